What follows belongs to an exercise in optimizing a design on an open flow for small area and a short achievable clock period; a production flow would make more cautious choices.
Only simulation tests tie the RTL to the original design; equivalence was not proved.
Runs are listed by start time; runs that overlapped did not see each other's results, and the first one shown may already differ from the original design.
Not every run is shown, and edits may drop behaviour that the tests do not exercise.
No activity file was given, so power comes from the tool's default toggle rates.

## flow/design.v

```verilog
module fa(a, b, cin, sum, cout);
    input a, b, cin;
    output sum, cout;
    assign sum = a ^ b ^ cin;
    assign cout = (a&b)^(cin&(a^b));
endmodule  
module fa_nbit(A, B, cin, Sum, cout, of);
    parameter WIDTH=32;
    input [0:(WIDTH-1)] A, B;
    input cin;
    output [0:(WIDTH-1)] Sum;
    output cout;
    output of;
    wire [0:(WIDTH)] carry;
    genvar i;
    generate
        for (i=0; i<WIDTH; i=i+1) begin: FA_NBIT
            fa FA (
                .a(A[i]),
                .b(B[i]),
                .cin(carry[i+1]),
                .sum(Sum[i]),
                .cout(carry[i]));
        end
    endgenerate
    assign cout = carry[0];
    assign carry[WIDTH] = cin;
    assign of = carry[0] ^ carry[1];
endmodule
module and_1(x, y, z);
    input x, y;
    output z;
    assign z = x & y;
endmodule  
module and_32(X, Y, Z);
    parameter WIDTH = 32;
    input [0:(WIDTH-1)] X, Y;
    output [0:(WIDTH-1)] Z;
    genvar i;
    generate
        for (i=0;i<WIDTH;i=i+1) begin: AND_32BIT
            and_1 AND_1 (
                .x(X[i]),
                .y(Y[i]),
                .z(Z[i]));
        end
    endgenerate
endmodule
module or_1(x, y, z);
    input x, y;
    output z;
    assign z = x | y;
endmodule  
module or_32(X, Y, Z);
    parameter WIDTH = 32;
    input [0:(WIDTH-1)] X, Y;
    output [0:(WIDTH-1)] Z;
    genvar i;
    generate
        for (i=0;i<WIDTH;i=i+1) begin: OR_32BIT
            or_1 OR_1 (
                .x(X[i]),
                .y(Y[i]),
                .z(Z[i]));
        end
    endgenerate
endmodule
module not_1(x, z);
    input x;
    output z;
    assign z = ~x;
endmodule  
module not_32(X, Z);
    parameter WIDTH = 32;
    input [0:(WIDTH-1)] X;
    output [0:(WIDTH-1)] Z;
    genvar i;
    generate
        for (i=0;i<WIDTH;i=i+1) begin: NOT_32BIT
            not_1 NOT_1 (
                .x(X[i]),
                .z(Z[i]));
        end
    endgenerate
endmodule
module xor_1(x, y, z);
    input x, y;
    output z;
    assign z = x ^ y;
endmodule  
module xor_32(X, Y, Z);
    parameter WIDTH = 32;
    input [0:(WIDTH-1)] X, Y;
    output [0:(WIDTH-1)] Z;
    genvar i;
    generate
        for (i=0;i<WIDTH;i=i+1) begin: XOR_32BIT
            xor_1 XOR_1 (
                .x(X[i]),
                .y(Y[i]),
                .z(Z[i]));
        end
    endgenerate
endmodule
module xor_5(X, Y, Z);
    parameter WIDTH = 5;
    input [0:(WIDTH-1)] X, Y;
    output [0:(WIDTH-1)] Z;
    genvar i;
    generate
        for (i=0;i<WIDTH;i=i+1) begin: XOR_5BIT
            xor_1 XOR_1 (
                .x(X[i]),
                .y(Y[i]),
                .z(Z[i]));
        end
    endgenerate
endmodule
module zero(X,z);
    parameter WIDTH=32;
    input [0:(WIDTH-1)] X;
    output z;
    wire [0:WIDTH] cascade;
    assign z = (X==32'b0);
endmodule
module zero_5bit(X,z);
    parameter WIDTH=5;
    input [0:(WIDTH-1)] X;
    output z;
    wire [0:WIDTH] cascade;
    assign z = (X==5'b0);
endmodule
module mux_1(x,y,sel,z);
    input x,y,sel;
    output z;
    assign z = x&(~sel) | y&sel;
endmodule
module mux2to1_nbit #(parameter WIDTH=32) (X,Y,sel,Z);
    input [0:(WIDTH-1)] X, Y;
    input sel;
    output [0:(WIDTH-1)] Z;
    genvar i;
    generate
        for (i=0; i<WIDTH; i=i+1) begin: MUX2TO1_NBIT
            mux_1 MUX (
                .x(X[i]),
                .y(Y[i]),
                .sel(sel),
                .z(Z[i]));
        end
    endgenerate
endmodule
module mux2to1_277bit (X,Y,sel,Z);
    parameter WIDTH=277;
    input [0:(WIDTH-1)] X, Y;
    input sel;
    output [0:(WIDTH-1)] Z;
    genvar i;
    generate
        for (i=0; i<WIDTH; i=i+1) begin: MUX2TO1_NBIT
            mux_1 MUX (
                .x(X[i]),
                .y(Y[i]),
                .sel(sel),
                .z(Z[i]));
        end
    endgenerate
endmodule
module mux2to1_251bit  (X,Y,sel,Z);
    parameter WIDTH=251;
    input [0:(WIDTH-1)] X, Y;
    input sel;
    output [0:(WIDTH-1)] Z;
    genvar i;
    generate
        for (i=0; i<WIDTH; i=i+1) begin: MUX2TO1_NBIT
            mux_1 MUX (
                .x(X[i]),
                .y(Y[i]),
                .sel(sel),
                .z(Z[i]));
        end
    endgenerate
endmodule
module mux2to1_179bit (X,Y,sel,Z);
    parameter WIDTH=179;
    input [0:(WIDTH-1)] X, Y;
    input sel;
    output [0:(WIDTH-1)] Z;
    genvar i;
    generate
        for (i=0; i<WIDTH; i=i+1) begin: MUX2TO1_NBIT
            mux_1 MUX (
                .x(X[i]),
                .y(Y[i]),
                .sel(sel),
                .z(Z[i]));
        end
    endgenerate
endmodule
module mux2to1_64bit (X,Y,sel,Z);
    parameter WIDTH=64;
    input [0:(WIDTH-1)] X, Y;
    input sel;
    output [0:(WIDTH-1)] Z;
    genvar i;
    generate
        for (i=0; i<WIDTH; i=i+1) begin: MUX2TO1_NBIT
            mux_1 MUX (
                .x(X[i]),
                .y(Y[i]),
                .sel(sel),
                .z(Z[i]));
        end
    endgenerate
endmodule
module mux2to1_5bit(X,Y,sel,Z);
    parameter WIDTH=5;
    input [0:(WIDTH-1)] X, Y;
    input sel;
    output [0:(WIDTH-1)] Z;
    genvar i;
    generate
        for (i=0; i<WIDTH; i=i+1) begin: MUX2TO1_32BIT
            mux_1 MUX (
                .x(X[i]),
                .y(Y[i]),
                .sel(sel),
                .z(Z[i]));
        end
    endgenerate
endmodule
module mux2to1_32bit(X,Y,sel,Z);
    parameter WIDTH=32;
    input [0:(WIDTH-1)] X, Y;
    input sel;
    output [0:(WIDTH-1)] Z;
    genvar i;
    generate
        for (i=0; i<WIDTH; i=i+1) begin: MUX2TO1_32BIT
            mux_1 MUX (
                .x(X[i]),
                .y(Y[i]),
                .sel(sel),
                .z(Z[i]));
        end
    endgenerate
endmodule
module mux4to1_32bit(in0,in1,in2,in3,sel,Z);
    parameter WIDTH=32;
    parameter SEL=2;
    input [0:(WIDTH-1)] in0,in1,in2,in3;
    input [0:(SEL-1)] sel;
    output [0:(WIDTH-1)] Z;
    wire [0:(WIDTH-1)] bus1;
    wire [0:(WIDTH-1)] bus2;
    mux2to1_32bit MUX_BUS1 (
        .X(in0),
        .Y(in1),
        .sel(sel[1]),
        .Z(bus1)
    );
    mux2to1_32bit MUX_BUS2 (
        .X(in2),
        .Y(in3),
        .sel(sel[1]),
        .Z(bus2)
    );
    mux2to1_32bit MUX_OUT (
        .X(bus1),
        .Y(bus2),
        .sel(sel[0]),
        .Z(Z)
    );
endmodule
module mux8to1_32bit(in0,in1,in2,in3,in4,in5,in6,in7,sel,Z);
    parameter WIDTH=32;
    parameter SEL=3;
    input [0:(WIDTH-1)] in0,in1,in2,in3,in4,in5,in6,in7;
    input [0:(SEL-1)] sel;
    output [0:(WIDTH-1)] Z;
    wire [0:(WIDTH-1)] bus1;
    wire [0:(WIDTH-1)] bus2;
    mux4to1_32bit MUX_BUS1 (
        .in0(in0),
        .in1(in1),
        .in2(in2),
        .in3(in3),
        .sel(sel[1:2]),
        .Z(bus1)
    );
    mux4to1_32bit MUX_BUS2 (
        .in0(in4),
        .in1(in5),
        .in2(in6),
        .in3(in7),
        .sel(sel[1:2]),
        .Z(bus2)
    );
    mux2to1_32bit MUX_OUT (
        .X(bus1),
        .Y(bus2),
        .sel(sel[0]),
        .Z(Z)
    );
endmodule
module mux16to1_32bit(in0,in1,in2,in3,in4,in5,in6,in7,in8,in9,in10,in11,in12,in13,in14,in15,sel,Z);
    parameter WIDTH=32;
    parameter SEL=4;
    input [0:(WIDTH-1)] in0,in1,in2,in3,in4,in5,in6,in7,in8,in9,in10,in11,in12,in13,in14,in15;
    input [0:(SEL-1)] sel;
    output [0:(WIDTH-1)] Z;
    wire [0:(WIDTH-1)] bus1;
    wire [0:(WIDTH-1)] bus2;
    mux8to1_32bit MUX_BUS1 (
        .in0(in0),
        .in1(in1),
        .in2(in2),
        .in3(in3),
        .in4(in4),
        .in5(in5),
        .in6(in6),
        .in7(in7),
        .sel(sel[1:3]),
        .Z(bus1)
    );
    mux8to1_32bit MUX_BUS2 (
        .in0(in8),
        .in1(in9),
        .in2(in10),
        .in3(in11),
        .in4(in12),
        .in5(in13),
        .in6(in14),
        .in7(in15),
        .sel(sel[1:3]),
        .Z(bus2)
    );
    mux2to1_32bit MUX_OUT (
        .X(bus1),
        .Y(bus2),
        .sel(sel[0]),
        .Z(Z)
    );
endmodule
module mux32to1_32bit(in0,in1,in2,in3,in4,in5,in6,in7,in8,
                    in9,in10,in11,in12,in13,in14,in15,
                    in16,in17,in18,in19,in20,in21,in22,in23,in24,
                    in25,in26,in27,in28,in29,in30,in31,
                    sel,Z);
    parameter WIDTH=32;
    parameter SEL=5;
    input [0:(WIDTH-1)] in0,in1,in2,in3,in4,in5,in6,in7,in8,in9,in10,in11,in12,in13,in14,in15,in16,in17,in18,in19,in20,in21,in22,in23,in24,in25,in26,in27,in28,in29,in30,in31;
    input [0:(SEL-1)] sel;
    output [0:(WIDTH-1)] Z;
    wire [0:(WIDTH-1)] bus1;
    wire [0:(WIDTH-1)] bus2;
    mux16to1_32bit MUX_BUS1 (
        .in0(in0),
        .in1(in1),
        .in2(in2),
        .in3(in3),
        .in4(in4),
        .in5(in5),
        .in6(in6),
        .in7(in7),
        .in8(in8),
        .in9(in9),
        .in10(in10),
        .in11(in11),
        .in12(in12),
        .in13(in13),
        .in14(in14),
        .in15(in15),
        .sel(sel[1:4]),
        .Z(bus1)
    );
    mux16to1_32bit MUX_BUS2 (
        .in0(in16),
        .in1(in17),
        .in2(in18),
        .in3(in19),
        .in4(in20),
        .in5(in21),
        .in6(in22),
        .in7(in23),
        .in8(in24),
        .in9(in25),
        .in10(in26),
        .in11(in27),
        .in12(in28),
        .in13(in29),
        .in14(in30),
        .in15(in31),
        .sel(sel[1:4]),
        .Z(bus2)
    );
    mux2to1_32bit MUX_OUT (
        .X(bus1),
        .Y(bus2),
        .sel(sel[0]),
        .Z(Z)
    );
endmodule
module decoder_2to4(x, en, z);
    input [0:1] x;  
    input en;
    output [0:3] z;  
    assign z[0] = (en & ~x[1] & ~x[0]);
    assign z[1] = (en &  x[1] & ~x[0]);
    assign z[2] = (en & ~x[1] &  x[0]);
    assign z[3] = (en &  x[1] &  x[0]);
endmodule
module decoder_3to8(x, en, z);
    input [0:2] x;  
    input en;
    output [0:7] z;  
    wire not_x0;
    wire x0;
    assign not_x0 = ~ x[0] & en;
    assign x0 = x[0] & en;
    decoder_2to4 DECODER_1(x[1:2], not_x0, z[0:3]);
    decoder_2to4 DECODER_2(x[1:2], x0, z[4:7]);
endmodule
module decoder_5to32(x, en, z);
    input [0:4] x;  
    input en;
    output [0:31] z;  
    wire [0:3] enable;  
    decoder_2to4 GENERATE_ENABLE(x[0:1], en, enable[0:3]);
    decoder_3to8 DECODE_BYTE_0(x[2:4], enable[0], z[0:7]);
    decoder_3to8 DECODE_BYTE_1(x[2:4], enable[1], z[8:15]);
    decoder_3to8 DECODE_BYTE_2(x[2:4], enable[2], z[16:23]);
    decoder_3to8 DECODE_BYTE_3(x[2:4], enable[3], z[24:31]);
endmodule
module decoder_4to16(x, en, z);
    input [0:3] x;  
    input en;
    output [0:15] z;  
    wire enable_low;
    assign enable_low = en & (~x[0]);
    wire enable_high;
    assign enable_high = en & x[0];
    decoder_3to8 DECODE_BYTE_0(x[1:3], enable_low, z[0:7]);
    decoder_3to8 DECODE_BYTE_1(x[1:3], enable_high, z[8:15]);
endmodule
module dff(data, clk, reset, q);
    input data, clk, reset;
    output q;
    reg q;
    always @ (posedge clk)
    if (~reset) begin
        q <= 1'b0;
    end
    else begin
        q <= data;
    end
endmodule
module register1(inData, clk, writeEnable, reset, outData);
    input inData, clk, writeEnable,reset;
    output outData;
    wire ffOut;
    wire muxOut;
    mux_1 CHECK_WRITE(ffOut, inData, writeEnable, muxOut);
    dff STORE_DATA(muxOut, clk, reset, ffOut);
    assign outData = ffOut;
endmodule
module register32(inData,clk,writeEnable,reset,outData);
    input clk,writeEnable,reset;
    input [0:31] inData;
    output [0:31] outData;
    parameter WIDTH=32;
    genvar i;
    generate
        for (i=0; i<32; i=i+1) begin: REG_32BIT  
            register1 REGISTER1 (
                .inData(inData[i]),
                .clk(clk),
                .writeEnable(writeEnable),
                .reset(reset),
                .outData(outData[i]));
        end
    endgenerate
endmodule
module PipeCtlRegN #(parameter WIDTH=32) (out, in, ctl, clk, reset);  
   parameter init = 0;
   output [0:WIDTH-1] out;
   reg [0:WIDTH-1]    out;
   input [0:WIDTH-1]  in;
   input     	      ctl;
   input 	      clk, reset;
   always @ (posedge clk or negedge reset)
     if (~reset)
       out <= init;
     else begin
        if (ctl == 1'b0)
	        out <= in;
        else if (ctl == 1'b1)
	        out <= init;
     end
endmodule  
module PipeCtlRegN1 #(parameter WIDTH=32) (out, in, ctl, clk, reset,we);  
   parameter init = 0;
   output [0:WIDTH-1] out;
   reg [0:WIDTH-1]    out;
   input [0:WIDTH-1]  in;
   input            ctl;
   input        clk, reset;
   input we;
   always @ (posedge clk or negedge reset)
     if (~reset)
       out <= init;
     else begin
      if (we == 1'b0)
        out <= out;
      else begin
        if (ctl == 1'b0)
          out <= in;
        else if (ctl == 1'b1)
          out <= init;
      end
    end
endmodule  
module extend_1to32(x, sign, Z);
    input x, sign;
    output [0:31] Z;
    wire bit_to_extend;
    mux_1 SELECT_EXTEND(1'b0, x, sign, bit_to_extend);
    assign Z = {bit_to_extend,bit_to_extend,bit_to_extend,bit_to_extend,bit_to_extend,bit_to_extend,bit_to_extend,bit_to_extend,bit_to_extend,bit_to_extend,bit_to_extend,bit_to_extend,bit_to_extend,bit_to_extend,bit_to_extend,bit_to_extend,bit_to_extend,bit_to_extend,bit_to_extend,bit_to_extend,bit_to_extend,bit_to_extend,bit_to_extend,bit_to_extend,bit_to_extend,bit_to_extend,bit_to_extend,bit_to_extend,bit_to_extend,bit_to_extend,bit_to_extend,x};
endmodule
module extend_8to32(x, sign, Z);
    input [0:7] x;
    input sign;
    output [0:31] Z;
    wire bit_to_extend;
    mux_1 SELECT_EXTEND(1'b0, x[0], sign, bit_to_extend);
    assign Z = {
                bit_to_extend,bit_to_extend,bit_to_extend,bit_to_extend,
    			bit_to_extend,bit_to_extend,bit_to_extend,bit_to_extend,
    			bit_to_extend,bit_to_extend,bit_to_extend,bit_to_extend,
    			bit_to_extend,bit_to_extend,bit_to_extend,bit_to_extend,
    			bit_to_extend,bit_to_extend,bit_to_extend,bit_to_extend,
    			bit_to_extend,bit_to_extend,bit_to_extend,bit_to_extend,
    			bit_to_extend,bit_to_extend,bit_to_extend,bit_to_extend,
    			bit_to_extend,bit_to_extend,bit_to_extend,bit_to_extend,
    			x};
endmodule
module extend_16to32(x, sign, Z);
    input [0:15] x;
    input sign;
    output [0:31] Z;
    wire bit_to_extend;
    mux_1 SELECT_EXTEND(1'b0, x[0], sign, bit_to_extend);
    assign Z = {bit_to_extend,bit_to_extend,bit_to_extend,bit_to_extend,
    			bit_to_extend,bit_to_extend,bit_to_extend,bit_to_extend,
    			bit_to_extend,bit_to_extend,bit_to_extend,bit_to_extend,
    			bit_to_extend,bit_to_extend,bit_to_extend,bit_to_extend,
    			x};
endmodule
module extend_26to32(x, sign, Z);
    input [0:25] x; 
    input sign;
    output [0:31] Z;
    wire bit_to_extend;
    mux_1 SELECT_EXTEND(1'b0, x[0], sign, bit_to_extend);
    assign Z = {bit_to_extend,bit_to_extend,bit_to_extend,bit_to_extend,
    			bit_to_extend,bit_to_extend,x};
endmodule
module shift(X, shamt, arith, right, Z);
    input [0:31] X;
    input [0:4] shamt; 
    input arith, right;
    output [0:31] Z;
    wire [0:31] lmask0, lmask1, lmask2, lmask3, lmask4;
    wire [0:31] ltemp0, ltemp1, ltemp2, ltemp3, ltemp4;
    wire [0:31] rmask0, rmask1, rmask2, rmask3, rmask4;
    wire [0:31] rtemp0, rtemp1, rtemp2, rtemp3, rtemp4;
    wire extend;
    wire [0:15] extend16;
    assign lmask0 = {X[16:31], 16'h0000};
    mux2to1_32bit SHIFTLEFT16(X, lmask0, shamt[0], ltemp0);
    assign lmask1 = {ltemp0[8:31], 8'h00};
    mux2to1_32bit SHIFTLEFT8(ltemp0, lmask1, shamt[1], ltemp1);
    assign lmask2 = {ltemp1[4:31], 4'h0};
    mux2to1_32bit SHIFTLEFT4(ltemp1, lmask2, shamt[2], ltemp2);
    assign lmask3 = {ltemp2[2:31], 2'b00};
    mux2to1_32bit SHIFTLEFT2(ltemp2, lmask3, shamt[3], ltemp3);
    assign lmask4 = {ltemp3[1:31], 1'b0};
    mux2to1_32bit SHIFTLEFT1(ltemp3, lmask4, shamt[4], ltemp4);
    assign rmask0 = {extend16, X[0:15]};
    mux2to1_32bit SHIFTRIGHT16(X, rmask0, shamt[0], rtemp0);
    assign rmask1 = {extend16[0:7], rtemp0[0:23]};
    mux2to1_32bit SHIFTRIGHT8(rtemp0, rmask1, shamt[1], rtemp1);
    assign rmask2 = {extend16[0:3], rtemp1[0:27]};
    mux2to1_32bit SHIFTRIGHT4(rtemp1, rmask2, shamt[2], rtemp2);
    assign rmask3 = {extend16[0:1], rtemp2[0:29]};
    mux2to1_32bit SHIFTRIGHT2(rtemp2, rmask3, shamt[3], rtemp3);
    assign rmask4 = {extend, rtemp3[0:30]};
    mux2to1_32bit SHIFTRIGHT1(rtemp3, rmask4, shamt[4], rtemp4);
    assign extend = X[0] & arith;
    assign extend16 = {extend, extend, extend, extend, extend, extend, extend, extend, extend, extend, extend, extend, extend, extend, extend, extend};
    mux2to1_32bit LEFTORRIGHT(ltemp4, rtemp4, right, Z);
endmodule
module setter(A, B, seq, sne, sle, slt, sge, sgt);
    input [0:31] A, B;
    output seq, sne, sle, slt, sge, sgt;
    wire [0:31] b_not;
    wire [0:31] difference;
    wire sub_cout;
    wire seq_temp, slt_temp, sge_temp, sle_temp;
    wire sub_of;
    not_32 NEGATE_B(B, b_not);
    fa_nbit FULL_ADDER(A, b_not, 1'b1, difference, sub_cout, sub_of);
    zero CHECK_EQ(difference, seq_temp);
    assign slt_temp = difference[0] ^ sub_of;
    assign sge_temp = ~slt_temp;
    assign sle_temp = seq_temp | slt_temp;
    assign sgt = ~sle_temp;
    assign sne = ~seq_temp;
    assign seq = seq_temp;
    assign slt = slt_temp;
    assign sge = sge_temp;
    assign sle = sle_temp;
endmodule
module alu(A, B, ctrl, ALUout, zero,of);
    input [0:31] A, B;
    input [0:3] ctrl;
    output [0:31] ALUout;
    output zero;
    output of;
    wire [0:31] and_out, or_out, xor_out;
    wire [0:31] b_not, add_sub_in, add_sub_out;
    wire [0:31] shift_out;
    wire seq_1bit, sne_1bit, sle_1bit, sgt_1bit, sge_1bit, slt_1bit;
    wire [0:31] seq_out, sne_out, sle_out, sgt_out, sge_out, slt_out;
    wire [0:4] shift_amount;
    wire add_sub_cout;
    wire add_of;
    assign of = add_of;
    and_32 AND_32(A, B, and_out);
    or_32 OR_32(A, B, or_out);
    xor_32 XOR_32(A, B, xor_out);
    not_32 NEGATE_B(B, b_not);
    mux2to1_32bit ADD_OR_SUB(B, b_not, ctrl[3], add_sub_in);
    fa_nbit FULL_ADDER(A, add_sub_in, ctrl[3], add_sub_out, add_sub_cout,add_of);
    assign shift_amount = {B[27:31]};
    shift SHIFTER(A, shift_amount, ctrl[1], ctrl[2], shift_out);
    setter SET_FLAGS(A, B, seq_1bit, sne_1bit, sle_1bit, slt_1bit, sge_1bit, sgt_1bit);
    assign zero = seq_1bit;
    extend_1to32 EXTEND_SEQ(seq_1bit, 1'b0, seq_out);
    extend_1to32 EXTEND_SNE(sne_1bit, 1'b0, sne_out);
    extend_1to32 EXTEND_SLE(sle_1bit, 1'b0, sle_out);
    extend_1to32 EXTEND_SLT(slt_1bit, 1'b0, slt_out);
    extend_1to32 EXTEND_SGE(sge_1bit, 1'b0, sge_out);
    extend_1to32 EXTEND_SGT(sgt_1bit, 1'b0, sgt_out);
    mux16to1_32bit FINAL_MUX
                (
                add_sub_out,  
                add_sub_out,  
                slt_out,  
                sle_out,  
                sgt_out,  
                sge_out,  
                and_out, 
                shift_out,  
                and_out, 
                shift_out,  
                shift_out,  
                seq_out, 
                sne_out,  
                and_out,  
                or_out, 
                xor_out,  
                ctrl,
                ALUout
                );
endmodule
module check_branch(busA,aluZero,branchZero,branch,jump,leap);
    input [0:31] busA;
    input branchZero,branch,jump,aluZero;
    output leap;
    wire zeroBit;
    wire andZeroBEQZ,andNotZeroBNEQZ,andNotZeroNotBNEQZ;
    wire branchConditionTrue;
    wire branchTrue;
    zero ZERO_A (.X(busA),.z(zeroBit));
    assign andZeroBEQZ = zeroBit & branchZero;
    assign andNotZeroNotBNEQZ = (~zeroBit)&(~branchZero);
    assign branchConditionTrue = andZeroBEQZ | andNotZeroNotBNEQZ;
    assign branchTrue = branchConditionTrue & branch;
    assign leap = branchTrue | jump;
endmodule
module control(
    instruction,  
    PCtoReg, 
    regToPC, 
    jump, 
    branch,
    branchZero, 
    RType,  
    RegWrite,  
    DSize,
    MemToReg,  
    MemWrite,  
    loadSign,  
    ALUCtrl,
    mul_out,
    extOp,  
    LHIOp,  
    jumpNonReg,
    FPRType_out,  
    FPRegWrite_out,
    movfp2i_out,
    movi2fp_out  
);
    input [0:31] instruction;
    output PCtoReg, regToPC, jump, branch, branchZero, RType, RegWrite, MemToReg, MemWrite, mul_out, extOp, LHIOp,loadSign,jumpNonReg;
    output [0:1] DSize;
    output [0:3] ALUCtrl;
    output FPRType_out,FPRegWrite_out;
    output movi2fp_out,movfp2i_out;
    wire FPRType;
    assign FPRType_out = FPRType;
    wire movi2fp;
    wire movfp2i;
    wire [0:5] opcode, func;
    wire [0:4] fpfunc;
    wire [0:4] rs1, rs2, rd;
    wire [0:15] imm16;
    wire [0:25] imm26;
    wire jumpNotLink;
    wire mul;
    wire sub;  
    wire slt, sle, sgt, sge, seq, sne;
    wire sra, srl, sll;
    wire andwire, orwire, xorwire;
    wire iz;
    assign opcode = instruction[0:5];
    assign func = instruction[26:31];
    assign fpfunc = instruction[27:31];
    assign rs1 = instruction[6:10];
    assign rs2 = instruction[11:15];
    assign rd = instruction[16:20];
    assign imm16 = instruction[16:31];
    assign imm26 = instruction[6:31];
    assign mul_out = mul;
    zero INSTRUCTION_ZERO(
        .X(instruction),
        .z(iz)
    );
    assign jumpNonReg = ~(opcode[0] | opcode[1] | opcode[2] | opcode[3] ) & opcode[4]& ~iz;
    assign PCtoReg = (~opcode[0]) & (~opcode[2]) & (~opcode[3]) & opcode[4] & opcode[5]& ~iz;
    assign regToPC = (~opcode[0]) & opcode[1] & (~opcode[2]) & (~opcode[3]) & opcode[4]&~iz;
    assign jump = (~opcode[0]) & (~opcode[2]) & (~opcode[3]) & opcode[4]&~iz;
    assign branch = (~opcode[0]) & (~opcode[1]) & (~opcode[2]) & opcode[3] & (~opcode[4])&~iz;
    assign branchZero = branch & (~opcode[5])&~iz;
    assign jumpNotLink = jump & (~PCtoReg)&~iz;
    assign RType = ((~opcode[0]) & (~opcode[1]) & (~opcode[2]) & (~opcode[3]) & (~opcode[4]) & (~opcode[5]))&~iz;
    assign FPRType = (~opcode[0]) & (~opcode[1]) & (~opcode[2]) & (~opcode[3]) & (~opcode[4]) & opcode[5]&~iz;  
    assign RegWrite = (movfp2i | ((~MemWrite) & (~jumpNotLink) & (~branch)) ) & (~movi2fp) &(~iz);
    assign MemToReg = opcode[0] & (~opcode[1]) & (~opcode[2]) & ((~opcode[4]) | ((~opcode[3]) & opcode[4] & opcode[5]))&~iz;
    assign MemWrite = opcode[0] & (~opcode[1]) & opcode[2] & (~opcode[3]) & ((~opcode[4]) | (opcode[4] & opcode[5]))&~iz;
    assign loadSign = opcode[0] & (~opcode[1]) & (~opcode[2]) & (~opcode[3]) & (~opcode[4])&~iz;
    assign mul = FPRType & fpfunc[2] & fpfunc[3] & (~fpfunc[4]) & (fpfunc[0] ^ fpfunc[1])&~iz;  
    assign extOp = opcode[0] | opcode[1] | (~opcode[2]) | opcode[3] | (~opcode[5])&~iz;  
    assign LHIOp = (~opcode[0]) & (~opcode[1]) & opcode[2] & opcode[3] & opcode[4] & opcode[5]&~iz;
    assign DSize[0] = opcode[0] & (~opcode[1]) & (~opcode[3]) & opcode[4] & opcode[5]&~iz;
    assign DSize[1] = (opcode[0] & (~opcode[1]) & (~opcode[3]) & opcode[5]) | (opcode[0] & (~opcode[1]) & (~opcode[2]) & opcode[3] & (~opcode[4]) & opcode[5])&~iz;
    assign sub = ((~opcode[0]) & (~opcode[1]) & opcode[2] & (~opcode[3]) & opcode[4]) | (RType & func[0] & (~func[1]) & (~func[2]) & (~func[3]) & func[4])&~iz;
    assign slt = ((~opcode[0]) & opcode[1] & opcode[2] & (~opcode[3]) & opcode[4] & (~opcode[5])) | (RType & func[0] & (~func[1]) & func[2] & (~func[3]) & func[4] & (~func[5]))&~iz;
    assign sle = ((~opcode[0]) & opcode[1] & opcode[2] & opcode[3] & (~opcode[4]) & (~opcode[5])) | (RType & func[0] & (~func[1]) & func[2] & func[3] & (~func[4]) & (~func[5]))&~iz;
    assign sgt = ((~opcode[0]) & opcode[1] & opcode[2] & (~opcode[3]) & opcode[4] & opcode[5]) | (RType & func[0] & (~func[1]) & func[2] & (~func[3]) & func[4] & func[5])&~iz;
    assign sge = ((~opcode[0]) & opcode[1] & opcode[2] & opcode[3] & (~opcode[4]) & opcode[5]) | (RType & func[0] & (~func[1]) & func[2] & func[3] & (~func[4]) & func[5])&~iz;
    assign seq = ((~opcode[0]) & opcode[1] & opcode[2] & (~opcode[3]) & (~opcode[4]) & (~opcode[5])) | (RType & func[0] & (~func[1]) & func[2] & (~func[3]) & (~func[4]) & (~func[5]))&~iz;
    assign sne = ((~opcode[0]) & opcode[1] & opcode[2] & (~opcode[3]) & (~opcode[4]) & opcode[5]) | (RType & func[0] & (~func[1]) & func[2] & (~func[3]) & (~func[4]) & func[5])&~iz;
    assign sra = ((~opcode[0]) & opcode[1] & (~opcode[2]) & opcode[3] & opcode[4] & opcode[5]) | (RType & (~func[0]) & (~func[1]) & (~func[2]) & func[3] & func[4] & func[5])&~iz;
    assign srl = ((~opcode[0]) & opcode[1] & (~opcode[2]) & opcode[3] & opcode[4] & (~opcode[5])) | (RType & (~func[0]) & (~func[1]) & (~func[2]) & func[3] & func[4] & (~func[5]))&~iz;
    assign sll = ((~opcode[0]) & (~opcode[1]) & opcode[2] & opcode[3] & opcode[4] & opcode[5]) | ((~opcode[0]) & opcode[1] & (~opcode[2]) & opcode[3] & (~opcode[4]) & (~opcode[5])) | (RType & (~func[0]) & (~func[1]) & (~func[2]) & func[3] & (~func[4]) & (~func[5]))&~iz;
    assign andwire = ((~opcode[0]) & (~opcode[1]) & opcode[2] & opcode[3] & (~opcode[4]) & (~opcode[5])) | (RType & func[0] & (~func[1]) & (~func[2]) & func[3] & (~func[4]) & (~func[5]))&~iz;
    assign orwire = ((~opcode[0]) & (~opcode[1]) & opcode[2] & opcode[3] & (~opcode[4]) & opcode[5]) | (RType & func[0] & (~func[1]) & (~func[2]) & func[3] & (~func[4]) & func[5])&~iz;
    assign xorwire = ((~opcode[0]) & (~opcode[1]) & opcode[2] & opcode[3] & opcode[4] & (~opcode[5])) | (RType & func[0] & (~func[1]) & (~func[2]) & func[3] & func[4] & (~func[5]))&~iz;
    assign ALUCtrl[0] = (sll | srl | seq | sne | andwire | orwire | xorwire)&~iz;
    assign ALUCtrl[1] = (sgt | sge | sra | sne | andwire | orwire | xorwire)&~iz;
    assign ALUCtrl[2] = (slt | sle | sra | srl | seq | orwire | xorwire)&~iz;
    assign ALUCtrl[3] = (sub | sle | sge | sra | sll | seq | andwire | xorwire)&~iz;
    assign movfp2i = RType & (func[0] & func[1] & (~func[2]) & func[3] & (~func[4]) & (~func[5]));
    assign movi2fp = RType & (func[0] & func[1] & (~func[2]) & func[3] & (~func[4]) & func[5]);
    assign movfp2i_out = movfp2i;
    assign movi2fp_out = movi2fp;
    assign FPRegWrite_out =  mul | movi2fp;
endmodule
module outData(rawMemOut,DSize,loadSign,dataOut);
    input [0:31] rawMemOut;
    input [0:1] DSize;
    input loadSign; 
    output [0:31] dataOut;
    wire [0:7] lsByte;
    wire [0:15] lsHalf;
    wire [0:31] selByte,selHalf,selWord;
    assign selWord = rawMemOut[0:31];
    assign lsByte = rawMemOut[0:7];
    assign lsHalf = rawMemOut[0:15];
    extend_8to32 EXTEND_BYTE (
        .x(lsByte),
        .sign(loadSign),
        .Z(selByte)
    );
    extend_16to32 EXTEND_HALF (
        .x(lsHalf),
        .sign(loadSign),
        .Z(selHalf)
    );
    mux4to1_32bit SEL_SIGNAL (
        .in0(selByte),
        .in1(selHalf),
        .in2(32'h0),
        .in3(selWord),
        .sel(DSize),
        .Z(dataOut)
    );
endmodule
module multiplier(clk,reset,mul,a,b,done,working,result);
	input clk,reset,mul;
	input [0:31] a,b;
	output done,working;
	output [0:63] result;
	wire [0:15] a_h,a_l,b_h,b_l;
	assign a_h = a[0:15];
	assign a_l = a[16:31];
	assign b_h = b[0:15];
	assign b_l = b[16:31];
	localparam STATE_Initial = 3'd0,
				STATE_1 = 3'd1,
				STATE_2 = 3'd2,
				STATE_3 = 3'd3,
				STATE_4 = 3'd4,
				STATE_5 = 3'd5,
				STATE_6 = 3'd6,
				STATE_7 = 3'd7;
	reg [0:2] CurrentState,NextState;
	reg [0:31] H,L,Z,P,P1,P2,H_L; 
	reg working,done;
	always @ (posedge clk) begin
		if (~reset)  
			CurrentState <= STATE_Initial;
		else 
			CurrentState <= NextState;
	end
	always @ (*) begin
		NextState = CurrentState;
		case (CurrentState)
			STATE_Initial: begin 
				if (mul==1'b0) 
					NextState = STATE_Initial;
				else
					NextState = STATE_1;
			end
			STATE_1: begin
				NextState = STATE_2;
			end
			STATE_2: begin
				NextState = STATE_3;
			end
			STATE_3: begin 
				NextState = STATE_4;
			end
			STATE_4: begin
				NextState = STATE_Initial;
			end
			STATE_5: begin
				NextState = STATE_Initial;
			end
			STATE_6: begin
				NextState = STATE_Initial;
			end
			STATE_7: begin
				NextState = STATE_Initial;
			end
		endcase
	end
	always @ (posedge clk) begin 
		case (CurrentState)
			STATE_Initial: begin 
				H <= a_h * b_h;
				P1 <= a_h+a_l;
			end 
			STATE_1: begin 
				P2 <= b_h+b_l;
				L <= a_l * b_l;
			end 
			STATE_2 : begin 
				P <= (P1)*(P2);
				H_L <= H + L;
			end
			STATE_3 : begin 
				Z <= P - H_L;
			end 
			default: begin
			end
		endcase
	end
	always @ (*) begin
		working = (CurrentState == STATE_Initial) ? mul :
		          (CurrentState == STATE_4) ? 1'b0 : 1'b1;
		done = (CurrentState == STATE_4);
	end
	assign result = ({32'd0,H}<<32)+({32'd0,Z}<<16)+{32'd0,L};
endmodule
module register_file(
    rd,  
    ra,  
    rb,  
    busW,  
    clk,  
    writeEnable,  
    reset,  
    busA,  
    busB  
    );
    input [0:4] rd, ra, rb;
    input [0:31] busW;
    input clk, writeEnable, reset;
    output [0:31] busA, busB;
    wire [0:31] reg_out[0:31];
    wire [0:31] reg_we;
    decoder_5to32 DECODE_REG_WRITE (rd, writeEnable, reg_we);
    genvar i;
    generate
        for (i=0; i<32; i=i+1) begin: REGISTER_FILE_32
            register32 REGISTER32 (
                .inData(busW),
                .clk(clk),
                .writeEnable(reg_we[i]),
                .reset(reset),
                .outData(reg_out[i]));
        end
    endgenerate
    mux32to1_32bit MUX_A (
        reg_out[0], reg_out[1], reg_out[2], reg_out[3],
        reg_out[4], reg_out[5], reg_out[6], reg_out[7],
        reg_out[8], reg_out[9], reg_out[10], reg_out[11],
        reg_out[12], reg_out[13], reg_out[14], reg_out[15],
        reg_out[16], reg_out[17], reg_out[18], reg_out[19],
        reg_out[20], reg_out[21], reg_out[22], reg_out[23],
        reg_out[24], reg_out[25], reg_out[26], reg_out[27],
        reg_out[28], reg_out[29], reg_out[30], reg_out[31],
        ra,
        busA
    );
    mux32to1_32bit MUX_B (
        reg_out[0], reg_out[1], reg_out[2], reg_out[3],
        reg_out[4], reg_out[5], reg_out[6], reg_out[7],
        reg_out[8], reg_out[9], reg_out[10], reg_out[11],
        reg_out[12], reg_out[13], reg_out[14], reg_out[15],
        reg_out[16], reg_out[17], reg_out[18], reg_out[19],
        reg_out[20], reg_out[21], reg_out[22], reg_out[23],
        reg_out[24], reg_out[25], reg_out[26], reg_out[27],
        reg_out[28], reg_out[29], reg_out[30], reg_out[31],
        rb,
        busB
    );
endmodule
module register_file_fp(
    rd,  
    ra,  
    rb,  
    busW,  
    bit_64,  
    clk,  
    writeEnable,  
    reset,  
    busA,  
    busB  
    );
    input [0:4] rd, ra, rb;
    input [0:63] busW;
    input bit_64;
    input clk, writeEnable, reset;
    output [0:31] busA, busB;
    wire [0:31] reg_out[0:31];
    wire [0:31] reg32_we, reg_we;
    wire [0:15] reg64_we;
    wire [0:31] busW_even, busW_odd;
    assign busW_odd = busW[32:63];
    mux2to1_32bit CHOOSE_EVEN_BUSW(
    	.X(busW[32:63]),
    	.Y(busW[0:31]),
    	.sel(bit_64),
    	.Z(busW_even)
    );
    decoder_5to32 DECODE_32BIT (rd, writeEnable, reg32_we);
    decoder_4to16 DECODE_64BIT (rd[0:3], writeEnable, reg64_we);
    genvar i;
    genvar j;
    genvar k;
    generate
    	for (i=0;i<32; i=i+1) begin: MUX_WE
    		mux_1 CHOOSE_WRITE_ENABLE (
    			.x(reg32_we[i]),
    			.y(reg64_we[i/2]),
    			.sel(bit_64),
    			.z(reg_we[i])
    		);
    	end
    endgenerate
    generate
        for (j=0; j<32; j=j+2) begin: REGISTER_FILE_EVEN
            register32 REGISTER32_EVEN (
                .inData(busW_even),
                .clk(clk),
                .writeEnable(reg_we[j]),
                .reset(reset),
                .outData(reg_out[j]));
        end
    endgenerate
    generate
        for (k=1; k<32; k=k+2) begin: REGISTER_FILE_ODD
            register32 REGISTER32_ODD (
                .inData(busW_odd),
                .clk(clk),
                .writeEnable(reg_we[k]),
                .reset(reset),
                .outData(reg_out[k]));
        end
    endgenerate
    mux32to1_32bit MUX_A (
        reg_out[0], reg_out[1], reg_out[2], reg_out[3],
        reg_out[4], reg_out[5], reg_out[6], reg_out[7],
        reg_out[8], reg_out[9], reg_out[10], reg_out[11],
        reg_out[12], reg_out[13], reg_out[14], reg_out[15],
        reg_out[16], reg_out[17], reg_out[18], reg_out[19],
        reg_out[20], reg_out[21], reg_out[22], reg_out[23],
        reg_out[24], reg_out[25], reg_out[26], reg_out[27],
        reg_out[28], reg_out[29], reg_out[30], reg_out[31],
        ra,
        busA
    );
    mux32to1_32bit MUX_B (
        reg_out[0], reg_out[1], reg_out[2], reg_out[3],
        reg_out[4], reg_out[5], reg_out[6], reg_out[7],
        reg_out[8], reg_out[9], reg_out[10], reg_out[11],
        reg_out[12], reg_out[13], reg_out[14], reg_out[15],
        reg_out[16], reg_out[17], reg_out[18], reg_out[19],
        reg_out[20], reg_out[21], reg_out[22], reg_out[23],
        reg_out[24], reg_out[25], reg_out[26], reg_out[27],
        reg_out[28], reg_out[29], reg_out[30], reg_out[31],
        rb,
        busB
    );
endmodule
module instruction_fetch(leap_addr, leap, pc_we, clk, reset, pcplus4, pc_out_);
    input [0:31] leap_addr;
    input leap, pc_we, clk, reset;
    output [0:31] pcplus4,pc_out_;
    wire [0:31] pc_out;
    wire [0:31] pc_new;
    register32 PC_REG(
        .inData(pc_new),
        .clk(clk),
        .writeEnable(pc_we),
        .reset(reset),
        .outData(pc_out)
    );
    assign pc_out_ = pc_out;
    fa_nbit ADD_FOUR(
        .A(pc_out),
        .B(32'd4),
        .cin(1'b0),
        .Sum(pcplus4)
    );
    mux2to1_32bit ADD_FOUR_OR_JUMP(
        .X(pcplus4),
        .Y(leap_addr),
        .sel(leap),
        .Z(pc_new)
    );
endmodule
module if_id_reg(in, flush, out, clk, reset,we);
    parameter width = 64;
    input [0:width-1] in;
    input flush;
    input clk,reset,we;
    output [0:width-1] out;
    wire [0:31] nextPC = in[0:31];
    wire [0:31] instruction = in[32:63];
    PipeCtlRegN1 #(width) IF_ID_REG (
        .in(in),
        .ctl(flush),
        .we(~we),
        .clk(clk),
        .reset(reset),
        .out(out)
    );
endmodule
module instruction_decode(
    nextPC_in, instruction_in,clk,reset,busA_in,busB_in,
    nextPC_out, PCtoReg_out,RegToPC_out,jump_out,branch_out,branchZero_out,
    RType_out,RegWrite_out,MemToReg_out,MemWrite_out,loadSign_out,mul_out,
    extOp_out,LHIOp_out,DSize_out,ALUCtrl_out,
    imm16_out,imm26_out,busA_out,busB_out,destReg,
    memVal_out,
    jumpNonReg_out,
    r1_out, r2_out,trap_out,
    FPRType_out,FPRegWrite_out,
    movi2fp_out,movfp2i_out
    );
    parameter SIZE = 32;
    input [0:SIZE-1] nextPC_in,instruction_in,busA_in,busB_in;
    input clk,reset;
    output [0:SIZE-1] nextPC_out;
    output PCtoReg_out,RegToPC_out,jump_out,branch_out,branchZero_out;
    output RType_out,RegWrite_out,MemToReg_out,MemWrite_out;
    output loadSign_out,mul_out,extOp_out,LHIOp_out;
    output [0:1] DSize_out;
    output [0:3] ALUCtrl_out;
    output [0:SIZE-1] busA_out,busB_out;
    output [0:15] imm16_out;
    output [0:25] imm26_out;
    output [0:4] destReg;
    output [0:31] memVal_out;
    output jumpNonReg_out;
    output [0:4] r1_out,r2_out;
    output trap_out;
    output FPRType_out;
    output FPRegWrite_out;
    output movi2fp_out;
    output movfp2i_out;
    wire [0:31] trap_xor;
    wire [0:4] rd,r1,r2;
    wire [0:4] r2OrRd,rw;
    wire extOp;
    wire LHIOp;
    wire RType;
    wire PCtoReg;
    wire [0:31] opA;
    wire [0:31] opB;
    wire [0:15] imm16;
    wire [0:25] imm26;
    wire [0:25] imm26_32;
    wire [0:SIZE-1] imm16Extended;
    wire [0:SIZE-1] busBImmediate;
    xor_32 XOR_TRAP(
        .X(instruction_in),
        .Y(32'h44000300),
        .Z(trap_xor)
    );
    zero CHECK_TRAP_INSTRUCTION(
        .X(trap_xor),
        .z(trap_out)
    );
    assign nextPC_out = nextPC_in;
    control CONTROL_ID_STAGE(
        .instruction(instruction_in),
        .PCtoReg(PCtoReg),
        .regToPC(RegToPC_out),
        .jump(jump_out),
        .branch(branch_out),
        .branchZero(branchZero_out),
        .RType(RType),
        .RegWrite(RegWrite_out),
        .DSize(DSize_out),
        .MemToReg(MemToReg_out),
        .MemWrite(MemWrite_out),
        .loadSign(loadSign_out),
        .ALUCtrl(ALUCtrl_out),
        .mul_out(mul_out),
        .extOp(extOp),
        .LHIOp(LHIOp),
        .jumpNonReg(jumpNonReg_out),
        .FPRType_out(FPRType_out),
        .FPRegWrite_out(FPRegWrite_out),
        .movfp2i_out(movfp2i_out),
        .movi2fp_out(movi2fp_out)
    );
    assign PCtoReg_out = PCtoReg;
    assign opA = busA_in;
    assign opB = busB_in;
    assign imm16 = instruction_in[16:31];
    assign imm16_out = imm16;
    assign imm26 = instruction_in[6:31];
    assign imm26_out = imm26;
    assign destReg = rw;
    assign memVal_out = busB_in;
    assign extOp_out = extOp;
    assign LHIOp_out = LHIOp;
    assign RType_out = RType;
    extend_16to32 EXTEND_IMM(
        .x(imm16),
        .sign(extOp),
        .Z(imm16Extended)
    );
    mux2to1_32bit EXTEND_16(
        .X(imm16Extended),
        .Y(32'h00000010),  
        .sel(LHIOp),
        .Z(busBImmediate)
    );
    mux2to1_32bit WIRE_ALU_B(
        .X(busBImmediate),
        .Y(busB_in),
        .sel(RType),
        .Z(busB_out)
    );
    wire [0:31] imm16_aluA;
    extend_16to32 EXTEND_IMM_A(
        .x(imm16),
        .sign(1'b0),
        .Z(imm16_aluA)
    );
    mux2to1_32bit WIRE_ALU_A(
        .X(opA),
        .Y(imm16_aluA),
        .sel(LHIOp),
        .Z(busA_out)
    );
    assign r1 = instruction_in[6:10];
    assign r2 = instruction_in[11:15];
    assign rd = instruction_in[16:20];     
    assign r1_out = r1;
    assign r2_out = r2;
    mux2to1_5bit R2_OR_RD(
        .X(r2),
        .Y(rd),
        .sel(RType),
        .Z(r2OrRd)
    );
    mux2to1_5bit SAVE_TO_PC(
        .X(r2OrRd),
        .Y(5'd31),
        .sel(PCtoReg),
        .Z(rw)
    );
endmodule
module id_ex_reg (in, flush, out, clk, reset,we);
    parameter width=277;
    input [0:width-1] in;
    input flush;
    input clk,reset,we;
    output [0:width-1] out;
    wire [0:31] nextPC = in[0:31];
    wire [0:31] opA = in[32:63];
    wire [0:31] opB = in[64:95];
    wire [0:25] offset_26 = in[96:121]; 
    wire [0:15] offset_16 = in[122:137];
    wire [0:4] destReg = in[138:142];
    wire PCtoReg = in[143];
    wire RegToPC = in[144];
    wire jump = in[145];
    wire branch = in[146];
    wire branchZero = in[147];
    wire RType = in[148];
    wire RegWrite = in[149];
    wire MemToReg = in[150];
    wire MemWrite = in[151];
    wire loadSign = in[152];
    wire mul = in[153];
    wire [0:1] DSize = in[154:155];
    wire [0:3] ALUCtrl = in[156:159];
    wire [0:31] memVal = in[160:191];
    wire jumpNonReg = in[192];
    wire [0:4] r1 = in[193:197];
    wire [0:4] r2 = in[198:202];
    wire trap = in[203];
    wire [0:31] f1 = in[204:235];
    wire [0:31] f2 = in[236:267];
    wire [0:4] fDestReg = in[268:272];
    wire fprtype = in[273];
    wire fpregwrite = in[274];
    wire movfp2i = in[275];
    wire movi2fp = in[276];
    PipeCtlRegN1 #(width) ID_EX_REG (
        .in(in),
        .ctl(flush),
        .we(~we),
        .clk(clk),
        .reset(reset),
        .out(out)
    );
endmodule
module execute (
    nextPC_in,opA_in,opB_in,offset26_in,offset16_in,destReg_in,PCtoReg_in,
    RegToPC_in,jump_in,branch_in,branchZero_in,RType_in,RegWrite_in,MemToReg_in,
    MemWrite_in,loadSign_in,mul_in,DSize_in,ALUCtrl_in, memVal_in, f1_in, f2_in, fDestReg_in,
    FPRType_in, FPRegWrite_in, movfp2i_in, movi2fp_in,
    clk,reset,
    nextPC_out, aluResult_out, leapAddr_out, destReg_out, leap_out,
    PCtoReg_out, RegToPC_out, 
    RegWrite_out, MemToReg_out, MemWrite_out, loadSign_out, DSize_out, memVal_out,
    stall_out, fDestReg_out, fbusW, FPRegWrite_out, mul_out
    );
    input [0:31] nextPC_in;
    input [0:31] opA_in;
    input [0:31] opB_in;
    input [0:25] offset26_in;
    input [0:15] offset16_in;
    input [0:4] destReg_in;
    input PCtoReg_in;
    input RegToPC_in;
    input jump_in;
    input branch_in;
    input branchZero_in;
    input RType_in;
    input RegWrite_in;
    input MemToReg_in;
    input MemWrite_in;
    input loadSign_in;
    input mul_in;
    input [0:1] DSize_in;
    input [0:3] ALUCtrl_in;
    input [0:31] memVal_in;
    input [0:31] f1_in, f2_in;
    input [0:4] fDestReg_in;
    input FPRType_in, FPRegWrite_in, movfp2i_in, movi2fp_in;
    input clk,reset;
    output [0:31] nextPC_out;
    output [0:31] aluResult_out;
    output [0:31] leapAddr_out;
    output [0:4] destReg_out;
    output leap_out;
    output PCtoReg_out;
    output RegToPC_out;
    output RegWrite_out;
    output MemToReg_out;
    output MemWrite_out;
    output loadSign_out;
    output [0:1] DSize_out;
    output [0:31] memVal_out;
    output stall_out;
    output [0:4] fDestReg_out;
    output [0:63] fbusW;
    output FPRegWrite_out, mul_out;
    wire [0:31] imm16_32, imm26_32, imm_final;
    wire sum_cout, sum_of;
    wire zero, of;
    wire [0:31] not_mul_result;
    wire [0:31] mul_result_short;
    wire [0:63] mul_result_long;
    wire [0:31] pc_nonreg;
    wire [0:63] opA_long;
    assign PCtoReg_out = PCtoReg_in;
    assign RegToPC_out = RegToPC_in;  
    assign RegWrite_out = RegWrite_in;
    assign MemToReg_out = MemToReg_in;
    assign MemWrite_out = MemWrite_in;
    assign loadSign_out = loadSign_in;
    assign DSize_out = DSize_in;
    assign nextPC_out = nextPC_in;
    assign destReg_out = destReg_in;
    assign memVal_out = memVal_in;
    assign fDestReg_out = fDestReg_in;
    assign mul_out = mul_in;
    assign FPRegWrite_out = FPRegWrite_in;
    alu alu_ex(
       .A(opA_in),
       .B(opB_in),
       .ctrl(ALUCtrl_in),
       .ALUout(not_mul_result),
       .zero(zero),
       .of(of)
    );
    mux2to1_32bit CHOOSE_FP_OR_NOTMUL(
        .X(not_mul_result),
        .Y(f1_in),
        .sel(movfp2i_in),
        .Z(aluResult_out)
    );
    multiplier mul_ex(
        .clk(clk),
        .reset(reset),
        .mul(mul_in),
        .a(f1_in),
        .b(f2_in),
        .done(mul_done),
        .result(mul_result_long)
    );
    assign opA_long = {32'd0,opA_in};
    mux2to1_64bit CHOOSE_MULT_OR_INT(
        .X(mul_result_long),
        .Y(opA_long),
        .sel(movi2fp_in),
        .Z(fbusW)
    );
    assign stall_out = mul_in & (~mul_done);
    check_branch decide_if_leap(
        .busA(opA_in),
        .aluZero(zero),
        .branchZero(branchZero_in),
        .branch(branch_in),
        .jump(jump_in),
        .leap(leap_out)
    );
    extend_16to32 EXTEND_IMM16(offset16_in, 1'b1, imm16_32);
    extend_26to32 EXTEND_IMM26(offset26_in, 1'b1, imm26_32);
    mux2to1_32bit CHOOSE_IMMEDIATE(imm26_32, imm16_32, branch_in, imm_final);
    assign leapAddr_out = imm_final;
endmodule
module ex_mem_reg (in, flush, out,clk, reset,we);
    parameter width=283;
    input [0:(width-1)] in;
    input flush;
    input clk,reset,we;
    output [0:(width-1)] out;
    wire [0:31] nextPC = in[0:31];
    wire [0:31] opB = in[32:63];
    wire [0:4] destReg = in[64:68];
    wire [0:31] aluResult = in[69:100];
    wire PCtoReg = in[101];
    wire RegToPC = in[102];  
    wire RegWrite = in[103];
    wire MemToReg = in[104];
    wire MemWrite = in[105];
    wire loadSign = in[106];
    wire [0:1] DSize = in[107:108];
    wire [0:31] leapAddr = in[109:140];
    wire leap = in[141];
    wire [0:31] memVal = in[142:173];
    wire [0:4] rs2 = in[174:178];
    wire trap = in[179];
    wire [0:4] fDestReg = in[180:184];
    wire [0:63] fbusW = in[185:248];
    wire FPRegWrite = in[249];
    wire mul = in[250];
    wire opA = in[251:282];
    PipeCtlRegN1 #(width) EX_MEM_REG(
        .in(in),
        .ctl(flush),
        .we(~we),
        .clk(clk),
        .reset(reset),
        .out(out)
    );
endmodule
module memory_stage(
    nextPC_in, opB_in, destReg_in, aluResult_in,
    PCtoReg_in,
    RegToPC_in,  
    RegWrite_in, MemToReg_in, MemWrite_in, loadSign_in,
    DSize_in, fDestReg_in, fbusW_in, FPRegWrite_in, mul_in,
    clk, reset,
    dMemValue_in,
    nextPC_out, destReg_out, aluResult_out, dataOut_out,
    PCtoReg_out, RegWrite_out, MemToReg_out, loadSign_out,
    DSize_out, fDestReg_out, fbusW_out, FPRegWrite_out, mul_out
    );
    input [0:31] nextPC_in;
    input [0:4] destReg_in;
    input [0:31] aluResult_in;
    input [0:31] opB_in;
    input PCtoReg_in;
    input RegToPC_in;
    input RegWrite_in;
    input MemToReg_in;
    input MemWrite_in;
    input loadSign_in;
    input [0:1] DSize_in;
    input [0:4] fDestReg_in;
    input [0:63] fbusW_in;
    input FPRegWrite_in, mul_in;
    input clk, reset;
    input [0:31] dMemValue_in;
    output [0:31] nextPC_out;
    output [0:4] destReg_out;
    output [0:31] aluResult_out;
    output [0:31] dataOut_out;
    output PCtoReg_out;
    output RegWrite_out;
    output MemToReg_out;
    output loadSign_out;
    output [0:1] DSize_out;
    output [0:4] fDestReg_out;
    output [0:63] fbusW_out;
    output FPRegWrite_out, mul_out;
    assign nextPC_out = nextPC_in;
    assign destReg_out = destReg_in;
    assign aluResult_out = aluResult_in;
    assign PCtoReg_out = PCtoReg_in;
    assign RegWrite_out = RegWrite_in;
    assign MemToReg_out = MemToReg_in;
    assign loadSign_out = loadSign_in;
    assign DSize_out = DSize_in;
    assign fDestReg_out = fDestReg_in;
    assign fbusW_out = fbusW_in;
    assign FPRegWrite_out = FPRegWrite_in;
    assign mul_out = mul_in;
    assign dataOut_out = dMemValue_in;
endmodule
module mem_wb_reg (in, flush, out,clk,reset,we);
    parameter width=179;
    input [0:width-1] in;
    input flush;
    input clk, reset,we;
    output [0:width-1] out;
    wire [0:31] nextPC = in[0:31];
    wire [0:4] destReg = in[32:36];
    wire [0:31] aluResult = in[37:68];
    wire [0:31] dataOut = in[69:100];
    wire PCtoReg = in[101];
    wire RegWrite = in[102];
    wire MemToReg = in[103];
    wire loadSign = in[104];
    wire [0:1] DSize = in[105:106];
    wire trap = in[107];
    wire [0:4] fDestReg = in[108:112];
    wire [0:63] fbusW = in[113:176];
    wire FPRegWrite = in[177];
    wire mul = in[178];
    PipeCtlRegN1 #(width) MEM_WB_REG(
        .in(in),
        .ctl(1'b0),
        .we(~we),
        .clk(clk),
        .reset(reset),
        .out(out)
    );
endmodule
module write_back(
    nextPC_in, destReg_in, aluResult_in, dataOut_in,
    PCtoReg_in, RegWrite_in, MemToReg_in, loadSign_in,
    DSize_in, fDestReg_in, fbusW_in, FPRegWrite_in, mul_in,
    destReg_out, RegWrite_out, RegWriteVal_out,
    fDestReg_out, fbusW_out, FPRegWrite_out, mul_out
    );
    input [0:31] nextPC_in;
    input [0:4] destReg_in;
    input [0:31] aluResult_in;
    input [0:31] dataOut_in;
    input PCtoReg_in;
    input RegWrite_in;
    input MemToReg_in;
    input loadSign_in;
    input [0:1] DSize_in;
    input [0:4] fDestReg_in;
    input [0:63] fbusW_in;
    input FPRegWrite_in, mul_in;
    output [0:4] destReg_out;
    output RegWrite_out;
    output [0:31] RegWriteVal_out;
    output [0:4] fDestReg_out;
    output [0:63] fbusW_out;
    output FPRegWrite_out, mul_out;
    wire [0:31] dataOutSized;
    wire [0:31] regWriteNonJump;
    assign RegWrite_out = RegWrite_in;
    assign fDestReg_out = fDestReg_in;
    assign fbusW_out = fbusW_in;
    assign FPRegWrite_out = FPRegWrite_in;
    assign mul_out = mul_in;
    assign destReg_out = destReg_in;
    outData SET_LOAD_SIZE(
        .rawMemOut(dataOut_in),
        .DSize(DSize_in),
        .loadSign(loadSign_in),
        .dataOut(dataOutSized)
    );
    mux2to1_32bit MEM_OR_ALU(
        .X(aluResult_in),
        .Y(dataOutSized),
        .sel(MemToReg_in),
        .Z(regWriteNonJump)
    );
    mux2to1_32bit JUMP_OR_NOT(
        .X(regWriteNonJump),
        .Y(nextPC_in),
        .sel(PCtoReg_in),
        .Z(RegWriteVal_out)
    );
endmodule
module load_stall(
	MemToReg_id, rd_id,
	instruction_if,
	stall
);
	input MemToReg_id;
	input [0:4] rd_id;
	input [0:31] instruction_if;
	output stall;
	wire [0:4] rs1, rs2, rs1_xor, rs2_xor;
	wire [0:5] opcode;
	wire rs1_equal, rs2_equal;
	wire jumpNonReg_if, RType_if, store_if;
	assign opcode = instruction_if[0:5];
	assign rs1 = instruction_if[6:10];
	assign rs2 = instruction_if[11:15];
	assign jumpNonReg_if =  ~(opcode[0] | opcode[1] | opcode[2] | opcode[3] ) & opcode[4];
	assign RType_if = (~opcode[0]) & (~opcode[1]) & (~opcode[2]) & (~opcode[3]) & (~opcode[4]) & (~opcode[5]);
	assign store_if = opcode[0] & (~opcode[1]) & opcode[2] & (~opcode[3]) & ((~opcode[4]) | (opcode[4] & opcode[5]));
	xor_5 XOR_RS1(
		.X(rd_id),
		.Y(rs1),
		.Z(rs1_xor)
	);
	xor_5 XOR_RS2(
		.X(rd_id),
		.Y(rs2),
		.Z(rs2_xor)
	);
	zero_5bit RS1_CHECK_RS1_EQUAL(
		.X(rs1_xor),
		.z(rs1_equal)
	);
	zero_5bit RS2_CHECK_RS2_EQUAL(
		.X(rs2_xor),
		.z(rs2_equal)
	);
	assign stall = (rs1_equal & MemToReg_id & (~jumpNonReg_if) & (~store_if)) | (rs2_equal & MemToReg_id & (~jumpNonReg_if) & (RType_if | store_if));
endmodule
module mem_ex_hazard(
	regWrite_mem, rd_mem, load_mem,
	jumpNonReg_ex, RType_ex, store_ex, rs1_ex, rs2_ex,
	rs1_hazard, rs2_hazard,store_hazard
);
	input regWrite_mem;
	input [0:4] rd_mem;
	input load_mem;
	input jumpNonReg_ex;
	input RType_ex;
	input store_ex;
	input [0:4] rs1_ex;
	input [0:4] rs2_ex;
	output rs1_hazard;
	output rs2_hazard;
	output store_hazard;
	wire [0:4] rs1_xor, rs2_xor;
	wire rs1_equal, rs2_equal;
	xor_5 XOR_RS1(
		.X(rd_mem),
		.Y(rs1_ex),
		.Z(rs1_xor)
	);
	xor_5 XOR_RS2(
		.X(rd_mem),
		.Y(rs2_ex),
		.Z(rs2_xor)
	);
	zero_5bit RS1_CHECK_EQUAL(
		.X(rs1_xor),
		.z(rs1_equal)
	);
	zero_5bit RS2_CHECK_EQUAL(
		.X(rs2_xor),
		.z(rs2_equal)
	);
	assign rs1_hazard = rs1_equal & regWrite_mem & (~load_mem) & (~jumpNonReg_ex) & (~store_ex);
	assign rs2_hazard = rs2_equal & regWrite_mem & (~load_mem) & (~jumpNonReg_ex) & (RType_ex);
	assign store_hazard = rs2_equal & regWrite_mem & store_ex;
endmodule
module wb_ex_hazard(
	regWrite_wb, rd_wb,
	jumpNonReg_ex, RType_ex, store_ex, rs1_ex, rs2_ex,
	rs1_hazard, rs2_hazard,store_hazard
);
	input regWrite_wb;
	input [0:4] rd_wb;
	input jumpNonReg_ex;
	input RType_ex;
	input store_ex;
	input [0:4] rs1_ex;
	input [0:4] rs2_ex;
	output rs1_hazard;
	output rs2_hazard;
	output store_hazard;
	wire [0:4] rs1_xor, rs2_xor;
	wire rs1_equal, rs2_equal;
	xor_5 XOR_RS1(
		.X(rd_wb),
		.Y(rs1_ex),
		.Z(rs1_xor)
	);
	xor_5 XOR_RS2(
		.X(rd_wb),
		.Y(rs2_ex),
		.Z(rs2_xor)
	);
	zero_5bit RS1_CHECK_EQUAL(
		.X(rs1_xor),
		.z(rs1_equal)
	);
	zero_5bit RS2_CHECK_EQUAL(
		.X(rs2_xor),
		.z(rs2_equal)
	);
	assign rs1_hazard = rs1_equal & regWrite_wb & (~jumpNonReg_ex); 
	assign rs2_hazard = rs2_equal & regWrite_wb & (~jumpNonReg_ex) & (RType_ex );
	assign store_hazard = rs2_equal & regWrite_wb & store_ex;
endmodule
module wb_id_hazard(
	rs1_id,rs2_id,rd_wb,we_wb,
	wb_id_hazard_rs1,wb_id_hazard_rs2
);
	input [0:4] rs1_id,rs2_id,rd_wb;
	input we_wb;
	output wb_id_hazard_rs1,wb_id_hazard_rs2;
	wire [0:4] rs1_xor, rs2_xor;
	wire rs1_equal, rs2_equal;
	xor_5 XOR_S1(
		.X(rd_wb),
		.Y(rs1_id),
		.Z(rs1_xor)
	);
	xor_5 XOR_S2(
		.X(rd_wb),
		.Y(rs2_id),
		.Z(rs2_xor)
	);
	zero_5bit CHECK_RS1_EQUAL(
		.X(rs1_xor),
		.z(rs1_equal)
	);
	zero_5bit CHECK_RS2_EQUAL(
		.X(rs2_xor),
		.z(rs2_equal)
	);
	assign wb_id_hazard_rs1 = rs1_equal & we_wb;
	assign wb_id_hazard_rs2 = rs2_equal & we_wb;
endmodule
module pipeline_processor(clk,reset,DMEM_BUS_OUT,DMEM_BUS_IN,IMEM_BUS_OUT,IMEM_BUS_IN);
    parameter DMEM_BUS_OUT_SIZE = 67;  
    parameter DMEM_BUS_IN_SIZE = 32;
    parameter IMEM_BUS_OUT_SIZE = 32;
    parameter IMEM_BUS_IN_SIZE = 32;
    parameter ID_EXEC_WIDTH = 277;
    parameter EXEC_MEM_WIDTH = 283;
    parameter MEM_WB_WIDTH = 179;
    input clk,reset;
    input [0:DMEM_BUS_IN_SIZE-1] DMEM_BUS_IN;  
    input [0:IMEM_BUS_IN_SIZE-1] IMEM_BUS_IN;  
    output [0:DMEM_BUS_OUT_SIZE-1] DMEM_BUS_OUT;  
    output [0:IMEM_BUS_OUT_SIZE-1] IMEM_BUS_OUT;  
    wire rs1_mem_ex_hazard,rs2_mem_ex_hazard;
    wire store_mem_ex_hazard,store_wb_ex_hazard;
    wire rs1_wb_ex_hazard,rs2_wb_ex_hazard;
    wire [0:31] aluResult_mem_in,aluResult_wb_in;  
    wire [0:31] RegWriteVal_wb_out;
    wire load_stall_id_if;
    wire wb_mem_hazard;
    wire [0:31] leapAddr_ex_out;
    wire [0:31] leapAddr_mem_in;
    wire leap_ex_out;
    wire leap_mem_in;
    wire trap_id;
    wire trap_ex;
    wire trap_mem;
    wire trap_wb;
    wire stall_ex_out;
    wire [0:31] pcplus4_if_out, instruction_if_out;
    wire [0:31] pc_out;
    wire pc_we;
    assign pc_we = ~load_stall_id_if & ~stall_ex_out;
    assign IMEM_BUS_OUT = pc_out;
    instruction_fetch IF_STAGE(
        .leap_addr(leapAddr_mem_in),
        .leap(leap_mem_in),
        .pc_we(pc_we),
        .clk(clk),
        .reset(reset),
        .pcplus4(pcplus4_if_out),
        .pc_out_(pc_out)
    );
    assign instruction_if_out = IMEM_BUS_IN;
    wire [0:63] IF_ID_IN,IF_ID_OUT;
    assign IF_ID_IN = {pcplus4_if_out,instruction_if_out};
    wire if_id_flush;
    assign if_id_flush = leap_mem_in | load_stall_id_if;
    if_id_reg IF_ID_REG(
        .in(IF_ID_IN),
        .flush(if_id_flush),
        .out(IF_ID_OUT),
        .clk(clk),
        .we(stall_ex_out),
        .reset(reset)
    );
    wire [0:31] nextPC_id_in, instruction_id_in;
    wire [0:4] r1_id,r2_id; 
    wire [0:31] reg1_id,reg2_id; 
    wire [0:31] nextPC_id_out;
    wire [0:31] opA_id;
    wire [0:31] opB_id;
    wire [0:25] offset_26_id;
    wire [0:15] offset_16_id;
    wire [0:4] destReg_id;
    wire PCtoReg_id;
    wire RegToPC_id;
    wire jump_id;
    wire branch_id;
    wire branchZero_id;
    wire RType_id;
    wire RegWrite_id;
    wire MemToReg_id;
    wire MemWrite_id;
    wire loadSign_id;
    wire mul_id;
    wire extOp_id;
    wire LHIOp_id;
    wire [0:1] DSize_id;
    wire [0:3] ALUCtrl_id;
    wire [0:25] imm26_id;
    wire [0:15] imm16_id;
    wire [0:31] memVal_id;
    wire jumpNonReg_id;
    wire FPRType_id;
    wire FPRegWrite_id;
    wire movfp2i_id,movi2fp_id;
    assign nextPC_id_in = IF_ID_OUT[0:31];
    assign instruction_id_in = IF_ID_OUT[32:63];
    assign r1_id = instruction_id_in[6:10];
    assign r2_id = instruction_id_in[11:15];
    wire [0:4] fDestReg_id;
    assign fDestReg_id = instruction_id_in[16:20];
    instruction_decode ID_STAGE(
        .nextPC_in(nextPC_id_in),
        .instruction_in(instruction_id_in),
        .clk(clk),
        .reset(reset),
        .busA_in(reg1_id),
        .busB_in(reg2_id),
        .nextPC_out(nextPC_id_out),
        .PCtoReg_out(PCtoReg_id),
        .RegToPC_out(RegToPC_id),
        .jump_out(jump_id),
        .branch_out(branch_id),
        .branchZero_out(branchZero_id),
        .RType_out(RType_id),
        .RegWrite_out(RegWrite_id),
        .MemToReg_out(MemToReg_id),
        .MemWrite_out(MemWrite_id),
        .loadSign_out(loadSign_id),
        .mul_out(mul_id),
        .extOp_out(extOp_id),
        .LHIOp_out(LHIOp_id),
        .DSize_out(DSize_id),
        .ALUCtrl_out(ALUCtrl_id),
        .busA_out(opA_id),
        .busB_out(opB_id),
        .imm16_out(offset_16_id),
        .imm26_out(offset_26_id),
        .destReg(destReg_id),
        .memVal_out(memVal_id),
        .jumpNonReg_out(jumpNonReg_id),
        .trap_out(trap_id),
        .FPRType_out(FPRType_id),
        .FPRegWrite_out(FPRegWrite_id),
        .movfp2i_out(movfp2i_id),
        .movi2fp_out(movi2fp_id)
    );
    wire [0:31] f1_id, f2_id;
    wire [0:ID_EXEC_WIDTH-1] ID_EXEC_IN,ID_EXEC_OUT;
    assign ID_EXEC_IN = 
    {
            nextPC_id_in,
            opA_id,opB_id, offset_26_id, offset_16_id,
            destReg_id,
            PCtoReg_id, RegToPC_id,
            jump_id, branch_id,
            branchZero_id, RType_id, 
            RegWrite_id, MemToReg_id, 
            MemWrite_id, loadSign_id, 
            mul_id, DSize_id, ALUCtrl_id,
            memVal_id,
            jumpNonReg_id,
            r1_id,r2_id,
            trap_id,
            f1_id,f2_id,fDestReg_id,
            FPRType_id,FPRegWrite_id,
            movfp2i_id,movi2fp_id
    };
    wire id_ex_flush;
    assign id_ex_flush = leap_mem_in;
    id_ex_reg ID_EX_REG(
        .in(ID_EXEC_IN),
        .clk(clk),
        .reset(reset),
        .we(stall_ex_out),
        .out(ID_EXEC_OUT),
        .flush(id_ex_flush)
    );
    wire [0:31] nextPC_ex_in,nextPC_ex_out;
    wire [0:31] opA_ex_in;
    wire [0:31] opB_ex_in;
    wire [0:25] offset_26_ex_in;
    wire [0:15] offset_16_ex_in;
    wire [0:4] destReg_ex_in;
    wire PCtoReg_ex_in;
    wire RegToPC_ex_in;
    wire jump_ex_in;
    wire branch_ex_in;
    wire branchZero_ex_in;
    wire RType_ex_in;
    wire RegWrite_ex_in;
    wire MemToReg_ex_in;
    wire MemWrite_ex_in;
    wire loadSign_ex_in;
    wire mul_ex_in;
    wire [0:1] DSize_ex_in;
    wire [0:3] ALUCtrl_ex_in;
    wire [0:31] memVal_ex_in;
    wire jumpNonReg_ex_in;
    wire [0:4] r1_ex_in,r2_ex_in;
    wire [0:31] f1_ex_in,f2_ex_in;
    wire [0:4] fDestReg_ex_in;
    wire FPRType_ex_in,FPRegWrite_ex_in,movfp2i_ex_in,movi2fp_ex_in;
    wire [0:31] aluResult_ex_out;
    wire [0:4] destReg_ex_out;
    wire PCtoReg_ex_out;
    wire RegToPC_ex_out;
    wire RegWrite_ex_out;
    wire MemToReg_ex_out;
    wire MemWrite_ex_out;
    wire loadSign_ex_out;
    wire [0:1] DSize_ex_out;
    wire [0:31] memVal_ex_out;
    wire [0:4] fDestReg_ex_out;
    wire [0:63] fbusW_ex_out;
    wire FPRegWrite_ex_out; 
    wire mul_ex_out;  
    wire [0:31] opA_id_ex_out,opB_id_ex_out;
    assign nextPC_ex_in = ID_EXEC_OUT[0:31];
    assign opA_id_ex_out = ID_EXEC_OUT[32:63];
    assign opB_id_ex_out = ID_EXEC_OUT[64:95];
    assign offset_26_ex_in = ID_EXEC_OUT[96:121];
    assign offset_16_ex_in = ID_EXEC_OUT[122:137];
    assign destReg_ex_in = ID_EXEC_OUT[138:142];
    assign PCtoReg_ex_in = ID_EXEC_OUT[143];
    assign RegToPC_ex_in = ID_EXEC_OUT[144];
    assign jump_ex_in = ID_EXEC_OUT[145];
    assign branch_ex_in = ID_EXEC_OUT[146];
    assign branchZero_ex_in = ID_EXEC_OUT[147];
    assign RType_ex_in = ID_EXEC_OUT[148];
    assign RegWrite_ex_in = ID_EXEC_OUT[149];
    assign MemToReg_ex_in = ID_EXEC_OUT[150];
    assign MemWrite_ex_in = ID_EXEC_OUT[151];
    assign loadSign_ex_in = ID_EXEC_OUT[152];
    assign mul_ex_in = ID_EXEC_OUT[153];
    assign DSize_ex_in = ID_EXEC_OUT[154:155];
    assign ALUCtrl_ex_in = ID_EXEC_OUT[156:159];
    assign memVal_ex_in = ID_EXEC_OUT[160:191];
    assign jumpNonReg_ex_in = ID_EXEC_OUT[192];
    assign r1_ex_in = ID_EXEC_OUT[193:197];
    assign r2_ex_in = ID_EXEC_OUT[198:202];
    assign trap_ex = ID_EXEC_OUT[203];
    assign f1_ex_in = ID_EXEC_OUT[204:235];
    assign f2_ex_in = ID_EXEC_OUT[236:267];
    assign fDestReg_ex_in = ID_EXEC_OUT[268:272];
    assign FPRType_ex_in = ID_EXEC_OUT[273];
    assign FPRegWrite_ex_in = ID_EXEC_OUT[274];
    assign movfp2i_ex_in = ID_EXEC_OUT[275];
    assign movi2fp_ex_in = ID_EXEC_OUT[276];
    wire [0:31] opA_ex_mem_hzd,opB_ex_mem_hzd;
    wire [0:31] opA_wb_ex_hzd, opB_wb_ex_hzd;
    mux2to1_32bit OPA_WB_EX_HAZARD(
        .X(opA_id_ex_out),
        .Y(RegWriteVal_wb_out),
        .sel(rs1_wb_ex_hazard),
        .Z(opA_wb_ex_hzd)
    );
    mux2to1_32bit OPB_WB_EX_HAZARD(
        .X(opB_id_ex_out),
        .Y(RegWriteVal_wb_out),
        .sel(rs2_wb_ex_hazard),
        .Z(opB_wb_ex_hzd)
    );
    mux2to1_32bit OPA_MEM_EX_HAZARD(
        .X(opA_wb_ex_hzd),
        .Y(aluResult_mem_in),
        .sel(rs1_mem_ex_hazard),
        .Z(opA_ex_in)
    );
    mux2to1_32bit OPB_MEM_EX_HAZARD(
        .X(opB_wb_ex_hzd),
        .Y(aluResult_mem_in),
        .sel(rs2_mem_ex_hazard),
        .Z(opB_ex_in)
    );
    wire [0:31] memVal_partial_ex_in;
    wire [0:31] memVal_correct_ex_in;
    mux2to1_32bit WB_EX_STORE_HAZARD(
        .X(memVal_ex_in),
        .Y(aluResult_wb_in),
        .sel(store_wb_ex_hazard),
        .Z(memVal_partial_ex_in)
    );
    mux2to1_32bit MEM_EX_STORE_HAZARD(
        .X(memVal_partial_ex_in),
        .Y(aluResult_mem_in),
        .sel(store_mem_ex_hazard),
        .Z(memVal_correct_ex_in)
    );
    execute EXEC_STAGE(
        .clk(clk),
        .reset(reset),
        .nextPC_in(nextPC_ex_in),
        .opA_in(opA_ex_in),
        .opB_in(opB_ex_in),
        .offset26_in(offset_26_ex_in),
        .offset16_in(offset_16_ex_in),
        .destReg_in(destReg_ex_in),
        .PCtoReg_in(PCtoReg_ex_in),
        .RegToPC_in(RegToPC_ex_in),
        .jump_in(jump_ex_in),
        .branch_in(branch_ex_in),
        .branchZero_in(branchZero_ex_in),
        .RType_in(RType_ex_in),
        .RegWrite_in(RegWrite_ex_in),
        .MemToReg_in(MemToReg_ex_in),
        .MemWrite_in(MemWrite_ex_in),
        .loadSign_in(loadSign_ex_in),
        .mul_in(mul_ex_in),
        .DSize_in(DSize_ex_in),
        .ALUCtrl_in(ALUCtrl_ex_in),
        .memVal_in(memVal_correct_ex_in),
        .f1_in(f1_ex_in),  
        .f2_in(f2_ex_in),  
        .fDestReg_in(fDestReg_ex_in),  
        .FPRType_in(FPRType_ex_in),  
        .FPRegWrite_in(FPRegWrite_ex_in),  
        .movfp2i_in(movfp2i_ex_in),  
        .movi2fp_in(movi2fp_ex_in),  
        .nextPC_out(nextPC_ex_out),
        .aluResult_out(aluResult_ex_out),
        .leapAddr_out(leapAddr_ex_out),
        .destReg_out(destReg_ex_out),
        .PCtoReg_out(PCtoReg_ex_out),
        .RegToPC_out(RegToPC_ex_out),
        .RegWrite_out(RegWrite_ex_out),
        .MemToReg_out(MemToReg_ex_out),
        .MemWrite_out(MemWrite_ex_out),
        .loadSign_out(loadSign_ex_out),
        .DSize_out(DSize_ex_out),
        .leap_out(leap_ex_out),
        .memVal_out(memVal_ex_out),
        .stall_out(stall_ex_out),
        .fDestReg_out(fDestReg_ex_out),
        .fbusW(fbusW_ex_out),
        .FPRegWrite_out(FPRegWrite_ex_out),
        .mul_out(mul_ex_out)        
    );
    wire [0:31] opB_ex_out,opA_ex_out;
    assign opB_ex_out = opB_ex_in;
    assign opA_ex_out = opA_ex_in;
    wire [0:4] rs2_ex_out;
    assign rs2_ex_out = r2_ex_in;
    wire [0:EXEC_MEM_WIDTH-1] EXEC_MEM_IN,EXEC_MEM_OUT;
    assign EXEC_MEM_IN = 
    {
           nextPC_ex_out,opB_ex_out,
           destReg_ex_out,aluResult_ex_out,
           PCtoReg_ex_out,RegToPC_ex_out,
           RegWrite_ex_out,MemToReg_ex_out,
           MemWrite_ex_out,loadSign_ex_out,
           DSize_ex_out,
           leapAddr_ex_out, leap_ex_out,
           memVal_ex_out,
           rs2_ex_out,
           trap_ex,
           fDestReg_ex_out,fbusW_ex_out,
           FPRegWrite_ex_out,mul_ex_out,
           opA_ex_out
    };
    wire ex_mem_flush;
    assign ex_mem_flush = leap_mem_in;
    ex_mem_reg EX_MEM_REGISTER(
        .in(EXEC_MEM_IN),
        .clk(clk),
        .reset(reset),
        .we(stall_ex_out),
        .out(EXEC_MEM_OUT),
        .flush(ex_mem_flush)
    );
    wire [0:31] nextPC_mem_in;
    wire [0:31] opB_mem_in;
    wire [0:4] destReg_mem_in;
    wire PCtoReg_mem_in;
    wire RegToPC_mem_in;
    wire RegWrite_mem_in;
    wire MemToReg_mem_in;
    wire MemWrite_mem_in;
    wire loadSign_mem_in;
    wire [0:1] DSize_mem_in;
    wire [0:31] memVal_mem_in;
    wire [0:4] fDestReg_mem_in,fDestReg_mem_out;
    wire [0:63] fbusW_mem_in,fbusW_mem_out;
    wire FPRegWrite_mem_in, FPRegWrite_mem_out;
    wire mul_mem_in,mul_mem_out;
    wire [0:31] nextPC_mem_out;
    wire [0:4] destReg_mem_out;
    wire [0:31] aluResult_mem_out;
    wire [0:31] dataOut_mem_out;
    wire PCtoReg_mem_out, RegToPC_mem_out, RegWrite_mem_out, MemToReg_mem_out;
    wire loadSign_mem_out;
    wire [0:1] DSize_mem_out;
    wire [0:4] rs2_mem_in;
    assign nextPC_mem_in = EXEC_MEM_OUT[0:31];
    assign opB_mem_in = EXEC_MEM_OUT[32:63];
    assign destReg_mem_in = EXEC_MEM_OUT[64:68];
    assign aluResult_mem_in = EXEC_MEM_OUT[69:100];
    assign PCtoReg_mem_in = EXEC_MEM_OUT[101];
    assign RegToPC_mem_in = EXEC_MEM_OUT[102];
    assign RegWrite_mem_in = EXEC_MEM_OUT[103];
    assign MemToReg_mem_in = EXEC_MEM_OUT[104];
    assign MemWrite_mem_in = EXEC_MEM_OUT[105];
    assign loadSign_mem_in = EXEC_MEM_OUT[106];
    assign DSize_mem_in = EXEC_MEM_OUT[107:108];
    wire [0:31] leapAddr_mem_temp;
    assign leapAddr_mem_temp = EXEC_MEM_OUT[109:140];
    assign leap_mem_in = EXEC_MEM_OUT[141];
    assign memVal_mem_in = EXEC_MEM_OUT[142:173];
    assign rs2_mem_in = EXEC_MEM_OUT[174:178];
    assign trap_mem = EXEC_MEM_OUT[179];
    assign fDestReg_mem_in = EXEC_MEM_OUT[180:184];
    assign fbusW_mem_in = EXEC_MEM_OUT[185:248];
    assign FPRegWrite_mem_in = EXEC_MEM_OUT[249];
    assign mul_mem_in = EXEC_MEM_OUT[250];
    wire[0:31] OpA_mem_in;
    assign OpA_mem_in = EXEC_MEM_OUT[251:282];
    wire [0:31] pc_nonreg_mem;
    wire sum_cout,sum_of;
    fa_nbit ADD_IMM(leapAddr_mem_temp,nextPC_mem_in, 1'b0,pc_nonreg_mem,sum_cout,sum_of);
    mux2to1_32bit IMM_OR_REG(pc_nonreg_mem, OpA_mem_in, RegToPC_mem_in, leapAddr_mem_in);
    assign DMEM_BUS_OUT = {aluResult_mem_in,memVal_mem_in,MemWrite_mem_in,DSize_mem_in};
    wire [0:31] dataOut;
    assign dataOut = DMEM_BUS_IN;
    memory_stage MEM_STAGE(
        .clk(clk),
        .reset(reset),
        .nextPC_in(nextPC_mem_in),
        .opB_in(opB_mem_in),
        .destReg_in(destReg_mem_in),
        .aluResult_in(aluResult_mem_in),
        .PCtoReg_in(PCtoReg_mem_in),
        .RegWrite_in(RegWrite_mem_in),
        .MemToReg_in(MemToReg_mem_in),
        .loadSign_in(loadSign_mem_in),
        .DSize_in(DSize_mem_in),
        .dMemValue_in(dataOut),
        .fDestReg_in(fDestReg_mem_in),
        .fbusW_in(fbusW_mem_in),
        .FPRegWrite_in(FPRegWrite_mem_in),
        .mul_in(mul_mem_in),
        .nextPC_out(nextPC_mem_out),
        .destReg_out(destReg_mem_out),
        .aluResult_out(aluResult_mem_out),
        .dataOut_out(dataOut_mem_out),
        .PCtoReg_out(PCtoReg_mem_out),
        .RegWrite_out(RegWrite_mem_out),
        .MemToReg_out(MemToReg_mem_out),
        .loadSign_out(loadSign_mem_out),
        .DSize_out(DSize_mem_out),
        .fDestReg_out(fDestReg_mem_out),
        .fbusW_out(fbusW_mem_out),
        .FPRegWrite_out(FPRegWrite_mem_out),
        .mul_out(mul_mem_out)
    );
    wire[0:MEM_WB_WIDTH-1] MEM_WB_IN, MEM_WB_OUT;
    assign MEM_WB_IN = {
        nextPC_mem_out,destReg_mem_out,
        aluResult_mem_out,dataOut_mem_out,
        PCtoReg_mem_out, RegWrite_mem_out,
        MemToReg_mem_out, loadSign_mem_out,
        DSize_mem_out,
        trap_mem,
        fDestReg_mem_out,fbusW_mem_out,
        FPRegWrite_mem_out,mul_mem_out
    };
    mem_wb_reg MEM_WB_REG(
        .in(MEM_WB_IN),
        .clk(clk),
        .reset(reset),
        .we(stall_ex_out),
        .out(MEM_WB_OUT)
    );
    wire [0:31] nextPC_wb_in; 
    wire [0:4] destReg_wb_in; 
    wire [0:31] dataOut_wb_in; 
    wire PCtoReg_wb_in; 
    wire RegWrite_wb_in;
    wire MemToReg_wb_in;
    wire loadSign_wb_in;
    wire [0:1] DSize_wb_in;
    wire [0:4] destReg_wb_out;
    wire RegWrite_wb_out;
    wire [0:4] fDestReg_wb_in,fDestReg_wb_out;
    wire [0:63] fbusW_wb_in,fbusW_wb_out;
    wire FPRegWrite_wb_in,FPRegWrite_wb_out;
    wire mul_wb_in,mul_wb_out;
    assign nextPC_wb_in = MEM_WB_OUT[0:31];
    assign destReg_wb_in = MEM_WB_OUT[32:36];
    assign aluResult_wb_in = MEM_WB_OUT[37:68];
    assign dataOut_wb_in = MEM_WB_OUT[69:100];
    assign PCtoReg_wb_in = MEM_WB_OUT[101];
    assign RegWrite_wb_in = MEM_WB_OUT[102];
    assign MemToReg_wb_in = MEM_WB_OUT[103];
    assign loadSign_wb_in = MEM_WB_OUT[104];
    assign DSize_wb_in = MEM_WB_OUT[105:106];
    assign trap_wb = MEM_WB_OUT[107];
    assign fDestReg_wb_in = MEM_WB_OUT[108:112];
    assign fbusW_wb_in = MEM_WB_OUT[113:176];
    assign FPRegWrite_wb_in = MEM_WB_OUT[177];
    assign mul_wb_in = MEM_WB_OUT[178];
    assign fDestReg_wb_out = fDestReg_wb_in;
    assign fbusW_wb_out = fbusW_wb_in;
    assign FPRegWrite_wb_out = FPRegWrite_wb_in;
    assign mul_wb_out = mul_wb_in;
    write_back WRITE_BACK_STAGE(
        .nextPC_in(nextPC_wb_in),
        .destReg_in(destReg_wb_in),
        .aluResult_in(aluResult_wb_in),
        .dataOut_in(dataOut_wb_in),
        .PCtoReg_in(PCtoReg_wb_in),
        .RegWrite_in(RegWrite_wb_in),
        .MemToReg_in(MemToReg_wb_in),
        .loadSign_in(loadSign_wb_in),
        .DSize_in(DSize_wb_in),
        .destReg_out(destReg_wb_out),
        .RegWrite_out(RegWrite_wb_out),
        .RegWriteVal_out(RegWriteVal_wb_out)
    );
    wire [0:31] r1_reg_file,r2_reg_file;
    register_file REG_FILE(
            .rd(destReg_wb_out),  
            .ra(r1_id),  
            .rb(r2_id),  
            .busW(RegWriteVal_wb_out),  
            .clk(clk),  
            .writeEnable(RegWrite_wb_out),  
            .reset(reset),  
            .busA(r1_reg_file),  
            .busB(r2_reg_file)  
    );
    register_file_fp FP_REG_FILE(
        .rd(fDestReg_wb_out),
        .ra(r1_id),
        .rb(r2_id),
        .busW(fbusW_wb_out),
        .bit_64(mul_wb_out),
        .clk(clk),
        .reset(reset),
        .writeEnable(FPRegWrite_wb_out),
        .busA(f1_id),
        .busB(f2_id)
    );
    wire wb_id_hazard_rs1, wb_id_hazard_rs2;
    wire [0:31] busW;
    assign busW = RegWriteVal_wb_out;
    wb_id_hazard WB_ID_HAZARD(
        .rs1_id(r1_id),
        .rs2_id(r2_id),
        .rd_wb(destReg_wb_out),
        .we_wb(RegWrite_wb_out),
        .wb_id_hazard_rs1(wb_id_hazard_rs1),
        .wb_id_hazard_rs2(wb_id_hazard_rs2)
    );
    mux2to1_32bit HAZARD_BUS_A_ID(
        .X(r1_reg_file),
        .Y(busW),
        .sel(wb_id_hazard_rs1),
        .Z(reg1_id)
    );
    mux2to1_32bit HAZARD_BUS_B_ID(
        .X(r2_reg_file),
        .Y(busW),
        .sel(wb_id_hazard_rs2),
        .Z(reg2_id)
    );
    mem_ex_hazard MEM_EX_HAZARD(
        .regWrite_mem(RegWrite_mem_in),
        .rd_mem(destReg_mem_in),
        .load_mem(MemToReg_mem_in),
        .jumpNonReg_ex(jumpNonReg_ex_in),
        .RType_ex(RType_ex_in),
        .store_ex(MemWrite_ex_in),
        .rs1_ex(r1_ex_in),
        .rs2_ex(r2_ex_in),
        .rs1_hazard(rs1_mem_ex_hazard),
        .rs2_hazard(rs2_mem_ex_hazard),
        .store_hazard(store_mem_ex_hazard)
    );
    wb_ex_hazard WB_EX_HAZARD(
        .regWrite_wb(RegWrite_wb_in),
        .rd_wb(destReg_wb_in),
        .jumpNonReg_ex(jumpNonReg_ex_in),
        .RType_ex(RType_ex_in),
        .store_ex(MemWrite_ex_in),
        .rs1_ex(r1_ex_in),
        .rs2_ex(r2_ex_in),
        .rs1_hazard(rs1_wb_ex_hazard),
        .rs2_hazard(rs2_wb_ex_hazard),
        .store_hazard(store_wb_ex_hazard)
    );
    load_stall LOAD_STALL(
        .MemToReg_id(MemToReg_id),
        .rd_id(destReg_id),
        .instruction_if(instruction_if_out),
        .stall(load_stall_id_if)
    );
endmodule
```

## flow/run.sh

```bash
#!/bin/bash
# synth_recipe.tcl (not shown) runs the flow's synth.tcl, then flattens the netlist and writes it again
# the make line also repeats each setting of config.mk as NAME=value (left out here)
make -C /OpenROAD-flow-scripts/flow DESIGN_CONFIG=/design/flow/config.mk WORK_HOME=/design/flow/orfs CLKGATE_MAP_FILE= SYNTH_SCRIPT=/design/flow/synth_recipe.tcl finish
```

## flow/config.mk

```make
export PLATFORM = sky130hd
export DESIGN_NAME = pipeline_processor
export DESIGN_NICKNAME = pipeline_processor
export VERILOG_FILES = /design/flow/design.v
export SDC_FILE = /design/flow/constraint.sdc
export NUM_CORES = 4
export LEC_CHECK = 0
export CAP_MARGIN = 20
export CORE_MARGIN = 2
export CORE_UTILIZATION = 35
export SLEW_MARGIN = 20
```

## flow/constraint.sdc

```tcl
create_clock -name core_clock -period 18.0 [get_ports {clk}]
set_input_delay 3.6000 -clock core_clock [delete_from_list [all_inputs] [get_ports {clk}]]
set_output_delay 3.6000 -clock core_clock [all_outputs]
set_load 0.01 [all_outputs]
```

==> flow_metrics.env, run 1 <==
export IMPL_run_status="complete, no violations"
export IMPL_first_iter_violations=19170
export IMPL_synth_flop_cell="dfxtp_1"
export IMPL_fillers=52880
export IMPL_critPathSlowestCell="or4b_2"
export IMPL_hp_class="reg -> reg"
export IMPL_start_kind="register"
export IMPL_register_area_um2=65610
export IMPL_placed_cell_area_um2=198700
export IMPL_antenna_found_initial=86
export IMPL_async_flop_share_pct=24.02
export IMPL_die_w_um=740.0
export IMPL_drt_pass1_iter_count=10
export IMPL_cts_num_sinks=2997
export IMPL_clkTransAtPathRegs_ps=60
export IMPL_required_ps=18940
export IMPL_yosysMostFrequentCell="nand2_1"
export IMPL_cpMostUsedCell="fa_1"
export IMPL_ir_drop_v=0.0001518
export IMPL_hold_buffers=0
export IMPL_endpoint="EX_MEM_REGISTER.EX_MEM_REG.out[100]"
export IMPL_fin_crit_ps=17530
export IMPL_synth_area_leaders="dfxtp_1 (22%), mux4_2 (13%), nand2_1 (10%), dfrtp_1 (9.5%), fa_1 (7.4%)"
export IMPL_core_area_um2=540200
export IMPL_ys_types=107
export IMPL_critPathLaunch="MEM_WB_REG.MEM_WB_REG.out[36]"
export IMPL_rsz0062_at_grt="false"
export IMPL_grt_max_degree=191
export IMPL_die_y_um=740.0
export IMPL_r2r_end="EX_MEM_REGISTER.EX_MEM_REG.out[100]"
export IMPL_overflow=0
export IMPL_synthCells=19770
export IMPL_netlist_area_um2=189600
export IMPL_start_util_pct=35.10
export IMPL_arrival_ps=18470
export IMPL_dp_hpwl_um=561000
export IMPL_yosysSeqAreaShare_pct=34.57
export IMPL_multiInputGateArea_um2=114200
export IMPL_use_met1_pct=38.54
export IMPL_drive_above_1_share_pct=13.74
export IMPL_grt_pass1_wl_um=1173000
export IMPL_cellLeakagePower_uw=0.09123
export IMPL_area_delta_synth_final_pct=11.13
export IMPL_max_slew_worst_pin_slew_ps=1346
export IMPL_final_net_count=20420
export IMPL_root_buffer="clkbuf_16"
export IMPL_worstReg2RegStart="MEM_WB_REG.MEM_WB_REG.out[36]"
export IMPL_detail_route_antenna_nets=0
export IMPL_reg2reg_setup_slack_ps=470
export IMPL_met2_usage_pct=44.75
export IMPL_grt_util_all_layers_pct=29.80
export IMPL_via_per_inst=5.929
export IMPL_synth_edff_count=194
export IMPL_design_area_um2=210700
export IMPL_htreeDepth=5
export IMPL_hold_viol=0
export IMPL_yosys_warnings=9
export IMPL_wl_per_cell_um=31.62
export IMPL_worstSetupPathType="reg -> reg"
export IMPL_cap_violations=0
export IMPL_synth_top_area_share_pct=22.00
export IMPL_fin_skew_ps=97.29
export IMPL_vias=157900
export IMPL_setup_violations=0
export IMPL_cts_tree="built"
export IMPL_slew_headroom_pct=8.465
export IMPL_critPathMaxFanout=4
export IMPL_grt_busiest_layer="met2"
export IMPL_fin_tns_setup_ps=0
export IMPL_synth_area_leader_cell="dfxtp_1"
export IMPL_clock_path_buffers=4
export IMPL_grt_pass1_vias=150800
export IMPL_synth_area_per_cell_um2=9.589
export IMPL_synth_commonest_cells="nand2_1 (5242), dfxtp_1 (2083), clkbuf_1 (1445)"
export IMPL_syn_nets=21130
export IMPL_rr_worst_depth=58
export IMPL_max_freq_ghz=0.05705
export IMPL_slew_viol_final=0
export IMPL_clk_insertion_delay_late_ps=1030
export IMPL_routed_wl_um=842100
export IMPL_portBuffers=164
export IMPL_dieArea_um2=547600
export IMPL_ys_ff_latch=2997
export IMPL_post_route_period_util_pct=97.39
export IMPL_drc=0
export IMPL_num_io_pins=165
export IMPL_slowest_delay_ps=720
export IMPL_gp_congestion=1.028
export IMPL_power_density_nw_per_um2=155.1
export IMPL_rows=270
export IMPL_hold_ws_ps=414.0
export IMPL_use_met3_pct=6.812
export IMPL_cts_buffers=348
export IMPL_critical_path_endpoint_type="register"
## per-layer routing
layer | wire length, um | part of all wire (%)
met1 | 329200 | 39
met2 | 362200 | 43
met3 | 84110 | 10
met4 | 66310 | 7.9
met5 | 216 | 0.026
## cells by family after synthesis
group / after synthesis / share of synthesized area (%)
AO/OA/AOI/OAI: 4222 / 16.75
flip-flops: 2997 / 34.57
buffers and inverters: 2788 / 5.820
AND/OR/NAND/NOR: 6548 / 14.09
adder cells (fa/ha/maj): 1291 / 11.30
multiplexers: 1643 / 16.17
XOR/XNOR: 282 / 1.303
## what timing repair did
| action | in CTS | in global routing |
|---|---|---|
| gates resized for setup | 0 | 10 |
| setup endpoints to repair | 0 | 1 |
| setup buffers | 0 | 3 |
## final cells by class
cell class	count	share of cell area [%]
multi-input cells	13990	54.21
flip-flops and latches	2997	31.14
clock buffers	509	4.872
well taps	7208	4.281
repair buffers	765	3.045
inverters	968	1.726
clock inverters	121	0.6289
diodes	76	0.09027
## metrics by stage
step | worst slack (ps) | power, uW | util, % | std cells
floorplan | 1495 | 17900 | - | 19770
global placement | 103.2 | 24840 | 36.78 | 25920
detailed placement | 234.9 | 24840 | 36.79 | 25920
CTS | 201.5 | 32230 | 38.94 | 26550
global route | 32.81 | 33780 | 38.97 | 26560
finish | 470.3 | 32680 | 39.00 | 26630
## worst max-delay path, delay by kind of cell (launching register included)
| family | cells | cell delay [ps] |
|---|---|---|
| simple gates | 6 | 1670 |
| compound gates | 7 | 1190 |
| mux | 1 | 240 |
| buf+inv | 9 | 960 |
| flops | 1 | 430 |
| fa+ha+maj | 32 | 12320 |
| xor+xnor | 3 | 630 |
## cell usage in the layout (no fill, tap or decap), drive strengths merged, types with 602 or more instances in the layout
master and n:
a21boi 1279, buf 602, dfrtp 720, dfxtp 2083
fa 702, inv 980, mux4 1127, nand2 5243
o211a 808, o21ai 648
## report_power, final
group,switching (uW),total [uW],leakage [uW],internal [uW]
registers,1510,9250,0.0280,7740
logic,11000,16100,0.0575,5070
clock network,3150,7380,0.00571,4220
total,15600,32700,0.0912,17000
## worst min path at each step
| stage | endpoint | depth (start not counted) | slack (ps) | from |
|---|---|---|---|---|
| 6_report | MEM_WB_REG.MEM_WB_REG.out[163] | 2 | 410 | EX_MEM_REGISTER.EX_MEM_REG.out[235] |
| 3_5_place_dp | MEM_WB_REG.MEM_WB_REG.out[87] | 2 | 450 | MEM_WB_REG.MEM_WB_REG.out[87] |
| 2_1_floorplan | MEM_WB_REG.MEM_WB_REG.out[0] | 2 | 430 | MEM_WB_REG.MEM_WB_REG.out[0] |
| 3_3_place_gp | MEM_WB_REG.MEM_WB_REG.out[92] | 2 | 440 | MEM_WB_REG.MEM_WB_REG.out[92] |
| 4_1_cts | MEM_WB_REG.MEM_WB_REG.out[163] | 2 | 430 | EX_MEM_REGISTER.EX_MEM_REG.out[235] |
| 5_1_grt | MEM_WB_REG.MEM_WB_REG.out[171] | 2 | 460 | EX_MEM_REGISTER.EX_MEM_REG.out[243] |
==> run 2: changes to the inputs <==
==> flow/design.v (replaced) <==
module zero(X,z);
    parameter WIDTH=32;
    input [0:(WIDTH-1)] X;
    output z;
    wire [0:WIDTH] cascade;
    assign z = (X==32'b0);
endmodule
module zero_5bit(X,z);
    parameter WIDTH=5;
    input [0:(WIDTH-1)] X;
    output z;
    wire [0:WIDTH] cascade;
    assign z = (X==5'b0);
endmodule
module alu(A, B, ctrl, ALUout);
    input [0:31] A, B;
    input [0:3] ctrl;
    output reg [0:31] ALUout;
    wire sub = (ctrl != 4'd0);
    wire [0:31] sum = A + (B ^ {32{sub}}) + {31'd0, sub};
    wire eq = (A == B);
    wire lt = (A[0] ^ B[0]) ? A[0] : sum[0];
    wire [0:31] sl  = A << B[27:31];
    wire [0:63] srx = {{32{ctrl[1] & A[0]}}, A} >> B[27:31];
    wire [0:31] sr  = srx[32:63];
    always @(*) begin
        case (ctrl)
            4'd0, 4'd1: ALUout = sum;
            4'd2:  ALUout = {31'd0, lt};
            4'd3:  ALUout = {31'd0, lt | eq};
            4'd4:  ALUout = {31'd0, ~(lt | eq)};
            4'd5:  ALUout = {31'd0, ~lt};
            4'd7, 4'd10: ALUout = sr;
            4'd9:  ALUout = sl;
            4'd11: ALUout = {31'd0, eq};
            4'd12: ALUout = {31'd0, ~eq};
            4'd14: ALUout = A | B;
            4'd15: ALUout = A ^ B;
            default: ALUout = A & B;
        endcase
    end
endmodule
module control(
    instruction,  
    PCtoReg, 
    regToPC, 
    jump, 
    branch,
    branchZero, 
    RType,  
    RegWrite,  
    DSize,
    MemToReg,  
    MemWrite,  
    loadSign,  
    ALUCtrl,
    mul_out,
    extOp,  
    LHIOp,  
    jumpNonReg,
    FPRType_out,  
    FPRegWrite_out,
    movfp2i_out,
    movi2fp_out  
);
    input [0:31] instruction;
    output PCtoReg, regToPC, jump, branch, branchZero, RType, RegWrite, MemToReg, MemWrite, mul_out, extOp, LHIOp,loadSign,jumpNonReg;
    output [0:1] DSize;
    output [0:3] ALUCtrl;
    output FPRType_out,FPRegWrite_out;
    output movi2fp_out,movfp2i_out;
    wire FPRType;
    assign FPRType_out = FPRType;
    wire movi2fp;
    wire movfp2i;
    wire [0:5] opcode, func;
    wire [0:4] fpfunc;
    wire [0:4] rs1, rs2, rd;
    wire [0:15] imm16;
    wire [0:25] imm26;
    wire jumpNotLink;
    wire mul;
    wire sub;  
    wire slt, sle, sgt, sge, seq, sne;
    wire sra, srl, sll;
    wire andwire, orwire, xorwire;
    wire iz;
    assign opcode = instruction[0:5];
    assign func = instruction[26:31];
    assign fpfunc = instruction[27:31];
    assign rs1 = instruction[6:10];
    assign rs2 = instruction[11:15];
    assign rd = instruction[16:20];
    assign imm16 = instruction[16:31];
    assign imm26 = instruction[6:31];
    assign mul_out = mul;
    zero INSTRUCTION_ZERO(
        .X(instruction),
        .z(iz)
    );
    assign jumpNonReg = ~(opcode[0] | opcode[1] | opcode[2] | opcode[3] ) & opcode[4]& ~iz;
    assign PCtoReg = (~opcode[0]) & (~opcode[2]) & (~opcode[3]) & opcode[4] & opcode[5]& ~iz;
    assign regToPC = (~opcode[0]) & opcode[1] & (~opcode[2]) & (~opcode[3]) & opcode[4]&~iz;
    assign jump = (~opcode[0]) & (~opcode[2]) & (~opcode[3]) & opcode[4]&~iz;
    assign branch = (~opcode[0]) & (~opcode[1]) & (~opcode[2]) & opcode[3] & (~opcode[4])&~iz;
    assign branchZero = branch & (~opcode[5])&~iz;
    assign jumpNotLink = jump & (~PCtoReg)&~iz;
    assign RType = ((~opcode[0]) & (~opcode[1]) & (~opcode[2]) & (~opcode[3]) & (~opcode[4]) & (~opcode[5]))&~iz;
    assign FPRType = (~opcode[0]) & (~opcode[1]) & (~opcode[2]) & (~opcode[3]) & (~opcode[4]) & opcode[5]&~iz;  
    assign RegWrite = (movfp2i | ((~MemWrite) & (~jumpNotLink) & (~branch)) ) & (~movi2fp) &(~iz);
    assign MemToReg = opcode[0] & (~opcode[1]) & (~opcode[2]) & ((~opcode[4]) | ((~opcode[3]) & opcode[4] & opcode[5]))&~iz;
    assign MemWrite = opcode[0] & (~opcode[1]) & opcode[2] & (~opcode[3]) & ((~opcode[4]) | (opcode[4] & opcode[5]))&~iz;
    assign loadSign = opcode[0] & (~opcode[1]) & (~opcode[2]) & (~opcode[3]) & (~opcode[4])&~iz;
    assign mul = FPRType & fpfunc[2] & fpfunc[3] & (~fpfunc[4]) & (fpfunc[0] ^ fpfunc[1])&~iz;  
    assign extOp = opcode[0] | opcode[1] | (~opcode[2]) | opcode[3] | (~opcode[5])&~iz;  
    assign LHIOp = (~opcode[0]) & (~opcode[1]) & opcode[2] & opcode[3] & opcode[4] & opcode[5]&~iz;
    assign DSize[0] = opcode[0] & (~opcode[1]) & (~opcode[3]) & opcode[4] & opcode[5]&~iz;
    assign DSize[1] = (opcode[0] & (~opcode[1]) & (~opcode[3]) & opcode[5]) | (opcode[0] & (~opcode[1]) & (~opcode[2]) & opcode[3] & (~opcode[4]) & opcode[5])&~iz;
    assign sub = ((~opcode[0]) & (~opcode[1]) & opcode[2] & (~opcode[3]) & opcode[4]) | (RType & func[0] & (~func[1]) & (~func[2]) & (~func[3]) & func[4])&~iz;
    assign slt = ((~opcode[0]) & opcode[1] & opcode[2] & (~opcode[3]) & opcode[4] & (~opcode[5])) | (RType & func[0] & (~func[1]) & func[2] & (~func[3]) & func[4] & (~func[5]))&~iz;
    assign sle = ((~opcode[0]) & opcode[1] & opcode[2] & opcode[3] & (~opcode[4]) & (~opcode[5])) | (RType & func[0] & (~func[1]) & func[2] & func[3] & (~func[4]) & (~func[5]))&~iz;
    assign sgt = ((~opcode[0]) & opcode[1] & opcode[2] & (~opcode[3]) & opcode[4] & opcode[5]) | (RType & func[0] & (~func[1]) & func[2] & (~func[3]) & func[4] & func[5])&~iz;
    assign sge = ((~opcode[0]) & opcode[1] & opcode[2] & opcode[3] & (~opcode[4]) & opcode[5]) | (RType & func[0] & (~func[1]) & func[2] & func[3] & (~func[4]) & func[5])&~iz;
    assign seq = ((~opcode[0]) & opcode[1] & opcode[2] & (~opcode[3]) & (~opcode[4]) & (~opcode[5])) | (RType & func[0] & (~func[1]) & func[2] & (~func[3]) & (~func[4]) & (~func[5]))&~iz;
    assign sne = ((~opcode[0]) & opcode[1] & opcode[2] & (~opcode[3]) & (~opcode[4]) & opcode[5]) | (RType & func[0] & (~func[1]) & func[2] & (~func[3]) & (~func[4]) & func[5])&~iz;
    assign sra = ((~opcode[0]) & opcode[1] & (~opcode[2]) & opcode[3] & opcode[4] & opcode[5]) | (RType & (~func[0]) & (~func[1]) & (~func[2]) & func[3] & func[4] & func[5])&~iz;
    assign srl = ((~opcode[0]) & opcode[1] & (~opcode[2]) & opcode[3] & opcode[4] & (~opcode[5])) | (RType & (~func[0]) & (~func[1]) & (~func[2]) & func[3] & func[4] & (~func[5]))&~iz;
    assign sll = ((~opcode[0]) & (~opcode[1]) & opcode[2] & opcode[3] & opcode[4] & opcode[5]) | ((~opcode[0]) & opcode[1] & (~opcode[2]) & opcode[3] & (~opcode[4]) & (~opcode[5])) | (RType & (~func[0]) & (~func[1]) & (~func[2]) & func[3] & (~func[4]) & (~func[5]))&~iz;
    assign andwire = ((~opcode[0]) & (~opcode[1]) & opcode[2] & opcode[3] & (~opcode[4]) & (~opcode[5])) | (RType & func[0] & (~func[1]) & (~func[2]) & func[3] & (~func[4]) & (~func[5]))&~iz;
    assign orwire = ((~opcode[0]) & (~opcode[1]) & opcode[2] & opcode[3] & (~opcode[4]) & opcode[5]) | (RType & func[0] & (~func[1]) & (~func[2]) & func[3] & (~func[4]) & func[5])&~iz;
    assign xorwire = ((~opcode[0]) & (~opcode[1]) & opcode[2] & opcode[3] & opcode[4] & (~opcode[5])) | (RType & func[0] & (~func[1]) & (~func[2]) & func[3] & func[4] & (~func[5]))&~iz;
    assign ALUCtrl[0] = (sll | srl | seq | sne | andwire | orwire | xorwire)&~iz;
    assign ALUCtrl[1] = (sgt | sge | sra | sne | andwire | orwire | xorwire)&~iz;
    assign ALUCtrl[2] = (slt | sle | sra | srl | seq | orwire | xorwire)&~iz;
    assign ALUCtrl[3] = (sub | sle | sge | sra | sll | seq | andwire | xorwire)&~iz;
    assign movfp2i = RType & (func[0] & func[1] & (~func[2]) & func[3] & (~func[4]) & (~func[5]));
    assign movi2fp = RType & (func[0] & func[1] & (~func[2]) & func[3] & (~func[4]) & func[5]);
    assign movfp2i_out = movfp2i;
    assign movi2fp_out = movi2fp;
    assign FPRegWrite_out =  mul | movi2fp;
endmodule
module multiplier(clk, reset, mul, a, b, done, result);
    input clk, reset, mul;
    input [0:31] a, b;
    output done;
    output [0:63] result;
    reg [0:2] state;
    always @(posedge clk) begin
        if (~reset)
            state <= 3'd0;
        else case (state)
            3'd0: state <= mul ? 3'd1 : 3'd0;
            3'd1: state <= 3'd2;
            3'd2: state <= 3'd3;
            3'd3: state <= 3'd4;
            default: state <= 3'd0;
        endcase
    end
    assign done = (state == 3'd4);
    reg [0:31] H, L, X;
    wire a_lo = (state == 3'd0) | (state == 3'd3);
    wire b_lo = (state == 3'd0) | (state == 3'd2);
    wire [0:15] ma = a_lo ? a[16:31] : a[0:15];
    wire [0:15] mb = b_lo ? b[16:31] : b[0:15];
    wire [0:31] addend = (state == 3'd3) ? X : 32'd0;
    wire [0:31] p = ma * mb + addend;
    always @(posedge clk) begin
        case (state)
            3'd0: L <= p;
            3'd1: H <= p;
            3'd2, 3'd3: X <= p;
            default: ;
        endcase
    end
    assign result = {H, L} + {16'd0, X, 16'd0};
endmodule
module register_file(clk, reset, we, wa, wd, ra, rb, qa, qb);
    input clk, reset, we;
    input [0:4] wa, ra, rb;
    input [0:31] wd;
    output [0:31] qa, qb;
    reg [0:31] r [0:31];
    wire [0:31] wdr = wd & {32{reset}};
    genvar i;
    generate
        for (i = 0; i < 32; i = i + 1) begin: REGS
            wire wen = (we & (wa == i)) | ~reset;
            always @(posedge clk)
                if (wen) r[i] <= wdr;
        end
    endgenerate
    assign qa = r[ra];
    assign qb = r[rb];
endmodule
module register_file_fp(clk, reset, we, w64, wa, wd, ra, rb, qa, qb);
    input clk, reset, we, w64;
    input [0:4] wa, ra, rb;
    input [0:63] wd;
    output [0:31] qa, qb;
    reg [0:31] r [0:31];
    wire [0:31] wlo = wd[32:63] & {32{reset}};
    wire [0:31] whi = (w64 ? wd[0:31] : wd[32:63]) & {32{reset}};
    genvar i;
    generate
        for (i = 0; i < 32; i = i + 1) begin: REGS
            wire hit = w64 ? (wa[0:3] == (i >> 1)) : (wa == i);
            wire wen = (we & hit) | ~reset;
            always @(posedge clk)
                if (wen) r[i] <= (i % 2 == 0) ? whi : wlo;
        end
    endgenerate
    assign qa = r[ra];
    assign qb = r[rb];
endmodule
module pipeline_processor(clk,reset,DMEM_BUS_OUT,DMEM_BUS_IN,IMEM_BUS_OUT,IMEM_BUS_IN);
    input clk,reset;
    input [0:31] DMEM_BUS_IN;
    input [0:31] IMEM_BUS_IN;
    output [0:66] DMEM_BUS_OUT;
    output [0:31] IMEM_BUS_OUT;
    wire stall;              
    wire ls;                 
    reg  [0:31] pc;
    reg  [0:31] d_npc, d_ir;
    reg  [0:31] e_npc, e_ra, e_rb, e_f1, e_f2;
    reg  [0:25] e_imm;
    reg  [0:3]  e_aluc;
    reg  [0:1]  e_dsize;
    reg         e_regwrite, e_memtoreg, e_memwrite, e_jump, e_branch, e_mul, e_fpregwrite;
    reg         e_loadsign, e_rtype, e_jnr, e_pctoreg, e_regtopc, e_bz;
    reg         e_movfp2i, e_movi2fp, e_lhi, e_extop;
    reg  [0:31] m_alu, m_memval, m_la;
    reg  [0:63] m_fbus;
    reg  [0:4]  m_rd, m_fd;
    reg  [0:1]  m_dsize;
    reg         m_regwrite, m_memtoreg, m_memwrite, m_leap, m_fpregwrite;
    reg         m_loadsign, m_mul;
    reg  [0:31] w_val, w_alu;
    reg  [0:63] w_fbus;
    reg  [0:4]  w_rd, w_fd;
    reg         w_regwrite, w_fpregwrite, w_mul;
    wire [0:31] pc4 = pc + 32'd4;
    assign IMEM_BUS_OUT = pc;
    always @(posedge clk) begin
        if (~reset)
            pc <= 32'd0;
        else if (~ls & ~stall)
            pc <= m_leap ? m_la : pc4;
    end
    always @(posedge clk) begin
        if (~reset) begin
            d_ir  <= 32'd0;
        end else if (~stall) begin
            d_ir  <= (m_leap | ls) ? 32'd0 : IMEM_BUS_IN;
        end
    end
    always @(posedge clk) begin
        if (~stall)
            d_npc <= pc4;
    end
    wire [0:4] d_rs1 = d_ir[6:10];
    wire [0:4] d_rs2 = d_ir[11:15];
    wire [0:4] d_rdf = d_ir[16:20];
    wire c_pctoreg, c_regtopc, c_jump, c_branch, c_bz, c_rtype, c_regwrite;
    wire c_memtoreg, c_memwrite, c_loadsign, c_mul, c_extop, c_lhi, c_jnr;
    wire c_fprtype, c_fpregwrite, c_movfp2i, c_movi2fp;
    wire [0:1] c_dsize;
    wire [0:3] c_aluc;
    control CTRL(
        .instruction(d_ir),
        .PCtoReg(c_pctoreg), .regToPC(c_regtopc), .jump(c_jump), .branch(c_branch),
        .branchZero(c_bz), .RType(c_rtype), .RegWrite(c_regwrite), .DSize(c_dsize),
        .MemToReg(c_memtoreg), .MemWrite(c_memwrite), .loadSign(c_loadsign),
        .ALUCtrl(c_aluc), .mul_out(c_mul), .extOp(c_extop), .LHIOp(c_lhi),
        .jumpNonReg(c_jnr), .FPRType_out(c_fprtype), .FPRegWrite_out(c_fpregwrite),
        .movfp2i_out(c_movfp2i), .movi2fp_out(c_movi2fp)
    );
    wire [0:4] d_dest = c_pctoreg ? 5'd31 : (c_rtype ? d_rdf : d_rs2);
    wire [0:31] rf_a, rf_b, fp_a, fp_b;
    register_file RF(
        .clk(clk), .reset(reset),
        .we(w_regwrite), .wa(w_rd), .wd(w_val),
        .ra(d_rs1), .rb(d_rs2), .qa(rf_a), .qb(rf_b)
    );
    register_file_fp FPRF(
        .clk(clk), .reset(reset),
        .we(w_fpregwrite), .w64(w_mul), .wa(w_fd), .wd(w_fbus),
        .ra(d_rs1), .rb(d_rs2), .qa(fp_a), .qb(fp_b)
    );
    wire [0:31] d_ra = (w_regwrite && w_rd == d_rs1) ? w_val : rf_a;
    wire [0:31] d_rb = (w_regwrite && w_rd == d_rs2) ? w_val : rf_b;
    wire [0:5] f_op  = IMEM_BUS_IN[0:5];
    wire [0:4] f_rs1 = IMEM_BUS_IN[6:10];
    wire [0:4] f_rs2 = IMEM_BUS_IN[11:15];
    wire f_jnr   = ~(f_op[0] | f_op[1] | f_op[2] | f_op[3]) & f_op[4];
    wire f_rtype = (f_op == 6'd0);
    wire f_store = f_op[0] & ~f_op[1] & f_op[2] & ~f_op[3] & (~f_op[4] | (f_op[4] & f_op[5]));
    assign ls = c_memtoreg & ~f_jnr &
                (((f_rs1 == d_dest) & ~f_store) | ((f_rs2 == d_dest) & (f_rtype | f_store)));
    always @(posedge clk) begin
        if (~reset) begin
            e_regwrite <= 1'b0; e_memtoreg <= 1'b0; e_memwrite <= 1'b0;
            e_jump <= 1'b0; e_branch <= 1'b0; e_mul <= 1'b0; e_fpregwrite <= 1'b0;
        end else if (~stall) begin
            if (m_leap) begin
                e_regwrite <= 1'b0; e_memtoreg <= 1'b0; e_memwrite <= 1'b0;
                e_jump <= 1'b0; e_branch <= 1'b0; e_mul <= 1'b0; e_fpregwrite <= 1'b0;
            end else begin
                e_regwrite <= c_regwrite; e_memtoreg <= c_memtoreg; e_memwrite <= c_memwrite;
                e_jump <= c_jump; e_branch <= c_branch; e_mul <= c_mul; e_fpregwrite <= c_fpregwrite;
            end
        end
    end
    always @(posedge clk) begin
        if (~stall) begin
            e_npc <= d_npc;
            e_ra <= d_ra;
            e_rb <= d_rb;
            e_f1 <= fp_a;
            e_f2 <= fp_b;
            e_imm <= d_ir[6:31];
            e_aluc <= c_aluc;
            e_dsize <= c_dsize;
            e_loadsign <= c_loadsign;
            e_rtype <= c_rtype;
            e_jnr <= c_jnr;
            e_pctoreg <= c_pctoreg;
            e_regtopc <= c_regtopc;
            e_bz <= c_bz;
            e_movfp2i <= c_movfp2i;
            e_movi2fp <= c_movi2fp;
            e_lhi <= c_lhi;
            e_extop <= c_extop;
        end
    end
    wire [0:4]  e_rs1 = e_imm[0:4];
    wire [0:4]  e_rs2 = e_imm[5:9];
    wire [0:4]  e_rdf = e_imm[10:14];
    wire [0:15] e_i16 = e_imm[10:25];
    wire [0:4]  e_dest = e_pctoreg ? 5'd31 : (e_rtype ? e_rdf : e_rs2);
    wire m_eq1 = (m_rd == e_rs1) & m_regwrite;
    wire m_eq2 = (m_rd == e_rs2) & m_regwrite;
    wire w_eq1 = (w_rd == e_rs1) & w_regwrite;
    wire w_eq2 = (w_rd == e_rs2) & w_regwrite;
    wire hz1_m = m_eq1 & ~m_memtoreg & ~e_jnr & ~e_memwrite;
    wire hz2_m = m_eq2 & ~m_memtoreg & ~e_jnr & e_rtype;
    wire hzs_m = m_eq2 & e_memwrite;
    wire hz1_w = w_eq1 & ~e_jnr;
    wire hz2_w = w_eq2 & ~e_jnr & e_rtype;
    wire hzs_w = w_eq2 & e_memwrite;
    wire [0:31] e_a0 = e_lhi ? {16'd0, e_i16} : e_ra;
    wire [0:31] opA  = hz1_m ? m_alu : (hz1_w ? w_val : e_a0);
    wire [0:31] e_immb = e_lhi ? 32'd16 : {{16{e_extop & e_i16[0]}}, e_i16};
    wire [0:31] opB  = ~e_rtype ? e_immb : (hz2_m ? m_alu : (hz2_w ? w_val : e_rb));
    wire [0:31] e_memval = hzs_m ? m_alu : (hzs_w ? w_alu : e_rb);
    wire [0:31] alu_out;
    alu ALU(.A(opA), .B(opB), .ctrl(e_aluc), .ALUout(alu_out));
    wire [0:31] e_result = e_pctoreg ? e_npc : (e_movfp2i ? e_f1 : alu_out);
    wire a_zero = (opA == 32'd0);
    wire e_leap = e_jump | (e_branch & (e_bz ? a_zero : ~a_zero));
    wire [0:31] e_off = e_branch ? {{16{e_i16[0]}}, e_i16} : {{6{e_imm[0]}}, e_imm};
    wire [0:31] e_target = e_npc + e_off;
    wire [0:31] e_la = e_regtopc ? opA : e_target;
    wire        mul_done;
    wire [0:63] mul_result;
    multiplier MUL(
        .clk(clk), .reset(reset), .mul(e_mul),
        .a(e_f1), .b(e_f2), .done(mul_done), .result(mul_result)
    );
    assign stall = e_mul & ~mul_done;
    wire [0:63] e_fbus = {mul_result[0:31], e_movi2fp ? opA : mul_result[32:63]};
    always @(posedge clk) begin
        if (~reset) begin
            m_regwrite <= 1'b0; m_memwrite <= 1'b0; m_leap <= 1'b0; m_fpregwrite <= 1'b0;
        end else if (~stall) begin
            if (m_leap) begin
                m_regwrite <= 1'b0; m_memwrite <= 1'b0; m_leap <= 1'b0; m_fpregwrite <= 1'b0;
            end else begin
                m_regwrite <= e_regwrite; m_memwrite <= e_memwrite; m_leap <= e_leap;
                m_fpregwrite <= e_fpregwrite;
            end
        end
    end
    always @(posedge clk) begin
        if (~stall) begin
            m_alu <= e_result;
            m_memval <= e_memval;
            m_la <= e_la;
            m_fbus <= e_fbus;
            m_rd <= e_dest;
            m_fd <= e_rdf;
            m_dsize <= e_dsize;
            m_memtoreg <= e_memtoreg;
            m_loadsign <= e_loadsign;
            m_mul <= e_mul;
        end
    end
    assign DMEM_BUS_OUT = {m_alu, m_memval, m_memwrite, m_dsize};
    wire ext_b = m_loadsign & DMEM_BUS_IN[0];
    wire [0:31] m_load = (m_dsize == 2'b00) ? {{24{ext_b}}, DMEM_BUS_IN[0:7]} :
                         (m_dsize == 2'b01) ? {{16{ext_b}}, DMEM_BUS_IN[0:15]} :
                         (m_dsize == 2'b11) ? DMEM_BUS_IN : 32'd0;
    wire [0:31] m_val = m_memtoreg ? m_load : m_alu;
    always @(posedge clk) begin
        if (~reset) begin
            w_regwrite <= 1'b0; w_fpregwrite <= 1'b0;
        end else if (~stall) begin
            w_regwrite <= m_regwrite; w_fpregwrite <= m_fpregwrite;
        end
    end
    always @(posedge clk) begin
        if (~stall) begin
            w_val <= m_val;
            w_alu <= m_alu;
            w_fbus <= m_fbus;
            w_rd <= m_rd;
            w_fd <= m_fd;
            w_mul <= m_mul;
        end
    end
endmodule
==> flow_metrics.env, run 2 <==
export IMPL_detail_route_antenna_nets=0
export IMPL_critPathMaxFanout=33
export IMPL_top_regs="FPRF.r: 1024 flops, RF.r: 1024 flops"
export IMPL_critical_path_endpoint_type="register"
export IMPL_final_net_count=11040
export IMPL_start_kind="register"
export IMPL_critPathLaunch="MUL.state[2]"
export IMPL_required_ps=18650
export IMPL_first_iter_violations=25340
export IMPL_synth_flop_cell="edfxtp_1"
export IMPL_rows=227
export IMPL_hp_class="reg -> reg"
export IMPL_core_area_um2=382300
export IMPL_ctsResizeCount=0
export IMPL_p_total_uw=27250
export IMPL_portBuffers=164
export IMPL_clock_path_buffers=4
export IMPL_arrival_ps=9870
export IMPL_fillers=35160
export IMPL_ys_types=94
export IMPL_gp_congestion=1.000
export IMPL_setup_violations=0
export IMPL_syn_nets=10950
export IMPL_ys_ff_latch=2772
export IMPL_drc=0
export IMPL_dieArea_um2=389100
export IMPL_stdcell_count=15800
export IMPL_power_density_nw_per_um2=177.0
export IMPL_dp_cells=15220
export IMPL_yosys_warnings=7
export IMPL_synth_top_area_share_pct=60.12
export IMPL_critPathSlowestCell="mux2i_1"
export IMPL_synth_area_per_cell_um2=12.93
export IMPL_start_util_pct=35.17
export IMPL_post_route_period_util_pct=51.22
export IMPL_rr_worst_depth=26
export IMPL_slew_headroom_pct=8.598
export IMPL_grt_util_all_layers_pct=33.35
export IMPL_die_y_um=623.8
export IMPL_routed_wl_um=676000
export IMPL_clkTransAtPathRegs_ps=60
export IMPL_cellLeakagePower_uw=0.05506
export IMPL_die_w_um=623.8
export IMPL_slowest_delay_ps=910
export IMPL_cap_violations=0
export IMPL_synth_commonest_cells="edfxtp_1 (2692), a22oi_1 (668), clkbuf_1 (584)"
export IMPL_fin_skew_ps=102.3
export IMPL_cpMostUsedCell="fa_1"
export IMPL_most_common_layout_cells="edfxtp_1 (2692), a22oi_1 (668), a221oi_1 (572)"
export IMPL_hold_viol=0
export IMPL_synth_area_leaders="edfxtp_1 (60%), a22oi_1 (3.7%), a221oi_1 (3.7%), a22o_1 (3.6%), fa_1 (3.4%)"
export IMPL_netlist_area_um2=134500
export IMPL_grt_pass1_vias=105600
export IMPL_antenna_found_initial=57
export IMPL_grt_max_degree=116
export IMPL_worstReg2RegStart="MUL.state[2]"
export IMPL_fin_crit_ps=9220
export IMPL_hold_buffers=0
export IMPL_post_cts_buffers=0
export IMPL_clk_insertion_delay_late_ps=990
export IMPL_async_flop_share_pct=0
export IMPL_overflow=0
export IMPL_r2r_end="MUL.H[0]"
export IMPL_max_freq_ghz=0.1085
export IMPL_drt_pass1_iter_count=21
export IMPL_reg2reg_setup_slack_ps=8780
export IMPL_rsz0062_at_grt="false"
export IMPL_area_delta_synth_final_pct=14.46
export IMPL_drive_above_1_share_pct=9.863
export IMPL_cts_tree="built"
export IMPL_max_slew_worst_pin_slew_ps=1371
export IMPL_ir_drop_v=0.0006538
export IMPL_yosysSeqAreaShare_pct=61.32
export IMPL_vias=113600
export IMPL_worstSetupPathType="reg -> reg"
export IMPL_synth_area_leader_cell="edfxtp_1"
export IMPL_final_common_cell="edfxtp_1"
export IMPL_num_io_pins=165
export IMPL_slew_viol_final=0
export IMPL_cts_buffers=294
export IMPL_fin_tns_setup_ps=0
export IMPL_synth_edff_count=2692
export IMPL_run_status="complete, no violations"
export IMPL_synthCells=10400
export IMPL_endpoint="MUL.H[0]"
export IMPL_via_per_inst=7.189
export IMPL_yosysMostFrequentCell="edfxtp_1"
export IMPL_dp_hpwl_um=386300
export IMPL_htreeDepth=5
export IMPL_wl_per_cell_um=42.78
export IMPL_grt_pass1_wl_um=899900
export IMPL_root_buffer="clkbuf_16"
export IMPL_cts_num_sinks=2772
export IMPL_hold_ws_ps=399.3
[run 2: cell count changes after synthesis, moves of 425 or more]
cell,delta
dfxtp_1,-2003
a21boi_0,-1266
mux4_2,-1124
inv_1,-488
clkbuf_1,-861
nand2_1,-4671
fa_1,-474
a22oi_1,+626
a221oi_1,+516
o211a_1,-807
a22o_1,+425
edfxtp_1,+2498
dfrtp_1,-720
[run 2: kinds of logic after synthesis]
logic type / Yosys count / synth area share (%)
AND/OR/NAND/NOR: 2147 / 7.587
AO/OA/AOI/OAI: 3314 / 18.30
multiplexers: 281 / 2.175
adder cells (fa/ha/maj): 486 / 5.796
buffers and inverters: 1169 / 3.342
flip-flops: 2772 / 61.32
XOR/XNOR: 228 / 1.485
[run 2: worst min path at each step]
stage | end | from | depth (start not counted)
final | w_fbus[11] | m_fbus[11] | 0
after global routing | w_fbus[3] | m_fbus[3] | 0
after CTS | w_fbus[3] | m_fbus[3] | 0
after detailed placement | w_fbus[22] | m_fbus[22] | 0
after global placement | w_fd[0] | m_fd[0] | 0
after floorplan | e_npc[0] | d_npc[0] | 0
[run 2: power by group]
group	internal [uW]	switching, uW
Combinational	3130	6970
Sequential	9530	1150
Clock	3760	2710
Total	16400	10800
[run 2: cell type report]
type	count	area, um^2	share of cell area [%]
diodes	44	110.1	0.07155
clock buffers	347	7864	5.110
clock inverters	183	2167	1.408
inverters	470	1772	1.151
multi-input cells	6456	48900	31.78
flip-flops and latches	2772	82440	53.57
well taps	5038	6304	4.096
repair buffers	489	4339	2.820
[run 2: metrics by stage]
stage	util (%)	setup WS (ps)	area [um^2]
2_1_floorplan	-	5349	134500
3_3_place_gp	37.57	8910	143600
3_5_place_dp	37.57	8809	143600
4_1_cts	40.20	8807	153700
5_1_grt	40.23	8309	153800
6_report	40.26	8780	153900
[run 2: layer usage]
layer,track usage (%),vias up,share of wire [%]
li1,-,41640,-
met1,42.89,55270,34
met2,45.04,13080,39
met3,14.22,3571,18
met4,22.68,28,9.1
met5,0.4075,-,0.045
[run 2: worst max-delay path, delay by kind of cell, from the launching register on]
kind	cells	cell delay [ps]
compound gates	9	2240
xor+xnor	1	110
fa+ha+maj	7	3430
buf+inv	5	560
flops	1	760
mux	1	910
simple gates	3	940
==> run 3: changes to the inputs <==
--- a/flow/design.v
+++ b/flow/design.v
@@ -157,22 +157,66 @@
         endcase
     end
     assign done = (state == 3'd4);
-    reg [0:31] H, L, X;
-    wire a_lo = (state == 3'd0) | (state == 3'd3);
-    wire b_lo = (state == 3'd0) | (state == 3'd2);
-    wire [0:15] ma = a_lo ? a[16:31] : a[0:15];
-    wire [0:15] mb = b_lo ? b[16:31] : b[0:15];
-    wire [0:31] addend = (state == 3'd3) ? X : 32'd0;
-    wire [0:31] p = ma * mb + addend;
-    always @(posedge clk) begin
-        case (state)
-            3'd0: L <= p;
-            3'd1: H <= p;
-            3'd2, 3'd3: X <= p;
-            default: ;
-        endcase
+    wire st0 = (state == 3'd0);
+    wire st1 = (state == 3'd1);
+    wire st2 = (state == 3'd2);
+    wire st3 = (state == 3'd3);
+    wire [15:0] al = a[16:31];
+    wire [15:0] ah = a[0:15];
+    wire [15:0] bl = b[16:31];
+    wire [15:0] bh = b[0:15];
+    wire [15:0] ma = (st0 | st3) ? al : ah;
+    wire [15:0] mb = (st0 | st2) ? bl : bh;
+    reg [31:0] S, C, H, L;
+    wire [31:0] r [0:17];
+    genvar j;
+    generate
+        for (j = 0; j < 16; j = j + 1) begin: PP
+            assign r[j] = {16'd0, ma & {16{mb[j]}}} << j;
+        end
+    endgenerate
+    assign r[16] = S & {32{st3}};
+    assign r[17] = C & {32{st3}};
+    wire [31:0] s1 [0:5];
+    wire [31:0] c1 [0:5];
+    generate
+        for (j = 0; j < 6; j = j + 1) begin: L1
+            csa32 A(r[3*j], r[3*j+1], r[3*j+2], s1[j], c1[j]);
+        end
+    endgenerate
+    wire [31:0] s2 [0:3];
+    wire [31:0] c2 [0:3];
+    csa32 L2A(s1[0], c1[0], s1[1], s2[0], c2[0]);
+    csa32 L2B(c1[1], s1[2], c1[2], s2[1], c2[1]);
+    csa32 L2C(s1[3], c1[3], s1[4], s2[2], c2[2]);
+    csa32 L2D(c1[4], s1[5], c1[5], s2[3], c2[3]);
+    wire [31:0] s3 [0:1];
+    wire [31:0] c3 [0:1];
+    csa32 L3A(s2[0], c2[0], s2[1], s3[0], c3[0]);
+    csa32 L3B(c2[1], s2[2], c2[2], s3[1], c3[1]);
+    wire [31:0] s4 [0:1];
+    wire [31:0] c4 [0:1];
+    csa32 L4A(s3[0], c3[0], s3[1], s4[0], c4[0]);
+    csa32 L4B(c3[1], s2[3], c2[3], s4[1], c4[1]);
+    wire [31:0] s5, c5;
+    csa32 L5A(s4[0], c4[0], s4[1], s5, c5);
+    wire [31:0] s6, c6;
+    csa32 L6A(s5, c5, c4[1], s6, c6);
+    wire [31:0] sc = S + C;
+    always @(posedge clk) begin
+        S <= s6;
+        C <= c6;
+        if (st1) L <= sc;
+        if (st2) H <= sc;
     end
-    assign result = {H, L} + {16'd0, X, 16'd0};
+    assign result = {H, L} + {16'd0, sc, 16'd0};
+endmodule
+module csa32(x, y, z, s, c);
+    input [31:0] x, y, z;
+    output [31:0] s, c;
+    assign s = x ^ y ^ z;
+    wire [31:0] m = (x & y) | (x & z) | (y & z);
+    assign c = {m[30:0], 1'b0};
 endmodule
 module register_file(clk, reset, we, wa, wd, ra, rb, qa, qb);
     input clk, reset, we;
@@ -221,21 +265,26 @@
     wire stall;              
     wire ls;                 
     reg  [0:31] pc;
-    reg  [0:31] d_npc, d_ir;
-    reg  [0:31] e_npc, e_ra, e_rb, e_f1, e_f2;
+    reg  [0:31] d_ir;            
+    reg         d_kill;          
+    reg  [0:31] e_ra, e_rb, e_f1;
     reg  [0:25] e_imm;
-    reg  [0:3]  e_aluc;
+    reg  [0:4]  e_dest;
     reg  [0:1]  e_dsize;
     reg         e_regwrite, e_memtoreg, e_memwrite, e_jump, e_branch, e_mul, e_fpregwrite;
-    reg         e_loadsign, e_rtype, e_jnr, e_pctoreg, e_regtopc, e_bz;
-    reg         e_movfp2i, e_movi2fp, e_lhi, e_extop;
+    reg         e_loadsign, e_bz, e_movi2fp, e_lhi, e_extop;
+    reg         e_a_m, e_a_w, e_a_r, e_a_i;         
+    reg         e_b_m, e_b_w, e_b_r, e_b_i;         
+    reg         e_s_m, e_s_r;                       
+    reg         e_r_sum, e_r_and, e_r_or, e_r_xor, e_r_sl, e_r_sr, e_r_npc, e_r_f1;
+    reg         e_r_lt, e_r_le, e_r_gt, e_r_ge, e_r_eq, e_r_ne;
+    reg         e_sub, e_arith;
     reg  [0:31] m_alu, m_memval, m_la;
-    reg  [0:63] m_fbus;
     reg  [0:4]  m_rd, m_fd;
     reg  [0:1]  m_dsize;
-    reg         m_regwrite, m_memtoreg, m_memwrite, m_leap, m_fpregwrite;
-    reg         m_loadsign, m_mul;
-    reg  [0:31] w_val, w_alu;
+    reg         m_regwrite, m_memwrite, m_leap, m_fpregwrite, m_mul;
+    reg         m_v_alu, m_v_w, m_v_h, m_v_b, m_v_hx, m_v_bx;    
+    reg  [0:31] w_val;
     reg  [0:63] w_fbus;
     reg  [0:4]  w_rd, w_fd;
     reg         w_regwrite, w_fpregwrite, w_mul;
@@ -248,16 +297,17 @@
             pc <= m_leap ? m_la : pc4;
     end
     always @(posedge clk) begin
-        if (~reset) begin
-            d_ir  <= 32'd0;
-        end else if (~stall) begin
-            d_ir  <= (m_leap | ls) ? 32'd0 : IMEM_BUS_IN;
-        end
+        if (~reset)
+            d_kill <= 1'b1;
+        else if (~stall)
+            d_kill <= m_leap | ls;
     end
     always @(posedge clk) begin
-        if (~stall)
-            d_npc <= pc4;
+        if (~stall) begin
+            d_ir  <= IMEM_BUS_IN;
+        end
     end
+    wire [0:31] d_ins = d_ir & {32{~d_kill}};
     wire [0:4] d_rs1 = d_ir[6:10];
     wire [0:4] d_rs2 = d_ir[11:15];
     wire [0:4] d_rdf = d_ir[16:20];
@@ -267,7 +317,7 @@
     wire [0:1] c_dsize;
     wire [0:3] c_aluc;
     control CTRL(
-        .instruction(d_ir),
+        .instruction(d_ins),
         .PCtoReg(c_pctoreg), .regToPC(c_regtopc), .jump(c_jump), .branch(c_branch),
         .branchZero(c_bz), .RType(c_rtype), .RegWrite(c_regwrite), .DSize(c_dsize),
         .MemToReg(c_memtoreg), .MemWrite(c_memwrite), .loadSign(c_loadsign),
@@ -297,6 +347,19 @@
     wire f_store = f_op[0] & ~f_op[1] & f_op[2] & ~f_op[3] & (~f_op[4] | (f_op[4] & f_op[5]));
     assign ls = c_memtoreg & ~f_jnr &
                 (((f_rs1 == d_dest) & ~f_store) | ((f_rs2 == d_dest) & (f_rtype | f_store)));
+    wire x1m = (d_rs1 == e_dest) & e_regwrite;
+    wire x2m = (d_rs2 == e_dest) & e_regwrite;
+    wire x1w = (d_rs1 == m_rd) & m_regwrite;
+    wire x2w = (d_rs2 == m_rd) & m_regwrite;
+    wire h1m = x1m & ~e_memtoreg & ~c_jnr & ~c_memwrite;
+    wire h2m = x2m & ~e_memtoreg & ~c_jnr & c_rtype;
+    wire hsm = x2m & c_memwrite;
+    wire h1w = x1w & ~c_jnr;
+    wire h2w = x2w & ~c_jnr & c_rtype;
+    wire hsw = x2w & c_memwrite;
+    wire [0:31] d_off = c_branch ? {{16{d_ir[16]}}, d_ir[16:31]} : {{6{d_ir[6]}}, d_ir[6:31]};
+    wire [0:31] d_target = pc + d_off;
+    wire [0:31] d_rbx = c_branch ? d_target : (c_pctoreg ? pc : (c_mul ? fp_b : (hsw ? m_alu : d_rb)));
     always @(posedge clk) begin
         if (~reset) begin
             e_regwrite <= 1'b0; e_memtoreg <= 1'b0; e_memwrite <= 1'b0;
@@ -311,64 +374,80 @@
             end
         end
     end
+    wire d_alu = ~c_pctoreg & ~c_movfp2i;
     always @(posedge clk) begin
         if (~stall) begin
-            e_npc <= d_npc;
-            e_ra <= d_ra;
-            e_rb <= d_rb;
+            e_ra <= c_jnr ? d_target : d_ra;
+            e_rb <= d_rbx;
             e_f1 <= fp_a;
-            e_f2 <= fp_b;
             e_imm <= d_ir[6:31];
-            e_aluc <= c_aluc;
+            e_dest <= d_dest;
             e_dsize <= c_dsize;
             e_loadsign <= c_loadsign;
-            e_rtype <= c_rtype;
-            e_jnr <= c_jnr;
-            e_pctoreg <= c_pctoreg;
-            e_regtopc <= c_regtopc;
             e_bz <= c_bz;
-            e_movfp2i <= c_movfp2i;
             e_movi2fp <= c_movi2fp;
             e_lhi <= c_lhi;
             e_extop <= c_extop;
+            e_a_m <= h1m;
+            e_a_w <= ~h1m & h1w;
+            e_a_r <= ~h1m & ~h1w & ~c_lhi;
+            e_a_i <= ~h1m & ~h1w & c_lhi;
+            e_b_i <= ~c_rtype;
+            e_b_m <= h2m;
+            e_b_w <= ~h2m & h2w;
+            e_b_r <= c_rtype & ~h2m & ~h2w;
+            e_s_m <= hsm;
+            e_s_r <= ~hsm;
+            e_r_npc <= c_pctoreg;
+            e_r_f1  <= c_movfp2i;
+            e_r_sum <= d_alu & (c_aluc == 4'd0 || c_aluc == 4'd1);
+            e_r_lt  <= d_alu & (c_aluc == 4'd2);
+            e_r_le  <= d_alu & (c_aluc == 4'd3);
+            e_r_gt  <= d_alu & (c_aluc == 4'd4);
+            e_r_ge  <= d_alu & (c_aluc == 4'd5);
+            e_r_and <= d_alu & (c_aluc == 4'd6 || c_aluc == 4'd8 || c_aluc == 4'd13);
+            e_r_sr  <= d_alu & (c_aluc == 4'd7 || c_aluc == 4'd10);
+            e_r_sl  <= d_alu & (c_aluc == 4'd9);
+            e_r_eq  <= d_alu & (c_aluc == 4'd11);
+            e_r_ne  <= d_alu & (c_aluc == 4'd12);
+            e_r_or  <= d_alu & (c_aluc == 4'd14);
+            e_r_xor <= d_alu & (c_aluc == 4'd15);
+            e_sub   <= (c_aluc != 4'd0);
+            e_arith <= c_aluc[1];
         end
     end
-    wire [0:4]  e_rs1 = e_imm[0:4];
-    wire [0:4]  e_rs2 = e_imm[5:9];
-    wire [0:4]  e_rdf = e_imm[10:14];
     wire [0:15] e_i16 = e_imm[10:25];
-    wire [0:4]  e_dest = e_pctoreg ? 5'd31 : (e_rtype ? e_rdf : e_rs2);
-    wire m_eq1 = (m_rd == e_rs1) & m_regwrite;
-    wire m_eq2 = (m_rd == e_rs2) & m_regwrite;
-    wire w_eq1 = (w_rd == e_rs1) & w_regwrite;
-    wire w_eq2 = (w_rd == e_rs2) & w_regwrite;
-    wire hz1_m = m_eq1 & ~m_memtoreg & ~e_jnr & ~e_memwrite;
-    wire hz2_m = m_eq2 & ~m_memtoreg & ~e_jnr & e_rtype;
-    wire hzs_m = m_eq2 & e_memwrite;
-    wire hz1_w = w_eq1 & ~e_jnr;
-    wire hz2_w = w_eq2 & ~e_jnr & e_rtype;
-    wire hzs_w = w_eq2 & e_memwrite;
-    wire [0:31] e_a0 = e_lhi ? {16'd0, e_i16} : e_ra;
-    wire [0:31] opA  = hz1_m ? m_alu : (hz1_w ? w_val : e_a0);
+    wire [0:4]  e_rdf = e_imm[10:14];
     wire [0:31] e_immb = e_lhi ? 32'd16 : {{16{e_extop & e_i16[0]}}, e_i16};
-    wire [0:31] opB  = ~e_rtype ? e_immb : (hz2_m ? m_alu : (hz2_w ? w_val : e_rb));
-    wire [0:31] e_memval = hzs_m ? m_alu : (hzs_w ? w_alu : e_rb);
-    wire [0:31] alu_out;
-    alu ALU(.A(opA), .B(opB), .ctrl(e_aluc), .ALUout(alu_out));
-    wire [0:31] e_result = e_pctoreg ? e_npc : (e_movfp2i ? e_f1 : alu_out);
+    wire [0:31] opA = ({32{e_a_m}} & m_alu) | ({32{e_a_w}} & w_val) |
+                      ({32{e_a_r}} & e_ra)  | ({32{e_a_i}} & {16'd0, e_i16});
+    wire [0:31] opB = ({32{e_b_m}} & m_alu) | ({32{e_b_w}} & w_val) |
+                      ({32{e_b_r}} & e_rb)  | ({32{e_b_i}} & e_immb);
+    wire [0:31] e_memval = ({32{e_s_m}} & m_alu) | ({32{e_s_r}} & e_rb);
+    wire [0:31] sum = opA + (opB ^ {32{e_sub}}) + {31'd0, e_sub};
+    wire eq = (opA == opB);
+    wire lt = (opA[0] ^ opB[0]) ? opA[0] : sum[0];
+    wire [0:31] sl = opA << opB[27:31];
+    wire [0:63] srx = {{32{e_arith & opA[0]}}, opA} >> opB[27:31];
+    wire setbit = (e_r_lt & lt) | (e_r_le & (lt | eq)) | (e_r_gt & ~(lt | eq)) |
+                  (e_r_ge & ~lt) | (e_r_eq & eq) | (e_r_ne & ~eq);
+    wire [0:31] e_result = ({32{e_r_sum}} & sum) | ({32{e_r_and}} & (opA & opB)) |
+                           ({32{e_r_or}} & (opA | opB)) | ({32{e_r_xor}} & (opA ^ opB)) |
+                           ({32{e_r_sl}} & sl) | ({32{e_r_sr}} & srx[32:63]) |
+                           ({32{e_r_npc}} & e_rb) | ({32{e_r_f1}} & e_f1) |
+                           {31'd0, setbit};
     wire a_zero = (opA == 32'd0);
     wire e_leap = e_jump | (e_branch & (e_bz ? a_zero : ~a_zero));
-    wire [0:31] e_off = e_branch ? {{16{e_i16[0]}}, e_i16} : {{6{e_imm[0]}}, e_imm};
-    wire [0:31] e_target = e_npc + e_off;
-    wire [0:31] e_la = e_regtopc ? opA : e_target;
+    wire [0:31] e_la = e_branch ? e_rb : opA;
     wire        mul_done;
     wire [0:63] mul_result;
     multiplier MUL(
         .clk(clk), .reset(reset), .mul(e_mul),
-        .a(e_f1), .b(e_f2), .done(mul_done), .result(mul_result)
+        .a(e_f1), .b(e_rb), .done(mul_done), .result(mul_result)
     );
     assign stall = e_mul & ~mul_done;
-    wire [0:63] e_fbus = {mul_result[0:31], e_movi2fp ? opA : mul_result[32:63]};
+    wire [0:31] e_memlo = ~e_fpregwrite ? e_memval : (e_movi2fp ? opA : mul_result[32:63]);
+    wire [0:31] e_lahi  = e_mul ? mul_result[0:31] : e_la;
     always @(posedge clk) begin
         if (~reset) begin
             m_regwrite <= 1'b0; m_memwrite <= 1'b0; m_leap <= 1'b0; m_fpregwrite <= 1'b0;
@@ -382,25 +461,39 @@
         end
     end
     always @(posedge clk) begin
-        if (~stall) begin
+        if (~reset) begin
+            m_alu <= 32'd0;
+            m_memval <= 32'd0;
+            m_dsize <= 2'd0;
+        end else if (~stall) begin
             m_alu <= e_result;
-            m_memval <= e_memval;
-            m_la <= e_la;
-            m_fbus <= e_fbus;
+            m_memval <= e_memlo;
+            m_dsize <= e_dsize;
+        end
+    end
+    always @(posedge clk) begin
+        if (~stall) begin
+            m_la <= e_lahi;
             m_rd <= e_dest;
             m_fd <= e_rdf;
-            m_dsize <= e_dsize;
-            m_memtoreg <= e_memtoreg;
-            m_loadsign <= e_loadsign;
             m_mul <= e_mul;
+            m_v_alu <= ~e_memtoreg;
+            m_v_w   <= e_memtoreg & (e_dsize == 2'b11);
+            m_v_h   <= e_memtoreg & (e_dsize == 2'b01);
+            m_v_b   <= e_memtoreg & (e_dsize == 2'b00);
+            m_v_hx  <= e_memtoreg & e_loadsign & (e_dsize == 2'b01 || e_dsize == 2'b00);
+            m_v_bx  <= e_memtoreg & e_loadsign & (e_dsize == 2'b00);
         end
     end
     assign DMEM_BUS_OUT = {m_alu, m_memval, m_memwrite, m_dsize};
-    wire ext_b = m_loadsign & DMEM_BUS_IN[0];
-    wire [0:31] m_load = (m_dsize == 2'b00) ? {{24{ext_b}}, DMEM_BUS_IN[0:7]} :
-                         (m_dsize == 2'b01) ? {{16{ext_b}}, DMEM_BUS_IN[0:15]} :
-                         (m_dsize == 2'b11) ? DMEM_BUS_IN : 32'd0;
-    wire [0:31] m_val = m_memtoreg ? m_load : m_alu;
+    wire [0:31] din = DMEM_BUS_IN;
+    wire [0:31] m_val;
+    assign m_val[0:15]  = ({16{m_v_alu}} & m_alu[0:15]) | ({16{m_v_w}} & din[0:15]) |
+                          {16{m_v_hx & din[0]}};
+    assign m_val[16:23] = ({8{m_v_alu}} & m_alu[16:23]) | ({8{m_v_w}} & din[16:23]) |
+                          ({8{m_v_h}} & din[0:7]) | {8{m_v_bx & din[0]}};
+    assign m_val[24:31] = ({8{m_v_alu}} & m_alu[24:31]) | ({8{m_v_w}} & din[24:31]) |
+                          ({8{m_v_h}} & din[8:15]) | ({8{m_v_b}} & din[0:7]);
     always @(posedge clk) begin
         if (~reset) begin
             w_regwrite <= 1'b0; w_fpregwrite <= 1'b0;
@@ -411,8 +504,7 @@
     always @(posedge clk) begin
         if (~stall) begin
             w_val <= m_val;
-            w_alu <= m_alu;
-            w_fbus <= m_fbus;
+            w_fbus <= {m_la, m_memval};
             w_rd <= m_rd;
             w_fd <= m_fd;
             w_mul <= m_mul;
==> flow/flow/run.sh (new file) <==
#!/bin/bash
set -euo pipefail
export SETUP_SLACK_MARGIN=13.0
bash standard.sh > standard_flow.log 2>&1
==> flow/standard.sh (new file) <==
#!/bin/bash
# synth_recipe.tcl (not shown) runs the flow's synth.tcl, then flattens the netlist and writes it again
# the make line also repeats each setting of config.mk as NAME=value (left out here)
make -C /OpenROAD-flow-scripts/flow DESIGN_CONFIG=/design/flow/config.mk WORK_HOME=/design/flow/orfs CLKGATE_MAP_FILE= SYNTH_SCRIPT=/design/flow/synth_recipe.tcl "${@:-finish}"
--- a/flow/config.mk
+++ b/flow/config.mk
@@ -7,5 +7,7 @@
 export LEC_CHECK = 0
 export CAP_MARGIN = 20
 export CORE_MARGIN = 2
-export CORE_UTILIZATION = 35
+export CORE_UTILIZATION = 50
+export CTS_CLUSTER_DIAMETER = 100
+export CTS_CLUSTER_SIZE = 25
 export SLEW_MARGIN = 20
removed: flow/run.sh
==> flow_metrics.env, run 3 <==
export IMPL_rsz0062_at_grt="true"
export IMPL_path_cells="buf_4 -> nor3b_2 -> and2_4 -> buf_6 -> buf_6 -> a22oi_1 -> nand2_1 -> nor4_1 -> a211oi_1 -> nor3_1 -> a211oi_1"
export IMPL_rows=188
export IMPL_synth_simple_gate_area_share_pct=8.998
export IMPL_routed_wl_um=721100
export IMPL_final_core_util_pct=56.48
export IMPL_detail_route_antenna_nets=0
export IMPL_synthAdderAreaFrac_pct=6.424
export IMPL_max_slew_worst_pin_slew_ps=1367
export IMPL_async_flop_share_pct=0
export IMPL_synth_area_mux_share_pct=1.641
export IMPL_drc=0
export IMPL_run_status="complete, no violations"
export IMPL_htreeDepth=4
export IMPL_portBuffers=164
export IMPL_root_buffer="clkbuf_16"
export IMPL_grt_max_degree=158
export IMPL_wl_per_cell_um=49.43
export IMPL_synth_xor_area_share_pct=1.236
export IMPL_critPathSlowestCell="a211oi_1"
export IMPL_synth_flop_cell="edfxtp_1"
export IMPL_worstSetupPathType="reg -> reg"
export IMPL_clkTransAtPathRegs_ps=100
export IMPL_fin_skew_ps=99.61
export IMPL_slew_viol_final=0
export IMPL_grt_pass1_vias=108900
export IMPL_arrival_ps=6020
export IMPL_gp_congestion=1.027
export IMPL_grt_pass1_wl_um=945900
export IMPL_slew_headroom_pct=8.892
export IMPL_yosys_warnings=6
export IMPL_start_kind="register"
export IMPL_fin_ws_ps=12700
export IMPL_final_common_cell="edfxtp_1"
export IMPL_ys_ff_latch=2627
export IMPL_worst_path_buf_inv=3
export IMPL_max_freq_ghz=0.1886
export IMPL_dp_hpwl_um=423500
export IMPL_cts_tree="built"
export IMPL_drt_pass1_iter_count=14
export IMPL_die_w_um=517.4
export IMPL_fin_tns_setup_ps=0
export IMPL_final_net_count=11540
export IMPL_synth_top_area_share_pct=55.83
export IMPL_top_regs="FPRF.r: 1024 flops, RF.r: 1024 flops, w_fbus: 64 flops"
export IMPL_synth_edff_count=2450
export IMPL_area_delta_synth_final_pct=12.40
export IMPL_post_route_period_util_pct=29.46
export IMPL_fillers=21560
export IMPL_power_density_nw_per_um2=121.4
export IMPL_critPathMaxFanout=30
export IMPL_first_iter_violations=27090
export IMPL_post_place_ws_ps=10870
export IMPL_synth_area_per_cell_um2=12.21
export IMPL_reg2reg_setup_slack_ps=12700
export IMPL_synth_compound_area_share_pct=19.75
export IMPL_ir_drop_v=0.0001003
export IMPL_setup_violations=0
export IMPL_clock_path_buffers=4
export IMPL_most_common_layout_cells="edfxtp_1 (2450), a22oi_1 (1228), nand2_1 (774)"
export IMPL_dieArea_um2=267700
export IMPL_critical_path_endpoint_type="register"
export IMPL_yosysSeqAreaShare_pct=58.52
export IMPL_slowest_delay_ps=1010
export IMPL_netlist_area_um2=131800
export IMPL_cap_violations=0
export IMPL_synth_commonest_cells="edfxtp_1 (2450), a22oi_1 (1229), nand2_1 (781)"
export IMPL_hold_viol=0
export IMPL_critical_path_top_delay_family="buffers and inverters"
export IMPL_synth_area_leaders="edfxtp_1 (56%), a22oi_1 (7.0%), fa_1 (3.9%), a221oi_1 (2.9%), a22o_1 (2.7%)"
export IMPL_hp_class="reg -> reg"
export IMPL_cts_buffers=144
export IMPL_yosysMostFrequentCell="edfxtp_1"
export IMPL_hold_buffers=0
export IMPL_clk_insertion_delay_late_ps=910
export IMPL_grt_util_all_layers_pct=52.34
export IMPL_core_area_um2=262300
export IMPL_syn_nets=11390
export IMPL_antenna_found_initial=104
export IMPL_required_ps=18720
export IMPL_synth_area_leader_cell="edfxtp_1"
export IMPL_cellLeakagePower_uw=0.05419
export IMPL_die_y_um=517.4
export IMPL_ys_types=92
export IMPL_overflow=0
export IMPL_drive_above_1_share_pct=13.50
export IMPL_synth_top_family_by_area="compound AO/OA/AOI/OAI gates"
export IMPL_start_util_pct=50.24
export IMPL_fin_crit_ps=5304
export IMPL_via_per_inst=8.114
export IMPL_vias=118400
export IMPL_hold_ws_ps=428.6
export IMPL_cts_num_sinks=2627
export IMPL_synthCells=10800
export IMPL_num_io_pins=165
[run 3: changes by cell type after synthesis, moves of 54 or more]
cell,delta
dfxtp_1,+97
buf_1,+75
edfxtp_1,-242
nor4_1,+72
nand2_1,+210
a22oi_1,+561
a222oi_1,-54
xnor2_1,-68
a22o_1,-145
nor2b_1,-57
and2_1,+73
a211oi_1,+81
nor2_1,+76
a221oi_1,-140
[run 3: metal layers]
layer / up-vias / routed length [um] / GRT usage, % / part of all wire [%]
li1: 42870 / - / - / -
met1: 57880 / 241500 / 66.76 / 33
met2: 13760 / 274600 / 68.68 / 38
met3: 3772 / 137400 / 26.27 / 19
met4: 96 / 66720 / 35.91 / 9.3
met5: - / 937 / 0.1442 / 0.13
[run 3: layout make-up]
| cell class | instances | area (um^2) | area share [%] |
|---|---|---|---|
| antenna | 76 | 190.2 | 0.1284 |
| sequential | 2627 | 77400 | 52.25 |
| clock inverter | 33 | 481.7 | 0.3252 |
| multi-input combinational | 6976 | 52980 | 35.77 |
| clock buffer | 157 | 3736 | 2.522 |
| timing repair buffer | 773 | 7300 | 4.928 |
| inverter | 432 | 1632 | 1.102 |
| tap | 3515 | 4398 | 2.969 |
[run 3: logic make-up (layout without fill, tap and decap cells)]
group / after synthesis / count (layout)
AO/OA/AOI/OAI: 3541 / 3541
flip-flops: 2627 / 2627
AND/OR/NAND/NOR: 2511 / 2515
buffers and inverters: 1197 / 1395
adder cells (fa/ha/maj): 523 / 523
multiplexers: 211 / 211
XOR/XNOR: 186 / 186
other: 0 / 76
[run 3: worst paths after layout]
kind / startpoint / endpoint / cells after the start
hold / removal: m_fpregwrite / w_fpregwrite / 2
setup reg to reg: d_ir[11] / e_rb[12] / 11
hold reg to reg: m_fpregwrite / w_fpregwrite / 2
setup / recovery: d_ir[11] / e_rb[12] / 11
[run 3: worst reg2reg max path, cell delays in order, from the launching register on]
cell and delay [ps]:
edfxtp_1 530, buf_4 340, nor3b_2 520, and2_4 630, buf_6 650, buf_6 670, a22oi_1 250, nand2_1 120
nor4_1 60, a211oi_1 1010, nor3_1 90, a211oi_1 260
[run 3: where the power goes]
| part | switching, uW | internal, uW | leakage (uW) |
|---|---|---|---|
| Sequential | 891 | 7790 | 0.0270 |
| Combinational | 3700 | 1850 | 0.0252 |
| Clock | 2190 | 1560 | 0.00206 |
[run 3: timing repair]
item | CTS | global route
resized for setup | 904 | 185
endpoints found under the setup margin | 2597 | 362
buffers inserted | 131 | 92
gates cloned | 7 | 6
pin swaps | 41 | 91
[run 3: metrics by stage]
step                      cell area (um^2)  total power (uW)  std cells
final                               148100             17990      14590
after CTS                           146100             17390      14410
after global routing                148000             18380      14530
after global placement              139300             13470      14080
after detailed placement            139400             13510      14080
after floorplan                     132200             10900      10800
==> run 4: changes to the inputs <==
--- a/flow/config.mk
+++ b/flow/config.mk
@@ -7,7 +7,7 @@
 export LEC_CHECK = 0
 export CAP_MARGIN = 20
 export CORE_MARGIN = 2
-export CORE_UTILIZATION = 50
+export CORE_UTILIZATION = 40
 export CTS_CLUSTER_DIAMETER = 100
 export CTS_CLUSTER_SIZE = 25
 export SLEW_MARGIN = 20
==> flow_metrics.env, run 4 <==
export IMPL_run_status="finished with violations"
export IMPL_so_faults="max-slew violations"
export IMPL_arrival_ps=6260
export IMPL_synth_area_per_cell_um2=12.21
export IMPL_core_area_um2=327700
export IMPL_drive_above_1_share_pct=13.52
export IMPL_rows=210
export IMPL_die_w_um=578.0
export IMPL_first_iter_violations=27280
export IMPL_overflow=0
export IMPL_routed_wl_um=750800
export IMPL_ys_ff_latch=2627
export IMPL_synth_commonest_cells="edfxtp_1 (2450), a22oi_1 (1229), nand2_1 (781)"
export IMPL_r2r_end="e_rb[8]"
export IMPL_required_ps=18720
export IMPL_antenna_found_initial=99
export IMPL_async_flop_share_pct=0
export IMPL_hp_class="reg -> reg"
export IMPL_htreeDepth=4
export IMPL_synth_area_leader_cell="edfxtp_1"
export IMPL_slew_headroom_pct=-1.570
export IMPL_fin_skew_ps=85.20
export IMPL_min_from="m_mul"
export IMPL_portBuffers=164
export IMPL_holdPathStages=0
export IMPL_die_y_um=578.0
export IMPL_critPathLaunch="d_ir[11]"
export IMPL_cellLeakagePower_uw=0.05419
export IMPL_slew_viol_final=8
export IMPL_clk_insertion_delay_late_ps=980
export IMPL_final_core_util_pct=45.54
export IMPL_start_util_pct=40.22
export IMPL_fin_crit_ps=5540
export IMPL_critPathMaxFanout=28
export IMPL_worstReg2RegStart="d_ir[11]"
export IMPL_critical_path_endpoint_type="register"
export IMPL_rsz0062_at_grt="true"
export IMPL_drc=0
export IMPL_grt_pass1_vias=109100
export IMPL_via_per_inst=7.674
export IMPL_synth_flop_cell="edfxtp_1"
export IMPL_most_common_layout_cells="edfxtp_1 (2450), a22oi_1 (1227), nand2_1 (767)"
export IMPL_max_slew_worst_pin_slew_ps=1524
export IMPL_synthCells=10800
export IMPL_max_freq_ghz=0.1805
export IMPL_detail_route_antenna_nets=0
export IMPL_cts_buffers=137
export IMPL_grt_util_all_layers_pct=43.48
export IMPL_clock_path_buffers=4
export IMPL_ir_drop_v=0.00008870
export IMPL_rr_worst_depth=11
export IMPL_yosysSeqAreaShare_pct=58.52
export IMPL_hold_viol=0
export IMPL_grt_max_degree=161
export IMPL_grt_pass1_wl_um=979300
export IMPL_post_route_period_util_pct=30.78
export IMPL_placed_cell_area_um2=140700
export IMPL_syn_nets=11390
export IMPL_drt_pass1_iter_count=13
export IMPL_reg2reg_setup_slack_ps=12460
export IMPL_netlist_area_um2=131800
export IMPL_wl_per_cell_um=48.71
export IMPL_final_net_count=11540
export IMPL_gp_congestion=1.037
export IMPL_dieArea_um2=334000
export IMPL_yosys_warnings=6
export IMPL_multiInputGateArea_um2=52920
export IMPL_yosysMostFrequentCell="edfxtp_1"
export IMPL_power_density_nw_per_um2=121.1
export IMPL_synth_edff_count=2450
export IMPL_ys_types=92
export IMPL_worstSetupPathType="reg -> reg"
export IMPL_cap_violations=0
export IMPL_num_io_pins=165
export IMPL_post_place_ws_ps=10650
export IMPL_cts_num_sinks=2627
export IMPL_synth_top_area_share_pct=55.83
export IMPL_cts_tree="built"
export IMPL_dp_hpwl_um=442800
export IMPL_clkTransAtPathRegs_ps=110
export IMPL_fillers=29310
export IMPL_register_area_um2=77410
export IMPL_area_delta_synth_final_pct=13.24
export IMPL_setup_violations=0
export IMPL_start_kind="register"
export IMPL_fin_ws_ps=12460
export IMPL_final_common_cell="edfxtp_1"
export IMPL_design_area_um2=149200
export IMPL_vias=118300
export IMPL_min_delay_worst_endpoint="w_mul"
export IMPL_synth_area_leaders="edfxtp_1 (56%), a22oi_1 (7.0%), fa_1 (3.9%), a221oi_1 (2.9%), a22o_1 (2.7%)"
export IMPL_top_regs="FPRF.r: 1024 flops, RF.r: 1024 flops, w_fbus: 64 flops"
export IMPL_fin_tns_setup_ps=0
export IMPL_root_buffer="clkbuf_16"
## run 4: cell counts after synthesis
No cell type changed its count.
## run 4: worst max path at each step
| stage | end | cells past startpoint | slack [ps] |
|---|---|---|---|
| final | e_rb[8] | 11 | 12460 |
| after global routing | DMEM_BUS_OUT[24] | 2 | 12840 |
| after CTS | DMEM_BUS_OUT[24] | 2 | 12840 |
| after detailed placement | pc[11] | 12 | 10650 |
| after global placement | pc[2] | 11 | 10530 |
| after floorplan | pc[12] | 12 | 12470 |
## run 4: area by class of cell
type / instances / share of cell area, %
flip-flops and latches: 2627 / 51.87
multi-input cells: 6976 / 35.46
repair buffers: 774 / 5.016
well taps: 4346 / 3.644
clock buffers: 162 / 2.474
inverters: 432 / 1.101
clock inverters: 27 / 0.3102
diodes: 71 / 0.1191
## run 4: logic make-up after synthesis
logic type / after synthesis / share of synthesized area (%)
muxes: 211 / 1.641
and+or+nand+nor: 2511 / 8.998
buffers and inverters: 1197 / 3.427
xor gates and xnor gates: 186 / 1.236
adders and majority gates: 523 / 6.424
DFF: 2627 / 58.52
AOI/OAI and AO/OA: 3541 / 19.75
## run 4: through the flow
step / instances / total power (uW) / hold WS (ps)
5_1_grt: 15360 / 18450 / 425.6
3_3_place_gp: 14940 / 13530 / 404.1
2_1_floorplan: 10800 / 10900 / 400.3
3_5_place_dp: 14940 / 13590 / 407.5
6_report: 15420 / 18080 / 400.0
4_1_cts: 15260 / 17460 / 410.6
## run 4: repair_timing
| action | 4_1_cts | 5_1_grt |
|---|---|---|
| hold buffers | 0 | 0 |
| gates cloned | 9 | 7 |
| setup endpoints to repair | 2233 | 634 |
| gates resized for setup | 954 | 236 |
| buffers inserted | 125 | 72 |
| pin swaps | 36 | 94 |
| hold endpoints to repair | 0 | 0 |
## run 4: where the power goes
part	switching [uW]	internal, uW	leakage, uW	total [uW]
logic	3780	1830	0.0252	5610
registers	920	7800	0.0270	8720
clock network	2190	1570	0.00202	3750
total	6890	11200	0.0542	18100
## run 4: layer usage
metal,share of wire [%],up-vias,track usage [%]
met2,38,13780,56.79
met1,34,57920,55.13
li1,-,42850,-
met5,0.060,-,0.2411
met3,19,3700,21.70
met4,9.3,56,30.94
## run 4: worst max-delay path, cell delays in order, from the launching register on
cell	delay [ps]
edfxtp_1	350
buf_4	470
nor3b_2	720
and2_4	680
buf_8	590
buf_4	600
a22oi_1	160
nand2_1	120
nor4_1	70
a211oi_4	970
nor3_1	180
nor2_1	300
==> run 5: changes to the inputs <==
==> flow/flow/run.sh (replaced) <==
#!/bin/bash
set -euo pipefail
export SETUP_SLACK_MARGIN=13.3
bash standard.sh > standard_flow.log 2>&1
--- a/flow/config.mk
+++ b/flow/config.mk
@@ -7,7 +7,7 @@
 export LEC_CHECK = 0
 export CAP_MARGIN = 20
 export CORE_MARGIN = 2
-export CORE_UTILIZATION = 40
+export CORE_UTILIZATION = 50
 export CTS_CLUSTER_DIAMETER = 100
 export CTS_CLUSTER_SIZE = 25
 export SLEW_MARGIN = 20
==> flow_metrics.env, run 5 <==
export IMPL_syn_nets=11390
export IMPL_most_common_layout_cells="edfxtp_1 (2450), a22oi_1 (1228), nand2_1 (768)"
export IMPL_synthCells=10800
export IMPL_start_util_pct=50.24
export IMPL_clkTransAtPathRegs_ps=110
export IMPL_num_io_pins=165
export IMPL_power_frac_seq_pct=47.4
export IMPL_fin_tns_setup_ps=0
export IMPL_synth_commonest_cells="edfxtp_1 (2450), a22oi_1 (1229), nand2_1 (781)"
export IMPL_area_delta_synth_final_pct=14.55
export IMPL_critPathMaxFanout=2
export IMPL_cts_tree="built"
export IMPL_worst_path_buf_inv=2
export IMPL_arrival_ps=1530
export IMPL_top_regs="FPRF.r: 1024 flops, RF.r: 1024 flops, w_fbus: 64 flops"
export IMPL_switching_share_pct=37.78
export IMPL_ir_drop_v=0.0001220
export IMPL_cts_num_sinks=2627
export IMPL_drive_above_1_share_pct=16.41
export IMPL_path_cells="buf_8 -> buf_6"
export IMPL_first_iter_violations=26700
export IMPL_synth_flop_cell="edfxtp_1"
export IMPL_power_density_nw_per_um2=121.1
export IMPL_post_route_period_util_pct=28.48
export IMPL_portBuffers=164
export IMPL_yosys_warnings=6
export IMPL_hp_class="reg -> reg"
export IMPL_placed_cell_area_um2=139600
export IMPL_rows=188
export IMPL_design_area_um2=151000
export IMPL_core_area_um2=262300
export IMPL_worstSetupPathType="reg -> out"
export IMPL_min_from="m_fd[0]"
export IMPL_overflow=0
export IMPL_async_flop_share_pct=0
export IMPL_netlist_area_um2=131800
export IMPL_detail_route_antenna_nets=0
export IMPL_routed_wl_um=717000
export IMPL_fin_crit_ps=5127
export IMPL_required_ps=14400
export IMPL_grt_max_degree=140
export IMPL_drc=0
export IMPL_worstReg2RegStart="MUL.C[2]"
export IMPL_grt_pass1_wl_um=939300
export IMPL_die_w_um=517.4
export IMPL_rsz0062_at_grt="true"
export IMPL_yosysMostFrequentCell="edfxtp_1"
export IMPL_clock_path_buffers=3
export IMPL_drt_pass1_iter_count=13
export IMPL_dieArea_um2=267700
export IMPL_critical_path_top_delay_family="flip-flops"
export IMPL_clk_insertion_delay_late_ps=920
export IMPL_max_freq_ghz=0.1950
export IMPL_htreeDepth=4
export IMPL_p_sw_uw=6905
export IMPL_p_int_uw=11370
export IMPL_final_net_count=11650
export IMPL_clkPwrFrac_pct=20.2
export IMPL_cellLeakagePower_uw=0.05504
export IMPL_vias=118300
export IMPL_hold_buffers=0
export IMPL_pwr_share_comb_pct=32.4
export IMPL_hold_viol=0
export IMPL_fin_ws_ps=12870
export IMPL_final_common_cell="edfxtp_1"
export IMPL_post_place_ws_ps=10790
export IMPL_grt_util_all_layers_pct=51.98
export IMPL_slowest_delay_ps=340
export IMPL_die_y_um=517.4
export IMPL_p_total_uw=18270
export IMPL_gp_congestion=1.051
export IMPL_antenna_found_initial=69
export IMPL_synth_area_per_cell_um2=12.21
export IMPL_max_slew_worst_pin_slew_ps=1402
export IMPL_synth_top_area_share_pct=55.83
export IMPL_synth_area_leader_cell="edfxtp_1"
export IMPL_grt_pass1_vias=108900
export IMPL_slew_headroom_pct=3.837
export IMPL_synth_area_leaders="edfxtp_1 (56%), a22oi_1 (7.0%), fa_1 (3.9%), a221oi_1 (2.9%), a22o_1 (2.7%)"
export IMPL_root_buffer="clkbuf_16"
export IMPL_fin_skew_ps=72.55
export IMPL_cap_violations=0
export IMPL_critPathLaunch="pc[18]"
export IMPL_run_status="complete, no violations"
export IMPL_cts_buffers=137
export IMPL_synth_edff_count=2450
export IMPL_ys_types=92
export IMPL_final_core_util_pct=57.55
export IMPL_critical_path_endpoint_type="output port"
export IMPL_setup_violations=0
export IMPL_via_per_inst=8.054
export IMPL_critPathSlowestCell="dfxtp_2"
export IMPL_dp_hpwl_um=419900
export IMPL_ys_ff_latch=2627
export IMPL_start_kind="register"
export IMPL_slew_viol_final=0
export IMPL_wl_per_cell_um=48.82
export IMPL_yosysSeqAreaShare_pct=58.52
[run 5: cell types whose count changed in the layout (fill, tap and decap cells not counted), moves of 15 or more]
| cell | previous run | this run |
|---|---|---|
| fa_2 | 4 | 44 |
| nor2_4 | 57 | 95 |
| buf_6 | 135 | 212 |
| diode_2 | 71 | 53 |
| nor2_1 | 563 | 528 |
| inv_2 | 7 | 54 |
| fa_1 | 252 | 212 |
| o21ai_0 | 280 | 265 |
| inv_1 | 419 | 370 |
[run 5: layer usage]
metal / share of wire, % / routed length [um] / global-route usage [%]
met5: 0.13 / 962 / 2.523
met3: 19 / 137900 / 25.30
met1: 33 / 237900 / 66.42
met4: 9.6 / 69090 / 37.07
met2: 38 / 271100 / 67.78
[run 5: path summary, 6_finish.rpt]
kind                      endpoint  slack, ps  cells after the start
hold / removal             w_fd[0]        440                      0
setup / recovery  IMEM_BUS_OUT[18]      12870                      2
setup reg to reg           m_la[8]      12950                     25
hold reg to reg            w_fd[0]        440                      0
[run 5: logic make-up (layout without fill, tap and decap cells)]
group                    count (synthesis)  in the layout  synth area share [%]
AO/OA/AOI/OAI                         3541           3541                 19.75
XOR/XNOR                               186            186                 1.236
adder cells (fa/ha/maj)                523            523                 6.424
buffers and inverters                 1197           1511                 3.427
flip-flops                            2627           2627                 58.52
multiplexers                           211            212                 1.641
other                                    0             53                     0
AND/OR/NAND/NOR                       2511           2518                 8.998
[run 5: area by class of cell]
cell class	instances	area, um^2
fill	21280	111300
sequential	2627	77410
multi-input combinational	6980	54110
timing repair buffer	881	9057
tap	3515	4398
clock buffer	157	3567
inverter	432	1649
clock inverter	40	620.6
antenna	53	132.6
timing repair inverter	1	5.005
[run 5: power groups by stage]
stage          Sequential [uW]  Clock (uW)  Combinational, uW
2_1_floorplan             8260           0               2680
3_3_place_gp              8800           0               4600
3_5_place_dp              8800           0               4660
4_1_cts                   8600        3630               5330
5_1_grt                   8680        3820               6150
6_report                  8670        3690               5920
[run 5: stage by stage]
stage	hold slack (ps)	cells
5_1_grt	433.5	14650
2_1_floorplan	400.3	10800
4_1_cts	433.5	14540
3_3_place_gp	400.9	14090
6_report	436.6	14690
3_5_place_dp	408.9	14090
[run 5: repair_timing]
item                                    4_1_cts  5_1_grt
gates cloned                                 16        9
resized for setup                          1152      370
buffers inserted                            241       77
pin swaps                                   125      141
endpoints found under the setup margin     3277     1536

==> separate check: timing with driven ports <==
How much do the figures lean on ideal ports? The routed layouts below were timed once more, with nothing changed but the port constraints. Step 1: set_driving_cell puts a clkbuf_16 on clk and a buf_2 on each other input, an assumption about the parent block. Step 2 also shifts input and output timing later by t, the mid clock arrival at the registers, as if the neighbouring blocks saw the same clock. Three values: no drivers, after step 1, after step 2; two values: the first two.
| run | shift t [ns] | slack for setup (ns) | hold slack, ns | pins driven straight from the clock port |
|---|---|---|---|---|
| run 1 | 1.104 | 0.470 / 0.470 / 0.470 | 0.414 / 0.414 / 0.414 | 1 |
| run 2 | 1.041 | 8.780 / 8.780 / 8.780 | 0.399 / 0.399 / 0.399 | 1 |
| run 3 | 0.989 | 12.697 / 12.697 / 11.939 | 0.429 / 0.429 / 0.429 | 1 |
| run 4 | 1.042 | 12.460 / 12.460 / 12.003 | 0.400 / 0.400 / 0.400 | 1 |
| run 5 | 1.006 | 12.873 / 12.754 / 12.031 | 0.437 / 0.437 / 0.437 | 1 |
The setup slack of run 5, which loses most, moves by -0.119 ns with the drivers and by -0.842 ns with both steps.
